This is an optimization exercise on Yosys and OpenROAD, whose aim is small area, not a production implementation. RTL that was checked went through simulation tests only; none was proved equivalent to the original. Order is by start time. A run may have started before the one above it ended, and the first run may already hold edits. Some runs may be left out. An edit can pass the tests and still lose a function that they never use. For runs 1 to 3, 5 and 6, only the layout was checked, not whether the RTL still works. No activity file was given, so power comes from the tool's default toggle rates.

==> flow/design.v <==
`timescale 1ns / 1ps
module vga_640x480(
input wire clk,
input wire clr,
output reg hsync,
output reg vsync,
output reg [9:0] hc,
output reg [9:0] vc,
output reg vidon
    );
	 parameter hpixels = 10'b1100100000;
	 parameter vlines = 10'b1000001001;
	 parameter hbp = 10'b0010010000;
	 parameter hfp = 10'b1100010000;
	 parameter vbp = 10'b0000011111;
	 parameter vfp = 10'b0111111111;
	 reg vsenable;
	 always @ (posedge clk)
		begin
			if (clr == 1)
			begin
				hc <= 0;
				vsenable <= 0;
			end
			else
			begin
				if (hc == hpixels - 1)
					begin
						hc <= 0;
						vsenable <= 1;
					end
				else
				begin
					hc <= hc + 1;
					vsenable <= 0;
				end
			end
		end
	always @(*)
		begin
			if (hc < 96)
				hsync = 0;
			else
				hsync = 1;
		end
	always @(posedge clk)
		begin
			if (clr == 1)
				vc <= 0;
			else
				if (vsenable == 1)
					begin
						if (vc == vlines - 1)
							vc <= 0;
						else
							vc <= vc + 1;
					end
		end
	always @(*)
		begin
			 if (vc < 2)
				vsync = 0;
			 else
				vsync = 1;
		end
	always @(*)
		begin
			if ((hc < hfp) && (hc > hbp) && (vc < vfp) && (vc > vbp))
				vidon = 1;
			else
				vidon = 0;
		end
endmodule
`timescale 1ns / 1ps
module vga_initials(
	input wire clk,
	input wire rst,
	input wire tick,
	input wire vidon,
	input wire [9:0] hc,
	input wire [9:0] vc,
	input wire [12:0] ax, bx, cx,
	input wire [9:0] at, bt, ct,
	input wire [9:0] bird,
	input wire [7:0] back_data,
	input wire [7:0] bird_data1,
	input wire [7:0] bird_data2,
	input wire [7:0] bird_data3,
	input wire [7:0] downtube_data1,
	input wire [7:0] downtube_data2,
	input wire [7:0] downtube_data3,
	input wire [7:0] uptube_data1,
	input wire [7:0] uptube_data2,
	input wire [7:0] uptube_data3,
	input wire [7:0] strip_data,
	input wire [7:0] num_data1,
	input wire [7:0] num_data2,
	input wire [7:0] num_data3,
	input wire [3:0] score1,
	input wire [3:0] score2,
	input wire [3:0] score3,
	input wire [1:0]  state,
	input wire [7:0] startback_data,
	input wire [7:0] retback_data,
	output wire [10:0] startback_add,
	output wire [10:0] retback_add,
	output wire [10:0] num_add1,
	output wire [10:0] num_add2,
	output wire [10:0] num_add3,
	output wire [8:0] strip_add,
	output wire [12:0] downtube_add1,
	output wire [12:0] downtube_add2,
	output wire [12:0] downtube_add3,
	output wire [12:0] uptube_add1,
	output wire [12:0] uptube_add2,
	output wire [12:0] uptube_add3,
	output wire [14:0] back_add,
	output wire [9:0] bird_add,
	output reg[2:0] red,
	output reg[2:0] green,
	output reg[1:0] blue
);
parameter hbp = 10'b0010010000;
parameter vbp = 10'b0000011111;
parameter gap = 100;
wire [9:0] x, y;
assign x = hc - hbp - 1;
assign y = vc - vbp - 1;
assign back_add = y[9:2] * 160 + x[9:2];
assign bird_add = (x - 150) + (23 + y - bird) * 34;
assign downtube_add1 = ((ax - x) >> 2) + ((at - y) >> 2) * 25;
assign uptube_add1 = ((ax - x) >> 2) + ((y - at - gap) >> 2) * 25;
assign downtube_add2 = ((bx - x) >> 2) + ((bt - y) >> 2) * 25;
assign uptube_add2 = ((bx - x) >> 2) + ((y - bt - gap) >> 2) * 25;
assign downtube_add3 = ((cx - x) >> 2) + ((ct - y) >> 2) * 25;
assign uptube_add3 = ((cx - x) >> 2) + ((y - ct - gap) >> 2) * 25;
assign num_add1 = ((x - 275) >> 1) + 130 * ((y - 41) >> 1) + 13 * score1;
assign num_add2 = ((x - 301) >> 1) + 130 * ((y - 41) >> 1) + 13 * score2;
assign num_add3 = ((x - 327) >> 1) + 130 * ((y - 41) >> 1) + 13 * score3;
assign strip_add = ((x + cnt2) % 12) + 12 * (y - 451);
assign startback_add = (x - 240) + 160 * (y - 240);
assign retback_add = (x - 240) + 152 * (y - 240);
wire [10:0] ax1, bx1, cx1;
assign ax1 = ax - 100;
assign bx1 = bx - 100;
assign cx1 = cx - 100;
reg [3:0] cnt;
reg [5:0] cnt2;
always @ (posedge clk)
begin
	if (rst)
		cnt2 <= 0;
	else if (tick)
	cnt2 <= (cnt2 + 1 ) % 12; 
end
always @(posedge clk)
begin
	if (rst)
		cnt <= 0;
	else if (tick)
	cnt <= cnt + 1; 
end
always @ (*)
begin
	if ((vidon == 1))
	begin
		if (y > 450) 
		begin
			red = strip_data[7:5];
			green = strip_data[4:2];
			blue = strip_data[1:0];
		end
		else
		if (state != 2) 
		begin
			if ( ( state == 0) && (x > 240) && (x < 400) && (y >= 240) && (y < 251) && (startback_data != 'b11111111) )
			begin
				red = startback_data[7:5];
				green = startback_data[4:2];
				blue = startback_data[1:0];
			end
			else
			if ( ( x > 150 ) && (x < 184) && ( (y >= (bird - 23) ) || ( (bird < 23)  ) ) && (y <= bird) )
			begin
				if ( (cnt[3:2] == 2'b00) && (bird_data1 != 8'b11111111) )
				begin
					red = bird_data1[7:5];
					green = bird_data1[4:2];
					blue = bird_data1[1:0];
				end
				else
				if ( (cnt[3:2] == 2'b01) && (bird_data2 != 8'b11111111) )
				begin
					red = bird_data2[7:5];
					green = bird_data2[4:2];
					blue = bird_data2[1:0];
				end
				else
				if ( (cnt[3:2] == 2'b10) && (bird_data3 != 8'b11111111) )
				begin
					red = bird_data3[7:5];
					green = bird_data3[4:2];
					blue = bird_data3[1:0];
				end
				else
				if ( (cnt[3:2] == 2'b11) && (bird_data1 != 8'b11111111) )
				begin
					red = bird_data1[7:5];
					green = bird_data1[4:2];
					blue = bird_data1[1:0];
				end
				else
				begin
					red = back_data[7:5];
					green = back_data[4:2];
					blue = back_data[1:0];
				end
			end
			else
			begin
 				if ( (num_data1 != 8'b11111111) && (x > 274) && (x <= 300) && (y > 40) && (y <= 70) && (score1 != 0) )
				begin
					red = num_data1[7:5];
					green = num_data1[4:2];
					blue = num_data1[1:0];
				end
				else
				if ( (num_data2 != 8'b11111111) && (x > 300) && (x <= 326) && (y > 40) && (y <= 70) && ( ( score2 != 0) || (score1 != 0) ) )
				begin
					red = num_data2[7:5];
					green = num_data2[4:2];
					blue = num_data2[1:0];
				end
				else
				if ( (num_data3 != 8'b11111111) && (x > 326) && (x <= 352) && (y > 40) && (y <= 70) )
				begin
					red = num_data3[7:5];
					green = num_data3[4:2];
					blue = num_data3[1:0];
				end
				else
				if ( ( (x > ax1) || (ax < 100) ) && (x <= ax) )
				begin
					if (y <= at && downtube_data1 != 8'b11111111)
					begin
						red = downtube_data1[7:5];
						green = downtube_data1[4:2];
						blue = downtube_data1[1:0];
					end
					else
						if (y >= at + gap && uptube_data1 != 8'b11111111)
						begin
							red = uptube_data1[7:5];
							green = uptube_data1[4:2];
							blue = uptube_data1[1:0];
						end
					else
					begin
							red = back_data[7:5];
							green = back_data[4:2];
							blue = back_data[1:0];
					end
				end
				else
				if ( ( (x > bx1) || (bx < 100) ) && (x <= bx) )
				begin
					if (y <= bt && downtube_data2 != 8'b11111111)
					begin
						red = downtube_data2[7:5];
						green = downtube_data2[4:2];
						blue = downtube_data2[1:0];
					end
					else
						if (y >= bt + gap && uptube_data2 != 8'b11111111)
						begin
							red = uptube_data2[7:5];
							green = uptube_data2[4:2];
							blue = uptube_data2[1:0];
						end
					else
					begin
							red = back_data[7:5];
							green = back_data[4:2];
							blue = back_data[1:0];
					end
				end
				else
				if ( ( (x > cx1) || (cx < 100) ) && (x <= cx) )
				begin
					if (y <= ct && downtube_data3 != 8'b11111111)
					begin
						red = downtube_data3[7:5];
						green = downtube_data3[4:2];
						blue = downtube_data3[1:0];
					end
					else
						if (y >= ct + gap && uptube_data3 != 8'b11111111)
						begin
							red = 7;
							red = uptube_data3[7:5];
							green = uptube_data3[4:2];
							blue = uptube_data3[1:0];
						end
					else
					begin
							red = back_data[7:5];
							green = back_data[4:2];
							blue = back_data[1:0];
					end
				end
				else
				begin
					red = back_data[7:5];
					green = back_data[4:2];
					blue = back_data[1:0];
				end
			end
		end
		else
		begin 
				if ( (num_data1 != 8'b11111111) && (x > 274) && (x <= 300) && (y > 40) && (y <= 70) && (score1 != 0) )
				begin
					red = num_data1[7:5];
					green = num_data1[4:2];
					blue = num_data1[1:0];
				end
				else
				if ( (num_data2 != 8'b11111111) && (x > 300) && (x <= 326) && (y > 40) && (y <= 70) && ( ( score2 != 0) || (score1 != 0) ) )
				begin
					red = num_data2[7:5];
					green = num_data2[4:2];
					blue = num_data2[1:0];
				end
				else
				if ( (num_data3 != 8'b11111111) && (x > 326) && (x <= 352) && (y > 40) && (y <= 70) )
				begin
					red = num_data3[7:5];
					green = num_data3[4:2];
					blue = num_data3[1:0];
				end
				else
				if ((x > 240) && (x < 392) && (y >= 240) && (y < 251) && (retback_data != 'b11111111) )
				begin
					red = retback_data[7:5];
					green = retback_data[4:2];
					blue = retback_data[1:0];
				end
				else
				begin
					red = back_data[7:5];
					green = back_data[4:2];
					blue = back_data[1:0];
				end
			end
	end
	else 
		begin
			red = 'b000;
			green = 'b000;
			blue = 'b00;
		end
end
endmodule
`timescale 1ns / 1ps
module randomgenerator(
			input wire clk,
			input wire rst,
			input wire fly,
			output reg [9:0] num
    );
	 always @(posedge clk)
	 begin
		if (rst)
			num <= 0;
		else
			if (fly)
				num <= (num + 1023) % 349;
			else
			num <= (num + 1) % 349;
	 end
endmodule
`timescale 1ns / 1ps
module objects(
	 input wire clk,
	 input wire rst,
	 input wire clk10ms,
	 input wire [9:0] num,
	 input wire fly,
	 input start,
	 input ret,
	 output reg [12:0] ax, bx, cx,
	 output reg [9:0] at, bt, ct,
	 output reg [9:0] bird,
	 output reg plusone,
	 output reg clr,
	 output reg [1:0] state
    );
	 reg signed [20:0] speed;
	 reg [1:0] clk10ms_filter, start_filter, ret_filter;
	 always @(posedge clk)
	 begin
		if (rst)
		begin
		speed <= 0;
		ax <= 740;
		bx <= 740 + 270;
		cx <= 740 + 270 + 270;
		at <= 220;
		bt <= 330;
		ct <= 210;
		bird <= 250;
		plusone <= 0;
		state <= 0;
		clk10ms_filter = 0;
		start_filter = 0;
		ret_filter = 0;
		clr <= 0;
		end
		else
		begin
		clk10ms_filter = {clk10ms_filter[0], clk10ms};
		start_filter = {start_filter[0], start};
		ret_filter = {ret_filter[0], ret};
		if (start_filter == 2'b01 && state == 0)
		begin
			state <= 1;
		end
		else
		if (ret_filter == 2'b01 && state == 2)
		begin
			state <= 0;
		end
		else
		begin
			if (state == 0)
			begin
				speed <= 0;
				ax <= 740;
				bx <= 740 + 270;
				cx <= 740 + 270 + 270;
				at <= 220;
				bt <= 330;
				ct <= 210;
				bird <= 250;
				plusone <= 0;
				clr <= 1;
			end
			else
			begin
				clr <= 0;
				if (state == 1)
				begin
					if (clk10ms_filter == 2'b01)
					begin
						if (fly)
							speed <= - 15;
						else speed <= speed + 1;
						if (ax == 0)
							begin
								ax <= cx + 270;
								at <= num;
							end
							else
							begin
								ax <= ax - 1;
								at <= at;
							end
						if (bx == 0)
							begin
								bx <= ax + 270;
								bt <= num;
							end
							else
							begin
								bx <= bx - 1;
								bt <= bt;
							end
						if (cx == 0)
							begin
								cx <= bx + 270;
								ct <= num;
							end
							else
							begin
								cx <= cx - 1;
								ct <= ct;
							end
							bird <= (bird + speed[20:3]);
						if ( ax == 201 || bx == 201 || cx == 201 )
							plusone <= 1;
						else
							plusone <= 0;
						if ( ( ( (ax <= 282) && (ax >= 151) ) && ( ( at + 24 >= bird)  || (at + 100 <= bird) ) ) ||
							  ( ( (bx <= 282) && (bx >= 151) ) && ( ( bt + 24 >= bird)  || (bt + 100 <= bird) ) ) ||
							  ( ( (cx <= 282) && (cx >= 151) ) && ( ( ct + 24 >= bird)  || (ct + 100 <= bird) ) ) ||
							  ( bird > 450) )
							  state <= 2;
					end
				end
			end
		end
		end
	 end
endmodule
`timescale 1ns / 1ps
module scorecnt(
input wire clk,
input wire rst,
input wire plusone,
input wire reset,
output wire [3:0] score1, score2, score3,
						high_score1, high_score2, high_score3
    );
	 reg [9:0] score;
	 reg [9:0] high_score;
	 reg [1:0] filter_plusone, filter_reset;
	 always @(posedge clk)
	 begin
		if (rst)
		begin
			score <= 0;
			high_score <= 0;
			filter_plusone = 0;
			filter_reset = 0;
		end
		else
		begin
		filter_plusone = {filter_plusone[0], plusone};
		filter_reset = {filter_reset[0], reset};
		if (reset == 2'b01)
			score <= 0;
		else
		begin
			if (filter_plusone == 2'b01)
				score <= score + 1;
			if (high_score < score)
				high_score <= score;
		end
		end
	 end
	 assign score1 = score % 10;
	 assign score2 = (score / 10) % 10;
	 assign score3 = (score / 100);
	 assign high_score1 = high_score % 10;
	 assign high_score2 = (high_score / 10) % 10;
	 assign high_score3 = (high_score / 100);
endmodule
`timescale 1ns / 1ps
module flappy_core(
	input  wire        clk,
	input  wire        rst,
	input  wire        tick,
	input  wire        fly,
	input  wire        start,
	input  wire        ret,
	input  wire        rnd_btn,
	input  wire [7:0]  back_data,
	input  wire [7:0]  bird_data1,
	input  wire [7:0]  bird_data2,
	input  wire [7:0]  bird_data3,
	input  wire [7:0]  downtube_data1,
	input  wire [7:0]  downtube_data2,
	input  wire [7:0]  downtube_data3,
	input  wire [7:0]  uptube_data1,
	input  wire [7:0]  uptube_data2,
	input  wire [7:0]  uptube_data3,
	input  wire [7:0]  strip_data,
	input  wire [7:0]  num_data1,
	input  wire [7:0]  num_data2,
	input  wire [7:0]  num_data3,
	input  wire [7:0]  startback_data,
	input  wire [7:0]  retback_data,
	output wire        hsync,
	output wire        vsync,
	output wire [2:0]  red,
	output wire [2:0]  green,
	output wire [1:0]  blue,
	output wire [14:0] back_add,
	output wire [9:0]  bird_add,
	output wire [12:0] downtube_add1,
	output wire [12:0] downtube_add2,
	output wire [12:0] downtube_add3,
	output wire [12:0] uptube_add1,
	output wire [12:0] uptube_add2,
	output wire [12:0] uptube_add3,
	output wire [8:0]  strip_add,
	output wire [10:0] num_add1,
	output wire [10:0] num_add2,
	output wire [10:0] num_add3,
	output wire [10:0] startback_add,
	output wire [10:0] retback_add,
	output wire [1:0]  game_state,
	output wire [9:0]  bird_y,
	output wire [12:0] tube_x1,
	output wire [12:0] tube_x2,
	output wire [12:0] tube_x3,
	output wire [9:0]  tube_top1,
	output wire [9:0]  tube_top2,
	output wire [9:0]  tube_top3,
	output wire [3:0]  score_d0,
	output wire [3:0]  score_d1,
	output wire [3:0]  score_d2,
	output wire [3:0]  high_score_d0,
	output wire [3:0]  high_score_d1,
	output wire [3:0]  high_score_d2
);
	wire vidon;
	wire [9:0] hc, vc, num;
	wire [12:0] ax, bx, cx;
	wire [9:0] at, bt, ct;
	wire [9:0] bird;
	wire [3:0] score1, score2, score3, high_score1, high_score2, high_score3;
	wire plusone;
	wire clr2;
	wire [1:0] state;
	vga_640x480 U2 (.clk(clk), .clr(rst), .hsync(hsync), .vsync(vsync), .hc(hc), .vc(vc), .vidon(vidon));
	vga_initials U3 (.clk(clk), .rst(rst), .tick(tick), .vidon(vidon), .hc(hc), .vc(vc),
		.ax(ax), .bx(bx), .cx(cx), .at(at), .bt(bt), .ct(ct), .bird(bird),
		.back_data(back_data), .back_add(back_add), .red(red), .green(green), .blue(blue),
		.bird_add(bird_add), .bird_data1(bird_data1), .bird_data2(bird_data2), .bird_data3(bird_data3),
		.downtube_add1(downtube_add1), .downtube_data1(downtube_data1),
		.uptube_data1(uptube_data1), .uptube_add1(uptube_add1),
		.downtube_add2(downtube_add2), .downtube_data2(downtube_data2),
		.uptube_data2(uptube_data2), .uptube_add2(uptube_add2),
		.downtube_add3(downtube_add3), .downtube_data3(downtube_data3),
		.uptube_data3(uptube_data3), .uptube_add3(uptube_add3),
		.strip_data(strip_data), .strip_add(strip_add),
		.num_add1(num_add1), .num_add2(num_add2), .num_add3(num_add3),
		.num_data1(num_data1), .num_data2(num_data2), .num_data3(num_data3),
		.score1(score1), .score2(score2), .score3(score3), .state(state),
		.startback_add(startback_add), .startback_data(startback_data),
		.retback_add(retback_add), .retback_data(retback_data));
	randomgenerator U4 (.clk(clk), .rst(rst), .fly(rnd_btn), .num(num));
	objects U5 (.clk(clk), .rst(rst), .clk10ms(tick), .num(num), .fly(fly), .ax(ax), .bx(bx), .cx(cx),
		.at(at), .bt(bt), .ct(ct), .bird(bird), .plusone(plusone),
		.start(start), .ret(ret), .clr(clr2), .state(state));
	scorecnt U20 (.clk(clk), .rst(rst), .plusone(plusone), .score1(score3), .score2(score2), .score3(score1),
		.reset(clr2), .high_score1(high_score3), .high_score2(high_score2), .high_score3(high_score1));
	assign game_state = state;
	assign bird_y     = bird;
	assign tube_x1    = ax;
	assign tube_x2    = bx;
	assign tube_x3    = cx;
	assign tube_top1  = at;
	assign tube_top2  = bt;
	assign tube_top3  = ct;
	assign score_d0   = score3;
	assign score_d1   = score2;
	assign score_d2   = score1;
	assign high_score_d0 = high_score3;
	assign high_score_d1 = high_score2;
	assign high_score_d2 = high_score1;
endmodule
==> flow/run.sh <==
#!/bin/bash
# synth_recipe.tcl (not shown) runs the flow's synth.tcl, then flattens the netlist and writes it again
# the make line also repeats each setting of config.mk as NAME=value (left out here)
make -C /OpenROAD-flow-scripts/flow DESIGN_CONFIG=/design/flow/config.mk WORK_HOME=/design/flow/orfs CLKGATE_MAP_FILE= SYNTH_SCRIPT=/design/flow/synth_recipe.tcl finish
==> flow/config.mk <==
export PLATFORM = sky130hd
export DESIGN_NAME = flappy_core
export DESIGN_NICKNAME = flappy_core
export VERILOG_FILES = /design/flow/design.v
export SDC_FILE = /design/flow/constraint.sdc
export NUM_CORES = 4
export LEC_CHECK = 0
export CAP_MARGIN = 20
export CORE_MARGIN = 2
export CORE_UTILIZATION = 40
export SLEW_MARGIN = 20
==> flow/constraint.sdc <==
create_clock -name core_clock -period 14.0 [get_ports {clk}]
set_input_delay 2.8000 -clock core_clock [delete_from_list [all_inputs] [get_ports {clk}]]
set_output_delay 2.8000 -clock core_clock [all_outputs]
set_load 0.01 [all_outputs]
==> results by group, run 1 <==
Synth
  – Sequential area share after synthesis: 8.529%
  – Xor-xnor portion of the synthesized cell area: 11.82%
  – Synth top area share: 24.27%
  – Syn Inst Count: 4,927
  – Yosys cell types: 116
  – Post-synthesis mux area share: 2.284%
  – Syn Area/Cell: 7.670 um^2
  – Synth Area in Simple Gates: 17.27%
  – Post-synth EDFFs: 0
  – Post-Synth Adder-Cell Area: 31.79%
  – Leading area contributor after synthesis: ha_1
  – Synth warn: 5
  – Fraction of registers with async set/reset: 0%
  – Main synth FF type: dfxtp_1
  – Synth area leaders: ha_1 (24%), xnor2_1 (9.0%), dfxtp_1 (8.5%), fa_1 (7.4%), a21oi_1 (5.9%)
  – Synthesized cell area: 37,790 um^2
  – Combinational family with the most area after synthesis: adder cells
  – #FFs+latches synth: 161
  – Compound-cell area share of the yosys netlist: 21.67%

STA
  – Final slew viol count: 0
  – RSZ-0062 raised after global routing: false
  – Clk_skew: 0.01869 ns
  – Tcrit/Tclk final: 95.22%
  – Slew headroom: 23.95%
  – Setup violators final: 0
  – Fin. Hold Viols: 0
  – Fin crit period: 13.33 ns
  – TNS Setup: 0 ns
  – Setup ws final: 0.6695 ns
  – Worst-margin pin slew: 1.141 ns
  – FMAX: 0.07502 GHz

Clocking
  – Worst-Skew Late Latency: 0.50 ns
  – Clk buf depth: 2
  – CTS tree: built
  – CTS root buffer: clkbuf_16
  – Number of H-tree levels: 4
  – Clk sinks: 161
  – Clock slew at reported path FFs: 0.07 ns
  – Clock buffer count from CTS: 17

Worst setup path
  – Crit path kind: flop to output port
  – WP data arrival: 10.53 ns
  – Worst path most repeated cell: ha_1
  – Reg2Reg Launch Point: U4.num[0]
  – R2R Setup Slk: 7.31 ns
  – Reg2Reg Depth: 25
  – Crit-path max cell delay: 0.56 ns
  – Crit. End Element: output port
  – Reg2reg end: U4.num[6]
  – Crit-path slowest cell: clkdlybuf4s50_1
  – Critical path required time: 11.20 ns
  – Startpoint Class: flop
  – Worst Path Max Fanout: 10

Pwr
  – VDD IR-drop max: 411.9 uV
  – Internal power: 2.651 mW
  – Sw Share: 45.96%
  – Logic gate share of total power: 79.2%
  – Lkg Pwr: 19.71 nW
  – Psw: 2.254 mW
  – Power Density: 111.2 nW/um^2
  – Register share of total power: 10.9%
  – PnR Total Power: 4.905 mW
  – Part of the power in the clock network: 9.9%

Final layout
  – Final non-filler cell total: 6,536
  – Nets@finish: 6,276
  – P&R area growth vs syn: 16.73%
  – Commonest non-fill, non-tap cell in the layout: ha_1
  – Share of cells above drive strength 1: 4.396%
  – Most frequent cells in the layout: ha_1 (733), a21oi_1 (443), inv_1 (439)
  – Fin util: 47.19%

Global route
  – Total GRT Usage: 28.07%
  – First-pass GRT wire length: 213,400 um
  – Largest net degree at the start of global routing: 53
  – Vias in the first global route: 35,500
  – Gr ovfl total: 0
  – Initial antenna violation count: 7

Die
  – DIE AREA: 96,950 um^2
  – I/O pin count: 417
  – Die W: 311.4 um
  – Core area: 93,470 um^2
  – Std cell rows: 112
  – Initial Utilization: 40.43%
  – Die H: 311.4 um

Placed design
  – Port Buf Inserts: 416
  – RePlAce Congestion: 0.9226
  – Pre-CTS setup slack: 0.9785 ns
  – Placed Cells: 6,498
  – DP HPWL: 113,600 um

Hold path
  – Cells on Worst Hold Path: 2
  – Hold_sp: U5.speed[1]
  – Worst Hold Path EP: U5.speed[1]
  – Hold Crit Class: flop to flop

Detailed routing
  – Post-Route WL: 139,800 um
  – Per-cell routed wire length: 21.39 um
  – DRC violation count after routing: 0
  – Via Count: 37,180
  – ANT nets after route: 0
  – Vias/cell: 5.689
  – DR iter-0 viols: 2,925
  – First drt pass iteration count: 5

Run
  – MaxCap Viol Count: 0

Run status
  – Status: complete, no violations
## synth_stat cells, types with 26 or more instances
library cell,instances
nand3_1,88
o21ai_0,268
clkbuf_1,135
or3_1,33
nand2_1,311
a211oi_1,26
xor2_1,119
a21oi_1,444
nor2b_1,72
o22ai_1,35
fa_1,140
ha_1,733
o21bai_1,88
xnor2_1,388
and3_1,30
dfxtp_1,161
nand2b_1,67
mux2i_1,66
nand4_1,71
nor2_1,415
nor3_1,150
inv_1,439
a21o_1,86
o211ai_1,26
o21a_1,58
a31oi_1,34
## layout make-up
| cell class | instances | area (um^2) |
|---|---|---|
| fillers | 9442 | 49360 |
| multi-input cells | 4123 | 32180 |
| repair buffers | 507 | 4845 |
| flip-flops and latches | 161 | 3224 |
| inverters | 458 | 1722 |
| well taps | 1254 | 1569 |
| clock buffers | 19 | 442.9 |
| clock inverters | 9 | 112.6 |
| diodes | 5 | 12.51 |
## power groups by stage
| stage | sequential, mW | combinational [mW] | clock [mW] |
|---|---|---|---|
| floorplan | 0.522 | 2.44 | 0 |
| global placement | 0.543 | 3.88 | 0 |
| detailed placement | 0.543 | 3.90 | 0 |
| CTS | 0.533 | 3.94 | 0.492 |
| global route | 0.536 | 4.31 | 0.507 |
| finish | 0.533 | 3.89 | 0.486 |
## worst max-delay path, delay by kind of cell (launching register included)
kind / cells / cell delay, ns
xor+xnor: 2 / 0.36
simple gates: 9 / 2.54
fa+ha+maj: 8 / 2.68
buf+inv: 8 / 1.03
flops: 1 / 0.31
compound gates: 16 / 3.10
## repair_timing
action	in CTS	in global routing
buffers inserted	0	5
resized for setup	0	11
hold buffers	0	0
setup endpoints to repair	0	3
## cell families after synthesis
| group | Yosys count |
|---|---|
| AND/OR/NAND/NOR | 1358 |
| other | 1 |
| XOR/XNOR | 508 |
| buffers and inverters | 643 |
| flip-flops | 161 |
| adder cells (fa/ha/maj) | 877 |
| AO/OA/AOI/OAI | 1295 |
| multiplexers | 84 |
## worst max-delay path by stage
stage                       startpoint           end  cells past startpoint  slack (ns)
after floorplan           U20.score[7]  num_add2[10]                     41        2.11
after global placement    U20.score[7]  num_add2[10]                     42        1.09
after detailed placement  U20.score[7]  num_add2[10]                     42        0.98
after CTS                 U20.score[7]  num_add2[10]                     42        0.41
after global routing      U20.score[7]  num_add2[10]                     43       0.006
final                     U20.score[7]  num_add2[10]                     43        0.67
## sequential cells by signal (all words and copies together), names as in the netlist
signal              flops
U2.hc                  10
U5.bird                10
U5.bx                  13
U5.at                  10
U5.clk10ms_filter       1
U5.clr                  1
U5.speed               13
U5.ct                  10
U5.state                2
U5.bt                  10
U5.plusone              1
U4.num                 10
U20.score              10
U20.high_score         10
U3.cnt2                 6
U2.vsenable             1
U5.ret_filter           1
U3.cnt                  4
U5.cx                  13
U5.start_filter         1
U5.ax                  13
U20.filter_plusone      1
U2.vc                  10
## metrics by stage
stage          hold slack (ns)  instance area, um^2
5_1_grt                 0.5153                44110
6_report                0.4777                44110
2_1_floorplan           0.4443                37790
3_3_place_gp            0.4577                43440
3_5_place_dp            0.4665                43450
4_1_cts                 0.4750                44000
## metal layers
metal | track usage (%) | routed length, um
met5 | 0 | 27
met4 | 10.09 | 5411
met3 | 4.259 | 9875
met2 | 46.16 | 63940
met1 | 37.09 | 60530
==> inputs of run 2 (changes only) <==
==> flow/design.v (replaced) <==
`timescale 1ns / 1ps
module vga_640x480(
	input  wire       clk,
	input  wire       clr,
	output wire       hsync,
	output wire       vsync,
	output reg  [9:0] x,
	output reg  [9:0] y,
	output wire       xjump,
	output wire       vidon
);
	reg vsenable;
	wire xend = (x == 10'd654);
	assign xjump = xend | (&x);
	always @(posedge clk) begin
		if (clr) begin
			x <= 10'd879;
			vsenable <= 1'b0;
		end else begin
			x <= xend ? 10'd879 : x + 10'd1;
			vsenable <= xend;
		end
	end
	always @(posedge clk) begin
		if (clr)
			y <= 10'd992;
		else if (vsenable)
			y <= (y == 10'd488) ? 10'd992 : y + 10'd1;
	end
	assign hsync = ~((x > 10'd654) && (x < 10'd975));
	assign vsync = ~(y[9:1] == 9'd496);
	assign vidon = (x < 10'd639) && (y < 10'd479);
endmodule
`timescale 1ns / 1ps
module vga_initials(
	input  wire        clk,
	input  wire        rst,
	input  wire        tick,
	input  wire        vidon,
	input  wire        xjump,
	input  wire [9:0]  x,
	input  wire [9:0]  y,
	input  wire [10:0] ax, bx, cx,
	input  wire [8:0]  at, bt, ct,
	input  wire [9:0]  bird,
	input  wire [7:0]  back_data,
	input  wire [7:0]  bird_data1,
	input  wire [7:0]  bird_data2,
	input  wire [7:0]  bird_data3,
	input  wire [7:0]  downtube_data1,
	input  wire [7:0]  downtube_data2,
	input  wire [7:0]  downtube_data3,
	input  wire [7:0]  uptube_data1,
	input  wire [7:0]  uptube_data2,
	input  wire [7:0]  uptube_data3,
	input  wire [7:0]  strip_data,
	input  wire [7:0]  num_data1,
	input  wire [7:0]  num_data2,
	input  wire [7:0]  num_data3,
	input  wire [3:0]  score1,
	input  wire [3:0]  score2,
	input  wire [3:0]  score3,
	input  wire [1:0]  state,
	input  wire [7:0]  startback_data,
	input  wire [7:0]  retback_data,
	output wire [10:0] startback_add,
	output wire [10:0] retback_add,
	output wire [10:0] num_add1,
	output wire [10:0] num_add2,
	output wire [10:0] num_add3,
	output wire [8:0]  strip_add,
	output wire [12:0] downtube_add1,
	output wire [12:0] downtube_add2,
	output wire [12:0] downtube_add3,
	output wire [12:0] uptube_add1,
	output wire [12:0] uptube_add2,
	output wire [12:0] uptube_add3,
	output wire [14:0] back_add,
	output wire [9:0]  bird_add,
	output reg  [2:0]  red,
	output reg  [2:0]  green,
	output reg  [1:0]  blue
);
	reg [3:0] cnt;
	reg [3:0] m;
	wire [4:0] mstep = {1'b0, m} + (xjump ? 5'd9 : 5'd1) + {4'd0, tick};
	always @(posedge clk) begin
		if (rst) begin
			cnt <= 4'd0;
			m <= 4'd3;
		end else begin
			if (tick)
				cnt <= cnt + 4'd1;
			m <= (mstep >= 5'd12) ? mstep[3:0] - 4'd12 : mstep[3:0];
		end
	end
	assign back_add = {y[9:2] * 10'd5 + {7'd0, x[9:7]}, x[6:2]};
	wire [9:0] yb = y - bird;
	assign bird_add = x + 10'd632 + {yb[8:0], 1'b0} + {yb[4:0], 5'd0};
	wire signed [11:0] da = {1'b0, ax} - {2'b0, x};
	wire signed [11:0] db = {1'b0, bx} - {2'b0, x};
	wire signed [11:0] dc = {1'b0, cx} - {2'b0, x};
	wire signed [10:0] ea = {2'b0, at} - {1'b0, y};
	wire signed [10:0] eb = {2'b0, bt} - {1'b0, y};
	wire signed [10:0] ec = {2'b0, ct} - {1'b0, y};
	wire signed [10:0] fa = {1'b0, y} - {2'b0, at} - 11'sd100;
	wire signed [10:0] fb = {1'b0, y} - {2'b0, bt} - 11'sd100;
	wire signed [10:0] fc = {1'b0, y} - {2'b0, ct} - 11'sd100;
	function [12:0] tubeadd(input signed [11:0] d, input signed [10:0] e);
		reg [12:0] p, q;
		begin
			p = {{3{d[11]}}, d[11:2]};
			q = {{4{e[10]}}, e[10:2]};
			tubeadd = p + (q << 4) + (q << 3) + q;
		end
	endfunction
	assign downtube_add1 = tubeadd(da, ea);
	assign uptube_add1   = tubeadd(da, fa);
	assign downtube_add2 = tubeadd(db, eb);
	assign uptube_add2   = tubeadd(db, fb);
	assign downtube_add3 = tubeadd(dc, ec);
	assign uptube_add3   = tubeadd(dc, fc);
	wire [11:0] xn = {2'b0, x} - 12'd275;
	wire [11:0] yn = {2'b0, y} - 12'd41;
	wire [10:0] nbase = xn[11:1] + {yn[4:1], 7'd0} + {yn[10:1], 1'b0};
	function [10:0] x13(input [3:0] s);
		x13 = {s, 3'b0} + {s, 2'b0} + s;
	endfunction
	assign num_add1 = nbase + x13(score1);
	assign num_add2 = nbase + x13(score2) - 11'd13;
	assign num_add3 = nbase + x13(score3) - 11'd26;
	assign strip_add = {5'd0, m} + {y[5:0], 3'b0} + {y[6:0], 2'b0} + 9'd220;
	wire [10:0] xs = {1'b0, x} - 11'd240;
	wire [10:0] ys = {1'b0, y} - 11'd240;
	assign startback_add = xs + {ys[3:0], 7'd0} + {ys[5:0], 5'd0};
	assign retback_add   = xs + {ys[3:0], 7'd0} + {ys[6:0], 4'd0} + {ys[7:0], 3'd0};
	wire [9:0] gb = bird - y;    
	wire in_bird = (x > 10'd150) && (x < 10'd184) && (y <= bird) && (gb <= 10'd23);
	wire nrow = (y > 10'd40) && (y <= 10'd70);
	wire n1 = (num_data1 != 8'hFF) && (x > 10'd274) && (x <= 10'd300) && nrow && (score1 != 4'd0);
	wire n2 = (num_data2 != 8'hFF) && (x > 10'd300) && (x <= 10'd326) && nrow && ((score2 != 4'd0) || (score1 != 4'd0));
	wire n3 = (num_data3 != 8'hFF) && (x > 10'd326) && (x <= 10'd352) && nrow;
	wire capt = (x > 10'd240) && (y >= 10'd240) && (y < 10'd251);
	wire in_a = !da[11] && (da < 12'sd100);
	wire in_b = !db[11] && (db < 12'sd100);
	wire in_c = !dc[11] && (dc < 12'sd100);
	reg [7:0] birdpix;
	always @(*) begin
		case (cnt[3:2])
			2'b01: birdpix = bird_data2;
			2'b10: birdpix = bird_data3;
			default: birdpix = bird_data1;
		endcase
	end
	function [7:0] tubepix(input signed [10:0] e, input signed [10:0] f,
	                       input [7:0] down, input [7:0] up, input [7:0] back);
		begin
			if (!e[10] && down != 8'hFF)
				tubepix = down;
			else if (!f[10] && up != 8'hFF)
				tubepix = up;
			else
				tubepix = back;
		end
	endfunction
	reg [7:0] pix;
	always @(*) begin
		if (!vidon)
			pix = 8'h00;
		else if (y > 10'd450)
			pix = strip_data;
		else if (state != 2'd2) begin
			if (state == 2'd0 && capt && x < 10'd400 && startback_data != 8'hFF)
				pix = startback_data;
			else if (in_bird)
				pix = (birdpix != 8'hFF) ? birdpix : back_data;
			else if (n1)
				pix = num_data1;
			else if (n2)
				pix = num_data2;
			else if (n3)
				pix = num_data3;
			else if (in_a)
				pix = tubepix(ea, fa, downtube_data1, uptube_data1, back_data);
			else if (in_b)
				pix = tubepix(eb, fb, downtube_data2, uptube_data2, back_data);
			else if (in_c)
				pix = tubepix(ec, fc, downtube_data3, uptube_data3, back_data);
			else
				pix = back_data;
		end else begin
			if (n1)
				pix = num_data1;
			else if (n2)
				pix = num_data2;
			else if (n3)
				pix = num_data3;
			else if (capt && x < 10'd392 && retback_data != 8'hFF)
				pix = retback_data;
			else
				pix = back_data;
		end
		{red, green, blue} = pix;
	end
endmodule
`timescale 1ns / 1ps
module randomgenerator(
	input  wire       clk,
	input  wire       rst,
	input  wire       fly,
	output reg  [8:0] num
);
	always @(posedge clk) begin
		if (rst)
			num <= 9'd0;
		else if (fly)
			num <= (num >= 9'd24) ? num - 9'd24 : num + 9'd325;
		else
			num <= (num == 9'd348) ? 9'd0 : num + 9'd1;
	end
endmodule
`timescale 1ns / 1ps
module objects(
	input  wire        clk,
	input  wire        rst,
	input  wire        clk10ms,
	input  wire [8:0]  num,
	input  wire        fly,
	input  wire        start,
	input  wire        ret,
	output reg  [10:0] ax, bx, cx,
	output reg  [8:0]  at, bt, ct,
	output reg  [9:0]  bird,
	output reg         plusone,
	output reg         clr,
	output reg  [1:0]  state
);
	reg [12:0] speed;
	reg tf, sf, rf;
	reg af, bf;
	wire hit_a = (ax <= 11'd282) && (ax >= 11'd151) &&
	             (({1'b0, at} + 10'd24 >= bird) || ({1'b0, at} + 10'd100 <= bird));
	wire hit_b = (bx <= 11'd282) && (bx >= 11'd151) &&
	             (({1'b0, bt} + 10'd24 >= bird) || ({1'b0, bt} + 10'd100 <= bird));
	wire hit_c = (cx <= 11'd282) && (cx >= 11'd151) &&
	             (({1'b0, ct} + 10'd24 >= bird) || ({1'b0, ct} + 10'd100 <= bird));
	always @(posedge clk) begin
		if (rst) begin
			speed <= 13'd0;
			ax <= 11'd740; bx <= 11'd1010; cx <= 11'd1280;
			af <= 1'b0; bf <= 1'b0;
			at <= 9'd220; bt <= 9'd330; ct <= 9'd210;
			bird <= 10'd250;
			plusone <= 1'b0;
			state <= 2'd0;
			tf <= 1'b0; sf <= 1'b0; rf <= 1'b0;
			clr <= 1'b0;
		end else begin
			tf <= clk10ms; sf <= start; rf <= ret;
			if (start && !sf && state == 2'd0)
				state <= 2'd1;
			else if (ret && !rf && state == 2'd2)
				state <= 2'd0;
			else if (state == 2'd0) begin
				speed <= 13'd0;
				ax <= 11'd740; bx <= 11'd1010; cx <= 11'd1280;
				af <= 1'b0; bf <= 1'b0;
				at <= 9'd220; bt <= 9'd330; ct <= 9'd210;
				bird <= 10'd250;
				plusone <= 1'b0;
				clr <= 1'b1;
			end else begin
				clr <= 1'b0;
				if (state == 2'd1 && clk10ms && !tf) begin
					speed <= fly ? -13'd15 : speed + 13'd1;
					if (ax == 11'd0) begin
						ax <= af ? 11'd812 : 11'd810; af <= 1'b1; at <= num;
					end else
						ax <= ax - 11'd1;
					if (bx == 11'd0) begin
						bx <= bf ? 11'd812 : 11'd811; bf <= 1'b1; bt <= num;
					end else
						bx <= bx - 11'd1;
					if (cx == 11'd0) begin
						cx <= 11'd812; ct <= num;
					end else
						cx <= cx - 11'd1;
					bird <= bird + speed[12:3];
					plusone <= (ax == 11'd201) || (bx == 11'd201) || (cx == 11'd201);
					if (hit_a || hit_b || hit_c || bird > 10'd450)
						state <= 2'd2;
				end
			end
		end
	end
endmodule
`timescale 1ns / 1ps
module scorecnt(
	input  wire       clk,
	input  wire       rst,
	input  wire       plusone,
	input  wire       reset,
	output reg  [3:0] s0, s1, s2,
	output reg  [3:0] h0, h1, h2
);
	reg fp;
	wire inc = plusone & ~fp;
	always @(posedge clk) begin
		if (rst) begin
			fp <= 1'b0;
			{s2, s1, s0} <= 12'd0;
			{h2, h1, h0} <= 12'd0;
		end else begin
			fp <= plusone;
			if (reset)
				{s2, s1, s0} <= 12'd0;
			else begin
				if (inc) begin
					if (s2 == 4'd10 && s1 == 4'd2 && s0 == 4'd3)
						{s2, s1, s0} <= 12'd0;
					else if (s0 == 4'd9) begin
						s0 <= 4'd0;
						if (s1 == 4'd9) begin
							s1 <= 4'd0;
							s2 <= s2 + 4'd1;
						end else
							s1 <= s1 + 4'd1;
					end else
						s0 <= s0 + 4'd1;
				end
				if ({h2, h1, h0} < {s2, s1, s0})
					{h2, h1, h0} <= {s2, s1, s0};
			end
		end
	end
endmodule
`timescale 1ns / 1ps
module flappy_core(
	input  wire        clk,
	input  wire        rst,
	input  wire        tick,
	input  wire        fly,
	input  wire        start,
	input  wire        ret,
	input  wire        rnd_btn,
	input  wire [7:0]  back_data,
	input  wire [7:0]  bird_data1,
	input  wire [7:0]  bird_data2,
	input  wire [7:0]  bird_data3,
	input  wire [7:0]  downtube_data1,
	input  wire [7:0]  downtube_data2,
	input  wire [7:0]  downtube_data3,
	input  wire [7:0]  uptube_data1,
	input  wire [7:0]  uptube_data2,
	input  wire [7:0]  uptube_data3,
	input  wire [7:0]  strip_data,
	input  wire [7:0]  num_data1,
	input  wire [7:0]  num_data2,
	input  wire [7:0]  num_data3,
	input  wire [7:0]  startback_data,
	input  wire [7:0]  retback_data,
	output wire        hsync,
	output wire        vsync,
	output wire [2:0]  red,
	output wire [2:0]  green,
	output wire [1:0]  blue,
	output wire [14:0] back_add,
	output wire [9:0]  bird_add,
	output wire [12:0] downtube_add1,
	output wire [12:0] downtube_add2,
	output wire [12:0] downtube_add3,
	output wire [12:0] uptube_add1,
	output wire [12:0] uptube_add2,
	output wire [12:0] uptube_add3,
	output wire [8:0]  strip_add,
	output wire [10:0] num_add1,
	output wire [10:0] num_add2,
	output wire [10:0] num_add3,
	output wire [10:0] startback_add,
	output wire [10:0] retback_add,
	output wire [1:0]  game_state,
	output wire [9:0]  bird_y,
	output wire [12:0] tube_x1,
	output wire [12:0] tube_x2,
	output wire [12:0] tube_x3,
	output wire [9:0]  tube_top1,
	output wire [9:0]  tube_top2,
	output wire [9:0]  tube_top3,
	output wire [3:0]  score_d0,
	output wire [3:0]  score_d1,
	output wire [3:0]  score_d2,
	output wire [3:0]  high_score_d0,
	output wire [3:0]  high_score_d1,
	output wire [3:0]  high_score_d2
);
	wire vidon, xjump;
	wire [9:0] x, y;
	wire [8:0] num;
	wire [10:0] ax, bx, cx;
	wire [8:0] at, bt, ct;
	wire [9:0] bird;
	wire [3:0] s0, s1, s2, h0, h1, h2;
	wire plusone;
	wire clr2;
	wire [1:0] state;
	vga_640x480 U2 (.clk(clk), .clr(rst), .hsync(hsync), .vsync(vsync), .x(x), .y(y), .xjump(xjump), .vidon(vidon));
	vga_initials U3 (.clk(clk), .rst(rst), .tick(tick), .vidon(vidon), .xjump(xjump), .x(x), .y(y),
		.ax(ax), .bx(bx), .cx(cx), .at(at), .bt(bt), .ct(ct), .bird(bird),
		.back_data(back_data), .back_add(back_add), .red(red), .green(green), .blue(blue),
		.bird_add(bird_add), .bird_data1(bird_data1), .bird_data2(bird_data2), .bird_data3(bird_data3),
		.downtube_add1(downtube_add1), .downtube_data1(downtube_data1),
		.uptube_data1(uptube_data1), .uptube_add1(uptube_add1),
		.downtube_add2(downtube_add2), .downtube_data2(downtube_data2),
		.uptube_data2(uptube_data2), .uptube_add2(uptube_add2),
		.downtube_add3(downtube_add3), .downtube_data3(downtube_data3),
		.uptube_data3(uptube_data3), .uptube_add3(uptube_add3),
		.strip_data(strip_data), .strip_add(strip_add),
		.num_add1(num_add1), .num_add2(num_add2), .num_add3(num_add3),
		.num_data1(num_data1), .num_data2(num_data2), .num_data3(num_data3),
		.score1(s2), .score2(s1), .score3(s0), .state(state),
		.startback_add(startback_add), .startback_data(startback_data),
		.retback_add(retback_add), .retback_data(retback_data));
	randomgenerator U4 (.clk(clk), .rst(rst), .fly(rnd_btn), .num(num));
	objects U5 (.clk(clk), .rst(rst), .clk10ms(tick), .num(num), .fly(fly), .ax(ax), .bx(bx), .cx(cx),
		.at(at), .bt(bt), .ct(ct), .bird(bird), .plusone(plusone),
		.start(start), .ret(ret), .clr(clr2), .state(state));
	scorecnt U20 (.clk(clk), .rst(rst), .plusone(plusone), .reset(clr2),
		.s0(s0), .s1(s1), .s2(s2), .h0(h0), .h1(h1), .h2(h2));
	assign game_state = state;
	assign bird_y     = bird;
	assign tube_x1    = {2'b0, ax};
	assign tube_x2    = {2'b0, bx};
	assign tube_x3    = {2'b0, cx};
	assign tube_top1  = {1'b0, at};
	assign tube_top2  = {1'b0, bt};
	assign tube_top3  = {1'b0, ct};
	assign score_d0   = s0;
	assign score_d1   = s1;
	assign score_d2   = s2;
	assign high_score_d0 = h0;
	assign high_score_d1 = h1;
	assign high_score_d2 = h2;
endmodule
==> run 2 against run 1 <==
  * Clock skew down 0.0059 ns
  * Clock power down 0.8%
  * Final cell count down 30%
  * Largest power group unchanged
  * Highest routed layer is now met4
==> results by group, run 2 <==
Synth
  – Syn Inst Count: 3,322 (-33%)
  – Most frequent cells after synthesis: ha_1 (511), inv_1 (404), a21oi_1 (292), nor2_1 (241), xnor2_1 (236)
  – Synthesized cell area: 26,850 um^2 (-29%)
  – Yosys cell types: 93 (-20%)
  – #FFs+latches synth: 155 (-3.7%)
  – Most common cell in the synthesized netlist: ha_1
  – Sequential area share after synthesis: 11.56% (+3.0 points)
  – Post-synth EDFFs: 0 (unchanged)
  – Fraction of registers with async set/reset: 0% (unchanged)
  – Synth top area share: 23.81% (-0.46 points)
  – Synth warn: 5 (unchanged)
  – Synth area leaders: ha_1 (24%), dfxtp_1 (12%), fa_1 (10%), xnor2_1 (7.7%), inv_1 (5.6%)
  – Leading area contributor after synthesis: ha_1
  – Syn Area/Cell: 8.082 um^2 (+5.4%)
  – Main synth FF type: dfxtp_1

Global route
  – Vias in the first global route: 23,990 (-32%)
  – Total GRT Usage: 26.40% (-1.7 points)
  – Largest net degree at the start of global routing: 61 (+15%)
  – First-pass GRT wire length: 142,600 um (-33%)
  – Initial antenna violation count: 2 (-5)
  – Gr ovfl total: 0 (unchanged)

Final layout
  – Most frequent cells in the layout: ha_1 (511), clkdlybuf4s50_1 (406), inv_1 (404)
  – Share of cells above drive strength 1: 3.067% (-1.3 points)
  – Post-route cell area: 32,320 um^2 (-27%)
  – Commonest non-fill, non-tap cell in the layout: ha_1
  – P&R area growth vs syn: 20.39%
  – Register with the most flip-flops: U5.speed
  – Filler Cells Inserted: 6,558 (-31%)
  – Largest register FFs: 13
  – Nets@finish: 4,456 (-29%)

Clocking
  – CTS tree: built
  – Clock slew at reported path FFs: 0.07 ns (about the same)
  – CTS root buffer: clkbuf_16
  – Worst-Skew Late Latency: 0.48 ns (-0.02 ns)
  – Clk buf depth: 2 (unchanged)
  – Clk sinks: 155 (-3.7%)
  – Number of H-tree levels: 4 (unchanged)
  – CTS Hold Buffers Added: 0 (unchanged)
  – Post-CTS setup buffer count: 0 (unchanged)
  – CTS-repair resized insts: 0 (unchanged)
  – Clock buffer count from CTS: 17 (unchanged)

Die
  – Initial Utilization: 40.62% (+0.19 points)
  – DIE AREA: 69,210 um^2 (-29%)
  – Std cell rows: 94 (-16%)
  – Die W: 263.1 um (-16%)
  – Die H: 263.1 um (-16%)
  – I/O pin count: 417 (unchanged)
  – Core area: 66,100 um^2 (-29%)

Detailed routing
  – ANT nets after route: 0 (unchanged)
  – Per-cell routed wire length: 20.60 um (-3.7%)
  – Post-Route WL: 93,730 um (-33%)
  – Via Count: 24,960 (-33%)
  – Vias/cell: 5.486 (-3.6%)
  – First drt pass iteration count: 5 (unchanged)
  – DR iter-0 viols: 1,799 (-38%)
  – DRC violation count after routing: 0 (unchanged)

STA
  – Final slew viol count: 0 (unchanged)
  – Slew headroom: 29.73% (+5.8 points)
  – Worst-margin pin slew: 1.046 ns (-0.09479 ns)
  – Fin crit period: 9.941 ns (-3.390 ns)
  – Clk_skew: 0.01282 ns (-0.005872 ns)
  – Fin. Hold Viols: 0 (unchanged)
  – Tcrit/Tclk final: 71.01% (-24 points)
  – FMAX: 0.1006 GHz (+34%)
  – RSZ-0062 raised after global routing: false
  – Setup violators final: 0 (unchanged)
  – TNS Setup: 0 ns (unchanged)

Placed design
  – Port Buf Inserts: 407 (-2.2%)
  – DP HPWL: 77,130 um (-32%)
  – Post-place instance area: 31,730 um^2 (-27%)
  – RePlAce Congestion: 0.9395 (+1.8%)

Worst setup path
  – Worst Path Max Fanout: 12 (+2)
  – Startpoint Class: flop
  – Crit-path slowest cell: dfxtp_1
  – WP data arrival: 7.14 ns (-3.39 ns)
  – Crit-path max cell delay: 0.65 ns (+0.09 ns)
  – Bufs and invs on worst path: 5 (-3)
  – Critical path required time: 11.20 ns (about the same)
  – Top delay family on crit path: adder cells
  – Crit. End Element: output port
  – Crit path kind: flop to output port
  – Cells along the critical path: inv_1 -> buf_4 -> ha_1 -> inv_1 -> fa_1 -> o21ba_2 -> a211o_1 -> nor2b_1 -> xor2_1 -> inv_1 -> fa_1 -> fa_1 -> ha_1 -> a21o_1 -> a21oi_1 -> o21bai_1 -> a21oi_1 -> nor2b_1 -> o21a_1 -> o21ai_0 -> nand2b_1 -> a21oi_1 -> xnor2_1 -> clkdlybuf4s50_1

Pwr
  – VDD IR-drop max: 254.0 uV (-38%)
  – Lkg Pwr: 15.13 nW (-23%)
  – Power Density: 144.8 nW/um^2 (+30%)

Run status
  – Status: complete, no violations

Run
  – MaxCap Viol Count: 0 (unchanged)

Hold path
  – Hold Crit Class: flop to flop
-- run 2: cell count changes after synthesis, sizes merged, moves of 32 or more --
cell | previous run | this run
a21oi | 447 | 292
clkbuf | 135 | 79
ha | 733 | 511
inv | 453 | 405
nand2 | 314 | 179
nand3 | 90 | 58
nor2 | 417 | 243
nor3 | 152 | 66
o21a | 58 | 17
o21ai | 283 | 150
o21bai | 88 | 51
xnor2 | 389 | 237
xor2 | 119 | 69
-- run 2: kinds of logic (layout without fill, tap and decap cells) --
group	Yosys count	after routing	share of synthesized area, %
xor+xnor	306	306	10.01
buf+inv	524	878	7.759
other cells	1	11	0.01397
simple gates	799	799	14.46
fa+ha+maj	652	652	34.25
compound gates	828	828	19.77
flops	155	155	11.56
mux	57	57	2.176
-- run 2: worst paths after layout --
kind	to	from	slack [ns]	depth (start not counted)
worst max-delay path	uptube_add1[12]	U2.y[3]	4.06	24
worst min-delay path	U5.speed[1]	U5.speed[1]	0.47	2
worst max register to register	U3.m[2]	U2.x[4]	10.19	16
worst min register to register	U5.speed[1]	U5.speed[1]	0.47	2
-- run 2: worst reg2reg max path, cell delays in order (launching register included) --
cell	delay, ns
dfxtp_1	0.67
inv_1	0.32
buf_4	0.28
ha_1	0.26
inv_1	0.08
nor3_1	0.06
and4_1	0.31
a31o_2	0.25
ha_1	0.32
xor2_1	0.20
inv_1	0.09
ha_1	0.19
nand2_1	0.06
o21bai_1	0.10
o21ai_0	0.21
o21ai_0	0.11
a211oi_1	0.22
-- run 2: per-layer routing --
layer / vias up / routed length (um) / share of wire (%) / global-route usage, %
met2: 708 / 43290 / 46 / 43.69
li1: 12220 / - / - / -
met1: 11920 / 42420 / 45 / 35.31
met3: 123 / 5191 / 5.5 / 3.910
met4: 0 / 2830 / 3.0 / 8.232
met5: - / 0 / 0 / 0
-- run 2: area by class of cell --
cell class | count | area [um^2] | share of cell area, %
clock inverters | 13 | 131.4 | 0.4064
inverters | 408 | 1531 | 4.738
clock buffers | 19 | 452.9 | 1.401
multi-input cells | 2651 | 21710 | 67.18
well taps | 864 | 1081 | 3.344
diodes | 2 | 5.005 | 0.01548
repair buffers | 438 | 4304 | 13.32
flip-flops and latches | 155 | 3103 | 9.600
-- run 2: per-stage QoR --
stage,util (%),std cells,setup WS (ns),power (mW),hold slack (ns)
after floorplan,-,3330,5.814,2.686,0.4443
after global placement,48.01,4516,4.625,4.213,0.4568
after detailed placement,48.01,4516,4.520,4.233,0.4626
after CTS,48.89,4548,3.986,4.731,0.4728
after global routing,48.90,4550,3.625,5.093,0.4921
final,48.90,4550,4.059,4.681,0.4710
-- run 2: where the power goes --
group / switching (mW) / total [mW] / internal [mW]
registers: 0.0586 / 0.520 / 0.462
clock network: 0.223 / 0.482 / 0.259
logic: 1.76 / 3.68 / 1.92
total: 2.04 / 4.68 / 2.64
==> inputs of run 3 (changes only) <==
==> flow/flow/run.sh (new file) <==
#!/bin/bash
set -euo pipefail
export BUFFER_PORTS_ARGS="-buffer_cell sky130_fd_sc_hd__buf_1"
bash standard.sh > standard_flow.log 2>&1
==> flow/standard.sh (new file) <==
#!/bin/bash
# synth_recipe.tcl (not shown) runs the flow's synth.tcl, then flattens the netlist and writes it again
# the make line also repeats each setting of config.mk as NAME=value (left out here)
make -C /OpenROAD-flow-scripts/flow DESIGN_CONFIG=/design/flow/config.mk WORK_HOME=/design/flow/orfs CLKGATE_MAP_FILE= SYNTH_SCRIPT=/design/flow/synth_recipe.tcl "${@:-finish}"
removed: flow/run.sh
==> run 3 against run 2 <==
  * Total power down 15%
  * Highest routed layer is now met5
  * Worst setup slack better by 0.42 ns
  * Still clean on timing, DRC and antenna
  * Clock skew up 0.0048 ns
  * Sequential cell count unchanged
  * Fmax up 4.4%
  * Routed wire length down 1.3%
==> results by group, run 3 <==
Run status
  – Status: complete, no violations

Clocking
  – CTS tree: built
  – Post-CTS setup buffer count: 0 (unchanged)
  – Worst-Skew Late Latency: 0.46 ns (-0.02 ns)
  – CTS-repair resized insts: 0 (unchanged)
  – CTS Hold Buffers Added: 0 (unchanged)
  – Clock buffer count from CTS: 17 (unchanged)
  – Clk sinks: 155 (unchanged)
  – Clock slew at reported path FFs: 0.07 ns (about the same)
  – Clk buf depth: 2 (unchanged)
  – Number of H-tree levels: 4 (unchanged)
  – CTS root buffer: clkbuf_16

Final layout
  – Fin util: 45.06% (-3.8 points)
  – P&R area growth vs syn: 10.93%
  – Nets@finish: 4,459 (+0.067%)
  – Share of cells above drive strength 1: 3.146% (+0.079 points)
  – Final non-filler cell total: 4,552 (+0.044%)
  – Largest register FFs: 13 (unchanged)
  – Most frequent cells in the layout: ha_1 (511), buf_1 (406), inv_1 (404)
  – Register with the most flip-flops: U5.speed
  – Commonest non-fill, non-tap cell in the layout: ha_1

Synth
  – Leading area contributor after synthesis: ha_1
  – Combinational family with the most area after synthesis: adder cells
  – Fraction of registers with async set/reset: 0% (unchanged)
  – Synth Area in Simple Gates: 14.46% (unchanged)
  – Sequential area share after synthesis: 11.56% (unchanged)
  – Main synth FF type: dfxtp_1
  – Synth area leaders: ha_1 (24%), dfxtp_1 (12%), fa_1 (10%), xnor2_1 (7.7%), inv_1 (5.6%)
  – Yosys cell types: 93 (unchanged)
  – #FFs+latches synth: 155 (unchanged)
  – Xor-xnor portion of the synthesized cell area: 10.01% (unchanged)
  – Synthesized cell area: 26,850 um^2 (unchanged)
  – Post-synth EDFFs: 0 (unchanged)
  – Synth warn: 5 (unchanged)
  – Most common cell in the synthesized netlist: ha_1
  – Compound-cell area share of the yosys netlist: 19.77% (unchanged)
  – Syn Inst Count: 3,322 (unchanged)
  – Synth top area share: 23.81% (unchanged)
  – Post-Synth Adder-Cell Area: 34.25% (unchanged)
  – Post-synthesis mux area share: 2.176% (unchanged)
  – Syn Area/Cell: 8.082 um^2 (unchanged)
  – Most frequent cells after synthesis: ha_1 (511), inv_1 (404), a21oi_1 (292), nor2_1 (241), xnor2_1 (236)

Die
  – Die H: 263.1 um (unchanged)
  – DIE AREA: 69,210 um^2 (unchanged)
  – Initial Utilization: 40.62% (unchanged)
  – Core area: 66,100 um^2 (unchanged)
  – Die W: 263.1 um (unchanged)
  – I/O pin count: 417 (unchanged)
  – Std cell rows: 94 (unchanged)

Detailed routing
  – Vias/cell: 5.508 (+0.39%)
  – First drt pass iteration count: 6 (+1)
  – Via Count: 25,070 (+0.43%)
  – ANT nets after route: 0 (unchanged)
  – Post-Route WL: 92,490 um (-1.3%)
  – DRC violation count after routing: 0 (unchanged)
  – DR iter-0 viols: 1,809 (+0.56%)
  – Per-cell routed wire length: 20.32 um (-1.4%)

STA
  – Final slew viol count: 0 (unchanged)
  – Slew headroom: 29.97% (+0.24 points)
  – Setup violators final: 0 (unchanged)
  – Worst-margin pin slew: 1.042 ns (-0.004388 ns)
  – Fin crit period: 9.519 ns (-0.4221 ns)
  – FMAX: 0.1051 GHz (+4.4%)
  – RSZ-0062 raised after global routing: false
  – Fin. Hold Viols: 0 (unchanged)
  – Clk_skew: 0.01764 ns (+0.004822 ns)
  – TNS Setup: 0 ns (unchanged)
  – Tcrit/Tclk final: 67.99% (-3.0 points)

Global route
  – Gr ovfl total: 0 (unchanged)
  – First-pass GRT wire length: 141,300 um (-0.95%)
  – Vias in the first global route: 24,070 (+0.34%)
  – Largest net degree at the start of global routing: 57 (-6.6%)
  – Initial antenna violation count: 1 (-1)
  – Total GRT Usage: 26.02% (-0.37 points)

Worst setup path
  – Critical path required time: 11.20 ns (about the same)
  – Crit path kind: flop to output port
  – Crit-path slowest cell: fa_1
  – Worst Path Max Fanout: 14 (+2)
  – Crit-path max cell delay: 0.57 ns (-0.08 ns)
  – Crit. End Element: output port
  – WP data arrival: 6.72 ns (-0.42 ns)
  – Startpoint Class: flop
  – Cells along the critical path: inv_1 -> ha_1 -> fa_1 -> nor2_1 -> o21ba_2 -> a211o_1 -> nor2b_1 -> xor2_1 -> inv_1 -> fa_1 -> fa_1 -> ha_1 -> a21o_1 -> a21oi_1 -> o21bai_1 -> a21oi_1 -> nor2b_1 -> o21a_1 -> o21ai_0 -> nand2b_1 -> a21oi_1 -> xnor2_1 -> buf_1

Placed design
  – Port Buf Inserts: 407 (unchanged)
  – DP HPWL: 75,280 um (-2.4%)
  – RePlAce Congestion: 0.9374 (-0.22%)
  – Placed Cells: 4,519 (+0.066%)

Hold path
  – Hold Crit Class: flop to flop

Pwr
  – Power Density: 133.4 nW/um^2 (-7.9%)
  – Lkg Pwr: 14.05 nW (-7.1%)
  – PnR Total Power: 3.974 mW (-15%)
  – VDD IR-drop max: 165.6 uV (-35%)

Run
  – MaxCap Viol Count: 0 (unchanged)
-- run 3: cell types whose count changed in the layout (fill, tap and decap cells not counted), sizes merged --
cell,change
buf,+408
clkinv,+3
clkbuf,-1
clkdlybuf4s50,-406
inv,-1
diode,-1
-- run 3: final cells by class --
cell class | count | area [um^2]
clock inverter | 15 | 137.6
multi-input combinational | 2651 | 21720
timing repair buffer | 441 | 1787
tap | 864 | 1081
inverter | 408 | 1531
fill | 6730 | 36310
clock buffer | 17 | 425.4
sequential | 155 | 3103
antenna | 1 | 2.502
-- run 3: cell families (layout without fill, tap and decap cells) --
kind of cell | Yosys count | in the layout
AOI/OAI and AO/OA | 828 | 828
and+or+nand+nor | 799 | 799
adders and majority gates | 652 | 652
buffers and inverters | 524 | 881
xor gates and xnor gates | 306 | 306
DFF | 155 | 155
muxes | 57 | 57
other | 1 | 10
-- run 3: worst paths after layout --
kind                from               to  slack [ns]  cells after the start
max              U2.y[2]  uptube_add1[12]        4.48                     23
min          U5.speed[1]      U5.speed[1]        0.47                      2
max reg2reg      U2.x[3]          U3.m[2]       10.19                     13
min reg2reg  U5.speed[1]      U5.speed[1]        0.47                      2
-- run 3: stage by stage --
stage / setup slack, ns / instance area, um^2 / hold slack (ns)
after detailed placement: 4.924 / 29220 / 0.4638
after global routing: 3.933 / 29780 / 0.4968
after floorplan: 5.814 / 26880 / 0.4443
after CTS: 4.423 / 29780 / 0.4740
final: 4.481 / 29780 / 0.4721
after global placement: 5.017 / 29220 / 0.4568
-- run 3: critical path, delay by kind of cell, from the launching register on --
family / cells / cell delay, ns
AO/OA/AOI/OAI: 9 / 1.73
buffers and inverters: 3 / 0.82
adder cells (fa/ha/maj): 5 / 2.29
AND/OR/NAND/NOR: 4 / 0.37
XOR/XNOR: 2 / 0.52
flip-flops: 1 / 0.56
-- run 3: routing by layer --
layer | track usage [%] | share of wire, % | vias up
met5 | 0 | 0.014 | -
met4 | 8.911 | 3.5 | 2
met3 | 3.882 | 6.3 | 134
met2 | 42.73 | 46 | 822
met1 | 34.77 | 45 | 11890
li1 | - | - | 12220
-- run 3: report_power, final --
part	switching [mW]	total [mW]	leakage (nW)	internal, mW
clock	0.216	0.463	0.277	0.247
combinational	1.76	2.99	12.5	1.24
sequential	0.0562	0.518	1.26	0.462
==> inputs of run 4 (changes only) <==
--- a/flow/design.v
+++ b/flow/design.v
@@ -9,15 +9,28 @@
 	output wire       xjump,
 	output wire       vidon
 );
+	function [15:0] radd(input [15:0] a, input [15:0] b, input cin);
+		integer i;
+		reg c;
+		begin
+			c = cin;
+			for (i = 0; i < 16; i = i + 1) begin
+				radd[i] = a[i] ^ b[i] ^ c;
+				c = (a[i] & b[i]) | (c & (a[i] ^ b[i]));
+			end
+		end
+	endfunction
 	reg vsenable;
 	wire xend = (x == 10'd654);
 	assign xjump = xend | (&x);
+	wire [15:0] xinc = radd({6'd0, x}, 16'd0, 1'b1);
+	wire [15:0] yinc = radd({6'd0, y}, 16'd0, 1'b1);
 	always @(posedge clk) begin
 		if (clr) begin
 			x <= 10'd879;
 			vsenable <= 1'b0;
 		end else begin
-			x <= xend ? 10'd879 : x + 10'd1;
+			x <= xend ? 10'd879 : xinc[9:0];
 			vsenable <= xend;
 		end
 	end
@@ -25,7 +38,7 @@
 		if (clr)
 			y <= 10'd992;
 		else if (vsenable)
-			y <= (y == 10'd488) ? 10'd992 : y + 10'd1;
+			y <= (y == 10'd488) ? 10'd992 : yinc[9:0];
 	end
 	assign hsync = ~((x > 10'd654) && (x < 10'd975));
 	assign vsync = ~(y[9:1] == 9'd496);
@@ -81,6 +94,17 @@
 	output reg  [2:0]  green,
 	output reg  [1:0]  blue
 );
+	function [15:0] radd(input [15:0] a, input [15:0] b, input cin);
+		integer i;
+		reg c;
+		begin
+			c = cin;
+			for (i = 0; i < 16; i = i + 1) begin
+				radd[i] = a[i] ^ b[i] ^ c;
+				c = (a[i] & b[i]) | (c & (a[i] ^ b[i]));
+			end
+		end
+	endfunction
 	reg [3:0] cnt;
 	reg [3:0] m;
 	wire [4:0] mstep = {1'b0, m} + (xjump ? 5'd9 : 5'd1) + {4'd0, tick};
@@ -94,56 +118,71 @@
 			m <= (mstep >= 5'd12) ? mstep[3:0] - 4'd12 : mstep[3:0];
 		end
 	end
-	assign back_add = {y[9:2] * 10'd5 + {7'd0, x[9:7]}, x[6:2]};
-	wire [9:0] yb = y - bird;
-	assign bird_add = x + 10'd632 + {yb[8:0], 1'b0} + {yb[4:0], 5'd0};
-	wire signed [11:0] da = {1'b0, ax} - {2'b0, x};
-	wire signed [11:0] db = {1'b0, bx} - {2'b0, x};
-	wire signed [11:0] dc = {1'b0, cx} - {2'b0, x};
-	wire signed [10:0] ea = {2'b0, at} - {1'b0, y};
-	wire signed [10:0] eb = {2'b0, bt} - {1'b0, y};
-	wire signed [10:0] ec = {2'b0, ct} - {1'b0, y};
-	wire signed [10:0] fa = {1'b0, y} - {2'b0, at} - 11'sd100;
-	wire signed [10:0] fb = {1'b0, y} - {2'b0, bt} - 11'sd100;
-	wire signed [10:0] fc = {1'b0, y} - {2'b0, ct} - 11'sd100;
-	function [12:0] tubeadd(input signed [11:0] d, input signed [10:0] e);
-		reg [12:0] p, q;
+	wire [15:0] y5 = radd({8'd0, y[9:2]}, {6'd0, y[9:2], 2'b0}, 1'b0);
+	wire [15:0] bk = radd(y5, {13'd0, x[9:7]}, 1'b0);
+	assign back_add = {bk[9:0], x[6:2]};
+	wire [15:0] yb = radd({6'd0, y}, ~{6'd0, bird}, 1'b1);
+	wire [15:0] ba1 = radd({6'd0, x}, {yb[14:0], 1'b0}, 1'b0);
+	wire [15:0] ba2 = radd(ba1, {yb[10:0], 5'b0}, 1'b0);
+	wire [15:0] ba3 = radd(ba2, 16'd632, 1'b0);
+	assign bird_add = ba3[9:0];
+	wire [15:0] da = radd({5'd0, ax}, ~{6'd0, x}, 1'b1);
+	wire [15:0] db = radd({5'd0, bx}, ~{6'd0, x}, 1'b1);
+	wire [15:0] dc = radd({5'd0, cx}, ~{6'd0, x}, 1'b1);
+	wire [15:0] ea = radd({7'd0, at}, ~{6'd0, y}, 1'b1);
+	wire [15:0] eb = radd({7'd0, bt}, ~{6'd0, y}, 1'b1);
+	wire [15:0] ec = radd({7'd0, ct}, ~{6'd0, y}, 1'b1);
+	function [25:0] tubeadd(input [15:0] d, input [15:0] e);
+		reg [15:0] p, q, q3, t, pt, up, dn;
 		begin
-			p = {{3{d[11]}}, d[11:2]};
-			q = {{4{e[10]}}, e[10:2]};
-			tubeadd = p + (q << 4) + (q << 3) + q;
+			p = {{2{d[15]}}, d[15:2]};
+			q = {{2{e[15]}}, e[15:2]};
+			q3 = radd(q, {q[14:0], 1'b0}, 1'b0);
+			t = radd({q3[12:0], 3'b0}, q, 1'b0);
+			dn = radd(p, t, 1'b0);
+			pt = radd(p, ~t, 1'b1);
+			up = radd(pt, (e[1:0] != 2'b00) ? -16'd650 : -16'd625, 1'b0);
+			tubeadd = {dn[12:0], up[12:0]};
 		end
 	endfunction
-	assign downtube_add1 = tubeadd(da, ea);
-	assign uptube_add1   = tubeadd(da, fa);
-	assign downtube_add2 = tubeadd(db, eb);
-	assign uptube_add2   = tubeadd(db, fb);
-	assign downtube_add3 = tubeadd(dc, ec);
-	assign uptube_add3   = tubeadd(dc, fc);
-	wire [11:0] xn = {2'b0, x} - 12'd275;
-	wire [11:0] yn = {2'b0, y} - 12'd41;
-	wire [10:0] nbase = xn[11:1] + {yn[4:1], 7'd0} + {yn[10:1], 1'b0};
-	function [10:0] x13(input [3:0] s);
-		x13 = {s, 3'b0} + {s, 2'b0} + s;
+	assign {downtube_add1, uptube_add1} = tubeadd(da, ea);
+	assign {downtube_add2, uptube_add2} = tubeadd(db, eb);
+	assign {downtube_add3, uptube_add3} = tubeadd(dc, ec);
+	wire [15:0] nb1 = radd({7'd0, x[9:1]}, {6'd0, y[9:1], 1'b0}, 1'b0);
+	wire [15:0] nb2 = radd(nb1, {5'd0, y[4:1], 7'd0}, 1'b0);
+	function [10:0] nconst(input [3:0] s, input [1:0] k, input x0, input y0);
+		nconst = 11'd13 * s - 11'd13 * k - 11'd689 - (x0 ? 11'd0 : 11'd1) - (y0 ? 11'd0 : 11'd130);
 	endfunction
-	assign num_add1 = nbase + x13(score1);
-	assign num_add2 = nbase + x13(score2) - 11'd13;
-	assign num_add3 = nbase + x13(score3) - 11'd26;
-	assign strip_add = {5'd0, m} + {y[5:0], 3'b0} + {y[6:0], 2'b0} + 9'd220;
-	wire [10:0] xs = {1'b0, x} - 11'd240;
-	wire [10:0] ys = {1'b0, y} - 11'd240;
-	assign startback_add = xs + {ys[3:0], 7'd0} + {ys[5:0], 5'd0};
-	assign retback_add   = xs + {ys[3:0], 7'd0} + {ys[6:0], 4'd0} + {ys[7:0], 3'd0};
-	wire [9:0] gb = bird - y;    
-	wire in_bird = (x > 10'd150) && (x < 10'd184) && (y <= bird) && (gb <= 10'd23);
+	wire [15:0] na1 = radd(nb2, {5'd0, nconst(score1, 2'd0, x[0], y[0])}, 1'b0);
+	wire [15:0] na2 = radd(nb2, {5'd0, nconst(score2, 2'd1, x[0], y[0])}, 1'b0);
+	wire [15:0] na3 = radd(nb2, {5'd0, nconst(score3, 2'd2, x[0], y[0])}, 1'b0);
+	assign num_add1 = na1[10:0];
+	assign num_add2 = na2[10:0];
+	assign num_add3 = na3[10:0];
+	wire [15:0] y3 = radd({6'd0, y}, {5'd0, y, 1'b0}, 1'b0);
+	wire [6:0] s55 = 7'd55 + {5'd0, m[3:2]};
+	wire [15:0] st = radd(y3, {9'd0, s55}, 1'b0);
+	assign strip_add = {st[6:0], m[1:0]};
+	wire [15:0] r1 = radd(y3, {8'd0, y[3:0], 4'd0}, 1'b0);       
+	wire [15:0] r2 = radd(r1, {9'd0, x[9:3]}, 1'b0);
+	wire [15:0] r3 = radd(r2, 16'd18, 1'b0);
+	assign retback_add = {r3[7:0], x[2:0]};
+	wire [15:0] s1 = radd(r3, {8'd0, y[7:0]}, 1'b0);
+	wire [15:0] s2 = radd(s1, 16'd16, 1'b0);
+	assign startback_add = {s2[7:0], x[2:0]};
+	wire in_bird = (x > 10'd150) && (x < 10'd184) &&
+	               (yb[15] || yb[9:0] == 10'd0) && (!yb[15] || yb[9:0] >= 10'd1001);
 	wire nrow = (y > 10'd40) && (y <= 10'd70);
 	wire n1 = (num_data1 != 8'hFF) && (x > 10'd274) && (x <= 10'd300) && nrow && (score1 != 4'd0);
 	wire n2 = (num_data2 != 8'hFF) && (x > 10'd300) && (x <= 10'd326) && nrow && ((score2 != 4'd0) || (score1 != 4'd0));
 	wire n3 = (num_data3 != 8'hFF) && (x > 10'd326) && (x <= 10'd352) && nrow;
 	wire capt = (x > 10'd240) && (y >= 10'd240) && (y < 10'd251);
-	wire in_a = !da[11] && (da < 12'sd100);
-	wire in_b = !db[11] && (db < 12'sd100);
-	wire in_c = !dc[11] && (dc < 12'sd100);
+	wire in_a = !da[15] && (da[10:0] < 11'd100);
+	wire in_b = !db[15] && (db[10:0] < 11'd100);
+	wire in_c = !dc[15] && (dc[10:0] < 11'd100);
+	wire dn_a = !ea[15], up_a = ea[15] && (ea[10:0] <= 11'd1948);
+	wire dn_b = !eb[15], up_b = eb[15] && (eb[10:0] <= 11'd1948);
+	wire dn_c = !ec[15], up_c = ec[15] && (ec[10:0] <= 11'd1948);
 	reg [7:0] birdpix;
 	always @(*) begin
 		case (cnt[3:2])
@@ -152,12 +191,12 @@
 			default: birdpix = bird_data1;
 		endcase
 	end
-	function [7:0] tubepix(input signed [10:0] e, input signed [10:0] f,
+	function [7:0] tubepix(input dsel, input usel,
 	                       input [7:0] down, input [7:0] up, input [7:0] back);
 		begin
-			if (!e[10] && down != 8'hFF)
+			if (dsel && down != 8'hFF)
 				tubepix = down;
-			else if (!f[10] && up != 8'hFF)
+			else if (usel && up != 8'hFF)
 				tubepix = up;
 			else
 				tubepix = back;
@@ -181,11 +220,11 @@
 			else if (n3)
 				pix = num_data3;
 			else if (in_a)
-				pix = tubepix(ea, fa, downtube_data1, uptube_data1, back_data);
+				pix = tubepix(dn_a, up_a, downtube_data1, uptube_data1, back_data);
 			else if (in_b)
-				pix = tubepix(eb, fb, downtube_data2, uptube_data2, back_data);
+				pix = tubepix(dn_b, up_b, downtube_data2, uptube_data2, back_data);
 			else if (in_c)
-				pix = tubepix(ec, fc, downtube_data3, uptube_data3, back_data);
+				pix = tubepix(dn_c, up_c, downtube_data3, uptube_data3, back_data);
 			else
 				pix = back_data;
 		end else begin
@@ -210,13 +249,27 @@
 	input  wire       fly,
 	output reg  [8:0] num
 );
+	function [15:0] radd(input [15:0] a, input [15:0] b, input cin);
+		integer i;
+		reg c;
+		begin
+			c = cin;
+			for (i = 0; i < 16; i = i + 1) begin
+				radd[i] = a[i] ^ b[i] ^ c;
+				c = (a[i] & b[i]) | (c & (a[i] ^ b[i]));
+			end
+		end
+	endfunction
+	wire [15:0] dn = radd({7'd0, num}, -16'd24, 1'b0);
+	wire [15:0] up = radd({7'd0, num}, 16'd325, 1'b0);
+	wire [15:0] inc = radd({7'd0, num}, 16'd0, 1'b1);
 	always @(posedge clk) begin
 		if (rst)
 			num <= 9'd0;
 		else if (fly)
-			num <= (num >= 9'd24) ? num - 9'd24 : num + 9'd325;
+			num <= (num >= 9'd24) ? dn[8:0] : up[8:0];
 		else
-			num <= (num == 9'd348) ? 9'd0 : num + 9'd1;
+			num <= (num == 9'd348) ? 9'd0 : inc[8:0];
 	end
 endmodule
 `timescale 1ns / 1ps
@@ -235,15 +288,33 @@
 	output reg         clr,
 	output reg  [1:0]  state
 );
+	function [15:0] radd(input [15:0] a, input [15:0] b, input cin);
+		integer i;
+		reg c;
+		begin
+			c = cin;
+			for (i = 0; i < 16; i = i + 1) begin
+				radd[i] = a[i] ^ b[i] ^ c;
+				c = (a[i] & b[i]) | (c & (a[i] ^ b[i]));
+			end
+		end
+	endfunction
+	function hit(input [10:0] tx, input [8:0] tt, input [9:0] b);
+		reg [15:0] d;
+		begin
+			d = radd({6'd0, b}, ~{7'd0, tt}, 1'b1);
+			hit = (tx <= 11'd282) && (tx >= 11'd151) &&
+			      (d[15] || (d[10:0] <= 11'd24) || (d[10:0] >= 11'd100));
+		end
+	endfunction
 	reg [12:0] speed;
 	reg tf, sf, rf;
 	reg af, bf;
-	wire hit_a = (ax <= 11'd282) && (ax >= 11'd151) &&
-	             (({1'b0, at} + 10'd24 >= bird) || ({1'b0, at} + 10'd100 <= bird));
-	wire hit_b = (bx <= 11'd282) && (bx >= 11'd151) &&
-	             (({1'b0, bt} + 10'd24 >= bird) || ({1'b0, bt} + 10'd100 <= bird));
-	wire hit_c = (cx <= 11'd282) && (cx >= 11'd151) &&
-	             (({1'b0, ct} + 10'd24 >= bird) || ({1'b0, ct} + 10'd100 <= bird));
+	wire [15:0] adec = radd({5'd0, ax}, 16'hFFFF, 1'b0);
+	wire [15:0] bdec = radd({5'd0, bx}, 16'hFFFF, 1'b0);
+	wire [15:0] cdec = radd({5'd0, cx}, 16'hFFFF, 1'b0);
+	wire [15:0] sinc = radd({3'd0, speed}, 16'd0, 1'b1);
+	wire [15:0] bnew = radd({6'd0, bird}, {6'd0, speed[12:3]}, 1'b0);
 	always @(posedge clk) begin
 		if (rst) begin
 			speed <= 13'd0;
@@ -272,22 +343,22 @@
 			end else begin
 				clr <= 1'b0;
 				if (state == 2'd1 && clk10ms && !tf) begin
-					speed <= fly ? -13'd15 : speed + 13'd1;
+					speed <= fly ? -13'd15 : sinc[12:0];
 					if (ax == 11'd0) begin
 						ax <= af ? 11'd812 : 11'd810; af <= 1'b1; at <= num;
 					end else
-						ax <= ax - 11'd1;
+						ax <= adec[10:0];
 					if (bx == 11'd0) begin
 						bx <= bf ? 11'd812 : 11'd811; bf <= 1'b1; bt <= num;
 					end else
-						bx <= bx - 11'd1;
+						bx <= bdec[10:0];
 					if (cx == 11'd0) begin
 						cx <= 11'd812; ct <= num;
 					end else
-						cx <= cx - 11'd1;
-					bird <= bird + speed[12:3];
+						cx <= cdec[10:0];
+					bird <= bnew[9:0];
 					plusone <= (ax == 11'd201) || (bx == 11'd201) || (cx == 11'd201);
-					if (hit_a || hit_b || hit_c || bird > 10'd450)
+					if (hit(ax, at, bird) || hit(bx, bt, bird) || hit(cx, ct, bird) || bird > 10'd450)
 						state <= 2'd2;
 				end
 			end
==> run 4 against run 3 <==
  * Design area is 19% lower
  * Clock-buffer cell count is 3 higher
  * First-iteration DRC count is 23% lower
  * Sequential share of layout area is 2.5 points higher
  * Register-to-register slack worse by 1.3 ns
  * Worst setup slack worse by 2.1 ns
  * Worst hold slack better by 0.0026 ns
  * Sequential power is 4% higher
  * Via count is 27% lower
  * Critical endpoint is now uptube_add2[12]
==> results by group, run 4 <==
Final layout
  – Share of cells above drive strength 1: 2.791% (-0.35 points)
  – Largest register FFs: 13 (unchanged)
  – Commonest non-fill, non-tap cell in the layout: inv_1
  – Multi-input gate area: 16,160 um^2 (-26%)
  – Final non-filler cell total: 3,375 (-26%)
  – Seq. cell area: 3103 um^2 (unchanged)
  – P&R area growth vs syn: 12.89%
  – Nets@finish: 3,417 (-23%)
  – Post-route cell area: 24,070 um^2 (-19%)
  – # diodes: 0 (-1)
  – Most frequent cells in the layout: inv_1 (449), buf_1 (406), ha_1 (315)
  – Filler Cells Inserted: 5,179 (-23%)
  – Register with the most flip-flops: U5.speed

Pwr
  – Lkg Pwr: 11.16 nW (-21%)
  – VDD IR-drop max: 103.9 uV (-37%)
  – Power Density: 116.9 nW/um^2 (-12%)

Clocking
  – Clock buffer count from CTS: 17 (unchanged)
  – Clock slew at reported path FFs: 0.07 ns (about the same)
  – Post-CTS setup buffer count: 0 (unchanged)
  – CTS-repair resized insts: 0 (unchanged)
  – CTS root buffer: clkbuf_16
  – Number of H-tree levels: 4 (unchanged)
  – Clk sinks: 155 (unchanged)
  – Clk buf depth: 2 (unchanged)
  – Worst-Skew Late Latency: 0.46 ns (about the same)
  – CTS Hold Buffers Added: 0 (unchanged)
  – CTS tree: built

STA
  – FMAX: 0.08574 GHz (-18%)
  – Slew headroom: 28.83% (-1.1 points)
  – Final slew viol count: 0 (unchanged)
  – Worst-margin pin slew: 1.067 ns (+0.02588 ns)
  – Clk_skew: 0.01388 ns (-0.003763 ns)
  – RSZ-0062 raised after global routing: false
  – Fin. Hold Viols: 0 (unchanged)
  – Fin crit period: 11.66 ns (+2.145 ns)
  – TNS Setup: 0 ns (unchanged)
  – Setup violators final: 0 (unchanged)
  – Tcrit/Tclk final: 83.31% (+15 points)

Synth
  – Most common cell in the synthesized netlist: inv_1
  – Synth warn: 5 (unchanged)
  – Yosys cell types: 81 (-13%)
  – Synth top area share: 27.51% (+3.7 points)
  – Leading area contributor after synthesis: fa_1
  – Post-synth EDFFs: 0 (unchanged)
  – #FFs+latches synth: 155 (unchanged)
  – Syn Inst Count: 2,300 (-31%)
  – Main synth FF type: dfxtp_1
  – Synthesized cell area: 21,320 um^2 (-21%)
  – Sequential area share after synthesis: 14.55% (+3.0 points)
  – Syn Area/Cell: 9.270 um^2 (+15%)
  – Synth area leaders: fa_1 (28%), ha_1 (18%), dfxtp_1 (15%), inv_1 (7.9%), xnor2_1 (2.8%)
  – Fraction of registers with async set/reset: 0% (unchanged)
  – Most frequent cells after synthesis: inv_1 (449), ha_1 (315), fa_1 (293), dfxtp_1 (155), nand2_1 (136)

Die
  – Die W: 234.9 um (-11%)
  – Std cell rows: 84 (-11%)
  – DIE AREA: 55,160 um^2 (-20%)
  – I/O pin count: 417 (unchanged)
  – Core area: 52,660 um^2 (-20%)
  – Die H: 234.9 um (-11%)
  – Initial Utilization: 40.49% (-0.13 points)

Global route
  – Vias in the first global route: 18,300 (-24%)
  – First-pass GRT wire length: 115,000 um (-19%)
  – Largest net degree at the start of global routing: 64 (+12%)
  – Initial antenna violation count: 1 (unchanged)
  – Gr ovfl total: 0 (unchanged)
  – Total GRT Usage: 27.28% (+1.3 points)

Worst setup path
  – Critical path required time: 11.20 ns (about the same)
  – Reg2Reg Launch Point: U5.bird[0]
  – Worst path most repeated cell: fa_1
  – Crit-path slowest cell: dfxtp_1
  – Cells along the critical path: inv_1 -> fa_1 -> fa_1 -> fa_1 -> fa_1 -> fa_1 -> fa_1 -> inv_1 -> fa_1 -> fa_1 -> fa_1 -> fa_1 -> fa_1 -> fa_1 -> inv_1 -> fa_1 -> fa_1 -> ha_1 -> xor2_1 -> xnor2_1 -> buf_1
  – Crit. End Element: output port
  – Reg2Reg Depth: 18 (+5)
  – R2R Setup Slk: 8.87 ns (-1.32 ns)
  – Top delay family on crit path: adder cells
  – Crit-path max cell delay: 0.76 ns (+0.19 ns)
  – Crit path kind: flop to output port
  – Startpoint Class: flop
  – Worst Path Max Fanout: 13 (-1)
  – WP data arrival: 8.86 ns (+2.14 ns)
  – Bufs and invs on worst path: 4 (+1)
  – Reg2reg end: U5.state[1]

Run
  – MaxCap Viol Count: 0 (unchanged)

Hold path
  – Hold_sp: U5.speed[8]
  – Worst Hold Path EP: U5.speed[8]
  – Cells on Worst Hold Path: 2 (unchanged)
  – Hold Crit Class: flop to flop

Detailed routing
  – Post-Route WL: 75,860 um (-18%)
  – DRC violation count after routing: 0 (unchanged)
  – ANT nets after route: 0 (unchanged)
  – Per-cell routed wire length: 22.48 um (+11%)
  – First drt pass iteration count: 5 (-1)
  – Vias/cell: 5.424 (-1.5%)
  – DR iter-0 viols: 1,389 (-23%)
  – Via Count: 18,310 (-27%)

Placed design
  – Port Buf Inserts: 407 (unchanged)
  – Post-place instance area: 23,490 um^2 (-20%)
  – Placed Cells: 3,343 (-26%)
  – RePlAce Congestion: 0.9576 (+2.2%)
  – DP HPWL: 64,500 um (-14%)

Run status
  – Status: complete, no violations
-- run 4: cell count changes after synthesis, sizes merged, moves of 43 or more --
| cell | before | now |
|---|---|---|
| xnor2 | 237 | 67 |
| a21oi | 292 | 71 |
| nor2 | 243 | 132 |
| nand2 | 179 | 136 |
| o21bai | 51 | 4 |
| o21ai | 150 | 76 |
| fa | 139 | 293 |
| a21o | 86 | 15 |
| ha | 511 | 315 |
| inv | 405 | 449 |
| xor2 | 69 | 25 |
-- run 4: routing by layer --
metal / up-vias / global-route usage, % / routed length, um / share of wire, %
met1: 9072 / 37.13 / 32950 / 43
met4: 2 / 7.787 / 1878 / 2.5
met5: - / 0 / 19 / 0.025
met2: 766 / 43.72 / 35180 / 46
met3: 101 / 5.780 / 5829 / 7.7
li1: 8364 / - / - / -
-- run 4: worst max-delay path by stage --
stage,startpoint,end,cells after the start
after floorplan,U2.y[0],uptube_add1[12],22
after global placement,U2.y[2],uptube_add2[12],21
after detailed placement,U2.y[2],uptube_add2[12],21
after CTS,U2.y[2],uptube_add2[12],21
after global routing,U2.y[2],uptube_add2[12],21
final,U2.y[2],uptube_add2[12],21
-- run 4: tightest hold or removal path, cell delays in order, from the launching register on --
cell and delay [ns]:
dfxtp_1 0.34, nand2_1 0.06, nand2_1 0.04
-- run 4: area by class of cell --
type,count,area share (%)
multi-input cells,1625,67.16
flip-flops and latches,155,12.89
inverters,449,7.002
repair buffers,426,6.945
well taps,688,3.576
clock buffers,20,1.897
clock inverters,12,0.5302
-- run 4: report_power, final --
part           internal, mW  leakage [nW]  switching, mW  total [mW]
combinational         0.679          9.62           1.12        1.80
clock                 0.260         0.279          0.216       0.475
sequential            0.470          1.26         0.0669       0.537
total                  1.41          11.2           1.41        2.81
-- run 4: cell families (layout without fill, tap and decap cells) --
group / after synthesis / count (layout) / synth area share (%)
compound gates: 360 / 360 / 11.70
xor+xnor: 92 / 92 / 3.779
fa+ha+maj: 608 / 608 / 46.00
buf+inv: 528 / 907 / 9.771
flops: 155 / 155 / 14.55
mux: 44 / 44 / 2.083
other cells: 1 / 9 / 0.01759
simple gates: 512 / 512 / 12.10
-- run 4: stage by stage --
stage	total power, mW	util, %	setup WS, ns	hold WS (ns)
3_5_place_dp	2.352	44.60	2.852	0.4633
4_1_cts	2.836	45.71	2.354	0.4777
2_1_floorplan	1.714	-	3.628	0.4400
3_3_place_gp	2.318	44.60	3.000	0.4553
5_1_grt	3.055	45.71	1.988	0.5059
6_report	2.815	45.71	2.336	0.4747
==> inputs of run 5 (changes only) <==
--- a/flow/design.v
+++ b/flow/design.v
@@ -107,15 +107,83 @@
 	endfunction
 	reg [3:0] cnt;
 	reg [3:0] m;
-	wire [4:0] mstep = {1'b0, m} + (xjump ? 5'd9 : 5'd1) + {4'd0, tick};
+	function [3:0] mnext(input [3:0] mm, input j, input t);
+		case ({mm, j, t})
+			6'd0: mnext = 4'd1;
+			6'd1: mnext = 4'd2;
+			6'd2: mnext = 4'd9;
+			6'd3: mnext = 4'd10;
+			6'd4: mnext = 4'd2;
+			6'd5: mnext = 4'd3;
+			6'd6: mnext = 4'd10;
+			6'd7: mnext = 4'd11;
+			6'd8: mnext = 4'd3;
+			6'd9: mnext = 4'd4;
+			6'd10: mnext = 4'd11;
+			6'd11: mnext = 4'd0;
+			6'd12: mnext = 4'd4;
+			6'd13: mnext = 4'd5;
+			6'd14: mnext = 4'd0;
+			6'd15: mnext = 4'd1;
+			6'd16: mnext = 4'd5;
+			6'd17: mnext = 4'd6;
+			6'd18: mnext = 4'd1;
+			6'd19: mnext = 4'd2;
+			6'd20: mnext = 4'd6;
+			6'd21: mnext = 4'd7;
+			6'd22: mnext = 4'd2;
+			6'd23: mnext = 4'd3;
+			6'd24: mnext = 4'd7;
+			6'd25: mnext = 4'd8;
+			6'd26: mnext = 4'd3;
+			6'd27: mnext = 4'd4;
+			6'd28: mnext = 4'd8;
+			6'd29: mnext = 4'd9;
+			6'd30: mnext = 4'd4;
+			6'd31: mnext = 4'd5;
+			6'd32: mnext = 4'd9;
+			6'd33: mnext = 4'd10;
+			6'd34: mnext = 4'd5;
+			6'd35: mnext = 4'd6;
+			6'd36: mnext = 4'd10;
+			6'd37: mnext = 4'd11;
+			6'd38: mnext = 4'd6;
+			6'd39: mnext = 4'd7;
+			6'd40: mnext = 4'd11;
+			6'd41: mnext = 4'd0;
+			6'd42: mnext = 4'd7;
+			6'd43: mnext = 4'd8;
+			6'd44: mnext = 4'd0;
+			6'd45: mnext = 4'd1;
+			6'd46: mnext = 4'd8;
+			6'd47: mnext = 4'd9;
+			6'd48: mnext = 4'd1;
+			6'd49: mnext = 4'd2;
+			6'd50: mnext = 4'd9;
+			6'd51: mnext = 4'd10;
+			6'd52: mnext = 4'd2;
+			6'd53: mnext = 4'd3;
+			6'd54: mnext = 4'd10;
+			6'd55: mnext = 4'd11;
+			6'd56: mnext = 4'd3;
+			6'd57: mnext = 4'd4;
+			6'd58: mnext = 4'd11;
+			6'd59: mnext = 4'd12;
+			6'd60: mnext = 4'd4;
+			6'd61: mnext = 4'd5;
+			6'd62: mnext = 4'd12;
+			6'd63: mnext = 4'd13;
+			default: mnext = 4'd0;
+		endcase
+	endfunction
 	always @(posedge clk) begin
 		if (rst) begin
 			cnt <= 4'd0;
 			m <= 4'd3;
 		end else begin
 			if (tick)
-				cnt <= cnt + 4'd1;
-			m <= (mstep >= 5'd12) ? mstep[3:0] - 4'd12 : mstep[3:0];
+				cnt <= {cnt[3] ^ (&cnt[2:0]), cnt[2] ^ (&cnt[1:0]), cnt[1] ^ cnt[0], ~cnt[0]};
+			m <= mnext(m, xjump, tick);
 		end
 	end
 	wire [15:0] y5 = radd({8'd0, y[9:2]}, {6'd0, y[9:2], 2'b0}, 1'b0);
@@ -135,8 +203,8 @@
 	function [25:0] tubeadd(input [15:0] d, input [15:0] e);
 		reg [15:0] p, q, q3, t, pt, up, dn;
 		begin
-			p = {{2{d[15]}}, d[15:2]};
-			q = {{2{e[15]}}, e[15:2]};
+			p = {{6{d[11]}}, d[11:2]};
+			q = {{7{e[10]}}, e[10:2]};
 			q3 = radd(q, {q[14:0], 1'b0}, 1'b0);
 			t = radd({q3[12:0], 3'b0}, q, 1'b0);
 			dn = radd(p, t, 1'b0);
@@ -150,17 +218,229 @@
 	assign {downtube_add3, uptube_add3} = tubeadd(dc, ec);
 	wire [15:0] nb1 = radd({7'd0, x[9:1]}, {6'd0, y[9:1], 1'b0}, 1'b0);
 	wire [15:0] nb2 = radd(nb1, {5'd0, y[4:1], 7'd0}, 1'b0);
-	function [10:0] nconst(input [3:0] s, input [1:0] k, input x0, input y0);
-		nconst = 11'd13 * s - 11'd13 * k - 11'd689 - (x0 ? 11'd0 : 11'd1) - (y0 ? 11'd0 : 11'd130);
+	function [10:0] nconst1(input [3:0] s, input x0, input y0);
+		case ({s, x0, y0})
+			6'd0: nconst1 = 11'd1228;
+			6'd1: nconst1 = 11'd1358;
+			6'd2: nconst1 = 11'd1229;
+			6'd3: nconst1 = 11'd1359;
+			6'd4: nconst1 = 11'd1241;
+			6'd5: nconst1 = 11'd1371;
+			6'd6: nconst1 = 11'd1242;
+			6'd7: nconst1 = 11'd1372;
+			6'd8: nconst1 = 11'd1254;
+			6'd9: nconst1 = 11'd1384;
+			6'd10: nconst1 = 11'd1255;
+			6'd11: nconst1 = 11'd1385;
+			6'd12: nconst1 = 11'd1267;
+			6'd13: nconst1 = 11'd1397;
+			6'd14: nconst1 = 11'd1268;
+			6'd15: nconst1 = 11'd1398;
+			6'd16: nconst1 = 11'd1280;
+			6'd17: nconst1 = 11'd1410;
+			6'd18: nconst1 = 11'd1281;
+			6'd19: nconst1 = 11'd1411;
+			6'd20: nconst1 = 11'd1293;
+			6'd21: nconst1 = 11'd1423;
+			6'd22: nconst1 = 11'd1294;
+			6'd23: nconst1 = 11'd1424;
+			6'd24: nconst1 = 11'd1306;
+			6'd25: nconst1 = 11'd1436;
+			6'd26: nconst1 = 11'd1307;
+			6'd27: nconst1 = 11'd1437;
+			6'd28: nconst1 = 11'd1319;
+			6'd29: nconst1 = 11'd1449;
+			6'd30: nconst1 = 11'd1320;
+			6'd31: nconst1 = 11'd1450;
+			6'd32: nconst1 = 11'd1332;
+			6'd33: nconst1 = 11'd1462;
+			6'd34: nconst1 = 11'd1333;
+			6'd35: nconst1 = 11'd1463;
+			6'd36: nconst1 = 11'd1345;
+			6'd37: nconst1 = 11'd1475;
+			6'd38: nconst1 = 11'd1346;
+			6'd39: nconst1 = 11'd1476;
+			6'd40: nconst1 = 11'd1358;
+			6'd41: nconst1 = 11'd1488;
+			6'd42: nconst1 = 11'd1359;
+			6'd43: nconst1 = 11'd1489;
+			6'd44: nconst1 = 11'd1371;
+			6'd45: nconst1 = 11'd1501;
+			6'd46: nconst1 = 11'd1372;
+			6'd47: nconst1 = 11'd1502;
+			6'd48: nconst1 = 11'd1384;
+			6'd49: nconst1 = 11'd1514;
+			6'd50: nconst1 = 11'd1385;
+			6'd51: nconst1 = 11'd1515;
+			6'd52: nconst1 = 11'd1397;
+			6'd53: nconst1 = 11'd1527;
+			6'd54: nconst1 = 11'd1398;
+			6'd55: nconst1 = 11'd1528;
+			6'd56: nconst1 = 11'd1410;
+			6'd57: nconst1 = 11'd1540;
+			6'd58: nconst1 = 11'd1411;
+			6'd59: nconst1 = 11'd1541;
+			6'd60: nconst1 = 11'd1423;
+			6'd61: nconst1 = 11'd1553;
+			6'd62: nconst1 = 11'd1424;
+			6'd63: nconst1 = 11'd1554;
+			default: nconst1 = 11'd0;
+		endcase
+	endfunction
+	function [10:0] nconst2(input [3:0] s, input x0, input y0);
+		case ({s, x0, y0})
+			6'd0: nconst2 = 11'd1215;
+			6'd1: nconst2 = 11'd1345;
+			6'd2: nconst2 = 11'd1216;
+			6'd3: nconst2 = 11'd1346;
+			6'd4: nconst2 = 11'd1228;
+			6'd5: nconst2 = 11'd1358;
+			6'd6: nconst2 = 11'd1229;
+			6'd7: nconst2 = 11'd1359;
+			6'd8: nconst2 = 11'd1241;
+			6'd9: nconst2 = 11'd1371;
+			6'd10: nconst2 = 11'd1242;
+			6'd11: nconst2 = 11'd1372;
+			6'd12: nconst2 = 11'd1254;
+			6'd13: nconst2 = 11'd1384;
+			6'd14: nconst2 = 11'd1255;
+			6'd15: nconst2 = 11'd1385;
+			6'd16: nconst2 = 11'd1267;
+			6'd17: nconst2 = 11'd1397;
+			6'd18: nconst2 = 11'd1268;
+			6'd19: nconst2 = 11'd1398;
+			6'd20: nconst2 = 11'd1280;
+			6'd21: nconst2 = 11'd1410;
+			6'd22: nconst2 = 11'd1281;
+			6'd23: nconst2 = 11'd1411;
+			6'd24: nconst2 = 11'd1293;
+			6'd25: nconst2 = 11'd1423;
+			6'd26: nconst2 = 11'd1294;
+			6'd27: nconst2 = 11'd1424;
+			6'd28: nconst2 = 11'd1306;
+			6'd29: nconst2 = 11'd1436;
+			6'd30: nconst2 = 11'd1307;
+			6'd31: nconst2 = 11'd1437;
+			6'd32: nconst2 = 11'd1319;
+			6'd33: nconst2 = 11'd1449;
+			6'd34: nconst2 = 11'd1320;
+			6'd35: nconst2 = 11'd1450;
+			6'd36: nconst2 = 11'd1332;
+			6'd37: nconst2 = 11'd1462;
+			6'd38: nconst2 = 11'd1333;
+			6'd39: nconst2 = 11'd1463;
+			6'd40: nconst2 = 11'd1345;
+			6'd41: nconst2 = 11'd1475;
+			6'd42: nconst2 = 11'd1346;
+			6'd43: nconst2 = 11'd1476;
+			6'd44: nconst2 = 11'd1358;
+			6'd45: nconst2 = 11'd1488;
+			6'd46: nconst2 = 11'd1359;
+			6'd47: nconst2 = 11'd1489;
+			6'd48: nconst2 = 11'd1371;
+			6'd49: nconst2 = 11'd1501;
+			6'd50: nconst2 = 11'd1372;
+			6'd51: nconst2 = 11'd1502;
+			6'd52: nconst2 = 11'd1384;
+			6'd53: nconst2 = 11'd1514;
+			6'd54: nconst2 = 11'd1385;
+			6'd55: nconst2 = 11'd1515;
+			6'd56: nconst2 = 11'd1397;
+			6'd57: nconst2 = 11'd1527;
+			6'd58: nconst2 = 11'd1398;
+			6'd59: nconst2 = 11'd1528;
+			6'd60: nconst2 = 11'd1410;
+			6'd61: nconst2 = 11'd1540;
+			6'd62: nconst2 = 11'd1411;
+			6'd63: nconst2 = 11'd1541;
+			default: nconst2 = 11'd0;
+		endcase
+	endfunction
+	function [10:0] nconst3(input [3:0] s, input x0, input y0);
+		case ({s, x0, y0})
+			6'd0: nconst3 = 11'd1202;
+			6'd1: nconst3 = 11'd1332;
+			6'd2: nconst3 = 11'd1203;
+			6'd3: nconst3 = 11'd1333;
+			6'd4: nconst3 = 11'd1215;
+			6'd5: nconst3 = 11'd1345;
+			6'd6: nconst3 = 11'd1216;
+			6'd7: nconst3 = 11'd1346;
+			6'd8: nconst3 = 11'd1228;
+			6'd9: nconst3 = 11'd1358;
+			6'd10: nconst3 = 11'd1229;
+			6'd11: nconst3 = 11'd1359;
+			6'd12: nconst3 = 11'd1241;
+			6'd13: nconst3 = 11'd1371;
+			6'd14: nconst3 = 11'd1242;
+			6'd15: nconst3 = 11'd1372;
+			6'd16: nconst3 = 11'd1254;
+			6'd17: nconst3 = 11'd1384;
+			6'd18: nconst3 = 11'd1255;
+			6'd19: nconst3 = 11'd1385;
+			6'd20: nconst3 = 11'd1267;
+			6'd21: nconst3 = 11'd1397;
+			6'd22: nconst3 = 11'd1268;
+			6'd23: nconst3 = 11'd1398;
+			6'd24: nconst3 = 11'd1280;
+			6'd25: nconst3 = 11'd1410;
+			6'd26: nconst3 = 11'd1281;
+			6'd27: nconst3 = 11'd1411;
+			6'd28: nconst3 = 11'd1293;
+			6'd29: nconst3 = 11'd1423;
+			6'd30: nconst3 = 11'd1294;
+			6'd31: nconst3 = 11'd1424;
+			6'd32: nconst3 = 11'd1306;
+			6'd33: nconst3 = 11'd1436;
+			6'd34: nconst3 = 11'd1307;
+			6'd35: nconst3 = 11'd1437;
+			6'd36: nconst3 = 11'd1319;
+			6'd37: nconst3 = 11'd1449;
+			6'd38: nconst3 = 11'd1320;
+			6'd39: nconst3 = 11'd1450;
+			6'd40: nconst3 = 11'd1332;
+			6'd41: nconst3 = 11'd1462;
+			6'd42: nconst3 = 11'd1333;
+			6'd43: nconst3 = 11'd1463;
+			6'd44: nconst3 = 11'd1345;
+			6'd45: nconst3 = 11'd1475;
+			6'd46: nconst3 = 11'd1346;
+			6'd47: nconst3 = 11'd1476;
+			6'd48: nconst3 = 11'd1358;
+			6'd49: nconst3 = 11'd1488;
+			6'd50: nconst3 = 11'd1359;
+			6'd51: nconst3 = 11'd1489;
+			6'd52: nconst3 = 11'd1371;
+			6'd53: nconst3 = 11'd1501;
+			6'd54: nconst3 = 11'd1372;
+			6'd55: nconst3 = 11'd1502;
+			6'd56: nconst3 = 11'd1384;
+			6'd57: nconst3 = 11'd1514;
+			6'd58: nconst3 = 11'd1385;
+			6'd59: nconst3 = 11'd1515;
+			6'd60: nconst3 = 11'd1397;
+			6'd61: nconst3 = 11'd1527;
+			6'd62: nconst3 = 11'd1398;
+			6'd63: nconst3 = 11'd1528;
+			default: nconst3 = 11'd0;
+		endcase
 	endfunction
-	wire [15:0] na1 = radd(nb2, {5'd0, nconst(score1, 2'd0, x[0], y[0])}, 1'b0);
-	wire [15:0] na2 = radd(nb2, {5'd0, nconst(score2, 2'd1, x[0], y[0])}, 1'b0);
-	wire [15:0] na3 = radd(nb2, {5'd0, nconst(score3, 2'd2, x[0], y[0])}, 1'b0);
+	wire [15:0] na1 = radd(nb2, {5'd0, nconst1(score1, x[0], y[0])}, 1'b0);
+	wire [15:0] na2 = radd(nb2, {5'd0, nconst2(score2, x[0], y[0])}, 1'b0);
+	wire [15:0] na3 = radd(nb2, {5'd0, nconst3(score3, x[0], y[0])}, 1'b0);
 	assign num_add1 = na1[10:0];
 	assign num_add2 = na2[10:0];
 	assign num_add3 = na3[10:0];
 	wire [15:0] y3 = radd({6'd0, y}, {5'd0, y, 1'b0}, 1'b0);
-	wire [6:0] s55 = 7'd55 + {5'd0, m[3:2]};
+	reg [6:0] s55;    
+	always @(*) begin
+		case (m[3:2])
+			2'd0: s55 = 7'd55;
+			2'd1: s55 = 7'd56;
+			2'd2: s55 = 7'd57;
+			default: s55 = 7'd58;
+		endcase
+	end
 	wire [15:0] st = radd(y3, {9'd0, s55}, 1'b0);
 	assign strip_add = {st[6:0], m[1:0]};
 	wire [15:0] r1 = radd(y3, {8'd0, y[3:0], 4'd0}, 1'b0);       
@@ -171,76 +451,62 @@
 	wire [15:0] s2 = radd(s1, 16'd16, 1'b0);
 	assign startback_add = {s2[7:0], x[2:0]};
 	wire in_bird = (x > 10'd150) && (x < 10'd184) &&
-	               (yb[15] || yb[9:0] == 10'd0) && (!yb[15] || yb[9:0] >= 10'd1001);
+	               (yb[10] || yb[9:0] == 10'd0) && (!yb[10] || yb[9:0] >= 10'd1001);
 	wire nrow = (y > 10'd40) && (y <= 10'd70);
 	wire n1 = (num_data1 != 8'hFF) && (x > 10'd274) && (x <= 10'd300) && nrow && (score1 != 4'd0);
 	wire n2 = (num_data2 != 8'hFF) && (x > 10'd300) && (x <= 10'd326) && nrow && ((score2 != 4'd0) || (score1 != 4'd0));
 	wire n3 = (num_data3 != 8'hFF) && (x > 10'd326) && (x <= 10'd352) && nrow;
 	wire capt = (x > 10'd240) && (y >= 10'd240) && (y < 10'd251);
-	wire in_a = !da[15] && (da[10:0] < 11'd100);
-	wire in_b = !db[15] && (db[10:0] < 11'd100);
-	wire in_c = !dc[15] && (dc[10:0] < 11'd100);
-	wire dn_a = !ea[15], up_a = ea[15] && (ea[10:0] <= 11'd1948);
-	wire dn_b = !eb[15], up_b = eb[15] && (eb[10:0] <= 11'd1948);
-	wire dn_c = !ec[15], up_c = ec[15] && (ec[10:0] <= 11'd1948);
-	reg [7:0] birdpix;
-	always @(*) begin
-		case (cnt[3:2])
-			2'b01: birdpix = bird_data2;
-			2'b10: birdpix = bird_data3;
-			default: birdpix = bird_data1;
-		endcase
-	end
-	function [7:0] tubepix(input dsel, input usel,
-	                       input [7:0] down, input [7:0] up, input [7:0] back);
-		begin
-			if (dsel && down != 8'hFF)
-				tubepix = down;
-			else if (usel && up != 8'hFF)
-				tubepix = up;
-			else
-				tubepix = back;
-		end
-	endfunction
-	reg [7:0] pix;
-	always @(*) begin
-		if (!vidon)
-			pix = 8'h00;
-		else if (y > 10'd450)
-			pix = strip_data;
-		else if (state != 2'd2) begin
-			if (state == 2'd0 && capt && x < 10'd400 && startback_data != 8'hFF)
-				pix = startback_data;
-			else if (in_bird)
-				pix = (birdpix != 8'hFF) ? birdpix : back_data;
-			else if (n1)
-				pix = num_data1;
-			else if (n2)
-				pix = num_data2;
-			else if (n3)
-				pix = num_data3;
-			else if (in_a)
-				pix = tubepix(dn_a, up_a, downtube_data1, uptube_data1, back_data);
-			else if (in_b)
-				pix = tubepix(dn_b, up_b, downtube_data2, uptube_data2, back_data);
-			else if (in_c)
-				pix = tubepix(dn_c, up_c, downtube_data3, uptube_data3, back_data);
-			else
-				pix = back_data;
-		end else begin
-			if (n1)
-				pix = num_data1;
-			else if (n2)
-				pix = num_data2;
-			else if (n3)
-				pix = num_data3;
-			else if (capt && x < 10'd392 && retback_data != 8'hFF)
-				pix = retback_data;
-			else
-				pix = back_data;
-		end
-		{red, green, blue} = pix;
-	end
+	wire in_a = !da[11] && (da[10:0] < 11'd100);
+	wire in_b = !db[11] && (db[10:0] < 11'd100);
+	wire in_c = !dc[11] && (dc[10:0] < 11'd100);
+	wire dn_a = !ea[10], up_a = ea[10] && (ea[10:0] <= 11'd1948);
+	wire dn_b = !eb[10], up_b = eb[10] && (eb[10:0] <= 11'd1948);
+	wire dn_c = !ec[10], up_c = ec[10] && (ec[10:0] <= 11'd1948);
+	wire nf_b1 = ~&bird_data1, nf_b2 = ~&bird_data2, nf_b3 = ~&bird_data3;
+	wire nf_d1 = ~&downtube_data1, nf_d2 = ~&downtube_data2, nf_d3 = ~&downtube_data3;
+	wire nf_u1 = ~&uptube_data1, nf_u2 = ~&uptube_data2, nf_u3 = ~&uptube_data3;
+	wire nf_sb = ~&startback_data, nf_rb = ~&retback_data;
+	wire play = ~state[1];                      
+	wire ystrip = (y > 10'd450);
+	wire sel_strip = vidon & ystrip;
+	wire q1 = vidon & ~ystrip;
+	wire sel_sb = q1 & play & (state == 2'd0) & capt & (x < 10'd400) & nf_sb;
+	wire q2 = q1 & play & ~sel_sb;
+	wire birdz = q2 & in_bird;
+	wire f1 = (cnt[3:2] == 2'b00) | (cnt[3:2] == 2'b11);
+	wire f2 = (cnt[3:2] == 2'b01);
+	wire f3 = (cnt[3:2] == 2'b10);
+	wire sel_b1 = birdz & f1 & nf_b1;
+	wire sel_b2 = birdz & f2 & nf_b2;
+	wire sel_b3 = birdz & f3 & nf_b3;
+	wire nr = (q2 & ~in_bird) | (q1 & ~play);
+	wire sel_n1 = nr & n1;
+	wire sel_n2 = nr & ~n1 & n2;
+	wire sel_n3 = nr & ~n1 & ~n2 & n3;
+	wire q4 = nr & ~n1 & ~n2 & ~n3;
+	wire ta = q4 & play & in_a;
+	wire tb = q4 & play & ~in_a & in_b;
+	wire tc = q4 & play & ~in_a & ~in_b & in_c;
+	wire sel_d1 = ta & dn_a & nf_d1;
+	wire sel_u1 = ta & ~(dn_a & nf_d1) & up_a & nf_u1;
+	wire sel_d2 = tb & dn_b & nf_d2;
+	wire sel_u2 = tb & ~(dn_b & nf_d2) & up_b & nf_u2;
+	wire sel_d3 = tc & dn_c & nf_d3;
+	wire sel_u3 = tc & ~(dn_c & nf_d3) & up_c & nf_u3;
+	wire sel_rb = q4 & ~play & capt & (x < 10'd392) & nf_rb;
+	wire sel_back = vidon & ~(sel_strip | sel_sb | sel_b1 | sel_b2 | sel_b3 |
+	                          sel_n1 | sel_n2 | sel_n3 | sel_d1 | sel_u1 |
+	                          sel_d2 | sel_u2 | sel_d3 | sel_u3 | sel_rb);
+	wire [7:0] pix = ({8{sel_strip}} & strip_data) | ({8{sel_sb}} & startback_data) |
+	                 ({8{sel_b1}} & bird_data1) | ({8{sel_b2}} & bird_data2) |
+	                 ({8{sel_b3}} & bird_data3) | ({8{sel_n1}} & num_data1) |
+	                 ({8{sel_n2}} & num_data2) | ({8{sel_n3}} & num_data3) |
+	                 ({8{sel_d1}} & downtube_data1) | ({8{sel_u1}} & uptube_data1) |
+	                 ({8{sel_d2}} & downtube_data2) | ({8{sel_u2}} & uptube_data2) |
+	                 ({8{sel_d3}} & downtube_data3) | ({8{sel_u3}} & uptube_data3) |
+	                 ({8{sel_rb}} & retback_data) | ({8{sel_back}} & back_data);
+	always @(*) {red, green, blue} = pix;
 endmodule
 `timescale 1ns / 1ps
 module randomgenerator(
@@ -304,7 +570,7 @@
 		begin
 			d = radd({6'd0, b}, ~{7'd0, tt}, 1'b1);
 			hit = (tx <= 11'd282) && (tx >= 11'd151) &&
-			      (d[15] || (d[10:0] <= 11'd24) || (d[10:0] >= 11'd100));
+			      (d[10] || (d[9:0] <= 10'd24) || (d[9:0] >= 10'd100));
 		end
 	endfunction
 	reg [12:0] speed;
@@ -374,8 +640,24 @@
 	output reg  [3:0] s0, s1, s2,
 	output reg  [3:0] h0, h1, h2
 );
+	function ltu(input [11:0] a, input [11:0] b);
+		integer i;
+		reg r;
+		begin
+			r = 1'b0;
+			for (i = 0; i < 12; i = i + 1)
+				r = (~a[i] & b[i]) | (~(a[i] ^ b[i]) & r);
+			ltu = r;
+		end
+	endfunction
+	function [3:0] inc4(input [3:0] d);
+		inc4 = {d[3] ^ (d[2] & d[1] & d[0]), d[2] ^ (d[1] & d[0]), d[1] ^ d[0], ~d[0]};
+	endfunction
 	reg fp;
 	wire inc = plusone & ~fp;
+	wire wrap = (s2 == 4'd10) && (s1 == 4'd2) && (s0 == 4'd3);
+	wire c0 = (s0 == 4'd9);
+	wire c1 = (s1 == 4'd9);
 	always @(posedge clk) begin
 		if (rst) begin
 			fp <= 1'b0;
@@ -383,25 +665,20 @@
 			{h2, h1, h0} <= 12'd0;
 		end else begin
 			fp <= plusone;
-			if (reset)
+			if (reset || (inc && wrap))
 				{s2, s1, s0} <= 12'd0;
 			else begin
 				if (inc) begin
-					if (s2 == 4'd10 && s1 == 4'd2 && s0 == 4'd3)
-						{s2, s1, s0} <= 12'd0;
-					else if (s0 == 4'd9) begin
-						s0 <= 4'd0;
-						if (s1 == 4'd9) begin
-							s1 <= 4'd0;
-							s2 <= s2 + 4'd1;
-						end else
-							s1 <= s1 + 4'd1;
-					end else
-						s0 <= s0 + 4'd1;
+					s0 <= c0 ? 4'd0 : inc4(s0);
+					if (c0) begin
+						s1 <= c1 ? 4'd0 : inc4(s1);
+						if (c1)
+							s2 <= inc4(s2);
+					end
 				end
-				if ({h2, h1, h0} < {s2, s1, s0})
-					{h2, h1, h0} <= {s2, s1, s0};
 			end
+			if (!reset && ltu({h2, h1, h0}, {s2, s1, s0}))
+				{h2, h1, h0} <= {s2, s1, s0};
 		end
 	end
 endmodule
--- a/flow/config.mk
+++ b/flow/config.mk
@@ -7,5 +7,6 @@
 export LEC_CHECK = 0
 export CAP_MARGIN = 20
 export CORE_MARGIN = 2
-export CORE_UTILIZATION = 40
+export CORE_UTILIZATION = 60
+export CTS_BUF_LIST = sky130_fd_sc_hd__clkbuf_8
 export SLEW_MARGIN = 20
==> run 5 against run 4 <==
  * Critical path type unchanged
  * Still clean
  * Largest cell class unchanged
  * Critical path depth up 1
  * Via count up 0.31%
  * Critical endpoint unchanged
  * Final cell count down 9.7%
  * Routed wire length down 5.6%
==> results by group, run 5 <==
Run status
  – Status: complete, no violations

Synth
  – Main synth FF type: dfxtp_1
  – Sequential area share after synthesis: 15.38% (+0.83 points)
  – Fraction of registers with async set/reset: 0% (unchanged)
  – Synth area leaders: fa_1 (28%), ha_1 (16%), dfxtp_1 (15%), inv_1 (7.7%), nand2_1 (2.7%)
  – Synth warn: 5 (unchanged)
  – Most frequent cells after synthesis: inv_1 (415), fa_1 (286), ha_1 (259), dfxtp_1 (155), nand2_1 (143)
  – Synth top area share: 28.38% (+0.87 points)
  – Post-synth EDFFs: 0 (unchanged)
  – Yosys cell types: 76 (-6.2%)
  – Most common cell in the synthesized netlist: inv_1
  – Leading area contributor after synthesis: fa_1
  – Syn Area/Cell: 9.103 um^2 (-1.8%)
  – #FFs+latches synth: 155 (unchanged)
  – Synthesized cell area: 20,170 um^2 (-5.4%)
  – Syn Inst Count: 2,216 (-3.7%)

Final layout
  – Final non-filler cell total: 3,046 (-9.7%)
  – Multi-input gate area: 15,090 um^2 (-6.6%)
  – Seq. cell area: 3103 um^2 (unchanged)
  – Register with the most flip-flops: U5.speed
  – Share of cells above drive strength 1: 3.002% (+0.21 points)
  – Filler Cells Inserted: 2,809 (-46%)
  – Most frequent cells in the layout: inv_1 (415), buf_1 (406), fa_1 (286)
  – Commonest non-fill, non-tap cell in the layout: inv_1
  – Largest register FFs: 13 (unchanged)
  – # diodes: 0 (unchanged)
  – P&R area growth vs syn: 11.19%
  – Nets@finish: 3,265 (-4.4%)
  – Fin util: 67.40% (+22 points)

STA
  – FMAX: 0.08275 GHz (-3.5%)
  – Fin crit period: 12.09 ns (+0.4214 ns)
  – Setup ws final: 1.915 ns (-0.4214 ns)
  – Worst-margin pin slew: 1.112 ns (+0.04413 ns)
  – Final slew viol count: 0 (unchanged)
  – Slew headroom: 25.32% (-3.5 points)
  – Setup violators final: 0 (unchanged)
  – TNS Setup: 0 ns (unchanged)
  – Clk_skew: 0.02333 ns (+0.009458 ns)
  – RSZ-0062 raised after global routing: false
  – Tcrit/Tclk final: 86.32% (+3.0 points)
  – Fin. Hold Viols: 0 (unchanged)
  – Hold slack: 0.4627 ns (-0.01203 ns)

Die
  – DIE AREA: 35,100 um^2 (-36%)
  – Initial Utilization: 60.62% (+20 points)
  – I/O pin count: 417 (unchanged)
  – Core area: 33,280 um^2 (-37%)
  – Die H: 187.4 um (-20%)
  – Die W: 187.4 um (-20%)
  – Std cell rows: 67 (-20%)

Worst setup path
  – Crit-path max cell delay: 0.63 ns (-0.13 ns)
  – Crit path kind: flop to output port
  – Reg2Reg Depth: 19 (+1)
  – Crit-path slowest cell: dfxtp_1
  – Crit. End Element: output port
  – Worst Path Max Fanout: 12 (-1)
  – Critical path required time: 11.20 ns (about the same)
  – Startpoint Class: flop
  – Cells along the critical path: inv_1 -> fa_1 -> fa_1 -> fa_1 -> fa_1 -> fa_1 -> fa_1 -> fa_1 -> inv_1 -> fa_1 -> fa_1 -> fa_1 -> fa_1 -> fa_1 -> inv_1 -> fa_1 -> fa_1 -> fa_1 -> ha_1 -> xor2_1 -> xnor2_1 -> buf_1
  – Worst path most repeated cell: fa_1
  – WP data arrival: 9.29 ns (+0.43 ns)

Clocking
  – Clk buf depth: 2 (unchanged)
  – CTS tree: built
  – Clk sinks: 155 (unchanged)
  – Post-CTS setup buffer count: 0 (unchanged)
  – CTS Hold Buffers Added: 0 (unchanged)
  – Clock buffer count from CTS: 17 (unchanged)
  – Clock slew at reported path FFs: 0.10 ns (+0.03 ns)
  – Number of H-tree levels: 4 (unchanged)
  – CTS root buffer: clkbuf_8
  – Worst-Skew Late Latency: 0.52 ns (+0.06 ns)
  – CTS-repair resized insts: 0 (unchanged)

Detailed routing
  – DRC violation count after routing: 0 (unchanged)
  – Vias/cell: 6.028 (+11%)
  – First drt pass iteration count: 5 (unchanged)
  – Per-cell routed wire length: 23.52 um (+4.6%)
  – Via Count: 18,360 (+0.31%)
  – DR iter-0 viols: 1,880 (+35%)
  – Post-Route WL: 71,650 um (-5.6%)
  – ANT nets after route: 0 (unchanged)

Placed design
  – DP HPWL: 59,650 um (-7.5%)
  – Placed Cells: 3,014 (-9.8%)
  – Port Buf Inserts: 407 (unchanged)
  – Pre-CTS setup slack: 2.529 ns (-0.3229 ns)
  – RePlAce Congestion: 1.022 (+6.7%)

Global route
  – Gr ovfl total: 0 (unchanged)
  – First-pass GRT wire length: 107,700 um (-6.3%)
  – Initial antenna violation count: 0 (-1)
  – Vias in the first global route: 18,190 (-0.60%)
  – Total GRT Usage: 40.68% (+13 points)
  – Largest net degree at the start of global routing: 49 (-23%)

Run
  – MaxCap Viol Count: 0 (unchanged)

Hold path
  – Hold Crit Class: flop to flop
  – Cells on Worst Hold Path: 2 (unchanged)

Pwr
  – Lkg Pwr: 10.08 nW (-9.7%)
  – VDD IR-drop max: 406.1 uV (+290%)
  – Power Density: 147.6 nW/um^2 (+26%)
## run 5: power breakdown
| part | switching (mW) | internal [mW] |
|---|---|---|
| sequential | 0.0731 | 0.473 |
| combinational | 1.51 | 0.886 |
| clock | 0.217 | 0.147 |
| total | 1.81 | 1.51 |
## run 5: metrics by stage
| stage | total power [mW] | instance area [um^2] |
|---|---|---|
| floorplan | 2.021 | 20200 |
| global placement | 2.866 | 22040 |
| detailed placement | 2.935 | 22040 |
| CTS | 3.302 | 22430 |
| global route | 3.540 | 22430 |
| finish | 3.311 | 22430 |
## run 5: per-layer routing
metal	track usage, %	part of all wire (%)
met3	6.548	9.0
met5	0	0
met2	66.03	46
met1	53.40	40
met4	19.54	5.1
## run 5: cells by family (layout without fill, tap and decap cells)
group	after synthesis	in the layout	share of synthesized area (%)
XOR/XNOR	69	69	2.996
multiplexers	28	28	1.396
adder cells (fa/ha/maj)	545	545	44.45
AO/OA/AOI/OAI	365	365	12.19
buffers and inverters	507	881	9.992
AND/OR/NAND/NOR	546	546	13.58
other	1	9	0.01859
flip-flops	155	155	15.38
## run 5: area by class of cell
class | count | area share (%)
Clock buffer | 17 | 1.043
Tap cell | 448 | 2.499
Multi-Input combinational cell | 1562 | 67.30
Sequential cell | 155 | 13.83
Timing Repair Buffer | 433 | 7.687
Inverter | 416 | 6.962
Clock inverter | 15 | 0.6805
## run 5: path summary, 6_finish.rpt
check              start  slack, ns         endpoint
min reg2reg  U5.speed[1]       0.46      U5.speed[1]
max reg2reg   U5.bird[0]       9.14      U5.state[0]
max              U2.y[1]       1.91  uptube_add2[12]
min          U5.speed[1]       0.46      U5.speed[1]
## run 5: critical path: cells and delay by family, from the launching register on
| family | cells | cell delay (ns) |
|---|---|---|
| XOR/XNOR | 2 | 0.56 |
| flip-flops | 1 | 0.63 |
| buffers and inverters | 4 | 0.79 |
| adder cells (fa/ha/maj) | 16 | 6.80 |
==> inputs of run 6 (changes only) <==
--- a/flow/design.v
+++ b/flow/design.v
@@ -20,6 +20,16 @@
 			end
 		end
 	endfunction
+	function ltc(input [15:0] a, input [15:0] k);
+		integer i;
+		reg r;
+		begin
+			r = 1'b0;
+			for (i = 0; i < 16; i = i + 1)
+				r = k[i] ? (~a[i] | r) : (~a[i] & r);
+			ltc = r;
+		end
+	endfunction
 	reg vsenable;
 	wire xend = (x == 10'd654);
 	assign xjump = xend | (&x);
@@ -40,9 +50,9 @@
 		else if (vsenable)
 			y <= (y == 10'd488) ? 10'd992 : yinc[9:0];
 	end
-	assign hsync = ~((x > 10'd654) && (x < 10'd975));
+	assign hsync = ~(!ltc(x, 655) && ltc(x, 975));
 	assign vsync = ~(y[9:1] == 9'd496);
-	assign vidon = (x < 10'd639) && (y < 10'd479);
+	assign vidon = ltc(x, 639) && ltc(y, 479);
 endmodule
 `timescale 1ns / 1ps
 module vga_initials(
@@ -53,7 +63,7 @@
 	input  wire        xjump,
 	input  wire [9:0]  x,
 	input  wire [9:0]  y,
-	input  wire [10:0] ax, bx, cx,
+	input  wire [10:0] nax, nbx, ncx,    
 	input  wire [8:0]  at, bt, ct,
 	input  wire [9:0]  bird,
 	input  wire [7:0]  back_data,
@@ -105,6 +115,16 @@
 			end
 		end
 	endfunction
+	function ltc(input [15:0] a, input [15:0] k);
+		integer i;
+		reg r;
+		begin
+			r = 1'b0;
+			for (i = 0; i < 16; i = i + 1)
+				r = k[i] ? (~a[i] | r) : (~a[i] & r);
+			ltc = r;
+		end
+	endfunction
 	reg [3:0] cnt;
 	reg [3:0] m;
 	function [3:0] mnext(input [3:0] mm, input j, input t);
@@ -194,13 +214,16 @@
 	wire [15:0] ba2 = radd(ba1, {yb[10:0], 5'b0}, 1'b0);
 	wire [15:0] ba3 = radd(ba2, 16'd632, 1'b0);
 	assign bird_add = ba3[9:0];
-	wire [15:0] da = radd({5'd0, ax}, ~{6'd0, x}, 1'b1);
-	wire [15:0] db = radd({5'd0, bx}, ~{6'd0, x}, 1'b1);
-	wire [15:0] dc = radd({5'd0, cx}, ~{6'd0, x}, 1'b1);
+	wire [15:0] sa = radd({5'd0, nax}, {6'd0, x}, 1'b0);
+	wire [15:0] sb = radd({5'd0, nbx}, {6'd0, x}, 1'b0);
+	wire [15:0] sc = radd({5'd0, ncx}, {6'd0, x}, 1'b0);
+	wire [11:0] da = {sa[11], ~sa[10:0]};
+	wire [11:0] db = {sb[11], ~sb[10:0]};
+	wire [11:0] dc = {sc[11], ~sc[10:0]};
 	wire [15:0] ea = radd({7'd0, at}, ~{6'd0, y}, 1'b1);
 	wire [15:0] eb = radd({7'd0, bt}, ~{6'd0, y}, 1'b1);
 	wire [15:0] ec = radd({7'd0, ct}, ~{6'd0, y}, 1'b1);
-	function [25:0] tubeadd(input [15:0] d, input [15:0] e);
+	function [25:0] tubeadd(input [11:0] d, input [15:0] e);
 		reg [15:0] p, q, q3, t, pt, up, dn;
 		begin
 			p = {{6{d[11]}}, d[11:2]};
@@ -450,28 +473,28 @@
 	wire [15:0] s1 = radd(r3, {8'd0, y[7:0]}, 1'b0);
 	wire [15:0] s2 = radd(s1, 16'd16, 1'b0);
 	assign startback_add = {s2[7:0], x[2:0]};
-	wire in_bird = (x > 10'd150) && (x < 10'd184) &&
-	               (yb[10] || yb[9:0] == 10'd0) && (!yb[10] || yb[9:0] >= 10'd1001);
-	wire nrow = (y > 10'd40) && (y <= 10'd70);
-	wire n1 = (num_data1 != 8'hFF) && (x > 10'd274) && (x <= 10'd300) && nrow && (score1 != 4'd0);
-	wire n2 = (num_data2 != 8'hFF) && (x > 10'd300) && (x <= 10'd326) && nrow && ((score2 != 4'd0) || (score1 != 4'd0));
-	wire n3 = (num_data3 != 8'hFF) && (x > 10'd326) && (x <= 10'd352) && nrow;
-	wire capt = (x > 10'd240) && (y >= 10'd240) && (y < 10'd251);
-	wire in_a = !da[11] && (da[10:0] < 11'd100);
-	wire in_b = !db[11] && (db[10:0] < 11'd100);
-	wire in_c = !dc[11] && (dc[10:0] < 11'd100);
-	wire dn_a = !ea[10], up_a = ea[10] && (ea[10:0] <= 11'd1948);
-	wire dn_b = !eb[10], up_b = eb[10] && (eb[10:0] <= 11'd1948);
-	wire dn_c = !ec[10], up_c = ec[10] && (ec[10:0] <= 11'd1948);
+	wire in_bird = !ltc(x, 151) && ltc(x, 184) &&
+	               (yb[10] || yb[9:0] == 10'd0) && (!yb[10] || !ltc(yb[9:0], 1001));
+	wire nrow = !ltc(y, 41) && ltc(y, 71);
+	wire n1 = (num_data1 != 8'hFF) && !ltc(x, 275) && ltc(x, 301) && nrow && (score1 != 4'd0);
+	wire n2 = (num_data2 != 8'hFF) && !ltc(x, 301) && ltc(x, 327) && nrow && ((score2 != 4'd0) || (score1 != 4'd0));
+	wire n3 = (num_data3 != 8'hFF) && !ltc(x, 327) && ltc(x, 353) && nrow;
+	wire capt = !ltc(x, 241) && !ltc(y, 240) && ltc(y, 251);
+	wire in_a = !da[11] && ltc(da[10:0], 100);
+	wire in_b = !db[11] && ltc(db[10:0], 100);
+	wire in_c = !dc[11] && ltc(dc[10:0], 100);
+	wire dn_a = !ea[10], up_a = ea[10] && ltc(ea[10:0], 1949);
+	wire dn_b = !eb[10], up_b = eb[10] && ltc(eb[10:0], 1949);
+	wire dn_c = !ec[10], up_c = ec[10] && ltc(ec[10:0], 1949);
 	wire nf_b1 = ~&bird_data1, nf_b2 = ~&bird_data2, nf_b3 = ~&bird_data3;
 	wire nf_d1 = ~&downtube_data1, nf_d2 = ~&downtube_data2, nf_d3 = ~&downtube_data3;
 	wire nf_u1 = ~&uptube_data1, nf_u2 = ~&uptube_data2, nf_u3 = ~&uptube_data3;
 	wire nf_sb = ~&startback_data, nf_rb = ~&retback_data;
 	wire play = ~state[1];                      
-	wire ystrip = (y > 10'd450);
+	wire ystrip = !ltc(y, 451);
 	wire sel_strip = vidon & ystrip;
 	wire q1 = vidon & ~ystrip;
-	wire sel_sb = q1 & play & (state == 2'd0) & capt & (x < 10'd400) & nf_sb;
+	wire sel_sb = q1 & play & (state == 2'd0) & capt & ltc(x, 400) & nf_sb;
 	wire q2 = q1 & play & ~sel_sb;
 	wire birdz = q2 & in_bird;
 	wire f1 = (cnt[3:2] == 2'b00) | (cnt[3:2] == 2'b11);
@@ -494,7 +517,7 @@
 	wire sel_u2 = tb & ~(dn_b & nf_d2) & up_b & nf_u2;
 	wire sel_d3 = tc & dn_c & nf_d3;
 	wire sel_u3 = tc & ~(dn_c & nf_d3) & up_c & nf_u3;
-	wire sel_rb = q4 & ~play & capt & (x < 10'd392) & nf_rb;
+	wire sel_rb = q4 & ~play & capt & ltc(x, 392) & nf_rb;
 	wire sel_back = vidon & ~(sel_strip | sel_sb | sel_b1 | sel_b2 | sel_b3 |
 	                          sel_n1 | sel_n2 | sel_n3 | sel_d1 | sel_u1 |
 	                          sel_d2 | sel_u2 | sel_d3 | sel_u3 | sel_rb);
@@ -526,6 +549,16 @@
 			end
 		end
 	endfunction
+	function ltc(input [15:0] a, input [15:0] k);
+		integer i;
+		reg r;
+		begin
+			r = 1'b0;
+			for (i = 0; i < 16; i = i + 1)
+				r = k[i] ? (~a[i] | r) : (~a[i] & r);
+			ltc = r;
+		end
+	endfunction
 	wire [15:0] dn = radd({7'd0, num}, -16'd24, 1'b0);
 	wire [15:0] up = radd({7'd0, num}, 16'd325, 1'b0);
 	wire [15:0] inc = radd({7'd0, num}, 16'd0, 1'b1);
@@ -533,7 +566,7 @@
 		if (rst)
 			num <= 9'd0;
 		else if (fly)
-			num <= (num >= 9'd24) ? dn[8:0] : up[8:0];
+			num <= !ltc(num, 24) ? dn[8:0] : up[8:0];
 		else
 			num <= (num == 9'd348) ? 9'd0 : inc[8:0];
 	end
@@ -547,7 +580,7 @@
 	input  wire        fly,
 	input  wire        start,
 	input  wire        ret,
-	output reg  [10:0] ax, bx, cx,
+	output reg  [10:0] nax, nbx, ncx,
 	output reg  [8:0]  at, bt, ct,
 	output reg  [9:0]  bird,
 	output reg         plusone,
@@ -565,68 +598,75 @@
 			end
 		end
 	endfunction
-	function hit(input [10:0] tx, input [8:0] tt, input [9:0] b);
+	function ltc(input [15:0] a, input [15:0] k);
+		integer i;
+		reg r;
+		begin
+			r = 1'b0;
+			for (i = 0; i < 16; i = i + 1)
+				r = k[i] ? (~a[i] | r) : (~a[i] & r);
+			ltc = r;
+		end
+	endfunction
+	function hit(input [10:0] ntx, input [8:0] tt, input [9:0] b);
 		reg [15:0] d;
 		begin
 			d = radd({6'd0, b}, ~{7'd0, tt}, 1'b1);
-			hit = (tx <= 11'd282) && (tx >= 11'd151) &&
-			      (d[10] || (d[9:0] <= 10'd24) || (d[9:0] >= 10'd100));
+			hit = !ltc(ntx, 1765) && ltc(ntx, 1897) &&
+			      (d[10] || ltc(d[9:0], 25) || !ltc(d[9:0], 100));
 		end
 	endfunction
 	reg [12:0] speed;
 	reg tf, sf, rf;
 	reg af, bf;
-	wire [15:0] adec = radd({5'd0, ax}, 16'hFFFF, 1'b0);
-	wire [15:0] bdec = radd({5'd0, bx}, 16'hFFFF, 1'b0);
-	wire [15:0] cdec = radd({5'd0, cx}, 16'hFFFF, 1'b0);
-	wire [15:0] sinc = radd({3'd0, speed}, 16'd0, 1'b1);
-	wire [15:0] bnew = radd({6'd0, bird}, {6'd0, speed[12:3]}, 1'b0);
+	wire go1 = start & ~sf & (state == 2'd0);
+	wire go0 = ret & ~rf & (state == 2'd2);
+	wire init = rst | ((state == 2'd0) & ~go1);
+	wire step = ~rst & (state == 2'd1) & clk10ms & ~tf;
+	wire az = &nax, bz = &nbx, cz = &ncx;
+	wire [15:0] ainc = radd({5'd0, nax}, 16'd0, step);
+	wire [15:0] binc = radd({5'd0, nbx}, 16'd0, step);
+	wire [15:0] cinc = radd({5'd0, ncx}, 16'd0, step);
+	wire [15:0] sinc = radd({3'd0, speed}, 16'd0, step);
+	wire [15:0] bnew = radd({6'd0, bird}, {6'd0, speed[12:3] & {10{step}}}, 1'b0);
 	always @(posedge clk) begin
-		if (rst) begin
+		if (init) begin
 			speed <= 13'd0;
-			ax <= 11'd740; bx <= 11'd1010; cx <= 11'd1280;
+			nax <= ~11'd740; nbx <= ~11'd1010; ncx <= ~11'd1280;
 			af <= 1'b0; bf <= 1'b0;
 			at <= 9'd220; bt <= 9'd330; ct <= 9'd210;
 			bird <= 10'd250;
 			plusone <= 1'b0;
+		end else begin
+			speed <= (step & fly) ? -13'd15 : sinc[12:0];
+			nax <= (step & az) ? (af ? ~11'd812 : ~11'd810) : ainc[10:0];
+			nbx <= (step & bz) ? (bf ? ~11'd812 : ~11'd811) : binc[10:0];
+			ncx <= (step & cz) ? ~11'd812 : cinc[10:0];
+			if (step & az) begin af <= 1'b1; at <= num; end
+			if (step & bz) begin bf <= 1'b1; bt <= num; end
+			if (step & cz) ct <= num;
+			bird <= bnew[9:0];
+			if (step)
+				plusone <= (nax == ~11'd201) || (nbx == ~11'd201) || (ncx == ~11'd201);
+		end
+	end
+	always @(posedge clk) begin
+		if (rst) begin
 			state <= 2'd0;
 			tf <= 1'b0; sf <= 1'b0; rf <= 1'b0;
 			clr <= 1'b0;
 		end else begin
 			tf <= clk10ms; sf <= start; rf <= ret;
-			if (start && !sf && state == 2'd0)
+			if (go1)
 				state <= 2'd1;
-			else if (ret && !rf && state == 2'd2)
+			else if (go0)
 				state <= 2'd0;
-			else if (state == 2'd0) begin
-				speed <= 13'd0;
-				ax <= 11'd740; bx <= 11'd1010; cx <= 11'd1280;
-				af <= 1'b0; bf <= 1'b0;
-				at <= 9'd220; bt <= 9'd330; ct <= 9'd210;
-				bird <= 10'd250;
-				plusone <= 1'b0;
+			else if (state == 2'd0)
 				clr <= 1'b1;
-			end else begin
+			else begin
 				clr <= 1'b0;
-				if (state == 2'd1 && clk10ms && !tf) begin
-					speed <= fly ? -13'd15 : sinc[12:0];
-					if (ax == 11'd0) begin
-						ax <= af ? 11'd812 : 11'd810; af <= 1'b1; at <= num;
-					end else
-						ax <= adec[10:0];
-					if (bx == 11'd0) begin
-						bx <= bf ? 11'd812 : 11'd811; bf <= 1'b1; bt <= num;
-					end else
-						bx <= bdec[10:0];
-					if (cx == 11'd0) begin
-						cx <= 11'd812; ct <= num;
-					end else
-						cx <= cdec[10:0];
-					bird <= bnew[9:0];
-					plusone <= (ax == 11'd201) || (bx == 11'd201) || (cx == 11'd201);
-					if (hit(ax, at, bird) || hit(bx, bt, bird) || hit(cx, ct, bird) || bird > 10'd450)
-						state <= 2'd2;
-				end
+				if (step && (hit(nax, at, bird) || hit(nbx, bt, bird) || hit(ncx, ct, bird) || !ltc(bird, 451)))
+					state <= 2'd2;
 			end
 		end
 	end
@@ -744,7 +784,7 @@
 	wire vidon, xjump;
 	wire [9:0] x, y;
 	wire [8:0] num;
-	wire [10:0] ax, bx, cx;
+	wire [10:0] nax, nbx, ncx;
 	wire [8:0] at, bt, ct;
 	wire [9:0] bird;
 	wire [3:0] s0, s1, s2, h0, h1, h2;
@@ -753,7 +793,7 @@
 	wire [1:0] state;
 	vga_640x480 U2 (.clk(clk), .clr(rst), .hsync(hsync), .vsync(vsync), .x(x), .y(y), .xjump(xjump), .vidon(vidon));
 	vga_initials U3 (.clk(clk), .rst(rst), .tick(tick), .vidon(vidon), .xjump(xjump), .x(x), .y(y),
-		.ax(ax), .bx(bx), .cx(cx), .at(at), .bt(bt), .ct(ct), .bird(bird),
+		.nax(nax), .nbx(nbx), .ncx(ncx), .at(at), .bt(bt), .ct(ct), .bird(bird),
 		.back_data(back_data), .back_add(back_add), .red(red), .green(green), .blue(blue),
 		.bird_add(bird_add), .bird_data1(bird_data1), .bird_data2(bird_data2), .bird_data3(bird_data3),
 		.downtube_add1(downtube_add1), .downtube_data1(downtube_data1),
@@ -769,16 +809,16 @@
 		.startback_add(startback_add), .startback_data(startback_data),
 		.retback_add(retback_add), .retback_data(retback_data));
 	randomgenerator U4 (.clk(clk), .rst(rst), .fly(rnd_btn), .num(num));
-	objects U5 (.clk(clk), .rst(rst), .clk10ms(tick), .num(num), .fly(fly), .ax(ax), .bx(bx), .cx(cx),
+	objects U5 (.clk(clk), .rst(rst), .clk10ms(tick), .num(num), .fly(fly), .nax(nax), .nbx(nbx), .ncx(ncx),
 		.at(at), .bt(bt), .ct(ct), .bird(bird), .plusone(plusone),
 		.start(start), .ret(ret), .clr(clr2), .state(state));
 	scorecnt U20 (.clk(clk), .rst(rst), .plusone(plusone), .reset(clr2),
 		.s0(s0), .s1(s1), .s2(s2), .h0(h0), .h1(h1), .h2(h2));
 	assign game_state = state;
 	assign bird_y     = bird;
-	assign tube_x1    = {2'b0, ax};
-	assign tube_x2    = {2'b0, bx};
-	assign tube_x3    = {2'b0, cx};
+	assign tube_x1    = {2'b0, ~nax};
+	assign tube_x2    = {2'b0, ~nbx};
+	assign tube_x3    = {2'b0, ~ncx};
 	assign tube_top1  = {1'b0, at};
 	assign tube_top2  = {1'b0, bt};
 	assign tube_top3  = {1'b0, ct};
==> flow/flow/run.sh (replaced) <==
#!/bin/bash
# The standard layout (standard.sh), with two changes:
#  - after synthesis, flow/polar.py re-chooses the polarity of the full adders
#    and rebuilds half adders with inverted inputs from plain gates, which
#    drops inverters; flow/eq.sh proves the new netlist equivalent to the
#    synthesized one (registers untouched), else the synthesized one is kept;
#  - the port buffers use the smallest buffer cell.
set -euo pipefail
export BUFFER_PORTS_ARGS="-buffer_cell sky130_fd_sc_hd__buf_1"
bash standard.sh synth > synth.log 2>&1
R=orfs/results/${FLOW_PLATFORM:-sky130hd}/flappy_core/base
cp "$R/1_2_yosys.v" polar_in.v
if python3 flow/polar.py polar_in.v polar_out.v > polar.log 2>&1 &&
   bash flow/eq.sh polar_in.v polar_out.v; then
  echo "polar: netlist replaced" >> polar.log
  cp polar_out.v "$R/1_2_yosys.v"
  rm -f "$R/1_synth.odb" "$R/1_synth.sdc"
else
  echo "polar: kept the synthesized netlist" >> polar.log
fi
bash standard.sh > standard_flow.log 2>&1
==> flow/flow/eq.sh (new file) <==
#!/bin/bash
# eq.sh GOLD.v GATE.v: prove that two mapped netlists of the top module are
# equivalent (same registers, matched by name). Exits non-zero unless proven.
set -uo pipefail
TOP=${FLOW_TOP:-flappy_core}
LIB=$FLOW_HOME/platforms/${FLOW_PLATFORM:-sky130hd}/lib/sky130_fd_sc_hd__tt_025C_1v80.lib
YOSYS=$(command -v yosys || echo "$FLOW_HOME/../tools/install/yosys/bin/yosys")
"$YOSYS" -p "read_liberty -ignore_miss_func $LIB; read_verilog $1; rename $TOP gold; read_verilog $2; rename $TOP gate; setattr -mod -unset top gold gate; flatten gold gate; opt_clean; rename -hide gold/w:_* gate/w:_*; equiv_make gold gate eq; hierarchy -top eq; equiv_simple; equiv_induct; equiv_status -assert" > eq.log 2>&1
==> flow/flow/polar.py (new file) <==
#!/usr/bin/env python3
"""Re-choose the polarity of the full adders in a mapped sky130 netlist.

A full adder is self-dual: FA(~a, ~b, ~c) = (~sum, ~cout). Yosys's extract_fa
often picks the polarity that needs an inverter on an input and on an output of
every bit of a subtraction. This pass removes the netlist's inverters (except
those driving ports), picks for each fa_1 whether to use it flipped so that as
few nets as possible need their complement, and then adds one inverter per net
whose complement is still needed. Registers and all other cells are untouched.

usage: polar.py IN.v OUT.v
"""
import re
import sys

OUT_PINS = {"X", "Y", "Q", "Q_N", "SUM", "COUT", "HI", "LO"}
INV_RE = re.compile(r"^sky130_fd_sc_hd__inv_\d+$")
FA_RE = re.compile(r"^sky130_fd_sc_hd__fa_\d+$")


def main(src, dst):
    text = open(src).read()
    m = re.search(r"\bmodule\s+(\S+)\s*\((.*?)\);", text, re.S)
    mod_start = m.end()
    mod_end = text.rindex("endmodule")
    body = text[mod_start:mod_end]
    outputs = set()
    for d in re.finditer(r"^\s*output\s+(\[\d+:\d+\]\s*)?(\S+)\s*;", body, re.M):
        rng, name = d.group(1), d.group(2)
        if rng:
            hi, lo = map(int, re.findall(r"\d+", rng))
            for i in range(min(hi, lo), max(hi, lo) + 1):
                outputs.add(f"{name}[{i}]")
        else:
            outputs.add(name)
    if re.search(r"^\s*assign\b", body, re.M):
        sys.exit("assign statements are not handled")

    # cells: (type, name, {pin: net}, span in body)
    cells = []
    cell_re = re.compile(r"^\s*(sky130_fd_sc_hd__\w+)\s+(\S+)\s*\((.*?)\);\s*$", re.M | re.S)
    pin_re = re.compile(r"\.(\w+)\(\s*(.*?)\s*\)\s*(?:,|$)", re.S)
    for c in cell_re.finditer(body):
        pins = {}
        for p in pin_re.finditer(c.group(3)):
            net = p.group(2).strip()
            if net.startswith("\\"):
                net = net + " "  # escaped identifiers end with a space
            pins[p.group(1)] = net
        cells.append([c.group(1), c.group(2), pins, c.span()])

    driver = {}
    for i, (t, n, pins, _) in enumerate(cells):
        for p, net in pins.items():
            if p in OUT_PINS:
                driver[net] = (i, p)

    def is_removable_inv(i):
        t, n, pins, _ = cells[i]
        return INV_RE.match(t) and pins["Y"] not in outputs and pins["Y"].strip() not in outputs

    lit_cache = {}

    def lit(net):
        if net in lit_cache:
            return lit_cache[net]
        d = driver.get(net)
        if d is not None and is_removable_inv(d[0]):
            b, q = lit(cells[d[0]][2]["A"])
            r = (b, q ^ 1)
        else:
            r = (net, 0)
        lit_cache[net] = r
        return r

    fa_ids = [i for i, c in enumerate(cells) if FA_RE.match(c[0])]
    flip = {i: 0 for i in fa_ids}
    # loads: list of (cell index, pin, base, pol)
    loads = []
    for i, (t, n, pins, _) in enumerate(cells):
        if is_removable_inv(i):
            continue
        for p, net in pins.items():
            if p in OUT_PINS:
                continue
            if re.match(r"^\d+'[bh]", net.strip()):
                continue
            b, q = lit(net)
            loads.append((i, p, b, q))
    port_loads = []
    for o in outputs:
        for key in (o, ):
            if key in driver:
                b, q = lit(key)
                port_loads.append((b, q))

    # phi: physical polarity of a base net
    def phi(b):
        d = driver.get(b)
        if d is not None and d[0] in flip:
            return flip[d[0]]
        return 0

    from collections import defaultdict
    req = defaultdict(lambda: [0, 0])
    loads_of_cell = defaultdict(list)
    for k, (i, p, b, q) in enumerate(loads):
        qq = q ^ (flip[i] if i in flip else 0)
        req[b][qq] += 1
        loads_of_cell[i].append(k)
    for b, q in port_loads:
        req[b][q] += 1

    def net_cost(b):
        return 1 if req[b][phi(b) ^ 1] > 0 else 0

    def total():
        return sum(net_cost(b) for b in list(req.keys()))

    def affected(group):
        nets = set()
        for i in group:
            for k in loads_of_cell[i]:
                nets.add(loads[k][2])
            for p in ("SUM", "COUT"):
                nets.add(cells[i][2][p])
        return nets

    def toggle(group):
        for i in group:
            for k in loads_of_cell[i]:
                _, _, b, q = loads[k]
                req[b][q ^ flip[i]] -= 1
                req[b][q ^ flip[i] ^ 1] += 1
            flip[i] ^= 1

    def try_group(group):
        nets = affected(group)
        before = sum(net_cost(b) for b in nets)
        toggle(group)
        after = sum(net_cost(b) for b in nets)
        if after < before:
            return before - after
        toggle(group)
        return 0

    # carry chains: COUT -> CIN between adders
    parent = {i: i for i in fa_ids}

    def find(i):
        while parent[i] != i:
            parent[i] = parent[parent[i]]
            i = parent[i]
        return i

    for i in fa_ids:
        co = cells[i][2]["COUT"]
        for j in fa_ids:
            pass
    cin_of = defaultdict(list)
    for j in fa_ids:
        cin_of[cells[j][2]["CIN"]].append(j)
    for i in fa_ids:
        for j in cin_of.get(cells[i][2]["COUT"], []):
            parent[find(i)] = find(j)
    chains = defaultdict(list)
    for i in fa_ids:
        chains[find(i)].append(i)

    start = total()
    improved = True
    rounds = 0
    while improved and rounds < 50:
        improved = False
        rounds += 1
        for g in chains.values():
            if try_group(g):
                improved = True
        for i in fa_ids:
            if try_group([i]):
                improved = True
    end = total()
    n_inv_before = sum(1 for i in range(len(cells)) if is_removable_inv(i))
    sys.stderr.write(f"polar: {len(fa_ids)} adders, {sum(flip.values())} flipped; "
                     f"removable inverters {n_inv_before} -> {end} (model start {start})\n")

    # Half adders that need the complement on an input are rebuilt from
    # plain gates, which take either polarity: ~a ^ ~b = a ^ b and
    # ~a & ~b = nor(a, b); ~a ^ b = xnor(a, b) and ~a & b = nor2b(a, b).
    HA_RE = re.compile(r"^sky130_fd_sc_hd__ha_\d+$")
    split_ha = {}
    changed = True
    while changed:
        changed = False
        for i, c in enumerate(cells):
            if not HA_RE.match(c[0]) or i in split_ha:
                continue
            ks = [k for k in loads_of_cell[i]]
            need = {}
            for k in ks:
                _, p, b, q = loads[k]
                need[p] = (b, q, q ^ phi(b))
            if set(need) != {"A", "B"}:
                continue
            inv = [p for p in ("A", "B") if need[p][2]]
            if not inv:
                continue
            if len(inv) == 1:
                b, q, _ = need[inv[0]]
                if req[b][q] != 1:
                    continue
            for k in ks:
                _, p, b, q = loads[k]
                req[b][q] -= 1
                req[b][q ^ 1] += 0
            split_ha[i] = {p: (need[p][0], need[p][2]) for p in ("A", "B")}
            loads_of_cell[i] = []
            changed = True
    end2 = total()
    sys.stderr.write(f"polar: {len(split_ha)} half adders rebuilt from gates; inverters -> {end2}\n")

    # emit
    fresh = [0]
    new_wires = []

    def new_net():
        fresh[0] += 1
        name = f"_polar{fresh[0]}_"
        new_wires.append(name)
        return name

    phys = {}  # (base, q) -> net name carrying base^q
    new_cells = []

    def net_for(b, q):
        key = (b, q)
        if key in phys:
            return phys[key]
        f = phi(b)
        if f == 0:
            if q == 0:
                phys[key] = b
            else:
                n = new_net()
                new_cells.append((b, n))
                phys[key] = n
        else:
            pn = net_for_flipped_driver(b)
            if q == 1:
                phys[key] = pn
            else:
                new_cells.append((pn, b))
                phys[key] = b
        return phys[key]

    flipped_out = {}

    def net_for_flipped_driver(b):
        if b not in flipped_out:
            flipped_out[b] = new_net()
        return flipped_out[b]

    # rewire loads
    for (i, p, b, q) in loads:
        if i in split_ha:
            continue
        qq = q ^ (flip[i] if i in flip else 0)
        cells[i][2][p] = net_for(b, qq)
    gate_cells = []
    for i, pins_need in split_ha.items():
        (ba, ia), (bb, ib) = pins_need["A"], pins_need["B"]
        wa = net_for(ba, phi(ba))
        wb = net_for(bb, phi(bb))
        s_net = cells[i][2]["SUM"]
        c_net = cells[i][2]["COUT"]
        if ia and ib:
            gate_cells.append(("sky130_fd_sc_hd__xor2_1", {"A": wa, "B": wb, "X": s_net}))
            gate_cells.append(("sky130_fd_sc_hd__nor2_1", {"A": wa, "B": wb, "Y": c_net}))
        else:
            if ib:
                wa, wb = wb, wa
            # the pin on wa needs the complement
            gate_cells.append(("sky130_fd_sc_hd__xnor2_1", {"A": wa, "B": wb, "Y": s_net}))
            gate_cells.append(("sky130_fd_sc_hd__nor2b_1", {"A": wa, "B_N": wb, "Y": c_net}))
    # ports needing the true value of a flipped base net
    for b, q in port_loads:
        net_for(b, q)
    # flipped adder outputs
    for i in fa_ids:
        if flip[i]:
            for p in ("SUM", "COUT"):
                b = cells[i][2][p]
                cells[i][2][p] = net_for_flipped_driver(b)

    out = []
    pos = 0
    for i, (t, n, pins, (s, e)) in enumerate(cells):
        out.append(body[pos:s])
        pos = e
        if is_removable_inv(i) or i in split_ha:
            continue
        conns = ",\n".join(f"    .{p}({net})" for p, net in pins.items())
        out.append(f"\n  {t} {n} (\n{conns}\n  );")
    out.append(body[pos:])
    extra = "".join(f"  wire {w};\n" for w in new_wires)
    for k, (a, y) in enumerate(new_cells):
        extra += f"  sky130_fd_sc_hd__inv_1 _polarinv{k}_ (\n    .A({a}),\n    .Y({y})\n  );\n"
    for k, (t, pins) in enumerate(gate_cells):
        conns = ",\n".join(f"    .{p}({net})" for p, net in pins.items())
        extra += f"  {t} _polarg{k}_ (\n{conns}\n  );\n"
    newbody = "".join(out)
    result = text[:mod_start] + "\n" + extra + newbody + text[mod_end:]
    open(dst, "w").write(result)
    sys.stderr.write(f"polar: wrote {len(new_cells)} inverters\n")


if __name__ == "__main__":
    main(sys.argv[1], sys.argv[2])
==> run 6 against run 5 <==
  * Still clean on timing, DRC and antenna
  * Worst setup slack improved by 0.40 ns
  * Highest routed layer is now met5
  * Global-route usage shrank 4.6 points
  * Critical path depth stayed put
  * Routed wire length shrank 17%
  * Synthesized area decreased by 5.5%
  * Total power shrank 46%
  * Via count fell by 9.4%
  * Sequential share of layout area grew 0.80 points
==> results by group, run 6 <==
Worst setup path
  – Reg2Reg Launch Point: U5.bird[0]
  – Crit-path slowest cell: fa_1
  – Worst Path Max Fanout: 8 (-4)
  – Reg2Reg Depth: 18 (-1)
  – WP data arrival: 8.88 ns (-0.41 ns)
  – Crit-path max cell delay: 0.57 ns (-0.06 ns)
  – Crit path kind: flop to output port
  – Worst path most repeated cell: fa_1
  – Crit. End Element: output port
  – Cells along the critical path: inv_1 -> fa_1 -> fa_1 -> fa_1 -> fa_1 -> fa_1 -> fa_1 -> fa_1 -> fa_1 -> inv_1 -> fa_1 -> fa_1 -> fa_1 -> fa_1 -> inv_1 -> fa_1 -> fa_1 -> fa_1 -> ha_1 -> xor2_1 -> xnor2_1 -> buf_1
  – Startpoint Class: flop
  – Reg2reg end: U5.state[1]
  – R2R Setup Slk: 8.67 ns (-0.47 ns)
  – Critical path required time: 11.20 ns (about the same)

Final layout
  – Share of cells above drive strength 1: 3.277% (+0.28 points)
  – Nets@finish: 3,014 (-7.7%)
  – Post-route cell area: 21,210 um^2 (-5.5%)
  – Largest register FFs: 13 (unchanged)
  – # diodes: 0 (unchanged)
  – Register with the most flip-flops: U5.speed
  – Most frequent cells in the layout: buf_1 (406), inv_1 (325), fa_1 (286)
  – Commonest non-fill, non-tap cell in the layout: buf_1
  – Filler Cells Inserted: 2,645 (-5.8%)
  – P&R area growth vs syn: 11.21% (about the same)

Die
  – Std cell rows: 65 (-3.0%)
  – Die W: 182.3 um (-2.7%)
  – Initial Utilization: 60.75% (+0.13 points)
  – DIE AREA: 33,230 um^2 (-5.3%)
  – Die H: 182.3 um (-2.7%)
  – I/O pin count: 417 (unchanged)
  – Core area: 31,390 um^2 (-5.7%)

Placed design
  – RePlAce Congestion: 0.9693 (-5.1%)
  – DP HPWL: 48,450 um (-19%)
  – Port Buf Inserts: 407 (unchanged)
  – Post-place instance area: 20,840 um^2 (-5.5%)

STA
  – Worst-margin pin slew: 1.239 ns (+0.1273 ns)
  – Clk_skew: 0.01850 ns (-0.004836 ns)
  – TNS Setup: 0 ns (unchanged)
  – Fin crit period: 11.68 ns (-0.4043 ns)
  – Setup violators final: 0 (unchanged)
  – FMAX: 0.08561 GHz (+3.5%)
  – Fin. Hold Viols: 0 (unchanged)
  – Tcrit/Tclk final: 83.43% (-2.9 points)
  – Slew headroom: 16.10% (-9.2 points)
  – Final slew viol count: 0 (unchanged)
  – RSZ-0062 raised after global routing: false

Pwr
  – VDD IR-drop max: 71.96 uV (-82%)
  – Internal power: 0.9636 mW (-36%)
  – Logic gate share of total power: 52.8% (-20 points)
  – Lkg Pwr: 9.204 nW (-8.7%)
  – Part of the power in the clock network: 19.3% (+8.3 points)
  – Sw Share: 45.75% (-8.8 points)
  – Register share of total power: 27.9% (+11 points)
  – Power Density: 83.76 nW/um^2 (-43%)
  – Psw: 0.8128 mW (-55%)

Global route
  – First-pass GRT wire length: 90,840 um (-16%)
  – Gr ovfl total: 0 (unchanged)
  – Total GRT Usage: 36.12% (-4.6 points)
  – Initial antenna violation count: 2 (+2)
  – Largest net degree at the start of global routing: 61 (+24%)
  – Vias in the first global route: 16,250 (-11%)

Synth
  – Syn Area/Cell: 9.226 um^2 (+1.4%)
  – Synth warn: 5 (unchanged)
  – Syn Inst Count: 2,067 (-6.7%)
  – Synthesized cell area: 19,070 um^2 (-5.5%)

Clocking
  – CTS root buffer: clkbuf_8
  – CTS Hold Buffers Added: 0 (unchanged)
  – Clock buffer count from CTS: 17 (unchanged)
  – CTS tree: built
  – Clk sinks: 155 (unchanged)
  – Post-CTS setup buffer count: 0 (unchanged)
  – Worst-Skew Late Latency: 0.51 ns (about the same)
  – Clock slew at reported path FFs: 0.10 ns (about the same)
  – Number of H-tree levels: 4 (unchanged)
  – CTS-repair resized insts: 0 (unchanged)
  – Clk buf depth: 2 (unchanged)

Hold path
  – Worst Hold Path EP: U20.fp
  – Hold Crit Class: flop to flop
  – Cells on Worst Hold Path: 1 (-1)
  – Hold_sp: U5.plusone

Detailed routing
  – Post-Route WL: 59,370 um (-17%)
  – Per-cell routed wire length: 20.88 um (-11%)
  – ANT nets after route: 0 (unchanged)
  – Vias/cell: 5.850 (-3.0%)
  – Via Count: 16,630 (-9.4%)
  – First drt pass iteration count: 6 (+1)
  – DRC violation count after routing: 0 (unchanged)
  – DR iter-0 viols: 1,285 (-32%)

Run status
  – Status: complete, no violations

Run
  – MaxCap Viol Count: 0 (unchanged)
## run 6: worst max-delay path by stage
stage / from / to / slack (ns) / cells past startpoint
after detailed placement: U2.y[1] / uptube_add1[12] / 2.84 / 22
after floorplan: U2.y[0] / uptube_add1[12] / 3.44 / 22
after global routing: U2.y[1] / uptube_add1[12] / 1.92 / 22
final: U2.y[1] / uptube_add1[12] / 2.32 / 22
after global placement: U2.y[1] / uptube_add1[12] / 2.98 / 22
after CTS: U2.y[1] / uptube_add1[12] / 2.29 / 22
## run 6: power groups by stage
stage          clock network [mW]  logic [mW]  registers, mW
2_1_floorplan                   0       0.640          0.496
6_report                    0.342       0.938          0.496
5_1_grt                     0.361        1.05          0.499
4_1_cts                     0.343       0.943          0.495
3_3_place_gp                    0       0.920          0.505
3_5_place_dp                    0       0.938          0.506
## run 6: area by class of cell
type                       instances  area [um^2]  share of cell area [%]
clock inverter                    14        125.1                  0.5900
timing repair buffer             427         1679                   7.917
inverter                         326         1224                   5.770
tap                              402        503.0                   2.372
clock buffer                      18        247.7                   1.168
multi-input combinational       1501        14330                   67.55
sequential                       155         3103                   14.63
## run 6: stage by stage
stage	utilization (%)	instances	worst slack, ns	power, mW	hold slack [ns]
2_1_floorplan	-	2075	3.439	1.135	0.4402
3_3_place_gp	66.37	2811	2.984	1.425	0.4517
5_1_grt	67.56	2843	1.919	1.907	0.5024
6_report	67.56	2843	2.319	1.776	0.4754
3_5_place_dp	66.37	2811	2.841	1.444	0.4657
4_1_cts	67.56	2843	2.291	1.781	0.4866
## run 6: critical path: cells and delay by family (launching register included)
| family | cells | cell delay, ns |
|---|---|---|
| XOR/XNOR | 2 | 0.34 |
| flip-flops | 1 | 0.56 |
| adder cells (fa/ha/maj) | 16 | 6.79 |
| buffers and inverters | 4 | 0.67 |
## run 6: layer usage
metal  vias to the layer above  global-route usage, %  share of wire (%)
li1                       7515                      -                  -
met1                      8084                  46.07                 39
met2                       893                  60.06                 47
met3                       137                  7.863                9.6
met4                         2                  14.65                4.2
met5                         -                      0              0.022
==> inputs of run 7 (changes only) <==
--- a/flow/design.v
+++ b/flow/design.v
@@ -125,8 +125,117 @@
 			ltc = r;
 		end
 	endfunction
-	reg [3:0] cnt;
-	reg [3:0] m;
+	function [10:0] nconst1(input [3:0] s, input y0);
+		case ({s, y0})
+			5'd0: nconst1 = 11'd1228;
+			5'd1: nconst1 = 11'd1358;
+			5'd2: nconst1 = 11'd1241;
+			5'd3: nconst1 = 11'd1371;
+			5'd4: nconst1 = 11'd1254;
+			5'd5: nconst1 = 11'd1384;
+			5'd6: nconst1 = 11'd1267;
+			5'd7: nconst1 = 11'd1397;
+			5'd8: nconst1 = 11'd1280;
+			5'd9: nconst1 = 11'd1410;
+			5'd10: nconst1 = 11'd1293;
+			5'd11: nconst1 = 11'd1423;
+			5'd12: nconst1 = 11'd1306;
+			5'd13: nconst1 = 11'd1436;
+			5'd14: nconst1 = 11'd1319;
+			5'd15: nconst1 = 11'd1449;
+			5'd16: nconst1 = 11'd1332;
+			5'd17: nconst1 = 11'd1462;
+			5'd18: nconst1 = 11'd1345;
+			5'd19: nconst1 = 11'd1475;
+			5'd20: nconst1 = 11'd1358;
+			5'd21: nconst1 = 11'd1488;
+			5'd22: nconst1 = 11'd1371;
+			5'd23: nconst1 = 11'd1501;
+			5'd24: nconst1 = 11'd1384;
+			5'd25: nconst1 = 11'd1514;
+			5'd26: nconst1 = 11'd1397;
+			5'd27: nconst1 = 11'd1527;
+			5'd28: nconst1 = 11'd1410;
+			5'd29: nconst1 = 11'd1540;
+			5'd30: nconst1 = 11'd1423;
+			5'd31: nconst1 = 11'd1553;
+			default: nconst1 = 11'd0;
+		endcase
+	endfunction
+	function [10:0] nconst2(input [3:0] s, input y0);
+		case ({s, y0})
+			5'd0: nconst2 = 11'd1215;
+			5'd1: nconst2 = 11'd1345;
+			5'd2: nconst2 = 11'd1228;
+			5'd3: nconst2 = 11'd1358;
+			5'd4: nconst2 = 11'd1241;
+			5'd5: nconst2 = 11'd1371;
+			5'd6: nconst2 = 11'd1254;
+			5'd7: nconst2 = 11'd1384;
+			5'd8: nconst2 = 11'd1267;
+			5'd9: nconst2 = 11'd1397;
+			5'd10: nconst2 = 11'd1280;
+			5'd11: nconst2 = 11'd1410;
+			5'd12: nconst2 = 11'd1293;
+			5'd13: nconst2 = 11'd1423;
+			5'd14: nconst2 = 11'd1306;
+			5'd15: nconst2 = 11'd1436;
+			5'd16: nconst2 = 11'd1319;
+			5'd17: nconst2 = 11'd1449;
+			5'd18: nconst2 = 11'd1332;
+			5'd19: nconst2 = 11'd1462;
+			5'd20: nconst2 = 11'd1345;
+			5'd21: nconst2 = 11'd1475;
+			5'd22: nconst2 = 11'd1358;
+			5'd23: nconst2 = 11'd1488;
+			5'd24: nconst2 = 11'd1371;
+			5'd25: nconst2 = 11'd1501;
+			5'd26: nconst2 = 11'd1384;
+			5'd27: nconst2 = 11'd1514;
+			5'd28: nconst2 = 11'd1397;
+			5'd29: nconst2 = 11'd1527;
+			5'd30: nconst2 = 11'd1410;
+			5'd31: nconst2 = 11'd1540;
+			default: nconst2 = 11'd0;
+		endcase
+	endfunction
+	function [10:0] nconst3(input [3:0] s, input y0);
+		case ({s, y0})
+			5'd0: nconst3 = 11'd1202;
+			5'd1: nconst3 = 11'd1332;
+			5'd2: nconst3 = 11'd1215;
+			5'd3: nconst3 = 11'd1345;
+			5'd4: nconst3 = 11'd1228;
+			5'd5: nconst3 = 11'd1358;
+			5'd6: nconst3 = 11'd1241;
+			5'd7: nconst3 = 11'd1371;
+			5'd8: nconst3 = 11'd1254;
+			5'd9: nconst3 = 11'd1384;
+			5'd10: nconst3 = 11'd1267;
+			5'd11: nconst3 = 11'd1397;
+			5'd12: nconst3 = 11'd1280;
+			5'd13: nconst3 = 11'd1410;
+			5'd14: nconst3 = 11'd1293;
+			5'd15: nconst3 = 11'd1423;
+			5'd16: nconst3 = 11'd1306;
+			5'd17: nconst3 = 11'd1436;
+			5'd18: nconst3 = 11'd1319;
+			5'd19: nconst3 = 11'd1449;
+			5'd20: nconst3 = 11'd1332;
+			5'd21: nconst3 = 11'd1462;
+			5'd22: nconst3 = 11'd1345;
+			5'd23: nconst3 = 11'd1475;
+			5'd24: nconst3 = 11'd1358;
+			5'd25: nconst3 = 11'd1488;
+			5'd26: nconst3 = 11'd1371;
+			5'd27: nconst3 = 11'd1501;
+			5'd28: nconst3 = 11'd1384;
+			5'd29: nconst3 = 11'd1514;
+			5'd30: nconst3 = 11'd1397;
+			5'd31: nconst3 = 11'd1527;
+			default: nconst3 = 11'd0;
+		endcase
+	endfunction
 	function [3:0] mnext(input [3:0] mm, input j, input t);
 		case ({mm, j, t})
 			6'd0: mnext = 4'd1;
@@ -196,6 +305,8 @@
 			default: mnext = 4'd0;
 		endcase
 	endfunction
+	reg [3:0] cnt;
+	reg [3:0] m;
 	always @(posedge clk) begin
 		if (rst) begin
 			cnt <= 4'd0;
@@ -241,216 +352,9 @@
 	assign {downtube_add3, uptube_add3} = tubeadd(dc, ec);
 	wire [15:0] nb1 = radd({7'd0, x[9:1]}, {6'd0, y[9:1], 1'b0}, 1'b0);
 	wire [15:0] nb2 = radd(nb1, {5'd0, y[4:1], 7'd0}, 1'b0);
-	function [10:0] nconst1(input [3:0] s, input x0, input y0);
-		case ({s, x0, y0})
-			6'd0: nconst1 = 11'd1228;
-			6'd1: nconst1 = 11'd1358;
-			6'd2: nconst1 = 11'd1229;
-			6'd3: nconst1 = 11'd1359;
-			6'd4: nconst1 = 11'd1241;
-			6'd5: nconst1 = 11'd1371;
-			6'd6: nconst1 = 11'd1242;
-			6'd7: nconst1 = 11'd1372;
-			6'd8: nconst1 = 11'd1254;
-			6'd9: nconst1 = 11'd1384;
-			6'd10: nconst1 = 11'd1255;
-			6'd11: nconst1 = 11'd1385;
-			6'd12: nconst1 = 11'd1267;
-			6'd13: nconst1 = 11'd1397;
-			6'd14: nconst1 = 11'd1268;
-			6'd15: nconst1 = 11'd1398;
-			6'd16: nconst1 = 11'd1280;
-			6'd17: nconst1 = 11'd1410;
-			6'd18: nconst1 = 11'd1281;
-			6'd19: nconst1 = 11'd1411;
-			6'd20: nconst1 = 11'd1293;
-			6'd21: nconst1 = 11'd1423;
-			6'd22: nconst1 = 11'd1294;
-			6'd23: nconst1 = 11'd1424;
-			6'd24: nconst1 = 11'd1306;
-			6'd25: nconst1 = 11'd1436;
-			6'd26: nconst1 = 11'd1307;
-			6'd27: nconst1 = 11'd1437;
-			6'd28: nconst1 = 11'd1319;
-			6'd29: nconst1 = 11'd1449;
-			6'd30: nconst1 = 11'd1320;
-			6'd31: nconst1 = 11'd1450;
-			6'd32: nconst1 = 11'd1332;
-			6'd33: nconst1 = 11'd1462;
-			6'd34: nconst1 = 11'd1333;
-			6'd35: nconst1 = 11'd1463;
-			6'd36: nconst1 = 11'd1345;
-			6'd37: nconst1 = 11'd1475;
-			6'd38: nconst1 = 11'd1346;
-			6'd39: nconst1 = 11'd1476;
-			6'd40: nconst1 = 11'd1358;
-			6'd41: nconst1 = 11'd1488;
-			6'd42: nconst1 = 11'd1359;
-			6'd43: nconst1 = 11'd1489;
-			6'd44: nconst1 = 11'd1371;
-			6'd45: nconst1 = 11'd1501;
-			6'd46: nconst1 = 11'd1372;
-			6'd47: nconst1 = 11'd1502;
-			6'd48: nconst1 = 11'd1384;
-			6'd49: nconst1 = 11'd1514;
-			6'd50: nconst1 = 11'd1385;
-			6'd51: nconst1 = 11'd1515;
-			6'd52: nconst1 = 11'd1397;
-			6'd53: nconst1 = 11'd1527;
-			6'd54: nconst1 = 11'd1398;
-			6'd55: nconst1 = 11'd1528;
-			6'd56: nconst1 = 11'd1410;
-			6'd57: nconst1 = 11'd1540;
-			6'd58: nconst1 = 11'd1411;
-			6'd59: nconst1 = 11'd1541;
-			6'd60: nconst1 = 11'd1423;
-			6'd61: nconst1 = 11'd1553;
-			6'd62: nconst1 = 11'd1424;
-			6'd63: nconst1 = 11'd1554;
-			default: nconst1 = 11'd0;
-		endcase
-	endfunction
-	function [10:0] nconst2(input [3:0] s, input x0, input y0);
-		case ({s, x0, y0})
-			6'd0: nconst2 = 11'd1215;
-			6'd1: nconst2 = 11'd1345;
-			6'd2: nconst2 = 11'd1216;
-			6'd3: nconst2 = 11'd1346;
-			6'd4: nconst2 = 11'd1228;
-			6'd5: nconst2 = 11'd1358;
-			6'd6: nconst2 = 11'd1229;
-			6'd7: nconst2 = 11'd1359;
-			6'd8: nconst2 = 11'd1241;
-			6'd9: nconst2 = 11'd1371;
-			6'd10: nconst2 = 11'd1242;
-			6'd11: nconst2 = 11'd1372;
-			6'd12: nconst2 = 11'd1254;
-			6'd13: nconst2 = 11'd1384;
-			6'd14: nconst2 = 11'd1255;
-			6'd15: nconst2 = 11'd1385;
-			6'd16: nconst2 = 11'd1267;
-			6'd17: nconst2 = 11'd1397;
-			6'd18: nconst2 = 11'd1268;
-			6'd19: nconst2 = 11'd1398;
-			6'd20: nconst2 = 11'd1280;
-			6'd21: nconst2 = 11'd1410;
-			6'd22: nconst2 = 11'd1281;
-			6'd23: nconst2 = 11'd1411;
-			6'd24: nconst2 = 11'd1293;
-			6'd25: nconst2 = 11'd1423;
-			6'd26: nconst2 = 11'd1294;
-			6'd27: nconst2 = 11'd1424;
-			6'd28: nconst2 = 11'd1306;
-			6'd29: nconst2 = 11'd1436;
-			6'd30: nconst2 = 11'd1307;
-			6'd31: nconst2 = 11'd1437;
-			6'd32: nconst2 = 11'd1319;
-			6'd33: nconst2 = 11'd1449;
-			6'd34: nconst2 = 11'd1320;
-			6'd35: nconst2 = 11'd1450;
-			6'd36: nconst2 = 11'd1332;
-			6'd37: nconst2 = 11'd1462;
-			6'd38: nconst2 = 11'd1333;
-			6'd39: nconst2 = 11'd1463;
-			6'd40: nconst2 = 11'd1345;
-			6'd41: nconst2 = 11'd1475;
-			6'd42: nconst2 = 11'd1346;
-			6'd43: nconst2 = 11'd1476;
-			6'd44: nconst2 = 11'd1358;
-			6'd45: nconst2 = 11'd1488;
-			6'd46: nconst2 = 11'd1359;
-			6'd47: nconst2 = 11'd1489;
-			6'd48: nconst2 = 11'd1371;
-			6'd49: nconst2 = 11'd1501;
-			6'd50: nconst2 = 11'd1372;
-			6'd51: nconst2 = 11'd1502;
-			6'd52: nconst2 = 11'd1384;
-			6'd53: nconst2 = 11'd1514;
-			6'd54: nconst2 = 11'd1385;
-			6'd55: nconst2 = 11'd1515;
-			6'd56: nconst2 = 11'd1397;
-			6'd57: nconst2 = 11'd1527;
-			6'd58: nconst2 = 11'd1398;
-			6'd59: nconst2 = 11'd1528;
-			6'd60: nconst2 = 11'd1410;
-			6'd61: nconst2 = 11'd1540;
-			6'd62: nconst2 = 11'd1411;
-			6'd63: nconst2 = 11'd1541;
-			default: nconst2 = 11'd0;
-		endcase
-	endfunction
-	function [10:0] nconst3(input [3:0] s, input x0, input y0);
-		case ({s, x0, y0})
-			6'd0: nconst3 = 11'd1202;
-			6'd1: nconst3 = 11'd1332;
-			6'd2: nconst3 = 11'd1203;
-			6'd3: nconst3 = 11'd1333;
-			6'd4: nconst3 = 11'd1215;
-			6'd5: nconst3 = 11'd1345;
-			6'd6: nconst3 = 11'd1216;
-			6'd7: nconst3 = 11'd1346;
-			6'd8: nconst3 = 11'd1228;
-			6'd9: nconst3 = 11'd1358;
-			6'd10: nconst3 = 11'd1229;
-			6'd11: nconst3 = 11'd1359;
-			6'd12: nconst3 = 11'd1241;
-			6'd13: nconst3 = 11'd1371;
-			6'd14: nconst3 = 11'd1242;
-			6'd15: nconst3 = 11'd1372;
-			6'd16: nconst3 = 11'd1254;
-			6'd17: nconst3 = 11'd1384;
-			6'd18: nconst3 = 11'd1255;
-			6'd19: nconst3 = 11'd1385;
-			6'd20: nconst3 = 11'd1267;
-			6'd21: nconst3 = 11'd1397;
-			6'd22: nconst3 = 11'd1268;
-			6'd23: nconst3 = 11'd1398;
-			6'd24: nconst3 = 11'd1280;
-			6'd25: nconst3 = 11'd1410;
-			6'd26: nconst3 = 11'd1281;
-			6'd27: nconst3 = 11'd1411;
-			6'd28: nconst3 = 11'd1293;
-			6'd29: nconst3 = 11'd1423;
-			6'd30: nconst3 = 11'd1294;
-			6'd31: nconst3 = 11'd1424;
-			6'd32: nconst3 = 11'd1306;
-			6'd33: nconst3 = 11'd1436;
-			6'd34: nconst3 = 11'd1307;
-			6'd35: nconst3 = 11'd1437;
-			6'd36: nconst3 = 11'd1319;
-			6'd37: nconst3 = 11'd1449;
-			6'd38: nconst3 = 11'd1320;
-			6'd39: nconst3 = 11'd1450;
-			6'd40: nconst3 = 11'd1332;
-			6'd41: nconst3 = 11'd1462;
-			6'd42: nconst3 = 11'd1333;
-			6'd43: nconst3 = 11'd1463;
-			6'd44: nconst3 = 11'd1345;
-			6'd45: nconst3 = 11'd1475;
-			6'd46: nconst3 = 11'd1346;
-			6'd47: nconst3 = 11'd1476;
-			6'd48: nconst3 = 11'd1358;
-			6'd49: nconst3 = 11'd1488;
-			6'd50: nconst3 = 11'd1359;
-			6'd51: nconst3 = 11'd1489;
-			6'd52: nconst3 = 11'd1371;
-			6'd53: nconst3 = 11'd1501;
-			6'd54: nconst3 = 11'd1372;
-			6'd55: nconst3 = 11'd1502;
-			6'd56: nconst3 = 11'd1384;
-			6'd57: nconst3 = 11'd1514;
-			6'd58: nconst3 = 11'd1385;
-			6'd59: nconst3 = 11'd1515;
-			6'd60: nconst3 = 11'd1397;
-			6'd61: nconst3 = 11'd1527;
-			6'd62: nconst3 = 11'd1398;
-			6'd63: nconst3 = 11'd1528;
-			default: nconst3 = 11'd0;
-		endcase
-	endfunction
-	wire [15:0] na1 = radd(nb2, {5'd0, nconst1(score1, x[0], y[0])}, 1'b0);
-	wire [15:0] na2 = radd(nb2, {5'd0, nconst2(score2, x[0], y[0])}, 1'b0);
-	wire [15:0] na3 = radd(nb2, {5'd0, nconst3(score3, x[0], y[0])}, 1'b0);
+	wire [15:0] na1 = radd(nb2, {5'd0, nconst1(score1, y[0])}, x[0]);
+	wire [15:0] na2 = radd(nb2, {5'd0, nconst2(score2, y[0])}, x[0]);
+	wire [15:0] na3 = radd(nb2, {5'd0, nconst3(score3, y[0])}, x[0]);
 	assign num_add1 = na1[10:0];
 	assign num_add2 = na2[10:0];
 	assign num_add3 = na3[10:0];
--- a/flow/flow/polar.py
+++ b/flow/flow/polar.py
@@ -292,6 +292,17 @@
                 b = cells[i][2][p]
                 cells[i][2][p] = net_for_flipped_driver(b)
 
+    # buffers that only copy a net to an output port (yosys's insbuf) are
+    # made the smallest buffer: the layout puts its own buffer at every port
+    nbuf = 0
+    for c in cells:
+        if re.match(r"^sky130_fd_sc_hd__buf_\d+$", c[0]) and c[0] != "sky130_fd_sc_hd__buf_1":
+            y = c[2].get("X", "")
+            if y in outputs or y.strip() in outputs:
+                c[0] = "sky130_fd_sc_hd__buf_1"
+                nbuf += 1
+    sys.stderr.write(f"polar: {nbuf} port copy buffers made buf_1\n")
+
     out = []
     pos = 0
     for i, (t, n, pins, (s, e)) in enumerate(cells):
==> run 7 against run 6 <==
  * Combinational power down 1%
  * Utilization fell by 0.064 points
  * Via count decreased by 0.76%
  * Critical path depth unchanged
  * Die area down 0.51%
  * Final cell count shrank 0.60%
  * Synthesized cell count hardly changed
  * Clock power up 6%
  * Sequential cell count is the same
  * Worst setup slack worse by 0.23 ns
  * Non-clock buffer count shrank 9
  * Design area fell by 0.35%
==> results by group, run 7 <==
Placed design
  – Post-place instance area: 20,720 um^2 (-0.55%)
  – Port Buf Inserts: 407 (unchanged)
  – DP HPWL: 51,660 um (+6.6%)
  – RePlAce Congestion: 0.9792 (+1.0%)

Hold path
  – Hold Crit Class: flop to flop

Synth
  – Synth warn: 5 (unchanged)
  – Syn Inst Count: 2,066 (-0.048%)
  – Syn Area/Cell: 9.182 um^2 (-0.48%)
  – Synthesized cell area: 18,970 um^2 (-0.53%)

Detailed routing
  – ANT nets after route: 0 (unchanged)
  – DR iter-0 viols: 1,131 (-12%)
  – Via Count: 16,510 (-0.76%)
  – First drt pass iteration count: 8 (+2)
  – Post-Route WL: 62,040 um (+4.5%)
  – Vias/cell: 5.840 (-0.16%)
  – Per-cell routed wire length: 21.95 um (+5.1%)
  – DRC violation count after routing: 0 (unchanged)

Die
  – Core area: 31,310 um^2 (-0.26%)
  – Die W: 181.8 um (-0.26%)
  – Std cell rows: 65 (unchanged)
  – Die H: 181.8 um (-0.26%)
  – I/O pin count: 417 (unchanged)
  – Initial Utilization: 60.58% (-0.17 points)
  – DIE AREA: 33,050 um^2 (-0.51%)

Global route
  – Initial antenna violation count: 0 (-2)
  – Largest net degree at the start of global routing: 50 (-18%)
  – Total GRT Usage: 37.73% (+1.6 points)
  – Vias in the first global route: 16,400 (+0.93%)
  – Gr ovfl total: 0 (unchanged)
  – First-pass GRT wire length: 94,010 um (+3.5%)

Worst setup path
  – WP data arrival: 9.11 ns (+0.23 ns)
  – Crit. End Element: output port
  – Crit path kind: flop to output port
  – Startpoint Class: flop
  – Cells along the critical path: inv_1 -> fa_1 -> fa_1 -> fa_1 -> fa_1 -> fa_1 -> fa_1 -> fa_1 -> fa_1 -> inv_1 -> fa_1 -> inv_1 -> fa_1 -> fa_1 -> fa_1 -> fa_1 -> fa_1 -> fa_1 -> ha_1 -> xor2_1 -> xnor2_1 -> buf_1
  – Crit-path slowest cell: dfxtp_1
  – Top delay family on crit path: adder cells
  – Worst path most repeated cell: fa_1
  – Bufs and invs on worst path: 4 (unchanged)
  – Crit-path max cell delay: 0.60 ns (+0.03 ns)
  – Critical path required time: 11.20 ns (about the same)
  – Worst Path Max Fanout: 10 (+2)

Pwr
  – VDD IR-drop max: 98.94 uV (+37%)
  – Lkg Pwr: 9.411 nW (+2.2%)
  – Power Density: 84.80 nW/um^2 (+1.2%)

Clocking
  – CTS Hold Buffers Added: 0 (unchanged)
  – CTS tree: built
  – Worst-Skew Late Latency: 0.50 ns (about the same)
  – Number of H-tree levels: 4 (unchanged)
  – CTS root buffer: clkbuf_8
  – Clk sinks: 155 (unchanged)
  – Post-CTS setup buffer count: 0 (unchanged)
  – Clock slew at reported path FFs: 0.10 ns (about the same)
  – Clk buf depth: 2 (unchanged)
  – CTS-repair resized insts: 0 (unchanged)
  – Clock buffer count from CTS: 17 (unchanged)

Final layout
  – # diodes: 0 (unchanged)
  – Commonest non-fill, non-tap cell in the layout: buf_1
  – Post-route cell area: 21,130 um^2 (-0.35%)
  – Register with the most flip-flops: U5.speed
  – Share of cells above drive strength 1: 2.847% (-0.43 points)
  – Filler Cells Inserted: 2,676 (+1.2%)
  – Most frequent cells in the layout: buf_1 (406), inv_1 (313), fa_1 (289)
  – Nets@finish: 3,002 (-0.40%)
  – Largest register FFs: 13 (unchanged)
  – P&R area growth vs syn: 11.40%

STA
  – Worst-margin pin slew: 1.008 ns (-0.2311 ns)
  – Clk_skew: 0.02340 ns (+0.004899 ns)
  – Fin crit period: 11.91 ns (+0.2256 ns)
  – Fin. Hold Viols: 0 (unchanged)
  – FMAX: 0.08399 GHz (-1.9%)
  – Slew headroom: 32.72% (+17 points)
  – Setup violators final: 0 (unchanged)
  – Tcrit/Tclk final: 85.05% (+1.6 points)
  – TNS Setup: 0 ns (unchanged)
  – Final slew viol count: 0 (unchanged)
  – RSZ-0062 raised after global routing: false

Run
  – MaxCap Viol Count: 0 (unchanged)

Run status
  – Status: complete, no violations
## run 7: worst paths after layout
kind / startpoint / to / slack (ns) / depth (start not counted)
max: U2.y[1] / uptube_add3[12] / 2.09 / 22
max reg2reg: U5.bird[0] / U5.state[0] / 8.69 / 19
min reg2reg: U5.af / U5.af / 0.50 / 2
min: U5.af / U5.af / 0.50 / 2
## run 7: cell type report
class / instances / area [um^2] / share of cell area [%]
tap: 402 / 503.0 / 2.380
multi-input combinational: 1505 / 14340 / 67.84
sequential: 155 / 3104 / 14.69
inverter: 314 / 1179 / 5.577
clock buffer: 18 / 247.7 / 1.172
timing repair buffer: 418 / 1612 / 7.626
clock inverter: 14 / 150.1 / 0.7105
## run 7: tightest hold or removal path: cells and delay by family (launching register included)
kind / cells / cell delay (ns)
simple gates: 2 / 0.13
flops: 1 / 0.32
## run 7: layer usage
metal  up-vias  GRT usage [%]  wire length, um
li1       7456              -                -
met2       789          61.24            29150
met3       179          7.962             5097
met5         -              0                0
met1      8081          47.84            24410
met4         0          19.48             3382
## run 7: where the power goes
| group | total (mW) | internal [mW] | switching [mW] |
|---|---|---|---|
| logic | 0.929 | 0.350 | 0.579 |
| registers | 0.502 | 0.457 | 0.0453 |
| clock network | 0.361 | 0.153 | 0.208 |
| total | 1.79 | 0.960 | 0.832 |
## run 7: through the flow
| stage | hold slack [ns] | setup slack (ns) | power, mW | cells | util, % |
|---|---|---|---|---|---|
| global placement | 0.4528 | 2.735 | 1.421 | 2794 | 66.16 |
| CTS | 0.5000 | 2.072 | 1.793 | 2826 | 67.45 |
| finish | 0.4967 | 2.094 | 1.792 | 2826 | 67.49 |
| detailed placement | 0.4759 | 2.651 | 1.435 | 2794 | 66.18 |
| floorplan | 0.4402 | 3.132 | 1.092 | 2074 | - |
| global route | 0.5191 | 1.652 | 1.908 | 2826 | 67.49 |
==> inputs of run 8 (changes only) <==
--- a/flow/design.v
+++ b/flow/design.v
@@ -522,7 +522,6 @@
 	endfunction
 	reg [12:0] speed;
 	reg tf, sf, rf;
-	reg af, bf;
 	wire go1 = start & ~sf & (state == 2'd0);
 	wire go0 = ret & ~rf & (state == 2'd2);
 	wire init = rst | ((state == 2'd0) & ~go1);
@@ -537,17 +536,16 @@
 		if (init) begin
 			speed <= 13'd0;
 			nax <= ~11'd740; nbx <= ~11'd1010; ncx <= ~11'd1280;
-			af <= 1'b0; bf <= 1'b0;
 			at <= 9'd220; bt <= 9'd330; ct <= 9'd210;
 			bird <= 10'd250;
 			plusone <= 1'b0;
 		end else begin
 			speed <= (step & fly) ? -13'd15 : sinc[12:0];
-			nax <= (step & az) ? (af ? ~11'd812 : ~11'd810) : ainc[10:0];
-			nbx <= (step & bz) ? (bf ? ~11'd812 : ~11'd811) : binc[10:0];
+			nax <= (step & az) ? (ncx[1] ? ~11'd810 : ~11'd812) : ainc[10:0];
+			nbx <= (step & bz) ? (nax[0] ? ~11'd812 : ~11'd811) : binc[10:0];
 			ncx <= (step & cz) ? ~11'd812 : cinc[10:0];
-			if (step & az) begin af <= 1'b1; at <= num; end
-			if (step & bz) begin bf <= 1'b1; bt <= num; end
+			if (step & az) at <= num;
+			if (step & bz) bt <= num;
 			if (step & cz) ct <= num;
 			bird <= bnew[9:0];
 			if (step)
==> flow/flow/run.sh (replaced) <==
#!/bin/bash
# The standard layout (standard.sh), with these changes:
#  - after synthesis, the netlist is reworked and then laid out:
#    flow/polar.py re-chooses the polarity of the full adders and rebuilds half
#    adders with inverted inputs from plain gates (fewer inverters);
#    flow/remap.sh maps the remaining plain logic again with ABC's area mapper
#    (adders, flip-flops and their names untouched);
#    flow/debuf.py drops buffers that only copy a net to an output port;
#    flow/eq.sh then proves the result equivalent to the synthesized netlist,
#    register by register; if any step fails, the synthesized netlist is used;
#  - the port buffers use the smallest buffer cell;
#  - clock tree synthesis uses clkbuf_8 and no dummy loads;
#  - after global routing, non-critical cells are sized down (RECOVER_POWER).
set -euo pipefail
export BUFFER_PORTS_ARGS="-buffer_cell sky130_fd_sc_hd__buf_1"
export CTS_ARGS="-sink_clustering_enable -repair_clock_nets -buf_list sky130_fd_sc_hd__clkbuf_8 -dont_use_dummy_load"
export RECOVER_POWER=100
bash standard.sh synth > synth.log 2>&1
R=orfs/results/${FLOW_PLATFORM:-sky130hd}/flappy_core/base
cp "$R/1_2_yosys.v" net0_synth.v
if python3 flow/polar.py net0_synth.v net1_polar.v > rework.log 2>&1 &&
   bash flow/remap.sh net1_polar.v net2_remap.v >> rework.log 2>&1 &&
   python3 flow/debuf.py net2_remap.v net3_debuf.v >> rework.log 2>&1 &&
   bash flow/eq.sh net0_synth.v net3_debuf.v; then
  echo "rework: netlist replaced" >> rework.log
  cp net3_debuf.v "$R/1_2_yosys.v"
  rm -f "$R/1_synth.odb" "$R/1_synth.sdc"
else
  echo "rework: kept the synthesized netlist" >> rework.log
fi
bash standard.sh > standard_flow.log 2>&1
==> flow/flow/area.abc (new file) <==
strash
dc2
dch
amap
topo
==> flow/flow/debuf.py (new file) <==
#!/usr/bin/env python3
"""Drop the buffers that only copy an internal net to an output port.

Yosys inserts such a buffer (insbuf) wherever an output port is an alias of
another net. When the net is driven by a cell (not by an input port) and the
buffer is the only one on it that feeds a port, the buffer is removed and the
net takes the port's name. The layout buffers every port anyway.

usage: debuf.py IN.v OUT.v
"""
import re
import sys

OUT_PINS = {"X", "Y", "Q", "Q_N", "SUM", "COUT", "HI", "LO"}


def norm(n):
    n = n.strip()
    return n + " " if n.startswith("\\") else n


def main(src, dst):
    text = open(src).read()
    m = re.search(r"\bmodule\s+(\S+)\s*\((.*?)\);", text, re.S)
    body_start, body_end = m.end(), text.rindex("endmodule")
    body = text[body_start:body_end]
    outputs, inputs = set(), set()
    for kind, rng, name in re.findall(r"^\s*(output|input)\s+(\[\d+:\d+\]\s*)?(\S+)\s*;", body, re.M):
        names = [name]
        if rng:
            hi, lo = map(int, re.findall(r"\d+", rng))
            names = [f"{name}[{i}]" for i in range(min(hi, lo), max(hi, lo) + 1)]
        (outputs if kind == "output" else inputs).update(names)
    if re.search(r"^\s*assign\b", body, re.M):
        sys.exit("assign statements are not handled")
    cell_re = re.compile(r"^\s*(sky130_fd_sc_hd__\w+)\s+(\S+)\s*\((.*?)\);\s*$", re.M | re.S)
    pin_re = re.compile(r"\.(\w+)\(\s*(.*?)\s*\)\s*(?:,|$)", re.S)
    cells = []
    for c in cell_re.finditer(body):
        pins = {p.group(1): norm(p.group(2)) for p in pin_re.finditer(c.group(3))}
        cells.append([c.group(1), c.group(2), pins, c.span()])
    driver = {}
    for i, (t, n, pins, _) in enumerate(cells):
        for p, net in pins.items():
            if p in OUT_PINS:
                driver[net] = i
    rename = {}
    drop = set()
    for i, (t, n, pins, _) in enumerate(cells):
        if not re.match(r"^sky130_fd_sc_hd__buf_\d+$", t):
            continue
        a, x = pins.get("A"), pins.get("X")
        if a is None or x is None or x.strip() not in outputs:
            continue
        if a.strip() in inputs or a.strip() in outputs or a not in driver:
            continue
        if a in rename:
            continue
        rename[a] = x
        drop.add(i)
    out, pos = [], 0
    for i, (t, n, pins, (s, e)) in enumerate(cells):
        out.append(body[pos:s])
        pos = e
        if i in drop:
            continue
        conns = ",\n".join(f"    .{p}({rename.get(net, net)})" for p, net in pins.items())
        out.append(f"\n  {t} {n} (\n{conns}\n  );")
    out.append(body[pos:])
    newbody = "".join(out)
    # drop the declarations of the renamed nets
    for a in rename:
        newbody = re.sub(r"^\s*wire\s+" + re.escape(a.strip()) + r"\s*;\s*$\n?", "", newbody, flags=re.M)
    open(dst, "w").write(text[:body_start] + newbody + text[body_end:])
    sys.stderr.write(f"debuf: removed {len(drop)} port copy buffers\n")


if __name__ == "__main__":
    main(sys.argv[1], sys.argv[2])
==> flow/flow/dontuse.txt (new file) <==
-dont_use sky130_fd_sc_hd__lpflow_bleeder_1 -dont_use sky130_fd_sc_hd__lpflow_clkbufkapwr_1 -dont_use sky130_fd_sc_hd__lpflow_clkbufkapwr_16 -dont_use sky130_fd_sc_hd__lpflow_clkbufkapwr_2 -dont_use sky130_fd_sc_hd__lpflow_clkbufkapwr_4 -dont_use sky130_fd_sc_hd__lpflow_clkbufkapwr_8 -dont_use sky130_fd_sc_hd__lpflow_clkinvkapwr_1 -dont_use sky130_fd_sc_hd__lpflow_clkinvkapwr_16 -dont_use sky130_fd_sc_hd__lpflow_clkinvkapwr_2 -dont_use sky130_fd_sc_hd__lpflow_clkinvkapwr_4 -dont_use sky130_fd_sc_hd__lpflow_clkinvkapwr_8 -dont_use sky130_fd_sc_hd__lpflow_decapkapwr_12 -dont_use sky130_fd_sc_hd__lpflow_decapkapwr_3 -dont_use sky130_fd_sc_hd__lpflow_decapkapwr_4 -dont_use sky130_fd_sc_hd__lpflow_decapkapwr_6 -dont_use sky130_fd_sc_hd__lpflow_decapkapwr_8 -dont_use sky130_fd_sc_hd__lpflow_inputiso0n_1 -dont_use sky130_fd_sc_hd__lpflow_inputiso0p_1 -dont_use sky130_fd_sc_hd__lpflow_inputiso1n_1 -dont_use sky130_fd_sc_hd__lpflow_inputiso1p_1 -dont_use sky130_fd_sc_hd__lpflow_inputisolatch_1 -dont_use sky130_fd_sc_hd__lpflow_isobufsrc_1 -dont_use sky130_fd_sc_hd__lpflow_isobufsrc_16 -dont_use sky130_fd_sc_hd__lpflow_isobufsrc_2 -dont_use sky130_fd_sc_hd__lpflow_isobufsrc_4 -dont_use sky130_fd_sc_hd__lpflow_isobufsrc_8 -dont_use sky130_fd_sc_hd__lpflow_isobufsrckapwr_16 -dont_use sky130_fd_sc_hd__lpflow_lsbuf_lh_hl_isowell_tap_1 -dont_use sky130_fd_sc_hd__lpflow_lsbuf_lh_hl_isowell_tap_2 -dont_use sky130_fd_sc_hd__lpflow_lsbuf_lh_hl_isowell_tap_4 -dont_use sky130_fd_sc_hd__lpflow_lsbuf_lh_isowell_4 -dont_use sky130_fd_sc_hd__lpflow_lsbuf_lh_isowell_tap_1 -dont_use sky130_fd_sc_hd__lpflow_lsbuf_lh_isowell_tap_2 -dont_use sky130_fd_sc_hd__lpflow_lsbuf_lh_isowell_tap_4 -dont_use sky130_fd_sc_hd__probe_p_8 -dont_use sky130_fd_sc_hd__probec_p_8 
--- a/flow/flow/polar.py
+++ b/flow/flow/polar.py
@@ -14,7 +14,7 @@
 import sys
 
 OUT_PINS = {"X", "Y", "Q", "Q_N", "SUM", "COUT", "HI", "LO"}
-INV_RE = re.compile(r"^sky130_fd_sc_hd__inv_\d+$")
+INV_RE = re.compile(r"^sky130_fd_sc_hd__(clk)?inv_\d+$")
 FA_RE = re.compile(r"^sky130_fd_sc_hd__fa_\d+$")
 
 
==> flow/flow/remap.sh (new file) <==
#!/bin/bash
# remap.sh IN.v OUT.v: map the plain logic of a mapped netlist again with ABC's
# area mapper (flow/area.abc), keeping the adders, flip-flops and tie cells as
# they are. Cells on the platform's don't-use list (flow/dontuse.txt) stay unused.
set -uo pipefail
D=$(cd "$(dirname "$0")" && pwd)
TOP=${FLOW_TOP:-flappy_core}
LIB=$FLOW_HOME/platforms/${FLOW_PLATFORM:-sky130hd}/lib/sky130_fd_sc_hd__tt_025C_1v80.lib
YOSYS=$(command -v yosys || echo "$FLOW_HOME/../tools/install/yosys/bin/yosys")
DU=$(cat "$D/dontuse.txt")
KEEP="sky130_fd_sc_hd__fa_1 sky130_fd_sc_hd__ha_1 sky130_fd_sc_hd__dfxtp_1 sky130_fd_sc_hd__conb_1"
"$YOSYS" -p "read_liberty -ignore_miss_func $LIB; blackbox $KEEP; read_verilog $1; hierarchy -top $TOP; flatten; rename -hide w:_*.*; opt_clean; abc -liberty $LIB $DU -script $D/area.abc; opt_clean -purge; splitnets; insbuf -buf sky130_fd_sc_hd__buf_1 A X; opt_clean -purge; stat -liberty $LIB; write_verilog -noattr -noexpr -nohex -nodec $2" > remap.log 2>&1
--- a/flow/config.mk
+++ b/flow/config.mk
@@ -8,5 +8,4 @@
 export CAP_MARGIN = 20
 export CORE_MARGIN = 2
 export CORE_UTILIZATION = 60
-export CTS_BUF_LIST = sky130_fd_sc_hd__clkbuf_8
 export SLEW_MARGIN = 20
==> run 8 against run 7 <==
  * Fmax fell by 7.0%
  * Combinational power is 31% lower
  * Highest routed layer unchanged
  * Clock skew is 0.012 ns higher
  * Synthesized area down 7.7%
  * Worst setup slack worse by 0.89 ns
  * Die area is 7.5% lower
  * Now fails the layout checks on max-capacitance violations, max-slew violations
==> results by group, run 8 <==
Pwr
  – Sw Share: 42.76% (-3.7 points)
  – Psw: 0.5853 mW (-30%)
  – PnR Total Power: 1.369 mW (-24%)
  – Register share of total power: 34.2% (+6.2 points)
  – Lkg Pwr: 7.521 nW (-20%)
  – Internal power: 0.7836 mW (-18%)
  – Power Density: 68.79 nW/um^2 (-19%)
  – Logic gate share of total power: 46.8% (-5.0 points)
  – VDD IR-drop max: 84.78 uV (-14%)
  – Part of the power in the clock network: 19.0% (-1.1 points)

Die
  – Initial Utilization: 60.99% (+0.41 points)
  – Std cell rows: 62 (-4.6%)
  – Die W: 174.8 um (-3.8%)
  – Die H: 174.8 um (-3.8%)
  – I/O pin count: 417 (unchanged)
  – DIE AREA: 30,560 um^2 (-7.5%)
  – Core area: 28,700 um^2 (-8.3%)

Final layout
  – Largest register FFs: 13 (unchanged)
  – Nets@finish: 2,964 (-1.3%)
  – P&R area growth vs syn: 13.68%
  – Final non-filler cell total: 2,759 (-2.4%)
  – Filler Cells Inserted: 2,446 (-8.6%)
  – Share of cells above drive strength 1: 1.476% (-1.4 points)
  – Register with the most flip-flops: U5.speed
  – Post-route cell area: 19,900 um^2 (-5.8%)
  – Commonest non-fill, non-tap cell in the layout: buf_1
  – Most frequent cells in the layout: buf_1 (404), clkinv_1 (361), fa_1 (289)

Detailed routing
  – DR iter-0 viols: 1,497 (+32%)
  – First drt pass iteration count: 6 (-2)
  – Vias/cell: 6.062 (+3.8%)
  – Post-Route WL: 61,770 um (-0.44%)
  – Per-cell routed wire length: 22.39 um (+2.0%)
  – Via Count: 16,720 (+1.3%)
  – ANT nets after route: 0 (unchanged)
  – DRC violation count after routing: 0 (unchanged)

STA
  – RSZ-0062 raised after global routing: false
  – Setup violators final: 0 (unchanged)
  – Final slew viol count: 37 (+37)
  – Worst-margin pin slew: 2.045 ns (+1.037 ns)
  – FMAX: 0.07815 GHz (-7.0%)
  – Clk_skew: 0.03528 ns (+0.01189 ns)
  – Tcrit/Tclk final: 91.41% (+6.4 points)
  – Fin crit period: 12.80 ns (+0.8903 ns)
  – TNS Setup: 0 ns (unchanged)
  – Fin. Hold Viols: 0 (unchanged)
  – Slew headroom: -39.87% (-73 points)

Clocking
  – Post-CTS setup buffer count: 0 (unchanged)
  – Clock slew at reported path FFs: 0.09 ns (about the same)
  – Clk sinks: 153 (-1.3%)
  – Clk buf depth: 2 (unchanged)
  – Clock buffer count from CTS: 17 (unchanged)
  – CTS Hold Buffers Added: 0 (unchanged)
  – Worst-Skew Late Latency: 0.47 ns (-0.03 ns)
  – CTS-repair resized insts: 0 (unchanged)
  – CTS root buffer: clkbuf_8
  – CTS tree: built
  – Number of H-tree levels: 4 (unchanged)

Placed design
  – DP HPWL: 51,520 um (-0.27%)
  – Placed Cells: 2,738 (-2.0%)
  – Port Buf Inserts: 407 (unchanged)
  – RePlAce Congestion: 1.040 (+6.2%)
  – Post-place instance area: 19,710 um^2 (-4.9%)

Hold path
  – Hold Crit Class: flop to flop

Worst setup path
  – Crit-path max cell delay: 1.57 ns (+0.97 ns)
  – Critical path required time: 11.20 ns (about the same)
  – Crit-path slowest cell: a2111oi_0
  – Worst path most repeated cell: fa_1
  – R2R Setup Slk: 7.87 ns (-0.82 ns)
  – Startpoint Class: flop
  – WP data arrival: 10.00 ns (+0.89 ns)
  – Crit path kind: flop to output port
  – Crit. End Element: output port
  – Worst Path Max Fanout: 22 (+12)
  – Cells along the critical path: clkinv_1 -> clkbuf_1 -> ha_1 -> fa_1 -> fa_1 -> fa_1 -> fa_1 -> fa_1 -> fa_1 -> fa_1 -> fa_1 -> fa_1 -> nor4b_1 -> a31oi_1 -> a2111oi_0 -> nand2_1 -> o2111ai_1 -> o221ai_1 -> buf_1

Run status
  – Status: complete, but fails checks
  – Fail Reasons: max-capacitance violations, max-slew violations

Synth
  – Synth warn: 5 (unchanged)
  – Syn Inst Count: 1,927 (-6.7%)
  – Syn Area/Cell: 9.085 um^2 (-1.1%)
  – Synthesized cell area: 17,510 um^2 (-7.7%)

Run
  – MaxCap Viol Count: 2 (+2)

Global route
  – Gr ovfl total: 0 (unchanged)
  – Total GRT Usage: 41.08% (+3.3 points)
  – Largest net degree at the start of global routing: 34 (-32%)
  – First-pass GRT wire length: 95,010 um (+1.1%)
  – Vias in the first global route: 16,720 (+1.9%)
  – Initial antenna violation count: 4 (+4)
-- run 8: cell types whose count changed in the layout (fill, tap and decap cells not counted), moves of 23 or more --
cell      previous run  this run
clkinv_1             1       361
inv_1              313         0
xnor2_1             82         0
nor2_1             169       249
xor2_1              46         5
mux2i_1             30         0
o211ai_1            32         4
a21oi_1             61        88
nor2b_1             45        19
o21ai_0             38        62
and3_1              30         7
-- run 8: metrics by stage --
step | utilization, % | setup WS (ns) | hold slack (ns)
5_1_grt | 69.34 | 1.054 | 0.4594
3_5_place_dp | 68.67 | 2.242 | 0.4308
4_1_cts | 69.48 | 1.647 | 0.4431
6_report | 69.34 | 1.203 | 0.4403
2_1_floorplan | - | 2.124 | 0.4131
3_3_place_gp | 68.65 | 2.333 | 0.4267
-- run 8: final cells by class --
type                    instances  area [um^2]  share of cell area [%]
diodes                          4        10.01                 0.05030
clock buffers                  17        234.0                   1.176
inverters                     361         1355                   6.809
multi-input cells            1405        13070                   65.65
flip-flops and latches        153         3063                   15.39
well taps                     384        480.5                   2.414
repair buffers                435         1694                   8.512
-- run 8: metal layers --
| layer | vias to the layer above | share of wire [%] | global-route usage (%) |
|---|---|---|---|
| met5 | - | 0 | 0 |
| met3 | 243 | 10 | 9.269 |
| met4 | 0 | 6.7 | 23.82 |
| met1 | 8017 | 37 | 51.81 |
| li1 | 7449 | - | - |
| met2 | 1015 | 46 | 65.35 |
-- run 8: power by group through the flow --
stage / registers (mW) / logic [mW] / clock network [mW]
floorplan: 0.478 / 0.408 / 0
global placement: 0.477 / 0.623 / 0
detailed placement: 0.478 / 0.638 / 0
CTS: 0.468 / 0.641 / 0.261
global route: 0.471 / 0.708 / 0.277
finish: 0.469 / 0.641 / 0.260
-- run 8: final timing paths --
kind	startpoint	to	cells after the start
hold / removal	U5.plusone	U20.fp	2
setup / recovery	U2.y[0]	blue[0]	19
setup reg to reg	U5.state[1]	U5.bird[9]	18
hold reg to reg	U5.plusone	U20.fp	2
-- run 8: critical path, delay by kind of cell, from the launching register on --
kind | cells | cell delay (ns)
compound gates | 4 | 2.91
flops | 1 | 0.34
buf+inv | 3 | 1.13
fa+ha+maj | 10 | 4.13
simple gates | 2 | 1.00
==> inputs of run 9 (changes only) <==
--- a/flow/flow/run.sh
+++ b/flow/flow/run.sh
@@ -9,12 +9,10 @@
 #    flow/eq.sh then proves the result equivalent to the synthesized netlist,
 #    register by register; if any step fails, the synthesized netlist is used;
 #  - the port buffers use the smallest buffer cell;
-#  - clock tree synthesis uses clkbuf_8 and no dummy loads;
-#  - after global routing, non-critical cells are sized down (RECOVER_POWER).
+#  - clock tree synthesis uses clkbuf_8 and no dummy loads.
 set -euo pipefail
 export BUFFER_PORTS_ARGS="-buffer_cell sky130_fd_sc_hd__buf_1"
 export CTS_ARGS="-sink_clustering_enable -repair_clock_nets -buf_list sky130_fd_sc_hd__clkbuf_8 -dont_use_dummy_load"
-export RECOVER_POWER=100
 bash standard.sh synth > synth.log 2>&1
 R=orfs/results/${FLOW_PLATFORM:-sky130hd}/flappy_core/base
 cp "$R/1_2_yosys.v" net0_synth.v
==> flow/flow/remap.sh (replaced) <==
#!/bin/bash
# remap.sh IN.v OUT.v: map the plain logic of a mapped netlist again with ABC's
# area mapper (flow/area.abc), keeping the full adders, flip-flops and tie cells as
# they are (half adders are mapped again too). Cells on the platform's don't-use list (flow/dontuse.txt) stay unused.
set -uo pipefail
D=$(cd "$(dirname "$0")" && pwd)
TOP=${FLOW_TOP:-flappy_core}
LIB=$FLOW_HOME/platforms/${FLOW_PLATFORM:-sky130hd}/lib/sky130_fd_sc_hd__tt_025C_1v80.lib
YOSYS=$(command -v yosys || echo "$FLOW_HOME/../tools/install/yosys/bin/yosys")
DU=$(cat "$D/dontuse.txt")
KEEP="sky130_fd_sc_hd__fa_1 sky130_fd_sc_hd__dfxtp_1 sky130_fd_sc_hd__conb_1"
"$YOSYS" -p "read_liberty -ignore_miss_func $LIB; blackbox $KEEP; read_verilog $1; hierarchy -top $TOP; flatten; rename -hide w:_*.*; opt_clean; abc -liberty $LIB $DU -script $D/area.abc; opt_clean -purge; splitnets; insbuf -buf sky130_fd_sc_hd__buf_1 A X; opt_clean -purge; stat -liberty $LIB; write_verilog -noattr -noexpr -nohex -nodec $2" > remap.log 2>&1
==> run 9 against run 8 <==
  * The run now finishes clean
  * Via count increased by 0.67%
  * Die area shrank 7.0%
  * Synthesized cell count up 3.1%
  * Sequential power decreased by 1%
  * Register-to-register slack gained 0.95 ns
  * Critical path depth increased by 6
  * Utilization is 0.24 points lower
  * Fmax up 3.0%
  * Clock-buffer cell count stayed put
  * Critical endpoint is now uptube_add3[12]
  * Largest power group unchanged
  * Highest routed layer unchanged
==> results by group, run 9 <==
Placed design
  – DP HPWL: 48,640 um (-5.6%)
  – Post-place instance area: 18,280 um^2 (-7.2%)
  – Port Buf Inserts: 407 (unchanged)
  – Pre-CTS setup slack: 2.042 ns (-0.1995 ns)
  – RePlAce Congestion: 0.9912 (-4.7%)

Final layout
  – P&R area growth vs syn: 13.95%
  – Commonest non-fill, non-tap cell in the layout: buf_1
  – Post-route cell area: 18,520 um^2 (-7.0%)
  – Filler Cells Inserted: 2,305 (-5.8%)
  – # diodes: 0 (-4)
  – Largest register FFs: 13 (unchanged)
  – Register with the most flip-flops: U5.speed
  – Nets@finish: 2,842 (-4.1%)
  – Most frequent cells in the layout: buf_1 (407), clkinv_1 (371), nor2_1 (348)
  – Share of cells above drive strength 1: 1.325% (-0.15 points)

Worst setup path
  – Critical path required time: 11.20 ns (about the same)
  – Startpoint Class: flop
  – Crit-path max cell delay: 0.75 ns (-0.82 ns)
  – Reg2reg end: U5.bird[9]
  – Crit path kind: flop to output port
  – Reg2Reg Depth: 17 (-1)
  – Crit. End Element: output port
  – Worst Path Max Fanout: 16 (-27%)
  – Reg2Reg Launch Point: U5.state[1]
  – Bufs and invs on worst path: 5 (+2)
  – WP data arrival: 9.62 ns (-0.38 ns)
  – Worst path most repeated cell: fa_1
  – Crit-path slowest cell: dfxtp_1
  – R2R Setup Slk: 8.82 ns (+0.95 ns)
  – Top delay family on crit path: adder cells

Global route
  – Total GRT Usage: 41.35% (+0.27 points)
  – Vias in the first global route: 16,360 (-2.2%)
  – Largest net degree at the start of global routing: 32 (-5.9%)
  – Gr ovfl total: 0 (unchanged)
  – First-pass GRT wire length: 89,020 um (-6.3%)
  – Initial antenna violation count: 0 (-4)

Pwr
  – Power Density: 69.35 nW/um^2 (+0.82%)
  – Lkg Pwr: 6.504 nW (-14%)
  – PnR Total Power: 1.284 mW (-6.2%)
  – VDD IR-drop max: 68.60 uV (-19%)

Clocking
  – Number of H-tree levels: 4 (unchanged)
  – CTS-repair resized insts: 0 (unchanged)
  – Clk sinks: 153 (unchanged)
  – CTS Hold Buffers Added: 0 (unchanged)
  – Clk buf depth: 2 (unchanged)
  – CTS root buffer: clkbuf_8
  – Clock buffer count from CTS: 17 (unchanged)
  – CTS tree: built
  – Worst-Skew Late Latency: 0.48 ns (about the same)
  – Post-CTS setup buffer count: 0 (unchanged)
  – Clock slew at reported path FFs: 0.07 ns (-0.02 ns)

Synth
  – Syn Inst Count: 1,986 (+3.1%)
  – Synthesized cell area: 16,250 um^2 (-7.2%)
  – Synth warn: 5 (unchanged)
  – Syn Area/Cell: 8.183 um^2 (-9.9%)

Detailed routing
  – Via Count: 16,840 (+0.67%)
  – ANT nets after route: 0 (unchanged)
  – Vias/cell: 6.107 (+0.74%)
  – Per-cell routed wire length: 21.18 um (-5.4%)
  – DR iter-0 viols: 2,093 (+40%)
  – DRC violation count after routing: 0 (unchanged)
  – Post-Route WL: 58,390 um (-5.5%)
  – First drt pass iteration count: 7 (+1)

STA
  – Worst-margin pin slew: 1.033 ns (-1.012 ns)
  – TNS Setup: 0 ns (unchanged)
  – Setup ws final: 1.580 ns (+0.3765 ns)
  – Clk_skew: 0.03380 ns (-0.001481 ns)
  – Slew headroom: 30.52% (+70 points)
  – RSZ-0062 raised after global routing: false
  – FMAX: 0.08051 GHz (+3.0%)
  – Fin crit period: 12.42 ns (-0.3765 ns)
  – Final slew viol count: 0 (-100%)
  – Tcrit/Tclk final: 88.72% (-2.7 points)
  – Fin. Hold Viols: 0 (unchanged)
  – Setup violators final: 0 (unchanged)

Hold path
  – Hold_sp: U5.plusone
  – Hold Crit Class: flop to flop
  – Worst Hold Path EP: U20.fp
  – Cells on Worst Hold Path: 2 (unchanged)

Run status
  – Status: complete, no violations

Die
  – Std cell rows: 60 (-3.2%)
  – DIE AREA: 28,420 um^2 (-7.0%)
  – Die H: 168.6 um (-3.6%)
  – Initial Utilization: 60.63% (-0.36 points)
  – Core area: 26,800 um^2 (-6.6%)
  – Die W: 168.6 um (-3.6%)
  – I/O pin count: 417 (unchanged)

Run
  – MaxCap Viol Count: 0 (-2)
## run 9: area by class of cell
type	count	area [um^2]	area share [%]
Sequential cell	153	3063	16.54
Tap cell	341	426.7	2.304
Clock buffer	17	234.0	1.264
Multi-Input combinational cell	1453	11760	63.51
Timing Repair Buffer	422	1640	8.858
Inverter	371	1393	7.520
## run 9: how the worst max path moves through the flow
| stage | start | end | cells past startpoint | slack (ns) |
|---|---|---|---|---|
| after detailed placement | U2.y[0] | uptube_add3[12] | 25 | 2.04 |
| after floorplan | U2.y[0] | uptube_add3[12] | 24 | 2.55 |
| after global placement | U2.y[0] | uptube_add3[12] | 25 | 2.19 |
| after CTS | U2.y[0] | uptube_add3[12] | 25 | 1.54 |
| final | U2.y[0] | uptube_add3[12] | 25 | 1.58 |
| after global routing | U2.y[0] | uptube_add3[12] | 25 | 0.94 |
## run 9: through the flow
step	util [%]	hold slack, ns	cells
6_report	69.09	0.4550	2757
5_1_grt	69.09	0.4687	2757
4_1_cts	69.09	0.4529	2757
3_5_place_dp	68.22	0.4438	2740
3_3_place_gp	68.22	0.4306	2740
2_1_floorplan	-	0.4126	1994
## run 9: metal layers
metal,global-route usage [%],vias to the layer above,wire [um]
met3,8.347,221,6158
met4,19.45,0,3206
met1,53.31,8034,21780
met5,0,-,0
li1,-,7483,-
met2,67.69,1098,27240
## run 9: power by group
part / switching (mW) / internal, mW / leakage [nW]
clock: 0.159 / 0.107 / 0.122
combinational: 0.365 / 0.192 / 5.14
sequential: 0.0170 / 0.445 / 1.24
## run 9: tightest hold or removal path: cells and delay by family, from the launching register on
kind          cells  cell delay (ns)
flops             1             0.31
buf+inv           1             0.07
simple gates      1             0.04
==> inputs of run 10 (changes only) <==
==> flow/flow/area.abc (replaced) <==
strash
dc2
dch
amap
strash
dc2
dch
amap
strash
dc2
dch
amap
topo
==> run 10 against run 9 <==
  * Sequential power about the same
  * Synthesized cell count decreased by 1.7%
  * Combinational power about the same
  * First-iteration DRC count decreased by 10%
  * Still clean
  * Largest cell class unchanged
  * Die area decreased by 1.0%
  * Routed wire length decreased by 0.11%
  * Worst setup slack improved by 0.12 ns
==> results by group, run 10 <==
Run status
  – Status: complete, no violations

Global route
  – Initial antenna violation count: 1 (+1)
  – First-pass GRT wire length: 88,510 um (-0.57%)
  – Largest net degree at the start of global routing: 30 (-6.3%)
  – Vias in the first global route: 16,070 (-1.7%)
  – Gr ovfl total: 0 (unchanged)
  – Total GRT Usage: 41.53% (+0.18 points)

Final layout
  – # diodes: 0 (unchanged)
  – Largest register FFs: 13 (unchanged)
  – Commonest non-fill, non-tap cell in the layout: buf_1
  – Nets@finish: 2,810 (-1.1%)
  – Most frequent cells in the layout: buf_1 (407), clkinv_1 (375), nor2_1 (342)
  – Post-route cell area: 18,350 um^2 (-0.93%)
  – Share of cells above drive strength 1: 1.384% (+0.060 points)
  – Filler Cells Inserted: 2,223 (-3.6%)
  – Register with the most flip-flops: U5.speed
  – P&R area growth vs syn: 14.11%

Placed design
  – RePlAce Congestion: 1.022 (+3.1%)
  – DP HPWL: 48,350 um (-0.59%)
  – Port Buf Inserts: 407 (unchanged)
  – Post-place instance area: 18,110 um^2 (-0.94%)

Worst setup path
  – Worst path most repeated cell: fa_1
  – Critical path required time: 11.20 ns (about the same)
  – Worst Path Max Fanout: 27 (+11)
  – Crit path kind: flop to output port
  – Crit. End Element: output port
  – WP data arrival: 9.50 ns (-0.12 ns)
  – Reg2Reg Depth: 18 (+1)
  – Crit-path slowest cell: dfxtp_1
  – Crit-path max cell delay: 0.78 ns (+0.03 ns)
  – Startpoint Class: flop

Detailed routing
  – DRC violation count after routing: 0 (unchanged)
  – DR iter-0 viols: 1,881 (-10%)
  – Per-cell routed wire length: 21.45 um (+1.3%)
  – Vias/cell: 6.121 (+0.24%)
  – First drt pass iteration count: 7 (unchanged)
  – ANT nets after route: 0 (unchanged)
  – Via Count: 16,640 (-1.1%)
  – Post-Route WL: 58,330 um (-0.11%)

Die
  – Die W: 167.7 um (-0.52%)
  – Core area: 26,210 um^2 (-2.2%)
  – DIE AREA: 28,120 um^2 (-1.0%)
  – Std cell rows: 59 (-1.7%)
  – Die H: 167.7 um (-0.52%)
  – Initial Utilization: 61.35% (+0.71 points)
  – I/O pin count: 417 (unchanged)

Synth
  – Synthesized cell area: 16,080 um^2 (-1.1%)
  – Syn Area/Cell: 8.232 um^2 (+0.60%)
  – Synth warn: 5 (unchanged)
  – Syn Inst Count: 1,953 (-1.7%)

STA
  – Clk_skew: 0.04352 ns (+0.009720 ns)
  – Worst-margin pin slew: 1.247 ns (+0.2148 ns)
  – Fin. Hold Viols: 0 (unchanged)
  – FMAX: 0.08129 GHz (+0.96%)
  – RSZ-0062 raised after global routing: false
  – Fin crit period: 12.30 ns (-0.1185 ns)
  – Tcrit/Tclk final: 87.87% (-0.85 points)
  – TNS Setup: 0 ns (unchanged)
  – Slew headroom: 14.69% (-16 points)
  – Final slew viol count: 0 (unchanged)
  – Setup violators final: 0 (unchanged)

Clocking
  – CTS root buffer: clkbuf_8
  – CTS-repair resized insts: 0 (unchanged)
  – Worst-Skew Late Latency: 0.48 ns (about the same)
  – Clk buf depth: 2 (unchanged)
  – Post-CTS setup buffer count: 0 (unchanged)
  – CTS tree: built
  – Clk sinks: 153 (unchanged)
  – Clock buffer count from CTS: 17 (unchanged)
  – Clock slew at reported path FFs: 0.08 ns (about the same)
  – Number of H-tree levels: 4 (unchanged)
  – CTS Hold Buffers Added: 0 (unchanged)

Hold path
  – Hold Crit Class: flop to flop
  – Cells on Worst Hold Path: 2 (unchanged)

Pwr
  – Lkg Pwr: 6.350 nW (-2.4%)
  – VDD IR-drop max: 58.00 uV (-15%)
  – Power Density: 70.29 nW/um^2 (+1.4%)

Run
  – MaxCap Viol Count: 0 (unchanged)
[run 10: changes by cell type in the layout (fill, tap and decap cells not counted), sizes merged, moves of 6 or more]
cell,delta
o21ai,-12
nand2,-11
a2111oi,+6
o2111ai,-6
o22ai,+10
a31oi,+6
a21oi,-11
nor2b,-8
nor2,-6
[run 10: final timing paths]
| kind | from | endpoint | slack, ns |
|---|---|---|---|
| worst min-delay path | U5.plusone | U20.fp | 0.44 |
| worst max register to register | U5.ct[0] | U5.state[1] | 8.59 |
| worst min register to register | U5.plusone | U20.fp | 0.44 |
| worst max-delay path | U2.y[0] | uptube_add1[12] | 1.70 |
[run 10: area by class of cell]
type	count	area (um^2)	share of cell area (%)
clock buffers	17	234.0	1.275
well taps	335	419.2	2.285
repair buffers	423	1648	8.982
multi-input cells	1416	11570	63.09
flip-flops and latches	153	3063	16.70
inverters	375	1408	7.673
[run 10: stage by stage]
stage / hold WS [ns] / total power, mW / utilization (%) / cells / setup slack, ns
floorplan: 0.4126 / 0.8163 / - / 1961 / 2.481
global placement: 0.4375 / 1.011 / 69.10 / 2702 / 2.478
detailed placement: 0.4458 / 1.021 / 69.11 / 2702 / 2.236
CTS: 0.4445 / 1.281 / 70.00 / 2719 / 1.728
global route: 0.4642 / 1.357 / 70.00 / 2719 / 1.159
finish: 0.4442 / 1.289 / 70.00 / 2719 / 1.698
[run 10: per-layer routing]
| metal | track usage (%) | wire length [um] |
|---|---|---|
| met3 | 11.44 | 7202 |
| met1 | 55.21 | 21820 |
| met2 | 64.75 | 26840 |
| met4 | 17.32 | 2446 |
| met5 | 0 | 17 |
[run 10: report_power, final]
group | switching (mW) | internal [mW]
registers | 0.0173 | 0.446
logic | 0.363 | 0.193
clock network | 0.163 | 0.107
total | 0.543 | 0.747
[run 10: worst max-delay path, delay by kind of cell, from the launching register on]
family	cells	cell delay [ns]
buffers and inverters	6	1.08
DFF	1	0.78
AOI/OAI and AO/OA	2	0.30
and+or+nand+nor	3	0.35
adders and majority gates	15	6.54
==> inputs of run 11 (changes only) <==
--- a/flow/design.v
+++ b/flow/design.v
@@ -548,8 +548,7 @@
 			if (step & bz) bt <= num;
 			if (step & cz) ct <= num;
 			bird <= bnew[9:0];
-			if (step)
-				plusone <= (nax == ~11'd201) || (nbx == ~11'd201) || (ncx == ~11'd201);
+			plusone <= step && ((nax == ~11'd201) || (nbx == ~11'd201) || (ncx == ~11'd201));
 		end
 	end
 	always @(posedge clk) begin
@@ -595,18 +594,15 @@
 	function [3:0] inc4(input [3:0] d);
 		inc4 = {d[3] ^ (d[2] & d[1] & d[0]), d[2] ^ (d[1] & d[0]), d[1] ^ d[0], ~d[0]};
 	endfunction
-	reg fp;
-	wire inc = plusone & ~fp;
+	wire inc = plusone;
 	wire wrap = (s2 == 4'd10) && (s1 == 4'd2) && (s0 == 4'd3);
 	wire c0 = (s0 == 4'd9);
 	wire c1 = (s1 == 4'd9);
 	always @(posedge clk) begin
 		if (rst) begin
-			fp <= 1'b0;
 			{s2, s1, s0} <= 12'd0;
 			{h2, h1, h0} <= 12'd0;
 		end else begin
-			fp <= plusone;
 			if (reset || (inc && wrap))
 				{s2, s1, s0} <= 12'd0;
 			else begin
==> run 11 against run 10 <==
  * Synthesized cell count rose by 0.10%
  * Sequential share of layout area fell by 0.11 points
  * Combinational power decreased by 6.7%
  * Register-to-register slack gained 0.24 ns
  * Total power is 3.6% lower
  * Global-route usage shrank 0.51 points
  * Critical endpoint unchanged
==> results by group, run 11 <==
Worst setup path
  – Critical path required time: 11.20 ns (about the same)
  – Crit-path max cell delay: 0.76 ns (-0.02 ns)
  – Worst Path Max Fanout: 24 (-11%)
  – Crit-path slowest cell: dfxtp_1
  – Crit path kind: flop to output port
  – WP data arrival: 9.48 ns (-0.02 ns)
  – Startpoint Class: flop
  – Crit. End Element: output port
  – Reg2Reg Depth: 18 (unchanged)
  – Worst path most repeated cell: fa_1

Placed design
  – Post-place instance area: 18,100 um^2 (about the same)
  – Port Buf Inserts: 407 (unchanged)
  – DP HPWL: 46,950 um (-2.9%)
  – RePlAce Congestion: 0.9834 (-3.7%)

Clocking
  – CTS root buffer: clkbuf_8
  – Clk sinks: 152 (-0.65%)
  – Worst-Skew Late Latency: 0.48 ns (about the same)
  – Clock buffer count from CTS: 17 (unchanged)
  – Post-CTS setup buffer count: 0 (unchanged)
  – Number of H-tree levels: 4 (unchanged)
  – CTS tree: built
  – CTS-repair resized insts: 0 (unchanged)
  – Clk buf depth: 2 (unchanged)
  – Clock slew at reported path FFs: 0.10 ns (+0.02 ns)
  – CTS Hold Buffers Added: 0 (unchanged)

Hold path
  – Cells on Worst Hold Path: 1 (-1)
  – Hold Crit Class: flop to flop

Detailed routing
  – DR iter-0 viols: 1,514 (-20%)
  – DRC violation count after routing: 0 (unchanged)
  – ANT nets after route: 0 (unchanged)
  – Vias/cell: 6.022 (-1.6%)
  – Per-cell routed wire length: 20.91 um (-2.5%)
  – First drt pass iteration count: 12 (+5)
  – Post-Route WL: 56,880 um (-2.5%)
  – Via Count: 16,380 (-1.6%)

STA
  – Fin. Hold Viols: 0 (unchanged)
  – Setup violators final: 0 (unchanged)
  – Final slew viol count: 0 (unchanged)
  – Worst-margin pin slew: 1.038 ns (-0.2094 ns)
  – TNS Setup: 0 ns (unchanged)
  – RSZ-0062 raised after global routing: false
  – Tcrit/Tclk final: 87.70% (-0.17 points)
  – Fin crit period: 12.28 ns (-0.02417 ns)
  – Slew headroom: 30.33% (+16 points)
  – Clk_skew: 0.03724 ns (-0.006281 ns)
  – FMAX: 0.08145 GHz (+0.20%)

Die
  – Die W: 167.8 um (about the same)
  – Std cell rows: 59 (unchanged)
  – Core area: 26,210 um^2 (unchanged)
  – I/O pin count: 417 (unchanged)
  – DIE AREA: 28,150 um^2 (about the same)
  – Initial Utilization: 61.40% (about the same)
  – Die H: 167.8 um (about the same)

Global route
  – Initial antenna violation count: 3 (+2)
  – Largest net degree at the start of global routing: 27 (-10%)
  – Total GRT Usage: 41.02% (-0.51 points)
  – First-pass GRT wire length: 87,690 um (-0.92%)
  – Vias in the first global route: 16,090 (+0.10%)
  – Gr ovfl total: 0 (unchanged)

Synth
  – Syn Area/Cell: 8.231 um^2 (about the same)
  – Synth warn: 5 (unchanged)
  – Syn Inst Count: 1,955 (+0.10%)
  – Synthesized cell area: 16,090 um^2 (about the same)

Final layout
  – P&R area growth vs syn: 14.02% (about the same)
  – Largest register FFs: 13 (unchanged)
  – Most frequent cells in the layout: buf_1 (408), clkinv_1 (352), nor2_1 (346)
  – Register with the most flip-flops: U5.speed
  – Post-route cell area: 18,350 um^2 (about the same)
  – Commonest non-fill, non-tap cell in the layout: buf_1
  – Share of cells above drive strength 1: 1.301% (-0.083 points)
  – Filler Cells Inserted: 2,267 (+2.0%)
  – Nets@finish: 2,808 (-0.071%)

Run
  – MaxCap Viol Count: 0 (unchanged)

Run status
  – Status: complete, no violations

Pwr
  – Power Density: 67.77 nW/um^2 (-3.6%)
  – VDD IR-drop max: 52.86 uV (-8.9%)
  – Lkg Pwr: 6.434 nW (+1.3%)
==> run 11: final timing paths <==
check              start              end  slack (ns)
max              U2.y[0]  uptube_add1[12]        1.72
min            U3.cnt[1]        U3.cnt[1]        0.47
max reg2reg  U5.state[1]       U5.bird[9]        8.83
min reg2reg    U3.cnt[1]        U3.cnt[1]        0.47
==> run 11: area by class of cell <==
class	count	area [um^2]	share of cell area [%]
Tap cell	335	419.2	2.285
Multi-Input combinational cell	1442	11710	63.82
Clock buffer	17	234.0	1.275
Inverter	352	1321	7.201
Sequential cell	152	3043	16.58
Timing Repair Buffer	419	1614	8.797
Antenna cell	3	7.507	0.04092
==> run 11: metal layers <==
metal | global-route usage [%] | routed length, um
met3 | 9.147 | 5667
met5 | 0 | 0
met4 | 23.44 | 3945
met2 | 65.33 | 25970
met1 | 52.02 | 21300
==> run 11: stage by stage <==
stage	util (%)	instances	hold WS [ns]	setup WS (ns)	power, mW
final	70.01	2720	0.4702	1.722	1.243
after global routing	70.01	2720	0.4813	1.216	1.312
after CTS	69.97	2717	0.4667	1.739	1.237
after detailed placement	69.08	2700	0.4552	2.266	0.9816
after global placement	69.07	2699	0.4370	2.470	0.9695
after floorplan	-	1963	0.4258	2.532	0.7970
==> run 11: worst max-delay path, delay by kind of cell, from the launching register on <==
| kind | cells | cell delay, ns |
|---|---|---|
| buffers and inverters | 6 | 1.02 |
| DFF | 1 | 0.76 |
| adders and majority gates | 15 | 6.57 |
| AOI/OAI and AO/OA | 2 | 0.31 |
| and+or+nand+nor | 3 | 0.33 |
==> run 11: power by group <==
part | internal (mW) | total (mW) | switching [mW]
Clock | 0.107 | 0.266 | 0.158
Sequential | 0.442 | 0.458 | 0.0165
Combinational | 0.182 | 0.519 | 0.337
Total | 0.732 | 1.24 | 0.512
==> inputs of run 12 (changes only) <==
--- a/flow/flow/run.sh
+++ b/flow/flow/run.sh
@@ -12,7 +12,7 @@
 #  - clock tree synthesis uses clkbuf_8 and no dummy loads.
 set -euo pipefail
 export BUFFER_PORTS_ARGS="-buffer_cell sky130_fd_sc_hd__buf_1"
-export CTS_ARGS="-sink_clustering_enable -repair_clock_nets -buf_list sky130_fd_sc_hd__clkbuf_8 -dont_use_dummy_load"
+export CTS_ARGS="-sink_clustering_enable -repair_clock_nets -buf_list {sky130_fd_sc_hd__clkbuf_4 sky130_fd_sc_hd__clkbuf_8} -dont_use_dummy_load"
 bash standard.sh synth > synth.log 2>&1
 R=orfs/results/${FLOW_PLATFORM:-sky130hd}/flappy_core/base
 cp "$R/1_2_yosys.v" net0_synth.v
==> run 12 against run 11 <==
  * Clock skew up 0.0036 ns
  * Critical path depth down 1
  * Fmax down 0.25%
  * Non-clock buffer count unchanged
  * Synthesized cell count unchanged
  * Die area unchanged
  * Total power down 0.25%
  * First-iteration DRC count up 1.8%
  * Global-route usage about the same
  * Worst hold slack worse by 0.0049 ns
  * Routed wire length down 0.56%
==> results by group, run 12 <==
Run status
  – Status: complete, no violations

Die
  – I/O pin count: 417 (unchanged)
  – DIE AREA: 28,150 um^2 (unchanged)
  – Die H: 167.8 um (unchanged)
  – Initial Utilization: 61.40% (unchanged)
  – Std cell rows: 59 (unchanged)
  – Core area: 26,210 um^2 (unchanged)
  – Die W: 167.8 um (unchanged)

Detailed routing
  – Vias/cell: 6.036 (+0.24%)
  – ANT nets after route: 0 (unchanged)
  – DR iter-0 viols: 1,541 (+1.8%)
  – Per-cell routed wire length: 20.80 um (-0.56%)
  – First drt pass iteration count: 6 (-6)
  – Via Count: 16,420 (+0.24%)
  – Post-Route WL: 56,570 um (-0.56%)
  – DRC violation count after routing: 0 (unchanged)

Synth
  – Synth warn: 5 (unchanged)
  – Synthesized cell area: 16,090 um^2 (unchanged)
  – Syn Inst Count: 1,955 (unchanged)
  – Syn Area/Cell: 8.231 um^2 (unchanged)

Clocking
  – Worst-Skew Late Latency: 0.46 ns (-0.02 ns)
  – Clock buffer count from CTS: 17 (unchanged)
  – Clock slew at reported path FFs: 0.08 ns (-0.02 ns)
  – Post-CTS setup buffer count: 0 (unchanged)
  – CTS tree: built
  – CTS Hold Buffers Added: 0 (unchanged)
  – Clk buf depth: 2 (unchanged)
  – CTS root buffer: clkbuf_8
  – Number of H-tree levels: 4 (unchanged)
  – Clk sinks: 152 (unchanged)
  – CTS-repair resized insts: 0 (unchanged)

Worst setup path
  – Crit. End Element: output port
  – Critical path required time: 11.20 ns (about the same)
  – Startpoint Class: flop
  – WP data arrival: 9.51 ns (+0.03 ns)
  – Worst Path Max Fanout: 18 (-25%)
  – Crit path kind: flop to output port

Global route
  – Vias in the first global route: 16,050 (-0.22%)
  – First-pass GRT wire length: 87,690 um (unchanged)
  – Initial antenna violation count: 2 (-1)
  – Gr ovfl total: 0 (unchanged)
  – Total GRT Usage: 40.97% (-0.047 points)
  – Largest net degree at the start of global routing: 27 (unchanged)

Final layout
  – P&R area growth vs syn: 14.10% (about the same)
  – Final non-filler cell total: 2,720 (unchanged)
  – Share of cells above drive strength 1: 1.385% (+0.084 points)
  – Fin util: 70.06% (about the same)
  – Register with the most flip-flops: U5.speed
  – Post-route cell area: 18,360 um^2 (about the same)
  – Largest register FFs: 13 (unchanged)
  – Most frequent cells in the layout: buf_1 (407), clkinv_1 (352), nor2_1 (346)
  – Nets@finish: 2,808 (unchanged)
  – Commonest non-fill, non-tap cell in the layout: buf_1

STA
  – Fin. Hold Viols: 0 (unchanged)
  – Final slew viol count: 0 (unchanged)
  – TNS Setup: 0 ns (unchanged)
  – Clk_skew: 0.04088 ns (+0.003635 ns)
  – Hold slack: 0.4653 ns (-0.004872 ns)
  – Slew headroom: 27.46% (-2.9 points)
  – Worst-margin pin slew: 1.081 ns (+0.04277 ns)
  – Tcrit/Tclk final: 87.92% (+0.22 points)
  – Setup violators final: 0 (unchanged)
  – RSZ-0062 raised after global routing: false
  – Setup ws final: 1.691 ns (-0.03133 ns)
  – FMAX: 0.08124 GHz (-0.25%)
  – Fin crit period: 12.31 ns (+0.03133 ns)

Pwr
  – VDD IR-drop max: 47.59 uV (-10%)
  – PnR Total Power: 1.240 mW (-0.25%)
  – Power Density: 67.55 nW/um^2 (-0.32%)
  – Lkg Pwr: 6.439 nW (about the same)

Placed design
  – RePlAce Congestion: 0.9810 (-0.24%)
  – DP HPWL: 46,840 um (-0.23%)
  – Port Buf Inserts: 407 (unchanged)
  – Placed Cells: 2,700 (unchanged)
  – Post-place instance area: 18,110 um^2 (about the same)
  – Pre-CTS setup slack: 2.160 ns (-0.1063 ns)

Hold path
  – Hold Crit Class: flop to flop

Run
  – MaxCap Viol Count: 0 (unchanged)
==> run 12: metal layers <==
metal | vias up | part of all wire (%) | global-route usage (%)
met1 | 7826 | 36 | 51.13
met5 | - | 0 | 0
met3 | 212 | 11 | 9.643
met4 | 0 | 6.9 | 24.27
li1 | 7376 | - | -
met2 | 1005 | 46 | 65.42
==> run 12: path summary, 6_finish.rpt <==
check,startpoint,end,slack [ns],cells past startpoint
setup / recovery,U2.y[0],uptube_add3[12],1.69,25
hold / removal,U3.cnt[1],U3.cnt[1],0.47,1
setup reg to reg,U5.state[1],U5.bird[9],8.86,18
hold reg to reg,U3.cnt[1],U3.cnt[1],0.47,1
==> run 12: critical path: stages (launching register included) <==
cell and delay (ns):
dfxtp_1 0.71, clkinv_1 0.37, nor2_1 0.25, clkinv_1 0.11
fa_1 0.38, fa_1 0.44, fa_1 0.41, fa_1 0.40
fa_1 0.39, fa_1 0.39, fa_1 0.39, fa_1 0.50
clkinv_1 0.18, fa_1 0.64, clkinv_1 0.09, fa_1 0.40
fa_1 0.46, fa_1 0.46, fa_1 0.45, fa_1 0.47
fa_1 0.57, nand2_1 0.08, a21oi_1 0.18, nor2_1 0.06
a21oi_1 0.12, buf_1 0.16
==> run 12: power breakdown <==
group          total [mW]  switching (mW)  internal [mW]
Clock               0.265           0.158          0.107
Sequential          0.458          0.0165          0.442
Combinational       0.517           0.334          0.183
==> run 12: area by class of cell <==
cell class / count / area, um^2
antenna: 3 / 7.507
clock buffer: 17 / 234.0
fill: 2293 / 7845
inverter: 352 / 1321
multi-input combinational: 1442 / 11720
sequential: 152 / 3043
tap: 335 / 419.2
timing repair buffer: 419 / 1618
==> inputs of run 13 (changes only) <==
--- a/flow/flow/run.sh
+++ b/flow/flow/run.sh
@@ -12,7 +12,7 @@
 #  - clock tree synthesis uses clkbuf_8 and no dummy loads.
 set -euo pipefail
 export BUFFER_PORTS_ARGS="-buffer_cell sky130_fd_sc_hd__buf_1"
-export CTS_ARGS="-sink_clustering_enable -repair_clock_nets -buf_list {sky130_fd_sc_hd__clkbuf_4 sky130_fd_sc_hd__clkbuf_8} -dont_use_dummy_load"
+export CTS_ARGS="-sink_clustering_enable -repair_clock_nets -buf_list sky130_fd_sc_hd__clkbuf_8 -root_buf sky130_fd_sc_hd__clkbuf_8 -sink_clustering_buffer sky130_fd_sc_hd__clkbuf_4 -sink_clustering_size 8 -dont_use_dummy_load"
 bash standard.sh synth > synth.log 2>&1
 R=orfs/results/${FLOW_PLATFORM:-sky130hd}/flappy_core/base
 cp "$R/1_2_yosys.v" net0_synth.v
==> run 13 against run 12 <==
  * Via count down 0.30%
  * Die area unchanged
  * Worst hold slack better by 0.0019 ns
  * Largest cell class unchanged
  * Sequential cell count unchanged
  * Critical path depth up 1
  * Utilization about the same
  * Total power up 0.65%
  * Sequential share of layout area about the same
==> results by group, run 13 <==
Run status
  – Status: complete, no violations

Final layout
  – Final non-filler cell total: 2,722 (+0.074%)
  – Fin util: 70.11% (about the same)
  – Register with the most flip-flops: U5.speed
  – Most frequent cells in the layout: buf_1 (407), clkinv_1 (352), nor2_1 (346)
  – Share of cells above drive strength 1: 1.469% (+0.083 points)
  – Largest register FFs: 13 (unchanged)
  – P&R area growth vs syn: 14.18% (about the same)
  – Commonest non-fill, non-tap cell in the layout: buf_1
  – Nets@finish: 2,809 (+0.036%)
  – Post-route cell area: 18,370 um^2 (about the same)

Worst setup path
  – Critical path required time: 11.20 ns (about the same)
  – Startpoint Class: flop
  – Reg2reg end: U5.bird[9]
  – WP data arrival: 9.43 ns (-0.08 ns)
  – R2R Setup Slk: 8.89 ns (+0.03 ns)
  – Reg2Reg Launch Point: U5.state[1]
  – Worst Path Max Fanout: 24 (+6)
  – Crit path kind: flop to output port
  – Crit. End Element: output port
  – Reg2Reg Depth: 18 (unchanged)

Clocking
  – Clk sinks: 152 (unchanged)
  – CTS-repair resized insts: 0 (unchanged)
  – CTS root buffer: clkbuf_8
  – Number of H-tree levels: 4 (unchanged)
  – CTS Hold Buffers Added: 0 (unchanged)
  – Clock buffer count from CTS: 17 (unchanged)
  – Clk buf depth: 2 (unchanged)
  – CTS tree: built
  – Post-CTS setup buffer count: 0 (unchanged)
  – Worst-Skew Late Latency: 0.47 ns (about the same)
  – Clock slew at reported path FFs: 0.07 ns (about the same)

Global route
  – First-pass GRT wire length: 86,700 um (-1.1%)
  – Total GRT Usage: 40.66% (-0.31 points)
  – Largest net degree at the start of global routing: 27 (unchanged)
  – Vias in the first global route: 15,880 (-1.1%)
  – Gr ovfl total: 0 (unchanged)
  – Initial antenna violation count: 3 (+1)

STA
  – Setup violators final: 0 (unchanged)
  – Fin. Hold Viols: 0 (unchanged)
  – Fin crit period: 12.23 ns (-0.07456 ns)
  – Hold slack: 0.4672 ns (+0.001869 ns)
  – Final slew viol count: 0 (unchanged)
  – Tcrit/Tclk final: 87.39% (-0.53 points)
  – Setup ws final: 1.766 ns (+0.07456 ns)
  – Worst-margin pin slew: 1.100 ns (+0.01875 ns)
  – Clk_skew: 0.03613 ns (-0.004750 ns)
  – TNS Setup: 0 ns (unchanged)
  – FMAX: 0.08174 GHz (+0.61%)
  – Slew headroom: 26.13% (-1.3 points)
  – RSZ-0062 raised after global routing: false

Detailed routing
  – DR iter-0 viols: 1,581 (+2.6%)
  – ANT nets after route: 0 (unchanged)
  – First drt pass iteration count: 6 (unchanged)
  – Per-cell routed wire length: 20.80 um (about the same)
  – DRC violation count after routing: 0 (unchanged)
  – Vias/cell: 6.014 (-0.37%)
  – Via Count: 16,370 (-0.30%)
  – Post-Route WL: 56,630 um (+0.11%)

Pwr
  – VDD IR-drop max: 57.84 uV (+22%)
  – Power Density: 67.95 nW/um^2 (+0.58%)
  – PnR Total Power: 1.248 mW (+0.65%)
  – Lkg Pwr: 6.443 nW (about the same)

Placed design
  – Pre-CTS setup slack: 2.276 ns (+0.1164 ns)
  – Placed Cells: 2,701 (+0.037%)
  – Port Buf Inserts: 407 (unchanged)
  – RePlAce Congestion: 0.9820 (+0.10%)
  – DP HPWL: 46,940 um (+0.22%)
  – Post-place instance area: 18,120 um^2 (about the same)

Synth
  – Synth warn: 5 (unchanged)
  – Syn Inst Count: 1,955 (unchanged)
  – Synthesized cell area: 16,090 um^2 (unchanged)
  – Syn Area/Cell: 8.231 um^2 (unchanged)

Die
  – Std cell rows: 59 (unchanged)
  – Die W: 167.8 um (unchanged)
  – Die H: 167.8 um (unchanged)
  – Core area: 26,210 um^2 (unchanged)
  – Initial Utilization: 61.40% (unchanged)
  – I/O pin count: 417 (unchanged)
  – DIE AREA: 28,150 um^2 (unchanged)

Hold path
  – Hold Crit Class: flop to flop
  – Worst Hold Path EP: U3.cnt[1]
  – Hold_sp: U3.cnt[1]
  – Cells on Worst Hold Path: 1 (unchanged)

Run
  – MaxCap Viol Count: 0 (unchanged)
-- run 13: worst max-delay path: stages (launching register included) --
cell	delay, ns
dfxtp_1	0.75
clkinv_1	0.20
buf_4	0.28
nor2_1	0.18
clkinv_1	0.10
fa_1	0.38
fa_1	0.44
fa_1	0.40
fa_1	0.40
fa_1	0.39
fa_1	0.38
fa_1	0.39
fa_1	0.50
clkinv_1	0.17
fa_1	0.59
clkinv_1	0.11
fa_1	0.45
fa_1	0.43
fa_1	0.43
fa_1	0.44
fa_1	0.42
fa_1	0.55
nand2_1	0.09
a21oi_1	0.18
nor2_1	0.06
a21oi_1	0.12
buf_1	0.16
-- run 13: worst max-delay path by stage --
stage	from	to	cells after the start
floorplan	U2.y[0]	uptube_add3[12]	24
global placement	U2.y[0]	uptube_add1[12]	26
detailed placement	U2.y[0]	uptube_add1[12]	26
CTS	U2.y[0]	uptube_add1[12]	26
global route	U2.y[0]	uptube_add1[12]	26
finish	U2.y[0]	uptube_add1[12]	26
-- run 13: final cells by class --
cell class / instances / area [um^2]
clock buffers: 17 / 234.0
flip-flops and latches: 152 / 3043
fillers: 2285 / 7833
repair buffers: 420 / 1625
diodes: 4 / 10.01
multi-input cells: 1442 / 11720
inverters: 352 / 1321
well taps: 335 / 419.2
-- run 13: report_power, final --
group | total [mW] | internal, mW | switching, mW
Clock | 0.270 | 0.107 | 0.163
Combinational | 0.520 | 0.184 | 0.336
Sequential | 0.458 | 0.442 | 0.0166
Total | 1.25 | 0.733 | 0.515
-- run 13: layer usage --
| layer | vias up | global-route usage [%] | routed length [um] |
|---|---|---|---|
| li1 | 7384 | - | - |
| met1 | 7797 | 50.17 | 20750 |
| met2 | 977 | 65.18 | 26060 |
| met3 | 212 | 10.78 | 5852 |
| met4 | 0 | 22.91 | 3967 |
| met5 | - | 0 | 0 |

## separate check: timing with driven ports
The flow's constraints put no driver on any port. The routed layouts listed below were extracted and timed again, unchanged, in two steps.
Step 1 sets driving cells, clkbuf_16 on the clock port and buf_2 on the other inputs (assumed; they add their load-dependent delay and slew).
Step 2 also shifts input and output timing later by t, the mid clock arrival at the registers, as if the neighbouring blocks saw the same clock.
Three values: ideal ports, drivers, drivers and shift; two values: the first two.
run | shift t [ns] | slack for setup (ns) | worst setup path at the end | worst register clock-pin slew, ns
run 1 | 0.560 | 0.669 / 0.604 / 1.164 | register to output | 0.08 / 0.08
run 2 | 0.524 | 4.059 / 4.004 / 4.528 | register to output | 0.08 / 0.08
run 3 | 0.506 | 4.481 / 4.429 / 4.934 | register to output | 0.08 / 0.08
run 4 | 0.505 | 2.336 / 2.283 / 2.788 | register to output | 0.08 / 0.08
run 5 | 0.561 | 1.915 / 1.860 / 2.422 | register to output | 0.11 / 0.11
run 6 | 0.547 | 2.319 / 2.269 / 2.816 | register to output | 0.10 / 0.10
run 7 | 0.538 | 2.094 / 2.043 / 2.581 | register to output | 0.11 / 0.11
run 8 | 0.499 | 1.203 / 1.154 / 1.653 | register to output | 0.09 / 0.09
run 9 | 0.512 | 1.580 / 1.533 / 2.045 | register to output | 0.11 / 0.11
run 10 | 0.504 | 1.698 / 1.649 / 2.153 | register to output | 0.11 / 0.11
run 11 | 0.504 | 1.722 / 1.676 / 2.180 | register to output | 0.10 / 0.10
run 12 | 0.488 | 1.691 / 1.647 / 2.135 | register to output | 0.10 / 0.10
run 13 | 0.500 | 1.766 / 1.719 / 2.219 | register to output | 0.10 / 0.10
